Background: an optimization exercise with open tools, aiming at small area. Do not read the settings as production practice.
RTL that was checked went through simulation tests only; none was proved equivalent to the original.
Runs are listed by start time; runs that overlapped did not see each other's results, and the first one shown may already differ from the original design.
Not every run is shown, and edits may drop behaviour that the tests do not exercise.
The RTL of runs 6 to 9 was laid out without a check of its function.
No driver is modelled on the clock port, so clocking that relies on it looks cheaper here than on a real chip.
Power is estimated from default activity; no workload was simulated.

===== design/flow/design.v =====
module VendingAlle (
    input wire clk,             
    input wire reset,			 
    input wire boton_moneda,
	 input wire boton_p1,		
	 input wire boton_p2,
	 input wire boton_p3,
	 input wire boton_p4,
    output reg [6:0] seg,       
    output reg [1:0] an,         
	 output reg [3:0] motor
);
reg [10:0] clk_divider;        
reg [16:0] multiplex_div;      
reg [6:0] contador;
reg [7:0] prueba;
reg [7:0] prueba1;
reg [7:0] prueba2;
reg [7:0] prueba3;
reg [7:0] prueba4;
reg [3:0] digit;
reg boton_moneda_prev;                
reg boton_prev_1; 
reg boton_prev_2; 
reg boton_prev_3; 
reg boton_prev_4;
reg [15:0] contador1;  
reg [15:0] contador2;
reg [15:0] contador3;
reg [15:0] contador4;
always @(posedge clk or posedge reset) begin
    if (reset) begin
        clk_divider <= 0;
        multiplex_div <= 0;
        contador <= 0;
        prueba <= 0;
        prueba1 <= 0;
        prueba2 <= 0;
        prueba3 <= 0;
        prueba4 <= 0;
        boton_moneda_prev <= 1'b0;  
		  boton_prev_1 <= 1'b0;  
		  boton_prev_2 <= 1'b0;  
		  boton_prev_3 <= 1'b0;  
		  boton_prev_4 <= 1'b0;  
		  motor <=0;
    end else begin
        clk_divider <= clk_divider + 1;
        multiplex_div <= multiplex_div + 1;
		  if (contador1 > 0) begin   
								contador1 <= contador1 - 1;
							end else begin
								motor[0] <= 0;    
							end
			if (contador2 > 0) begin   
								contador2 <= contador2 - 1;
							end else begin
								motor[1] <= 0;    
							end
			if (contador3 > 0) begin   
								contador3 <= contador3 - 1;
							end else begin
								motor[2] <= 0;    
							end
			if (contador4 > 0) begin   
					contador4 <= contador4 - 1;
				end else begin
					motor[3] <= 0;    
				end
        if(boton_moneda != boton_moneda_prev) begin
            if(boton_moneda && !boton_moneda_prev) begin
                prueba <= prueba + 1;
            end
            boton_moneda_prev <= boton_moneda;
        end
		   if(boton_p1 != boton_prev_1) begin
            if(boton_p1 && !boton_prev_1) begin
                prueba1 <= prueba1 + 1;
					 prueba2 <= 0;
					 prueba3 <= 0;
					 prueba4 <= 0;
            end
            boton_prev_1 <= boton_p1;
        end else if(boton_p2 != boton_prev_2) begin
            if(boton_p2 && !boton_prev_2) begin
                prueba2 <= prueba2 + 1;
					 prueba1 <= 0;
					 prueba3 <= 0;
					 prueba4 <= 0;
            end
            boton_prev_2 <= boton_p2;
        end else if(boton_p3 != boton_prev_3) begin
            if(boton_p3 && !boton_prev_3) begin
                prueba3 <= prueba3 + 1;
					 prueba1 <= 0;
					 prueba2 <= 0;
					 prueba4 <= 0;
            end
            boton_prev_3 <= boton_p3;
        end else if(boton_p4 != boton_prev_4) begin
            if(boton_p4 && !boton_prev_4) begin
                prueba4 <= prueba4 + 1;
					 prueba1 <= 0;
					 prueba2 <= 0;
					 prueba3 <= 0;
            end
            boton_prev_4 <= boton_p4;
        end
        if (clk_divider == 2000 - 1) begin
            clk_divider <= 0;
            if (prueba != 0) begin  
                prueba <= 0;
                if (boton_moneda) begin  
							if(contador !=95) begin 
                    contador <= contador + 5;
						  end
                end
            end
				if (prueba1 != 0 && motor==0) begin  
                prueba1 <= 0;
                if (boton_p1) begin  
							if(contador >= 5) begin 
                    contador <= contador - 5;
						  contador1 <=50000;
						  motor[0] <= 1;   
						  end
                end
            end else if (prueba2 != 0 && motor==0) begin  
                prueba2 <= 0;
                if (boton_p2) begin  
							if(contador >= 5) begin 
                    contador <= contador - 5;
						  contador2 <=50000;
						  motor[1] <= 1;
						  end
                end
            end else if (prueba3 != 0 && motor==0) begin  
                prueba3 <= 0;
                if (boton_p3) begin  
							if(contador >= 15) begin 
                    contador <= contador - 15;
						  contador3 <=50000;
						  motor[2] <= 1;
						  end
                end
            end else if (prueba4 != 0 && motor==0) begin  
                prueba4 <= 0;
                if (boton_p4) begin  
							if(contador >= 20) begin 
                    contador <= contador - 20;
						  contador4 <=50000;
						  motor[3] <= 1;
						  end
                end
            end
        end
        if (multiplex_div == 100000 - 1) begin   
            multiplex_div <= 0;
        end
    end
end
function [6:0] decodificar_7segmentos;
    input [3:0] digit;
    case (digit)
        4'd0: decodificar_7segmentos = 7'b0111111;
        4'd1: decodificar_7segmentos = 7'b0000110;
        4'd2: decodificar_7segmentos = 7'b1011011;
        4'd3: decodificar_7segmentos = 7'b1001111;
        4'd4: decodificar_7segmentos = 7'b1100110;
        4'd5: decodificar_7segmentos = 7'b1101101;
        4'd6: decodificar_7segmentos = 7'b1111101;
        4'd7: decodificar_7segmentos = 7'b0000111;
        4'd8: decodificar_7segmentos = 7'b1111111;
        4'd9: decodificar_7segmentos = 7'b1101111;
        default: decodificar_7segmentos = 7'b0000000;   
    endcase
endfunction
always @(posedge clk or posedge reset) begin
    if (reset) begin
        digit <= 4'd0;
        an <= 2'b00;   
        seg <= 7'b0000000;   
    end else begin
        an <= 2'b00;
        seg <= 7'b0000000;
        case (multiplex_div[16])   
            1'b0: begin
                an <= 2'b10;   
                digit <= contador / 10;
                seg <= decodificar_7segmentos(digit);   
           end
            1'b1: begin
                an <= 2'b01;   
                digit <= contador % 10;
                seg <= decodificar_7segmentos(digit);   
            end
        endcase
    end
end
endmodule

===== design/flow/constraint.sdc =====
create_clock -name core_clock -period 10.0 [get_ports {clk}]
set_input_delay 2.0000 -clock core_clock [delete_from_list [all_inputs] [get_ports {clk}]]
set_output_delay 2.0000 -clock core_clock [all_outputs]
set_load 0.01 [all_outputs]

===== design/flow/run.sh =====
#!/bin/bash
# synth_recipe.tcl (not shown) runs the flow's synth.tcl, then flattens the netlist and writes it again
# the make line also repeats each setting of config.mk as NAME=value (left out here)
make -C /OpenROAD-flow-scripts/flow DESIGN_CONFIG=/design/flow/config.mk WORK_HOME=/design/flow/orfs CLKGATE_MAP_FILE= SYNTH_SCRIPT=/design/flow/synth_recipe.tcl finish

===== design/flow/config.mk =====
export PLATFORM = sky130hd
export DESIGN_NAME = VendingAlle
export DESIGN_NICKNAME = VendingAlle
export VERILOG_FILES = /design/flow/design.v
export SDC_FILE = /design/flow/constraint.sdc
export NUM_CORES = 4
export LEC_CHECK = 0
export CAP_MARGIN = 20
export CORE_MARGIN = 2
export CORE_UTILIZATION = 40
export SLEW_MARGIN = 20

==> summary.md, run 1 <==
| Metric | Value |
|---|---|
| Most common cell in the synthesized netlist | `nor2_1` |
| Crit Reg-Reg Startpoint | `contador[2]` |
| N_diodes | `0` |
| Max-slew violations | `0` |
| Root Buffer | `clkbuf_16` |
| Vias per std cell | `between 5 and 6` |
| Nets@finish | `roughly 1100` |
| Max stage delay on crit path | `about 0.7 ns` |
| Part of the cycle the worst path needs | `~43%` |
| Crit. Startpoint | `boton_p1` |
| Synth area leader | `dfrtp_1` |
| Mean post-synth cell area | `around 9.2 um2` |
| Async SR Flop Fraction | `~60%` |
| Worst slew pin tran | `0.975 ns` |
| Worst rel slew slack | `about a third` |
| GR Overflow Total | `0` |
| Gr usage total | `16.9%` |
| Worst EP required | `around 10 ns` |
| CP Cell Sequence | `clkdlybuf4s50_1 > ha_1 > nand2_1 > nor2_1 > nand4_1 > or3_1 > a21oi_1` |
| Top FF cell, synth | `dfrtp_1` |
| Worst Skew | `approximately 0.012 ns` |
| DRC errors left | `0` |
| CORE AREA | `around 24000 um2` |
| Final core occ | `between 40% and 50%` |
| Initial antenna violation count | `0` |
| CP bufs+invs | `1` |
| Site Rows | `between 50 and 60` |
| Clock latency on the worst-skew pair | `0.43 ns` |
| Cells after Synth | `between 1000 and 1500` |
| Worst EP arrival | `4.66 ns` |
| Setup TNS | `0 ns` |
| Setup Buffers After CTS | `0` |
| Die span in x | `around 160 um` |
| Max frequency | `approximately 230 MHz` |
| Met2 Track Usage GR | `26.3%` |
| Yosys top cell area share | `about a quarter` |
| Outcome | `timing/DRC/antenna clean` |
| Initial core utilization | `40.5%` |
| Io pins | `20` |
| Tmin final | `4.31 ns` |
| Hold Crit Start | `clk_divider[0]` |
| Dpl ws | `roughly 5.3 ns` |
| Clock transition at path regs | `0.07 ns` |
| Fin. Hold Viols | `0` |
| Largest net degree at the start of global routing | `86` |
| Met1 GRT Util | `24.4%` |
| Netlist Area Pre-Place | `just under 10000 um2` |
| Die ar. | `roughly 26000 um2` |
| Fraction of layout cells with a size suffix above 1 | `under 10%` |
| Top delay family on crit path | `simple AND/OR/NAND/NOR gates` |
| CP Max Fanout | `17` |
| Routed wire length | `20800 um` |
| First-pass GRT wire length | `roughly 36000 um` |
| EDFF count, synth | `64` |
| CP startpoint kind | `primary input` |
| Ys Warns | `1` |
| Height of the die | `~160 um` |
| Syn nets | `around 1100` |
| CP endpoint kind | `flop` |
| Max clock buf depth | `2` |
| RSZ-0062 raised after global routing | `false` |
| PwrDens | `roughly 160 nW/um2` |
| Iteration-0 DRC count of the detailed router | `around 500` |
| Hpwl dp | `14400 um` |
| Hold_buf cts | `0` |
| Port bufs | `19` |
| Slowest CP cell | `ha_1` |
| H-tree Lvls | `4` |
| Yosys cell types | `75` |
| CTS Buf Count | `17` |
| WL/cell | `roughly 15 um` |
| Vias in the first global route | `a little over 7000` |
| Total Power | `1.75 mW` |
| Routed vias | `roughly 7600` |
| Static leakage | `about 4.3 nW` |
| Max Cap Violations | `0` |
| Area grow syn2layout | `10.2%` |
| M3 GR Usage | `under 10%` |
| Max IR drop VDD | `between 0.08 and 0.09 mV` |
| Post-synthesis sequential area ratio | `44.4%` |
| Yosys reg bits | `approximately 160` |
| DR pass1 iterations | `7` |
| Crit path kind | `in -> reg` |
| Largest cells by area after synthesis | `dfrtp_1 25%, edfxtp_1 20%, ha_1 5.7%` |
| GPL Wtd Cong | `0.923` |
| Final Worst Setup Slack | `approximately 5.7 ns` |
| Num Clock Sinks | `161` |
| CTS tree | `yes` |
| Setup violators final | `0` |
| Most frequent cells after synthesis | `133 x nor2_1, 109 x nand2_1, 97 x dfrtp_1` |
| CTS resizes | `0` |
| HP Class | `reg -> reg` |
| Gr busiest metal | `met2` |
| Antenna-violating nets left | `0` |
cell usage in the layout (no fill, tap or decap), drive strengths merged, types with 4 or more instances in the layout:
cell           instances
edfxtp                64
or4                    7
a211oi                 8
clkdlybuf4s50         19
mux2i                  9
dfrtp                 97
xnor2                 56
nor3b                  4
a21o                   4
nor4                  27
or3                   21
ha                    45
nor2b                 16
nor2                 135
o21ai                 63
nand4                 14
o22ai                 12
a22oi                  8
clkinv                 4
nand2                110
and3                  15
clkbuf                17
a21oi                 69
xor2                  30
nand3                 41
nand2b                10
nand4b                 4
nor3                  43
inv                   60
and2                   9
a31oi                 13
a221oi                 4
final cells by class:
| cell class | count | area [um2] |
|---|---|---|
| clock buffers | 17 | 425 |
| clock inverters | 15 | 123 |
| fillers | 2360 | 13400 |
| inverters | 50 | 193 |
| multi-input cells | 822 | 5090 |
| flip-flops and latches | 161 | 4350 |
| well taps | 324 | 405 |
| repair buffers | 22 | 213 |
power by group:
| group | total, mW | switching, mW | internal, mW |
|---|---|---|---|
| Clock | 0.626 | 0.300 | 0.327 |
| Sequential | 0.793 | 0.0474 | 0.746 |
| Combinational | 0.335 | 0.212 | 0.123 |
path summary, 6_finish.rpt:
path,endpoint,slack [ns],depth (start not counted)
worst min-delay path,clk_divider[0],0.46,1
worst max-delay path,prueba3[6],5.69,7
max in group asynchronous,prueba1[6],6.43,3
worst min register to register,clk_divider[0],0.46,1
worst max register to register,digit[2],5.74,16
min in group asynchronous,boton_moneda_prev,2.08,2
registers in the layout, indices dropped and copies added (netlist names), 4 cells and up:
register       flops
digit              4
contador1         16
clk_divider       11
contador           7
prueba             8
contador2         16
motor              4
prueba3            8
contador4         16
multiplex_div     17
seg                7
contador3         16
prueba2            8
prueba4            8
prueba1            8
stage by stage:
| stage | hold WS, ns | cells | area [um2] |
|---|---|---|---|
| floorplan | 0.355 | 1065 | 9800 |
| global placement | 0.447 | 1379 | 10300 |
| detailed placement | 0.455 | 1379 | 10300 |
| CTS | 0.465 | 1411 | 10800 |
| global route | 0.474 | 1411 | 10800 |
| finish | 0.462 | 1411 | 10800 |
cells by family (layout without fill, tap and decap cells):
group,count (synthesis),in the layout,synth area share [%]
and+or+nand+nor,466,466,23.4
AOI/OAI and AO/OA,213,213,13.7
DFF,161,161,44.4
xor gates and xnor gates,86,86,7.76
buffers and inverters,82,104,3.74
adders and majority gates,45,45,5.74
muxes,12,12,1.26
layer usage:
layer | routed length, um | up-vias
met1 | 10600 | 3607
met3 | 727 | 16
li1 | - | 3823
met2 | 9270 | 116
met4 | 245 | 0
met5 | 0 | -
==> run 2, diff against run 1 <==
==> design/flow/design.v (replaced) <==
module VendingAlle (
    input wire clk,
    input wire reset,
    input wire boton_moneda,
    input wire boton_p1,
    input wire boton_p2,
    input wire boton_p3,
    input wire boton_p4,
    output reg [6:0] seg,
    output reg [1:0] an,
    output reg [3:0] motor
);
reg [10:0] cd;
reg [5:0]  k;
reg [4:0]  credit;
reg        coin_prev, coin_pend, coin_go;
reg [3:0]  prev;
reg        sel_v;
reg [1:0]  sel;
reg [4:0]  tmr;         
reg [1:0]  midx;
reg        b16_d2;      
wire tick   = (cd == 11'd1999);
wire cd0    = (cd == 11'd0);
wire cd1    = (cd == 11'd1);
wire b16    = (k > 6'd32) | ((k == 6'd32) & cd[10] & cd[9]);
wire run    = (tmr != 5'd0);
wire coin_edge = boton_moneda & ~coin_prev;
wire [3:0] btn = {boton_p4, boton_p3, boton_p2, boton_p1};
wire [3:0] chg = btn ^ prev;
wire [3:0] first = chg & ~{chg[2:0] | {chg[1:0], 1'b0} | {chg[0], 2'b0}, 1'b0};
wire [3:0] pedge = first & btn;
wire       pe_any = |pedge;
wire [1:0] pe_idx = {pedge[3] | pedge[2], pedge[3] | pedge[1]};
wire consume = tick & sel_v & ~run;
reg  [2:0] price;
always @(*) begin
    case (sel)
        2'd0: price = 3'd1;
        2'd1: price = 3'd1;
        2'd2: price = 3'd3;
        default: price = 3'd4;
    endcase
end
wire buy = consume & btn[sel] & (credit >= {2'b00, price});
reg [2:0] mprice;
always @(*) begin
    case (midx)
        2'd0: mprice = 3'd1;
        2'd1: mprice = 3'd1;
        2'd2: mprice = 3'd3;
        default: mprice = 3'd4;
    endcase
end
wire bought = cd1 & (tmr == 5'd25);
always @(posedge clk or posedge reset) begin
    if (reset) begin
        cd <= 0;
        k <= 0;
        credit <= 0;
        coin_prev <= 0;
        coin_pend <= 0;
        coin_go <= 0;
        prev <= 0;
        sel_v <= 0;
        tmr <= 0;
        an <= 2'b00;
        b16_d2 <= 0;
    end else begin
        if (tick) begin
            cd <= 0;
            k <= (k == 6'd49) ? 6'd0 : k + 1'b1;
        end else begin
            cd <= cd + 1'b1;
        end
        an <= b16 ? 2'b01 : 2'b10;
        b16_d2 <= an[0];
        coin_prev <= boton_moneda;
        if (tick) begin
            coin_pend <= coin_pend ? 1'b0 : coin_edge;
            coin_go <= coin_pend & boton_moneda;
        end else begin
            coin_pend <= coin_pend | coin_edge;
        end
        prev <= prev ^ first;
        if (pe_any)
            sel_v <= ~(consume & (pe_idx == sel));
        else if (consume)
            sel_v <= 1'b0;
        if (buy)
            tmr <= 5'd26;
        else if (cd0 & run)
            tmr <= tmr - 1'b1;
        if (cd1) begin
            if (bought)
                credit <= credit - {2'b00, mprice};
            else if (coin_go & (credit != 5'd19))
                credit <= credit + 1'b1;
        end
    end
end
always @(posedge clk) begin
    if (pe_any) sel <= pe_idx;
    if (buy) midx <= sel;
end
function [6:0] decodificar_7segmentos;
    input [3:0] digit;
    case (digit)
        4'd0: decodificar_7segmentos = 7'b0111111;
        4'd1: decodificar_7segmentos = 7'b0000110;
        4'd2: decodificar_7segmentos = 7'b1011011;
        4'd3: decodificar_7segmentos = 7'b1001111;
        4'd4: decodificar_7segmentos = 7'b1100110;
        4'd5: decodificar_7segmentos = 7'b1101101;
        4'd6: decodificar_7segmentos = 7'b1111101;
        4'd7: decodificar_7segmentos = 7'b0000111;
        4'd8: decodificar_7segmentos = 7'b1111111;
        4'd9: decodificar_7segmentos = 7'b1101111;
        default: decodificar_7segmentos = 7'b0000000;
    endcase
endfunction
wire [3:0] digit = b16_d2 ? {1'b0, credit[0], 1'b0, credit[0]} : credit[4:1];
always @(*) begin
    seg = (an == 2'b00) ? 7'b0000000 : decodificar_7segmentos(digit);
    motor = run ? (4'b0001 << midx) : 4'b0000;
end
endmodule
==> summary.md, run 2 <==
| Metric | Value |
|---|---|
| Commonest non-fill, non-tap cell in the layout | `dfrtp_1` |
| Root Buffer | `clkbuf_8` |
| Mux cell area share after synthesis | `4.56% (+3.3 points)` |
| Most common cell in the synthesized netlist | `dfrtp_1` |
| Largest register FFs | `11 (-6)` |
| Netlist Area Pre-Place | `2610 um2 (-73%)` |
| Sw Pwr | `0.104 mW (-81%)` |
| Clock Power Share | `28.2% (-7.5 points)` |
| Io pins | `20 (unchanged)` |
| Routed vias | `1957 (-74%)` |
| Yosys reg bits | `42 (-74%)` |
| Hold_buf cts | `0 (unchanged)` |
| Area grow syn2layout | `13.7%` |
| Site Rows | `29 (-49%)` |
| Most frequent cells in the layout | `38 x dfrtp_1, 21 x nand2_1, 21 x nor2_1` |
| Setup Buffers After CTS | `0 (unchanged)` |
| Initial core utilization | `41.3% (+0.78 points)` |
| Max Cap Violations | `0 (unchanged)` |
| Mean post-synth cell area | `9.70 um2 (+5.4%)` |
| Die span in x | `84.8 um (-47%)` |
| DRC errors left | `0 (unchanged)` |
| Fin. Hold Viols | `0 (unchanged)` |
| CP startpoint kind | `flop` |
| Num Clock Sinks | `42 (-74%)` |
| Sequential share of power | `53.5% (+8.3 points)` |
| Hpwl dp | `3740 um (-74%)` |
| Vias per std cell | `5.32 (-0.77%)` |
| Cells after Synth | `269 (-75%)` |
| First-pass GRT wire length | `9160 um (-75%)` |
| Final core occ | `47.0% (+2.3 points)` |
| Max clock buf depth | `2 (unchanged)` |
| CORE AREA | `6310 um2 (-74%)` |
| Max-slew violations | `0 (unchanged)` |
| Max IR drop VDD | `0.0639 mV (-23%)` |
| Yosys top cell area share | `36.5% (+12 points)` |
| Post-synthesis adder-cell area fraction | `10.7% (+5.0 points)` |
| Post-synthesis sequential area ratio | `41.1% (-3.3 points)` |
| Regs by FF count | `cd (11), k (6)` |
| Largest cells by area after synthesis | `dfrtp_1 36%, ha_1 9.6%, xnor2_1 4.7%` |
| Worst Skew | `0.0101 ns (-0.00170 ns)` |
| Worst EP arrival | `2.31 ns (-2.35 ns)` |
| Switch share | `27.6% (-4.3 points)` |
| Fraction of layout cells with a size suffix above 1 | `6.87% (+1.1 points)` |
| N_diodes | `0 (unchanged)` |
| GR Overflow Total | `0 (unchanged)` |
| CTS resizes | `0 (unchanged)` |
| Fillers | `631 (-73%)` |
| Port bufs | `19 (unchanged)` |
| Synth area leader | `dfrtp_1` |
| Crit path kind | `reg -> out` |
| WL/cell | `13.9 um (-5.8%)` |
| Tmin final | `4.31 ns (-0.00573 ns)` |
| Internal Power | `0.272 mW (-77%)` |
| Worst rel slew slack | `42.6% (+8.1 points)` |
| Max frequency | `232 MHz (+0.13%)` |
| Dpl ws | `6.02 ns (+0.705 ns)` |
| Worst EP required | `8.00 ns (-2.35 ns)` |
| DR pass1 iterations | `4 (-3)` |
| CTS Buf Count | `5 (-12)` |
| Routed wire length | `5120 um (-75%)` |
| Yosys cell types | `49 (-35%)` |
| Setup violators final | `0 (unchanged)` |
| Async SR Flop Fraction | `90.5% (+30 points)` |
| Syn nets | `297 (-73%)` |
| Xor/xnor share of the synthesized area | `6.04% (-1.7 points)` |
| Gr usage total | `15.8% (-1.1 points)` |
| Antenna-violating nets left | `0 (unchanged)` |
| Static leakage | `1.25 nW (-71%)` |
| Simple-gate share of the synthesized area | `22.3% (-1.1 points)` |
| CP Cell Sequence | `inv_1 > o21a_1 > inv_1 > ha_1 > a21oi_1 > nor2_1 > nor3b_1 > clkdlybuf4s50_1` |
| CP endpoint kind | `primary output` |
| Crit path top cell by count | `inv_1` |
| EDFF count, synth | `4 (-94%)` |
| Max stage delay on crit path | `0.56 ns (-0.13 ns)` |
| Gate power share | `18.4% (-0.7 points)` |
| Worst slew pin tran | `0.853 ns (-0.122 ns)` |
| Height of the die | `84.8 um (-47%)` |
| Finished Layout Cells | `368 (-74%)` |
| Setup TNS | `0 ns (unchanged)` |
| Vias in the first global route | `1935 (-73%)` |
| Ys Warns | `1 (unchanged)` |
| Clock transition at path regs | `0.08 ns (about the same)` |
| Slowest CP cell | `clkdlybuf4s50_1` |
| Most frequent cells after synthesis | `38 x dfrtp_1, 21 x nand2_1, 21 x nor2_1` |
| GPL Wtd Cong | `0.802 (-13%)` |
| HP Class | `reg -> reg` |
| Largest family of logic cells by synthesized area | `simple AND/OR/NAND/NOR gates` |
| Iteration-0 DRC count of the detailed router | `114 (-78%)` |
| CP Max Fanout | `5 (-12)` |
| Final Worst Setup Slack | `5.69 ns (+0.00573 ns)` |
| PwrDens | `127 nW/um2 (-22%)` |
| Outcome | `timing/DRC/antenna clean` |
| CTS tree | `yes` |
| Top FF cell, synth | `dfrtp_1` |
| Initial antenna violation count | `0 (unchanged)` |
| RSZ-0062 raised after global routing | `false` |
| Compound-Gate Fraction of Synth Area | `11.4% (-2.3 points)` |
| Nets@finish | `318 (-72%)` |
| Die ar. | `7180 um2 (-72%)` |
| Largest net degree at the start of global routing | `39 (-55%)` |
| H-tree Lvls | `2 (-2)` |
| Clock latency on the worst-skew pair | `0.30 ns (-0.13 ns)` |
| Worst reg-to-reg setup slack | `7.04 ns (+1.30 ns)` |
| Dpl cells | `360 (-74%)` |
| Part of the cycle the worst path needs | `43.1% (-0.057 points)` |
| Top reg by flops | `cd` |
==> run 2: cell count changes in the layout (fill, tap and decap cells not counted), moves of 41 or more <==
cell      previous run  this run
nor2_1             133        21
nand2_1            109        21
edfxtp_1            64         4
dfrtp_1             97        38
a21oi_1             67        13
o21ai_0             57         8
xnor2_1             55        14
==> run 2: cell type report <==
type | count | area, um2 | share of cell area (%)
multi-input cells | 200 | 1440 | 48.4
flip-flops and latches | 42 | 1070 | 36.1
well taps | 77 | 96.3 | 3.25
clock buffers | 6 | 72.6 | 2.45
clock inverters | 2 | 8.76 | 0.295
inverters | 20 | 75.1 | 2.53
repair buffers | 21 | 205 | 6.92
==> run 2: routing by layer <==
| layer | share of wire, % | vias to the layer above | track usage (%) |
|---|---|---|---|
| li1 | - | 993 | - |
| met4 | 1.8 | 0 | 6.20 |
| met5 | 0 | - | 0 |
| met1 | 49 | 928 | 22.0 |
| met3 | 3.2 | 7 | 2.75 |
| met2 | 46 | 29 | 24.6 |
==> run 2: kinds of logic (layout without fill, tap and decap cells) <==
family	Yosys count	after routing
buffers and inverters	27	49
XOR/XNOR	18	18
multiplexers	10	10
AND/OR/NAND/NOR	104	104
adder cells (fa/ha/maj)	22	22
flip-flops	42	42
AO/OA/AOI/OAI	46	46
==> run 2: final timing paths <==
check,startpoint,endpoint,cells past startpoint
setup / recovery,credit[1],seg[6],8
hold reg to reg,coin_prev,coin_pend,1
hold / removal,coin_prev,coin_pend,1
min in group asynchronous,reset,credit[4],3
max in group asynchronous,reset,coin_pend,3
setup reg to reg,cd[4],credit[4],10
==> run 2: critical path: cells and delay by family, from the launching register on <==
kind	cells	cell delay, ns
AND/OR/NAND/NOR	2	0.23
buffers and inverters	3	0.78
adder cells (fa/ha/maj)	1	0.22
flip-flops	1	0.44
AO/OA/AOI/OAI	2	0.34
==> run 2: per-stage QoR <==
step,cell area (um2),total power [mW],hold slack (ns)
after floorplan,2610,0.257,0.400
after global placement,2880,0.273,0.418
after detailed placement,2880,0.275,0.417
after CTS,2970,0.383,0.430
after global routing,2970,0.403,0.439
final,2970,0.376,0.431
==> run 2: power by group through the flow <==
stage | combinational (mW) | sequential (mW) | clock (mW)
detailed placement | 0.0704 | 0.205 | 0
CTS | 0.0705 | 0.201 | 0.111
finish | 0.0690 | 0.201 | 0.106
floorplan | 0.0556 | 0.201 | 0
global route | 0.0807 | 0.204 | 0.119
global placement | 0.0687 | 0.204 | 0
==> run 3, diff against run 2 <==
==> design/flow/design.v (replaced) <==
module VendingAlle (
    input wire clk,
    input wire reset,
    input wire boton_moneda,
    input wire boton_p1,
    input wire boton_p2,
    input wire boton_p3,
    input wire boton_p4,
    output reg [6:0] seg,
    output reg [1:0] an,
    output reg [3:0] motor
);
reg [10:0] cd;
reg [5:0]  k;
reg [4:0]  credit;
reg        coin_prev, coin_pend, coin_go;
reg [3:0]  prev;
reg        sel_v;
reg [1:0]  sel;
reg [4:0]  tmr;         
reg [1:0]  midx;
reg        b16_d2;      
wire [11:0] cdn = cd + 1'b1;
wire tick   = cdn[11];
wire [6:0] kn = k + tick;
wire cd0    = (cd == 11'd48);
wire cd1    = (cd == 11'd49);
wire b16    = (k >= 6'd47) | ((k == 6'd46) & (cd >= 11'd1584));
wire run    = (tmr != 5'd0);
wire coin_edge = boton_moneda & ~coin_prev;
wire [3:0] btn = {boton_p4, boton_p3, boton_p2, boton_p1};
wire [3:0] chg = btn ^ prev;
wire [3:0] first = chg & ~{chg[2:0] | {chg[1:0], 1'b0} | {chg[0], 2'b0}, 1'b0};
wire [3:0] pedge = first & btn;
wire       pe_any = |pedge;
wire [1:0] pe_idx = {pedge[3] | pedge[2], pedge[3] | pedge[1]};
wire consume = tick & sel_v & ~run;
wire ge1 = |credit;
wire ge4 = credit[4] | credit[3] | credit[2];
wire ge3 = ge4 | (credit[1] & credit[0]);
wire afford = sel[1] ? (sel[0] ? ge4 : ge3) : ge1;
wire buy = consume & btn[sel] & afford;
wire bought = cd1 & (tmr == 5'd25);
wire coin_add = cd1 & coin_go & (credit != 5'd19);
wire [4:0] delta = bought ? (midx[1] ? (midx[0] ? 5'b11100 : 5'b11101) : 5'b11111)
                          : {4'b0000, coin_add};
always @(posedge clk or posedge reset) begin
    if (reset) begin
        cd <= 11'd48;
        k <= 6'd14;
        credit <= 0;
        coin_prev <= 0;
        coin_pend <= 0;
        coin_go <= 0;
        prev <= 0;
        sel_v <= 0;
        tmr <= 0;
        an <= 2'b00;
        b16_d2 <= 0;
    end else begin
        cd <= cdn[10:0] | {5'b0, tick, tick, 4'b0};
        k <= kn[5:0] | {2'b0, kn[6], kn[6], kn[6], 1'b0};
        an <= b16 ? 2'b01 : 2'b10;
        b16_d2 <= an[0];
        coin_prev <= boton_moneda;
        if (tick) begin
            coin_pend <= coin_pend ? 1'b0 : coin_edge;
            coin_go <= coin_pend & boton_moneda;
        end else begin
            coin_pend <= coin_pend | coin_edge;
        end
        prev <= prev ^ first;
        if (pe_any)
            sel_v <= ~(consume & (pe_idx == sel));
        else if (consume)
            sel_v <= 1'b0;
        if (buy)
            tmr <= 5'd26;
        else if (cd0 & run)
            tmr <= tmr - 1'b1;
        credit <= credit + delta;
    end
end
always @(posedge clk) begin
    if (pe_any) sel <= pe_idx;
    if (buy) midx <= sel;
end
wire       alive = an[1] | an[0];
wire       u = credit[0];
wire [3:0] t = credit[4:1];
wire sa = b16_d2 | t[3] | t[1] | ~(t[2] ^ t[0]);
wire sb = b16_d2 ? ~u : (~t[2] | ~(t[1] ^ t[0]));
wire sc = b16_d2 | t[2] | ~t[1] | t[0];
wire sd = b16_d2 | t[3] | (~t[2] & ~t[0]) | (t[1] & ~t[0]) | (~t[2] & t[1]) | (t[2] & ~t[1] & t[0]);
wire se = b16_d2 ? ~u : ((~t[2] & ~t[0]) | (t[1] & ~t[0]));
wire sf = b16_d2 | t[3] | (~t[1] & ~t[0]) | (t[2] & ~t[1]) | (t[2] & ~t[0]);
wire sg = b16_d2 ? u : (t[3] | (t[2] ^ t[1]) | (t[1] & ~t[0]));
always @(*) begin
    seg = {sg, sf, se, sd, sc, sb, sa} & {7{alive}};
    motor = run ? (4'b0001 << midx) : 4'b0000;
end
endmodule
==> summary.md, run 3 <==
| Metric | Value |
|---|---|
| Outcome | `timing/DRC/antenna clean` |
| GPL Wtd Cong | `0.789 (-1.7%)` |
| HP Class | `reg -> reg` |
| CP bufs+invs | `2 (-1)` |
| Met3 WL | `149 um (-9.7%)` |
| Top reg by flops | `cd` |
| Yosys reg bits | `42 (unchanged)` |
| Syn nets | `248 (-16%)` |
| Max IR drop VDD | `0.114 mV (+79%)` |
| Placed Area | `2640 um2 (-8.6%)` |
| Hpwl dp | `3090 um (-17%)` |
| Gr usage total | `14.7% (-1.1 points)` |
| Worst rel slew slack | `66.5% (+24 points)` |
| Sw Pwr | `0.106 mW (+2.2%)` |
| EDFF count, synth | `4 (unchanged)` |
| Max stage delay on crit path | `0.47 ns (-0.09 ns)` |
| CP endpoint kind | `primary output` |
| GR Overflow Total | `0 (unchanged)` |
| Commonest non-fill, non-tap cell in the layout | `dfrtp_1` |
| Regs by FF count | `cd (11), k (6)` |
| Max clock buf depth | `2 (unchanged)` |
| CTS resizes | `0 (unchanged)` |
| DR pass1 iterations | `4 (unchanged)` |
| Highest layer used for signal routing | `met4` |
| Clock latency on the worst-skew pair | `0.29 ns (about the same)` |
| Height of the die | `80.7 um (-4.8%)` |
| Max frequency | `240 MHz (+3.5%)` |
| Yosys top cell area share | `35.1% (-1.3 points)` |
| Antenna-violating nets left | `0 (unchanged)` |
| Final Worst Setup Slack | `5.84 ns (+0.147 ns)` |
| Finished Layout Cells | `321 (-13%)` |
| Gate power share | `17.2% (-1.2 points)` |
| Setup violators final | `0 (unchanged)` |
| Switch share | `27.7% (+0.071 points)` |
| Largest net degree at the start of global routing | `39 (unchanged)` |
| Synth area leader | `dfrtp_1` |
| Fillers | `538 (-15%)` |
| CP Cell Sequence | `inv_1 > ha_1 > or3b_4 > nor2_8 > and3b_1 > clkdlybuf4s50_1` |
| Most common cell in the synthesized netlist | `dfrtp_1` |
| Clock transition at path regs | `0.08 ns (about the same)` |
| Worst slew pin tran | `0.500 ns (-0.353 ns)` |
| Crit path kind | `reg -> out` |
| Max Cap Violations | `0 (unchanged)` |
| Largest cells by area after synthesis | `dfrtp_1 35%, ha_1 9.6%, dfstp_2 5.6%` |
| Initial antenna violation count | `0 (unchanged)` |
| Internal Power | `0.277 mW (+1.9%)` |
| Setup TNS | `0 ns (unchanged)` |
| Most frequent cells after synthesis | `33 x dfrtp_1, 18 x ha_1, 16 x nor2_1` |
| WL met1 | `2260 um (-9.3%)` |
| Iteration-0 DRC count of the detailed router | `60 (-47%)` |
| Root Buffer | `clkbuf_8` |
| Yosys cell types | `50 (+2.0%)` |
| Async SR Flop Fraction | `90.5% (unchanged)` |
| Vias per std cell | `5.06 (-4.9%)` |
| DRC errors left | `0 (unchanged)` |
| First-pass GRT wire length | `7310 um (-20%)` |
| Dpl ws | `6.16 ns (+0.143 ns)` |
| Fraction of layout cells with a size suffix above 1 | `11.2% (+4.4 points)` |
| CP Max Fanout | `7 (+2)` |
| Site Rows | `27 (-6.9%)` |
| Top FF cell, synth | `dfrtp_1` |
| Ys Warns | `1 (unchanged)` |
| Die ar. | `6510 um2 (-9.4%)` |
| H-tree Lvls | `2 (unchanged)` |
| Worst EP required | `8.00 ns (about the same)` |
| Io pins | `20 (unchanged)` |
| Setup Buffers After CTS | `0 (unchanged)` |
| Static leakage | `1.22 nW (-2.1%)` |
| Num Clock Sinks | `42 (unchanged)` |
| Mean post-synth cell area | `10.6 um2 (+9.3%)` |
| Tmin final | `4.16 ns (-0.147 ns)` |
| Slowest CP cell | `clkdlybuf4s50_1` |
| Worst reg-to-reg setup slack | `7.44 ns (+0.40 ns)` |
| Most frequent cells in the layout | `33 x dfrtp_1, 19 x clkdlybuf4s50_1, 18 x ha_1` |
| Die span in x | `80.7 um (-4.8%)` |
| DR WL met2 | `1800 um (-24%)` |
| PwrDens | `140 nW/um2 (+11%)` |
| Worst EP arrival | `2.16 ns (-0.15 ns)` |
| Nets@finish | `274 (-14%)` |
| Hold_buf cts | `0 (unchanged)` |
| Cells after Synth | `222 (-17%)` |
| Routed wire length | `4240 um (-17%)` |
| Port bufs | `19 (unchanged)` |
| Dpl cells | `313 (-13%)` |
| Max-slew violations | `0 (unchanged)` |
| Fin. Hold Viols | `0 (unchanged)` |
| WL/cell | `13.2 um (-5.1%)` |
| Largest register FFs | `11 (unchanged)` |
| Area grow syn2layout | `16.0%` |
| Final core occ | `48.6% (+1.7 points)` |
| Routed vias | `1623 (-17%)` |
| Vias in the first global route | `1560 (-19%)` |
| CP startpoint kind | `flop` |
| Part of the cycle the worst path needs | `41.6% (-1.5 points)` |
| CORE AREA | `5610 um2 (-11%)` |
| Worst Skew | `0.00164 ns (-0.00841 ns)` |
| Post-synthesis sequential area ratio | `45.8% (+4.7 points)` |
| Initial core utilization | `41.9% (+0.63 points)` |
| CTS tree | `yes` |
| Netlist Area Pre-Place | `2350 um2 (-9.8%)` |
| CTS Buf Count | `5 (unchanged)` |
| Fin area | `2730 um2 (-8.0%)` |
| Sequential share of power | `53.1% (-0.4 points)` |
| Top delay family on crit path | `simple AND/OR/NAND/NOR gates` |
| Clock Power Share | `29.7% (+1.5 points)` |
| N_diodes | `0 (unchanged)` |
| RSZ-0062 raised after global routing | `false` |
run 3: changes by cell type after synthesis, sizes merged, moves of 5 or more:
cell / delta
dfrtp: -5
nand2b: -7
nand2: -6
a21oi: -7
dfstp: +5
clkbuf: -6
inv: -5
run 3: layout make-up:
type                    instances  area [um2]  share of cell area (%)
multi-input cells             163        1210                    44.4
flip-flops and latches         42        1080                    39.5
repair buffers                 20         198                    7.25
well taps                      72        90.1                    3.30
clock buffers                   7        86.3                    3.17
inverters                      16        61.3                    2.25
clock inverters                 1        5.00                   0.183
run 3: stage by stage:
stage                     power [mW]  hold slack, ns
final                          0.383           0.415
after global routing           0.405           0.440
after CTS                      0.388           0.417
after detailed placement       0.273           0.395
after global placement         0.273           0.399
after floorplan                0.258           0.410
run 3: logic make-up (layout without fill, tap and decap cells):
family,count (synthesis),after routing,share of synthesized area (%)
and+or+nand+nor,85,85,20.9
DFF,42,42,45.8
AOI/OAI and AO/OA,29,29,8.19
xor gates and xnor gates,21,21,7.82
adders and majority gates,20,20,10.9
buffers and inverters,17,44,2.77
muxes,8,8,3.67
run 3: layer usage:
layer | GRT usage (%) | up-vias
met5 | 0 | -
met4 | 4.07 | 0
met3 | 4.27 | 2
met2 | 21.9 | 19
met1 | 20.7 | 763
li1 | - | 839
run 3: power by group through the flow:
stage	Combinational, mW	Sequential (mW)	Clock, mW
after global routing	0.0734	0.205	0.126
after detailed placement	0.0658	0.207	0
after CTS	0.0665	0.203	0.118
after floorplan	0.0543	0.203	0
final	0.0660	0.203	0.114
after global placement	0.0665	0.207	0
run 3: final timing paths:
check / startpoint / end / depth (start not counted)
min in group asynchronous: reset / cd[2] / 3
worst min-delay path: an[0] / b16_d2 / 0
worst max-delay path: tmr[0] / motor[3] / 6
max in group asynchronous: reset / k[1] / 3
worst max register to register: credit[2] / credit[4] / 11
worst min register to register: an[0] / b16_d2 / 0
run 3: worst register-to-register path, stage by stage (launching register included):
cell and delay (ns):
dfrtp_1 0.48, inv_1 0.19, ha_1 0.19, nand4_1 0.10, a31oi_1 0.18, nor2_1 0.06, ha_1 0.22, fa_1 0.46
o21ai_0 0.19, nand2b_1 0.07, mux2i_1 0.17, xor2_1 0.18
==> run 4, diff against run 3 <==
--- a/design/flow/config.mk
+++ b/design/flow/config.mk
@@ -9,3 +9,4 @@
 export CORE_MARGIN = 2
 export CORE_UTILIZATION = 40
+export CTS_BUF_LIST = sky130_fd_sc_hd__clkbuf_4
 export SLEW_MARGIN = 20
==> summary.md, run 4 <==
| Metric | Value |
|---|---|
| Outcome | `timing/DRC/antenna clean` |
| H-tree Lvls | `2 (unchanged)` |
| Yosys top cell area share | `35.1% (unchanged)` |
| RSZ-0062 raised after global routing | `false` |
| N_diodes | `0 (unchanged)` |
| CTS tree | `yes` |
| CP startpoint kind | `flop` |
| DR pass1 iterations | `4 (unchanged)` |
| Root Buffer | `clkbuf_4` |
| Part of the cycle the worst path needs | `42.3% (+0.71 points)` |
| Slowest CP cell | `clkdlybuf4s50_1` |
| Critical R2R Capture | `credit[4]` |
| Fin. Hold Viols | `0 (unchanged)` |
| Syn nets | `248 (unchanged)` |
| Hpwl dp | `3090 um (unchanged)` |
| First-pass GRT wire length | `7310 um (about the same)` |
| Cell count of the worst hold path | `0 (unchanged)` |
| Port bufs | `19 (unchanged)` |
| Area grow syn2layout | `14.4%` |
| CTS resizes | `0 (unchanged)` |
| CP Max Fanout | `7 (unchanged)` |
| Sequential share of power | `57.6% (+4.5 points)` |
| Top reg by flops | `cd` |
| Gr usage total | `14.7% (+0.048 points)` |
| Routed wire length | `4240 um (about the same)` |
| Post-synthesis sequential area ratio | `45.8% (unchanged)` |
| Hold Crit Start | `an[0]` |
| Final Worst Setup Slack | `5.77 ns (-0.0715 ns)` |
| Commonest non-fill, non-tap cell in the layout | `dfrtp_1` |
| Worst EP required | `8.00 ns (about the same)` |
| DRC errors left | `0 (unchanged)` |
| Max clock buf depth | `2 (unchanged)` |
| R2r worst-path depth | `11 (unchanged)` |
| Max-slew violations | `0 (unchanged)` |
| Worst reg-to-reg setup slack | `7.43 ns (about the same)` |
| Max Cap Violations | `0 (unchanged)` |
| WL/cell | `13.2 um (about the same)` |
| Nets@finish | `274 (unchanged)` |
| Fraction of layout cells with a size suffix above 1 | `11.2% (unchanged)` |
| Worst EP arrival | `2.23 ns (+0.07 ns)` |
| Vias per std cell | `5.07 (+0.31%)` |
| Setup TNS | `0 ns (unchanged)` |
| Yosys reg bits | `42 (unchanged)` |
| Die span in x | `80.7 um (unchanged)` |
| Worst slew pin tran | `0.502 ns (+0.00230 ns)` |
| HP Class | `reg -> reg` |
| CTS Buf Count | `5 (unchanged)` |
| Initial core utilization | `41.9% (unchanged)` |
| Async SR Flop Fraction | `90.5% (unchanged)` |
| Max IR drop VDD | `0.128 mV (+12%)` |
| Iteration-0 DRC count of the detailed router | `71 (+18%)` |
| CP endpoint kind | `primary output` |
| Yosys cell types | `50 (unchanged)` |
| Clock transition at path regs | `0.12 ns (+0.04 ns)` |
| Largest cells by area after synthesis | `dfrtp_1 35%, ha_1 9.6%, dfstp_2 5.6%` |
| Worst Skew | `0.00643 ns (+0.00478 ns)` |
| Finished Layout Cells | `321 (unchanged)` |
| Max frequency | `236 MHz (-1.7%)` |
| EDFF count, synth | `4 (unchanged)` |
| Ys Warns | `1 (unchanged)` |
| Sw Pwr | `0.103 mW (-3.1%)` |
| Setup Buffers After CTS | `0 (unchanged)` |
| Cells after Synth | `222 (unchanged)` |
| Fillers | `541 (+0.56%)` |
| Switch share | `29.1% (+1.4 points)` |
| Crit path kind | `reg -> out` |
| Site Rows | `27 (unchanged)` |
| Dpl ws | `6.16 ns (unchanged)` |
| CORE AREA | `5610 um2 (unchanged)` |
| GR Overflow Total | `0 (unchanged)` |
| Setup violators final | `0 (unchanged)` |
| Final core occ | `48.0% (-0.67 points)` |
| Netlist Area Pre-Place | `2350 um2 (unchanged)` |
| Antenna-violating nets left | `0 (unchanged)` |
| Most frequent cells after synthesis | `33 x dfrtp_1, 18 x ha_1, 16 x nor2_1` |
| Crit. Startpoint | `tmr[0]` |
| Synth area leader | `dfrtp_1` |
| CP Cell Sequence | `inv_1 > ha_1 > or3b_4 > nor2_8 > and3b_1 > clkdlybuf4s50_1` |
| Static leakage | `1.21 nW (-1.2%)` |
| GPL Wtd Cong | `0.789 (unchanged)` |
| CP endpoint | `motor[3]` |
| Tmin final | `4.23 ns (+0.0715 ns)` |
| Largest register FFs | `11 (unchanged)` |
| Top FF cell, synth | `dfrtp_1` |
| Height of the die | `80.7 um (unchanged)` |
| Die ar. | `6510 um2 (unchanged)` |
| Most common cell in the synthesized netlist | `dfrtp_1` |
| Internal Power | `0.251 mW (-9.6%)` |
| Initial antenna violation count | `0 (unchanged)` |
| Routed vias | `1628 (+0.31%)` |
| Num Clock Sinks | `42 (unchanged)` |
| Largest net degree at the start of global routing | `39 (unchanged)` |
| Hold_buf cts | `0 (unchanged)` |
| Crit Reg-Reg Startpoint | `credit[2]` |
| Vias in the first global route | `1558 (-0.13%)` |
| Clock Power Share | `23.7% (-6.0 points)` |
| Dpl cells | `313 (unchanged)` |
| Io pins | `20 (unchanged)` |
| PwrDens | `131 nW/um2 (-6.5%)` |
| Worst rel slew slack | `66.4% (-0.15 points)` |
| Regs by FF count | `cd (11), k (6)` |
| Clock latency on the worst-skew pair | `0.35 ns (+0.06 ns)` |
| Mean post-synth cell area | `10.6 um2 (unchanged)` |
| Max stage delay on crit path | `0.47 ns (about the same)` |
| Gate power share | `18.7% (+1.5 points)` |
| Most frequent cells in the layout | `33 x dfrtp_1, 19 x clkdlybuf4s50_1, 18 x ha_1` |
run 4: cell families after synthesis:
family | Yosys count | synth area share, %
mux | 8 | 3.67
fa+ha+maj | 20 | 10.9
flops | 42 | 45.8
buf+inv | 17 | 2.77
simple gates | 85 | 20.9
xor+xnor | 21 | 7.82
compound gates | 29 | 8.19
run 4: power groups by stage:
stage	Combinational (mW)	Clock, mW	Sequential [mW]
floorplan	0.0543	0	0.203
global placement	0.0665	0	0.207
detailed placement	0.0658	0	0.207
CTS	0.0664	0.0894	0.203
global route	0.0732	0.0964	0.206
finish	0.0661	0.0838	0.204
run 4: final cells by class:
cell class,count,area (um2),share of cell area (%)
clock inverter,2,8.76,0.326
multi-input combinational,163,1210,45.0
timing repair buffer,20,198,7.35
clock buffer,6,45.0,1.67
tap,72,90.1,3.35
sequential,42,1080,40.0
inverter,16,61.3,2.28
run 4: critical path: cells and delay by family, from the launching register on:
kind	cells	cell delay (ns)
flip-flops	1	0.41
AND/OR/NAND/NOR	3	0.74
adder cells (fa/ha/maj)	1	0.17
buffers and inverters	2	0.57
run 4: worst min-delay path by stage:
| stage | to | slack (ns) |
|---|---|---|
| 2_1_floorplan | coin_pend | 0.41 |
| 3_3_place_gp | b16_d2 | 0.40 |
| 3_5_place_dp | b16_d2 | 0.40 |
| 4_1_cts | b16_d2 | 0.43 |
| 5_1_grt | b16_d2 | 0.45 |
| 6_report | b16_d2 | 0.42 |
run 4: metal layers:
metal	routed length, um	global-route usage, %	share of wire, %	vias up
met5	0	0	0	-
met2	1820	22.0	43	18
met3	128	4.27	3.0	2
met4	29	4.58	0.68	0
li1	-	-	-	840
met1	2260	20.5	53	768
run 4: through the flow:
| step | instance area (um2) | hold WS (ns) | total power [mW] |
|---|---|---|---|
| floorplan | 2350 | 0.410 | 0.258 |
| global placement | 2640 | 0.399 | 0.273 |
| detailed placement | 2640 | 0.395 | 0.273 |
| CTS | 2690 | 0.427 | 0.359 |
| global route | 2690 | 0.449 | 0.375 |
| finish | 2690 | 0.422 | 0.353 |
==> run 5, diff against run 4 <==
==> design/flow/flow/run.sh (new file) <==
#!/bin/bash
# Own layout flow: the standard flow (standard.sh) with two changes:
#  - synthesis maps the logic with an area-oriented ABC script (flow/abc_area.script)
#    instead of ORFS's speed script; registers are mapped exactly as in the standard synthesis;
#  - port buffers use the smallest buffer cell.
set -euo pipefail
W=$(pwd)
{
  echo 'proc abc {args} {'
  echo '  set i [lsearch $args -script]'
  echo "  if {\$i >= 0} { lset args [expr {\$i+1}] $W/flow/abc_area.script }"
  echo '  yosys abc {*}$args'
  echo '}'
  cat "$W/synth_recipe.tcl"
} > "$W/own_synth.tcl"
bash "$W/standard.sh" "SYNTH_SCRIPT=$W/own_synth.tcl" \
  "BUFFER_PORTS_ARGS=-buffer_cell sky130_fd_sc_hd__buf_1" finish > "$W/flow.log" 2>&1
==> design/flow/flow/abc_area.script (new file) <==
strash
&get -n
&st
&dch -f
&nf -a -R 1000
&put
topo
==> design/flow/standard.sh (new file) <==
#!/bin/bash
# synth_recipe.tcl (not shown) runs the flow's synth.tcl, then flattens the netlist and writes it again
# the make line also repeats each setting of config.mk as NAME=value (left out here)
make -C /OpenROAD-flow-scripts/flow DESIGN_CONFIG=/design/flow/config.mk WORK_HOME=/design/flow/orfs CLKGATE_MAP_FILE= SYNTH_SCRIPT=/design/flow/synth_recipe.tcl "${@:-finish}"
--- a/design/flow/config.mk
+++ b/design/flow/config.mk
@@ -9,4 +9,3 @@
 export CORE_MARGIN = 2
 export CORE_UTILIZATION = 40
-export CTS_BUF_LIST = sky130_fd_sc_hd__clkbuf_4
 export SLEW_MARGIN = 20
removed: design/flow/run.sh
==> summary.md, run 5 <==
| Metric | Value |
|---|---|
| Max stage delay on crit path | `0.47 ns (about the same)` |
| Part of the cycle the worst path needs | `40.1% (-2.2 points)` |
| Worst slew pin tran | `0.529 ns (+0.0262 ns)` |
| First-pass GRT wire length | `7410 um (+1.4%)` |
| Num Clock Sinks | `42 (unchanged)` |
| Routed wire length | `4160 um (-1.9%)` |
| Commonest non-fill, non-tap cell in the layout | `dfrtp_1` |
| Max Cap Violations | `0 (unchanged)` |
| Syn nets | `237 (-4.4%)` |
| Hold Crit Start | `an[0]` |
| Largest cells by area after synthesis | `dfrtp_1 38%, ha_1 10%, dfstp_2 6.0%` |
| Top reg by flops | `cd` |
| Top delay family on crit path | `compound AO/OA/AOI/OAI gates` |
| Largest family of logic cells by synthesized area | `simple AND/OR/NAND/NOR gates` |
| Compound-Gate Fraction of Synth Area | `8.26% (+0.066 points)` |
| Iteration-0 DRC count of the detailed router | `55 (-23%)` |
| Synth area leader | `dfrtp_1` |
| Yosys top cell area share | `37.6% (+2.5 points)` |
| Hpwl dp | `3060 um (-0.96%)` |
| HP Class | `reg -> reg` |
| Placed Area | `2360 um2 (-10%)` |
| DR pass1 iterations | `4 (unchanged)` |
| Worst EP required | `8.00 ns (about the same)` |
| Worst path depth | `5 (-1)` |
| Regs by FF count | `cd (11), k (6)` |
| Async SR Flop Fraction | `90.5% (unchanged)` |
| Crit Reg-Reg Startpoint | `cd[5]` |
| Yosys reg bits | `42 (unchanged)` |
| Antenna-violating nets left | `0 (unchanged)` |
| Max IR drop VDD | `0.126 mV (-1.5%)` |
| Initial antenna violation count | `0 (unchanged)` |
| RSZ-0062 raised after global routing | `false` |
| Fraction of layout cells with a size suffix above 1 | `6.28% (-5.0 points)` |
| End of the worst hold path | `b16_d2` |
| H-tree Lvls | `2 (unchanged)` |
| Largest register FFs | `11 (unchanged)` |
| CP startpoint kind | `flop` |
| WL/cell | `13.5 um (+1.9%)` |
| CORE AREA | `5200 um2 (-7.2%)` |
| EDFF count, synth | `4 (unchanged)` |
| CP Max Fanout | `7 (unchanged)` |
| CTS resizes | `0 (unchanged)` |
| Critical R2R Capture | `credit[4]` |
| Tmin final | `4.01 ns (-0.223 ns)` |
| Slowest CP cell | `dfrtp_1` |
| Worst Skew | `0.00708 ns (+0.000655 ns)` |
| Gr usage total | `15.3% (+0.59 points)` |
| Crit path kind | `reg -> out` |
| Worst EP arrival | `2.01 ns (-0.22 ns)` |
| CTS tree | `yes` |
| Initial core utilization | `42.2% (+0.27 points)` |
| Simple-gate share of the synthesized area | `17.3% (-3.6 points)` |
| Outcome | `timing/DRC/antenna clean` |
| Routed vias | `1581 (-2.9%)` |
| Most frequent cells after synthesis | `33 x dfrtp_1, 24 x nand2_1, 18 x ha_1` |
| Hold_buf cts | `0 (unchanged)` |
| Netlist Area Pre-Place | `2200 um2 (-6.6%)` |
| Cell count of the worst hold path | `0 (unchanged)` |
| Most common cell in the synthesized netlist | `dfrtp_1` |
| Root Buffer | `clkbuf_8` |
| Post-synthesis sequential area ratio | `49.0% (+3.2 points)` |
| Max clock buf depth | `2 (unchanged)` |
| Height of the die | `78.1 um (-3.2%)` |
| Setup TNS | `0 ns (unchanged)` |
| CP endpoint kind | `primary output` |
| Xor/xnor share of the synthesized area | `10.4% (+2.5 points)` |
| Yosys cell types | `36 (-28%)` |
| Die span in x | `78.1 um (-3.2%)` |
| GPL Wtd Cong | `0.865 (+9.6%)` |
| Static leakage | `1.08 nW (-10%)` |
| Largest net degree at the start of global routing | `39 (unchanged)` |
| Worst reg-to-reg setup slack | `7.41 ns (-0.02 ns)` |
| Ys Warns | `1 (unchanged)` |
| CP Cell Sequence | `clkinv_1 > ha_1 > a2111oi_0 > a21oi_1 > buf_1` |
| GR Overflow Total | `0 (unchanged)` |
| Max frequency | `250 MHz (+5.6%)` |
| Cells after Synth | `211 (-5.0%)` |
| Setup violators final | `0 (unchanged)` |
| Post-synthesis adder-cell area fraction | `11.2% (+0.26 points)` |
| Area grow syn2layout | `12.5%` |
| R2r worst-path depth | `8 (-3)` |
| Mean post-synth cell area | `10.4 um2 (-1.7%)` |
| CP bufs+invs | `2 (unchanged)` |
| Top FF cell, synth | `dfrtp_1` |
| Die ar. | `6100 um2 (-6.3%)` |
| Nets@finish | `264 (-3.6%)` |
| PwrDens | `155 nW/um2 (+18%)` |
| Fin. Hold Viols | `0 (unchanged)` |
| Max-slew violations | `0 (unchanged)` |
| DRC errors left | `0 (unchanged)` |
| CTS Buf Count | `5 (unchanged)` |
| Io pins | `20 (unchanged)` |
| Site Rows | `26 (-3.7%)` |
| Worst rel slew slack | `64.3% (-2.1 points)` |
| Fin area | `2470 um2 (-8.1%)` |
| Clock transition at path regs | `0.08 ns (-0.04 ns)` |
| Vias per std cell | `5.12 (+0.88%)` |
| N_diodes | `0 (unchanged)` |
| Crit. Startpoint | `credit[1]` |
| Vias in the first global route | `1628 (+4.5%)` |
| Most frequent cells in the layout | `33 x dfrtp_1, 24 x nand2_1, 19 x buf_1` |
| Mux cell area share after synthesis | `1.03% (-2.6 points)` |
| Clock latency on the worst-skew pair | `0.30 ns (-0.05 ns)` |
| Setup Buffers After CTS | `0 (unchanged)` |
| Port bufs | `19 (unchanged)` |
## run 5: changes by cell type after synthesis, moves of 4 or more
cell,change
clkinv_1,+17
xor2_1,+8
inv_1,-15
nand2_1,+9
nand3_1,-4
mux2_2,-4
## run 5: routing by layer
layer / GRT usage [%] / wire, um
met5: 0 / 0
met4: 5.79 / 70
met3: 2.76 / 123
met2: 24.8 / 1940
met1: 20.5 / 2030
## run 5: worst max path at each step
stage	endpoint
2_1_floorplan	sel_v
3_3_place_gp	seg[3]
3_5_place_dp	motor[3]
6_report	seg[3]
4_1_cts	seg[3]
5_1_grt	seg[3]
## run 5: cells by family after synthesis
| kind of cell | after synthesis |
|---|---|
| AO/OA/AOI/OAI | 28 |
| XOR/XNOR | 26 |
| adder cells (fa/ha/maj) | 19 |
| buffers and inverters | 17 |
| flip-flops | 42 |
| multiplexers | 1 |
| AND/OR/NAND/NOR | 78 |
## run 5: final cells by class
class,count,area [um2]
flip-flops and latches,42,1080
clock buffers,5,68.8
well taps,70,87.6
clock inverters,3,40.0
inverters,17,63.8
fillers,512,2730
repair buffers,20,78.8
multi-input cells,152,1060
## run 5: stage by stage
step / instances / hold WS [ns] / utilization (%) / power, mW / setup WS, ns
4_1_cts: 309 / 0.441 / 47.5 / 0.389 / 6.01
5_1_grt: 309 / 0.464 / 47.5 / 0.402 / 5.86
2_1_floorplan: 211 / 0.435 / - / 0.241 / 6.60
3_5_place_dp: 301 / 0.422 / 45.4 / 0.254 / 6.37
6_report: 309 / 0.457 / 47.5 / 0.383 / 5.99
3_3_place_gp: 301 / 0.429 / 45.4 / 0.252 / 6.34
## run 5: report_power, final
part / total [mW] / switching (mW) / internal [mW]
Clock: 0.133 / 0.0598 / 0.0735
Combinational: 0.0483 / 0.0263 / 0.0220
Sequential: 0.201 / 0.0124 / 0.189
Total: 0.383 / 0.0985 / 0.284
==> run 6, diff against run 5 <==
--- a/design/flow/design.v
+++ b/design/flow/design.v
@@ -21,10 +21,11 @@
 reg [1:0]  midx;
 reg        b16_d2;      
-wire [11:0] cdn = cd + 1'b1;
-wire tick   = cdn[11];
+wire z49    = ~|cd[9:4];
+wire tick   = z49 & ~cd[3] & ~cd[2] & ~cd[1] & ~cd[0];             
+wire cd0    = z49 & ~cd[10] & ~cd[3] & ~cd[1] & ~cd[0];            
+wire cd1    = z49 & ~cd[10] & ~cd[2] & ~cd[1] & cd[0];             
+wire cd1536 = (cd == 11'b10010010001);                             
 wire [6:0] kn = k + tick;
-wire cd0    = (cd == 11'd48);
-wire cd1    = (cd == 11'd49);
-wire b16    = (k >= 6'd47) | ((k == 6'd46) & (cd >= 11'd1584));
+wire b16    = (k > 6'd46) | ((k == 6'd46) & (an[0] | cd1536));
 wire run    = (tmr != 5'd0);
 wire coin_edge = boton_moneda & ~coin_prev;
@@ -47,5 +48,5 @@
 always @(posedge clk or posedge reset) begin
     if (reset) begin
-        cd <= 11'd48;
+        cd <= 11'b00000000100;
         k <= 6'd14;
         credit <= 0;
@@ -59,5 +60,5 @@
         b16_d2 <= 0;
     end else begin
-        cd <= cdn[10:0] | {5'b0, tick, tick, 4'b0};
+        cd <= {cd[9:0], ~(cd[10] ^ cd[8])} | {8'b0, tick, 2'b0};
         k <= kn[5:0] | {2'b0, kn[6], kn[6], kn[6], 1'b0};
         an <= b16 ? 2'b01 : 2'b10;
==> design/flow/flow/run.sh (replaced) <==
#!/bin/bash
# Own layout flow: the standard flow (standard.sh) with these changes:
#  - synthesis maps the logic with an area-oriented ABC script (flow/abc_area.script)
#    instead of ORFS's speed script; registers are mapped exactly as in the standard synthesis;
#  - port buffers use the smallest buffer cell;
#  - clock tree synthesis options (CTS_ARGS below).
# Each tool's output goes to flow.log in the work folder (ORFS's own logs stay under orfs/logs).
set -euo pipefail
W=$(pwd)
{
  echo 'proc abc {args} {'
  echo '  set i [lsearch $args -script]'
  echo "  if {\$i >= 0} { lset args [expr {\$i+1}] $W/flow/abc_area.script }"
  echo '  yosys abc {*}$args'
  echo '}'
  cat "$W/synth_recipe.tcl"
} > "$W/own_synth.tcl"
bash "$W/standard.sh" "SYNTH_SCRIPT=$W/own_synth.tcl" \
  "BUFFER_PORTS_ARGS=-buffer_cell sky130_fd_sc_hd__buf_1" \
  "CTS_ARGS=-sink_clustering_enable -repair_clock_nets -dont_use_dummy_load -buf_list sky130_fd_sc_hd__clkbuf_4" finish > "$W/flow.log" 2>&1
==> summary.md, run 6 <==
| Metric | Value |
|---|---|
| Hpwl dp | `2520 um (-18%)` |
| Switch share | `27.4% (+1.6 points)` |
| HP Class | `reg -> reg` |
| Setup TNS | `0 ns (unchanged)` |
| Yosys cell types | `40 (+11%)` |
| Post-synthesis sequential area ratio | `53.1% (+4.1 points)` |
| CTS resizes | `0 (unchanged)` |
| Height of the die | `75.2 um (-3.8%)` |
| CP bufs+invs | `2 (unchanged)` |
| Antenna-violating nets left | `0 (unchanged)` |
| Gr usage total | `14.0% (-1.3 points)` |
| Max stage delay on crit path | `0.53 ns (+0.06 ns)` |
| Die span in x | `75.2 um (-3.8%)` |
| Top FF cell, synth | `dfrtp_1` |
| Clock latency on the worst-skew pair | `0.35 ns (+0.05 ns)` |
| Largest register FFs | `11 (unchanged)` |
| Yosys reg bits | `42 (unchanged)` |
| Top delay family on crit path | `compound AO/OA/AOI/OAI gates` |
| Setup violators final | `0 (unchanged)` |
| Hold_buf cts | `0 (unchanged)` |
| Worst Skew | `0.0278 ns (+0.0208 ns)` |
| Die ar. | `5650 um2 (-7.4%)` |
| Netlist Area Pre-Place | `2030 um2 (-7.8%)` |
| Initial core utilization | `42.1% (-0.16 points)` |
| PwrDens | `146 nW/um2 (-5.7%)` |
| Part of the cycle the worst path needs | `40.1% (+0.061 points)` |
| N_diodes | `0 (unchanged)` |
| Worst rel slew slack | `59.6% (-4.7 points)` |
| CP Cell Sequence | `clkinv_1 > ha_1 > a2111oi_0 > a21oi_1 > buf_1` |
| Mean post-synth cell area | `11.1 um2 (+6.9%)` |
| Tmin final | `4.01 ns (+0.00608 ns)` |
| GR Overflow Total | `0 (unchanged)` |
| Fraction of layout cells with a size suffix above 1 | `5.31% (-0.96 points)` |
| CP startpoint kind | `flop` |
| WL/cell | `12.5 um (-7.4%)` |
| Most common cell in the synthesized netlist | `dfrtp_1` |
| Routed wire length | `3410 um (-18%)` |
| Syn nets | `205 (-14%)` |
| Worst EP arrival | `2.01 ns (about the same)` |
| Nets@finish | `232 (-12%)` |
| Dpl ws | `6.29 ns (-0.0748 ns)` |
| Max-slew violations | `0 (unchanged)` |
| Setup Buffers After CTS | `0 (unchanged)` |
| CP Max Fanout | `9 (+2)` |
| Regs by FF count | `cd (11), k (6)` |
| Slowest CP cell | `dfrtp_1` |
| Cells after Synth | `182 (-14%)` |
| Ys Warns | `1 (unchanged)` |
| Root Buffer | `clkbuf_4` |
| DRC errors left | `0 (unchanged)` |
| Max clock buf depth | `2 (unchanged)` |
| Most frequent cells after synthesis | `34 x dfrtp_1, 15 x clkinv_1, 15 x ha_1` |
| Total Power | `0.325 mW (-15%)` |
| First-pass GRT wire length | `5730 um (-23%)` |
| Io pins | `20 (unchanged)` |
| Internal Power | `0.236 mW (-17%)` |
| CP endpoint kind | `primary output` |
| Area grow syn2layout | `9.88%` |
| GPL Wtd Cong | `0.745 (-14%)` |
| Commonest non-fill, non-tap cell in the layout | `dfrtp_1` |
| Gate power share | `15.5% (+2.9 points)` |
| DR pass1 iterations | `4 (unchanged)` |
| Iteration-0 DRC count of the detailed router | `33 (-40%)` |
| Sw Pwr | `0.0889 mW (-9.8%)` |
| RSZ-0062 raised after global routing | `false` |
| Largest net degree at the start of global routing | `39 (unchanged)` |
| Max Cap Violations | `0 (unchanged)` |
| Largest cells by area after synthesis | `dfrtp_1 42%, ha_1 9.3%, edfxtp_1 5.9%` |
| Routed vias | `1368 (-13%)` |
| Worst EP required | `8.00 ns (about the same)` |
| Worst slew pin tran | `0.601 ns (+0.0721 ns)` |
| Vias in the first global route | `1206 (-26%)` |
| Top reg by flops | `cd` |
| EDFF count, synth | `4 (unchanged)` |
| Num Clock Sinks | `42 (unchanged)` |
| Fin. Hold Viols | `0 (unchanged)` |
| Sequential share of power | `62.3% (+9.8 points)` |
| Site Rows | `25 (-3.8%)` |
| Initial antenna violation count | `0 (unchanged)` |
| CTS tree | `yes` |
| Most frequent cells in the layout | `34 x dfrtp_1, 19 x buf_1, 15 x clkinv_1, 15 x ha_1, 13 x nand2_1` |
| Max IR drop VDD | `0.0785 mV (-38%)` |
| CORE AREA | `4820 um2 (-7.5%)` |
| Outcome | `timing/DRC/antenna clean` |
| Crit path kind | `reg -> out` |
| Synth area leader | `dfrtp_1` |
| Worst hold slack | `0.396 ns (-0.0609 ns)` |
| Final Worst Setup Slack | `5.99 ns (-0.00608 ns)` |
| Static leakage | `0.877 nW (-19%)` |
| Async SR Flop Fraction | `90.5% (unchanged)` |
| Yosys top cell area share | `42.0% (+4.4 points)` |
| Max frequency | `249 MHz (-0.15%)` |
| Vias per std cell | `4.99 (-2.4%)` |
| CTS Buf Count | `5 (unchanged)` |
| H-tree Lvls | `2 (unchanged)` |
| Port bufs | `19 (unchanged)` |
| Clock Power Share | `22.2% (-13 points)` |
| Clock transition at path regs | `0.11 ns (+0.03 ns)` |
-- run 6: cell families after synthesis --
logic type | Yosys count | synth area share (%)
fa+ha+maj | 16 | 10.3
simple gates | 59 | 15.2
compound gates | 33 | 10.6
xor+xnor | 16 | 6.92
buf+inv | 15 | 2.78
flops | 42 | 53.1
mux | 1 | 1.11
-- run 6: power by group through the flow --
stage	Clock [mW]	Combinational [mW]	Sequential, mW
floorplan	0	0.0416	0.202
global placement	0	0.0504	0.205
detailed placement	0	0.0511	0.205
CTS	0.0761	0.0514	0.202
global route	0.0834	0.0582	0.204
finish	0.0722	0.0503	0.202
-- run 6: worst paths after layout --
path                           start        end  slack [ns]  cells past startpoint
max in group asynchronous      reset      cd[2]        7.94                      3
max                        credit[2]     seg[3]        5.99                      5
min                            cd[9]     cd[10]        0.40                      0
max reg2reg                    cd[7]  credit[3]        7.04                      9
min reg2reg                    cd[9]     cd[10]        0.40                      0
min in group asynchronous      reset       k[0]        1.71                      3
-- run 6: layout make-up --
class / count / area, um2
Inverter: 15 / 56.3
Timing Repair Buffer: 20 / 78.8
Fill cell: 490 / 2590
Tap cell: 67 / 83.8
Multi-Input combinational cell: 125 / 893
Clock buffer: 5 / 37.5
Sequential cell: 42 / 1080
-- run 6: stage by stage --
stage	util, %	instance area (um2)	instances
after floorplan	-	2030	182
after global placement	45.4	2190	269
after detailed placement	45.4	2190	269
after CTS	46.2	2230	274
after global routing	46.2	2230	274
final	46.2	2230	274
-- run 6: routing by layer --
layer	track usage, %	vias up	routed length, um
met4	6.43	0	72
met3	4.82	7	134
met1	19.4	632	1680
met2	19.8	23	1530
li1	-	706	-
met5	0	-	0
==> run 7, diff against run 6 <==
--- a/design/flow/flow/run.sh
+++ b/design/flow/flow/run.sh
@@ -18,3 +18,3 @@
 bash "$W/standard.sh" "SYNTH_SCRIPT=$W/own_synth.tcl" \
   "BUFFER_PORTS_ARGS=-buffer_cell sky130_fd_sc_hd__buf_1" \
-  "CTS_ARGS=-sink_clustering_enable -repair_clock_nets -dont_use_dummy_load -buf_list sky130_fd_sc_hd__clkbuf_4" finish > "$W/flow.log" 2>&1
+  "CTS_ARGS=-sink_clustering_enable -repair_clock_nets -dont_use_dummy_load -buf_list sky130_fd_sc_hd__clkbuf_8 -sink_clustering_size 50 -sink_clustering_max_diameter 500" finish > "$W/flow.log" 2>&1
==> summary.md, run 7 <==
| Metric | Value |
|---|---|
| Root Buffer | `clkbuf_8` |
| Hpwl dp | `2520 um (unchanged)` |
| Outcome | `timing/DRC/antenna clean` |
| CTS resizes | `0 (unchanged)` |
| DR pass1 iterations | `4 (unchanged)` |
| Max clock buf depth | `2 (unchanged)` |
| Regs by FF count | `cd (11), k (6)` |
| Part of the cycle the worst path needs | `39.5% (-0.61 points)` |
| First-pass GRT wire length | `5730 um (unchanged)` |
| Largest cells by area after synthesis | `dfrtp_1 42%, ha_1 9.3%, edfxtp_1 5.9%` |
| Hold_buf cts | `0 (unchanged)` |
| CP Max Fanout | `9 (unchanged)` |
| Die span in x | `75.2 um (unchanged)` |
| Post-synthesis sequential area ratio | `53.1% (unchanged)` |
| Max frequency | `253 MHz (+1.5%)` |
| Setup Buffers After CTS | `0 (unchanged)` |
| Crit path kind | `reg -> out` |
| WL/cell | `12.5 um (+0.32%)` |
| Most common cell in the synthesized netlist | `dfrtp_1` |
| Worst Skew | `0.0154 ns (-0.0125 ns)` |
| CTS Buf Count | `5 (unchanged)` |
| Slowest CP cell | `dfrtp_1` |
| Fin area | `2260 um2 (+1.4%)` |
| Antenna-violating nets left | `0 (unchanged)` |
| Most frequent cells after synthesis | `34 x dfrtp_1, 15 x clkinv_1, 15 x ha_1` |
| Area grow syn2layout | `11.4%` |
| Yosys top cell area share | `42.0% (unchanged)` |
| Worst hold slack | `0.387 ns (-0.00859 ns)` |
| Routed wire length | `3430 um (+0.32%)` |
| Site Rows | `25 (unchanged)` |
| Netlist Area Pre-Place | `2030 um2 (unchanged)` |
| Vias in the first global route | `1206 (unchanged)` |
| RSZ-0062 raised after global routing | `false` |
| Iteration-0 DRC count of the detailed router | `42 (+27%)` |
| Crit. Startpoint | `credit[2]` |
| Tmin final | `3.95 ns (-0.0607 ns)` |
| CP startpoint kind | `flop` |
| Hold Crit Start | `cd[9]` |
| Routed vias | `1364 (-0.29%)` |
| Max stage delay on crit path | `0.52 ns (about the same)` |
| Io pins | `20 (unchanged)` |
| CP endpoint kind | `primary output` |
| Synth area leader | `dfrtp_1` |
| Commonest non-fill, non-tap cell in the layout | `dfrtp_1` |
| Ys Warns | `1 (unchanged)` |
| Initial core utilization | `42.1% (unchanged)` |
| Setup violators final | `0 (unchanged)` |
| CP Cell Sequence | `clkinv_1 > ha_1 > a2111oi_0 > a21oi_1 > buf_1` |
| Worst rel slew slack | `59.8% (+0.19 points)` |
| Initial antenna violation count | `0 (unchanged)` |
| H-tree Lvls | `2 (unchanged)` |
| Crit Reg-Reg Startpoint | `cd[7]` |
| Fin. Hold Viols | `0 (unchanged)` |
| Height of the die | `75.2 um (unchanged)` |
| Max-slew violations | `0 (unchanged)` |
| CTS tree | `yes` |
| Placed Area | `2190 um2 (unchanged)` |
| GPL Wtd Cong | `0.745 (unchanged)` |
| EDFF count, synth | `4 (unchanged)` |
| Max Cap Violations | `0 (unchanged)` |
| Largest net degree at the start of global routing | `39 (unchanged)` |
| Port bufs | `19 (unchanged)` |
| Gr usage total | `13.8% (-0.14 points)` |
| Die ar. | `5650 um2 (unchanged)` |
| Worst EP required | `8.00 ns (about the same)` |
| Syn nets | `205 (unchanged)` |
| N_diodes | `0 (unchanged)` |
| CORE AREA | `4820 um2 (unchanged)` |
| Worst slew pin tran | `0.598 ns (-0.00282 ns)` |
| Worst reg-to-reg setup slack | `7.07 ns (+0.03 ns)` |
| Worst EP arrival | `1.95 ns (-0.06 ns)` |
| DRC errors left | `0 (unchanged)` |
| Fraction of layout cells with a size suffix above 1 | `5.31% (unchanged)` |
| Clock transition at path regs | `0.07 ns (-0.04 ns)` |
| Nets@finish | `232 (unchanged)` |
| HP Class | `reg -> reg` |
| PwrDens | `155 nW/um2 (+6.0%)` |
| Largest register FFs | `11 (unchanged)` |
| Yosys reg bits | `42 (unchanged)` |
| Cells after Synth | `182 (unchanged)` |
| Async SR Flop Fraction | `90.5% (unchanged)` |
| Yosys cell types | `40 (unchanged)` |
| Clock latency on the worst-skew pair | `0.29 ns (-0.06 ns)` |
| Top FF cell, synth | `dfrtp_1` |
| Setup TNS | `0 ns (unchanged)` |
| Num Clock Sinks | `42 (unchanged)` |
| Top reg by flops | `cd` |
| Static leakage | `0.890 nW (+1.5%)` |
| Max IR drop VDD | `0.0822 mV (+4.7%)` |
| Total Power | `0.349 mW (+7.5%)` |
| Most frequent cells in the layout | `34 x dfrtp_1, 19 x buf_1, 15 x clkinv_1, 15 x ha_1, 13 x nand2_1` |
| Mean post-synth cell area | `11.1 um2 (unchanged)` |
| Vias per std cell | `4.98 (-0.29%)` |
| GR Overflow Total | `0 (unchanged)` |
## run 7: cell types whose count changed in the layout (fill, tap and decap cells not counted)
cell / before / now
clkbuf_8: 0 / 5
clkbuf_4: 5 / 0
## run 7: kinds of logic (layout without fill, tap and decap cells)
| group | Yosys count | after routing | share of synthesized area, % |
|---|---|---|---|
| buffers and inverters | 15 | 40 | 2.78 |
| xor gates and xnor gates | 16 | 16 | 6.92 |
| DFF | 42 | 42 | 53.1 |
| muxes | 1 | 1 | 1.11 |
| and+or+nand+nor | 59 | 59 | 15.2 |
| AOI/OAI and AO/OA | 33 | 33 | 10.6 |
| adders and majority gates | 16 | 16 | 10.3 |
## run 7: stage by stage
| stage | util (%) | worst slack, ns | instances |
|---|---|---|---|
| 2_1_floorplan | - | 6.55 | 182 |
| 3_3_place_gp | 45.4 | 6.34 | 269 |
| 3_5_place_dp | 45.4 | 6.29 | 269 |
| 4_1_cts | 46.9 | 6.04 | 274 |
| 5_1_grt | 46.9 | 5.90 | 274 |
| 6_report | 46.9 | 6.05 | 274 |
## run 7: area by class of cell
cell class	count	area [um2]
fill	483	2560
sequential	42	1080
multi-input combinational	125	893
tap	67	83.8
timing repair buffer	20	78.8
clock buffer	5	68.8
inverter	15	56.3
## run 7: final timing paths
check | to | depth (start not counted)
min reg2reg | cd[10] | 0
min | cd[10] | 0
max | seg[3] | 5
min in group asynchronous | tmr[2] | 3
max reg2reg | credit[3] | 9
max in group asynchronous | cd[2] | 3
## run 7: worst max-delay path: cells and delay by family (launching register included)
kind | cells | cell delay, ns
adder cells (fa/ha/maj) | 1 | 0.25
buffers and inverters | 2 | 0.34
flip-flops | 1 | 0.52
AO/OA/AOI/OAI | 2 | 0.54
## run 7: report_power, final
group	internal (mW)	total (mW)	switching, mW
combinational	0.0234	0.0504	0.0271
sequential	0.189	0.202	0.0132
clock	0.0450	0.0965	0.0515
## run 7: per-layer routing
metal	GRT usage (%)	up-vias	routed length (um)
li1	-	704	-
met1	19.2	633	1700
met2	20.1	21	1530
met3	4.42	6	130
met4	5.85	0	63
met5	0	-	0
==> run 8, diff against run 7 <==
--- a/design/flow/flow/run.sh
+++ b/design/flow/flow/run.sh
@@ -18,3 +18,3 @@
 bash "$W/standard.sh" "SYNTH_SCRIPT=$W/own_synth.tcl" \
   "BUFFER_PORTS_ARGS=-buffer_cell sky130_fd_sc_hd__buf_1" \
-  "CTS_ARGS=-sink_clustering_enable -repair_clock_nets -dont_use_dummy_load -buf_list sky130_fd_sc_hd__clkbuf_8 -sink_clustering_size 50 -sink_clustering_max_diameter 500" finish > "$W/flow.log" 2>&1
+  "CTS_ARGS=-sink_clustering_enable -sink_clustering_levels 1 -sink_clustering_size 50 -sink_clustering_max_diameter 500 -repair_clock_nets -dont_use_dummy_load -buf_list sky130_fd_sc_hd__clkbuf_8" finish > "$W/flow.log" 2>&1
==> summary.md, run 8 <==
| Metric | Value |
|---|---|
| Outcome | `timing/DRC/antenna clean` |
| Most common cell in the synthesized netlist | `dfrtp_1` |
| Top reg by flops | `cd` |
| Regs by FF count | `cd (11), k (6)` |
| Worst EP required | `8.00 ns (about the same)` |
| Yosys reg bits | `42 (unchanged)` |
| Post-synthesis sequential area ratio | `53.1% (unchanged)` |
| Setup violators final | `0 (unchanged)` |
| DRC errors left | `0 (unchanged)` |
| CP endpoint kind | `primary output` |
| Top FF cell, synth | `dfrtp_1` |
| Largest register FFs | `11 (unchanged)` |
| Max IR drop VDD | `0.0822 mV (unchanged)` |
| Final Worst Setup Slack | `6.05 ns (unchanged)` |
| CP endpoint | `seg[3]` |
| Fraction of layout cells with a size suffix above 1 | `5.31% (unchanged)` |
| Max Cap Violations | `0 (unchanged)` |
| Yosys top cell area share | `42.0% (unchanged)` |
| Met1 GRT Util | `19.2% (unchanged)` |
| Max clock buf depth | `2 (unchanged)` |
| Setup TNS | `0 ns (unchanged)` |
| Met2 Track Usage GR | `20.1% (unchanged)` |
| Clock latency on the worst-skew pair | `0.29 ns (about the same)` |
| Fin. Hold Viols | `0 (unchanged)` |
| Dpl ws | `6.29 ns (unchanged)` |
| Hpwl dp | `2520 um (unchanged)` |
| GPL Wtd Cong | `0.745 (unchanged)` |
| CORE AREA | `4820 um2 (unchanged)` |
| Crit. Startpoint | `credit[2]` |
| Crit Reg-Reg Startpoint | `cd[7]` |
| Synth area leader | `dfrtp_1` |
| CP Max Fanout | `9 (unchanged)` |
| Part of the cycle the worst path needs | `39.5% (unchanged)` |
| Area grow syn2layout | `11.4% (unchanged)` |
| Slowest CP cell | `dfrtp_1` |
| CTS resizes | `0 (unchanged)` |
| M3 GR Usage | `4.42% (unchanged)` |
| CP startpoint kind | `flop` |
| Max frequency | `253 MHz (unchanged)` |
| Most frequent cells after synthesis | `34 x dfrtp_1, 15 x clkinv_1, 15 x ha_1` |
| Static leakage | `0.890 nW (unchanged)` |
| Syn nets | `205 (unchanged)` |
| Clock transition at path regs | `0.07 ns (about the same)` |
| Critical R2R Capture | `credit[3]` |
| Top delay family on crit path | `compound AO/OA/AOI/OAI gates` |
| Worst EP arrival | `1.95 ns (about the same)` |
| Antenna-violating nets left | `0 (unchanged)` |
| Initial antenna violation count | `0 (unchanged)` |
| R2r worst-path depth | `9 (unchanged)` |
| Crit path kind | `reg -> out` |
| Hold_buf cts | `0 (unchanged)` |
| H-tree Lvls | `2 (unchanged)` |
| Io pins | `20 (unchanged)` |
| Largest net degree at the start of global routing | `39 (unchanged)` |
| PwrDens | `155 nW/um2 (unchanged)` |
| Worst rel slew slack | `59.8% (unchanged)` |
| RSZ-0062 raised after global routing | `false` |
| Worst reg-to-reg setup slack | `7.07 ns (about the same)` |
| Tmin final | `3.95 ns (unchanged)` |
| Initial core utilization | `42.1% (unchanged)` |
| Most frequent cells in the layout | `34 x dfrtp_1, 19 x buf_1, 15 x clkinv_1, 15 x ha_1, 13 x nand2_1` |
| WL/cell | `12.5 um (unchanged)` |
| Fillers | `483 (unchanged)` |
| Die span in x | `75.2 um (unchanged)` |
| Setup Buffers After CTS | `0 (unchanged)` |
| First-pass GRT wire length | `5730 um (unchanged)` |
| Ys Warns | `1 (unchanged)` |
| Gr usage total | `13.8% (unchanged)` |
| Async SR Flop Fraction | `90.5% (unchanged)` |
| Vias per std cell | `4.98 (unchanged)` |
| Max-slew violations | `0 (unchanged)` |
| Total Power | `0.349 mW (unchanged)` |
| Iteration-0 DRC count of the detailed router | `42 (unchanged)` |
| Nets@finish | `232 (unchanged)` |
| Yosys cell types | `40 (unchanged)` |
| Largest cells by area after synthesis | `dfrtp_1 42%, ha_1 9.3%, edfxtp_1 5.9%` |
| Commonest non-fill, non-tap cell in the layout | `dfrtp_1` |
| DR pass1 iterations | `4 (unchanged)` |
| Height of the die | `75.2 um (unchanged)` |
| EDFF count, synth | `4 (unchanged)` |
| Die ar. | `5650 um2 (unchanged)` |
| Netlist Area Pre-Place | `2030 um2 (unchanged)` |
| GR Overflow Total | `0 (unchanged)` |
| Max stage delay on crit path | `0.52 ns (about the same)` |
| Mean post-synth cell area | `11.1 um2 (unchanged)` |
| Cells after Synth | `182 (unchanged)` |
| Worst Skew | `0.0154 ns (unchanged)` |
| CP Cell Sequence | `clkinv_1 > ha_1 > a2111oi_0 > a21oi_1 > buf_1` |
| HP Class | `reg -> reg` |
| Root Buffer | `clkbuf_8` |
| N_diodes | `0 (unchanged)` |
| Port bufs | `19 (unchanged)` |
| CTS Buf Count | `5 (unchanged)` |
| Site Rows | `25 (unchanged)` |
| CP bufs+invs | `2 (unchanged)` |
| Gr busiest metal | `met2` |
| Vias in the first global route | `1206 (unchanged)` |
| Routed vias | `1364 (unchanged)` |
| Worst slew pin tran | `0.598 ns (unchanged)` |
| Routed wire length | `3430 um (unchanged)` |
| Worst path depth | `5 (unchanged)` |
| CTS tree | `yes` |
| Num Clock Sinks | `42 (unchanged)` |
## run 8: cell families after synthesis
family	after synthesis	share of synthesized area (%)
AOI/OAI and AO/OA	33	10.6
xor gates and xnor gates	16	6.92
adders and majority gates	16	10.3
buffers and inverters	15	2.78
DFF	42	53.1
muxes	1	1.11
and+or+nand+nor	59	15.2
## run 8: worst min-delay path by stage
| stage | start | end | slack (ns) | cells after the start |
|---|---|---|---|---|
| floorplan | cd[9] | cd[10] | 0.35 | 0 |
| global placement | cd[9] | cd[10] | 0.36 | 0 |
| detailed placement | cd[9] | cd[10] | 0.37 | 0 |
| CTS | cd[9] | cd[10] | 0.39 | 0 |
| global route | cd[9] | cd[10] | 0.40 | 0 |
| finish | cd[9] | cd[10] | 0.39 | 0 |
## run 8: metal layers
metal | routed length, um | up-vias
li1 | - | 704
met1 | 1700 | 633
met2 | 1530 | 21
met3 | 130 | 6
met4 | 63 | 0
met5 | 0 | -
## run 8: area by class of cell
class	instances	area (um2)	area share [%]
inverters	15	56.3	2.49
repair buffers	20	78.8	3.49
clock buffers	5	68.8	3.05
flip-flops and latches	42	1080	47.7
well taps	67	83.8	3.71
multi-input cells	125	893	39.6
## run 8: metrics by stage
stage          hold slack, ns  util (%)  cell area [um2]  std cells
4_1_cts                 0.392      46.9             2260        274
5_1_grt                 0.405      46.9             2260        274
6_report                0.387      46.9             2260        274
3_5_place_dp            0.373      45.4             2190        269
3_3_place_gp            0.362      45.4             2190        269
2_1_floorplan           0.354         -             2030        182
## run 8: where the power goes
part	total, mW	switching, mW	leakage, nW	internal (mW)
logic	0.0504	0.0271	0.374	0.0234
registers	0.202	0.0132	0.480	0.189
clock network	0.0965	0.0515	0.0359	0.0450
total	0.349	0.0918	0.890	0.258
==> run 9, diff against run 8 <==
--- a/design/flow/flow/run.sh
+++ b/design/flow/flow/run.sh
@@ -18,3 +18,3 @@
 bash "$W/standard.sh" "SYNTH_SCRIPT=$W/own_synth.tcl" \
   "BUFFER_PORTS_ARGS=-buffer_cell sky130_fd_sc_hd__buf_1" \
-  "CTS_ARGS=-sink_clustering_enable -sink_clustering_levels 1 -sink_clustering_size 50 -sink_clustering_max_diameter 500 -repair_clock_nets -dont_use_dummy_load -buf_list sky130_fd_sc_hd__clkbuf_8" finish > "$W/flow.log" 2>&1
+  "CTS_ARGS=-repair_clock_nets -dont_use_dummy_load -buf_list sky130_fd_sc_hd__clkbuf_8" finish > "$W/flow.log" 2>&1
==> summary.md, run 9 <==
| Metric | Value |
|---|---|
| Outcome | `timing/DRC/antenna clean` |
| Most frequent cells after synthesis | `34 x dfrtp_1, 15 x clkinv_1, 15 x ha_1` |
| Async SR Flop Fraction | `90.5% (unchanged)` |
| Sequential share of power | `57.9% (about the same)` |
| Die span in x | `75.2 um (unchanged)` |
| CP startpoint kind | `flop` |
| Initial antenna violation count | `0 (unchanged)` |
| CORE AREA | `4820 um2 (unchanged)` |
| Initial core utilization | `42.1% (unchanged)` |
| Max frequency | `253 MHz (unchanged)` |
| Most frequent cells in the layout | `34 x dfrtp_1, 19 x buf_1, 15 x clkinv_1, 15 x ha_1, 13 x nand2_1` |
| Synth area leader | `dfrtp_1` |
| Routed vias | `1364 (unchanged)` |
| Top FF cell, synth | `dfrtp_1` |
| Switch share | `26.3% (unchanged)` |
| WL/cell | `12.5 um (unchanged)` |
| Max clock buf depth | `2 (unchanged)` |
| Vias per std cell | `4.98 (unchanged)` |
| Max Cap Violations | `0 (unchanged)` |
| Finished Layout Cells | `274 (unchanged)` |
| Clock latency on the worst-skew pair | `0.29 ns (about the same)` |
| Setup Buffers After CTS | `0 (unchanged)` |
| Max-slew violations | `0 (unchanged)` |
| Xor/xnor share of the synthesized area | `6.92% (unchanged)` |
| Total Power | `0.349 mW (unchanged)` |
| Yosys reg bits | `42 (unchanged)` |
| Yosys top cell area share | `42.0% (unchanged)` |
| Compound-Gate Fraction of Synth Area | `10.6% (unchanged)` |
| Iteration-0 DRC count of the detailed router | `42 (unchanged)` |
| Commonest non-fill, non-tap cell in the layout | `dfrtp_1` |
| Yosys cell types | `40 (unchanged)` |
| Largest net degree at the start of global routing | `39 (unchanged)` |
| Largest family of logic cells by synthesized area | `simple AND/OR/NAND/NOR gates` |
| Ys Warns | `1 (unchanged)` |
| DRC errors left | `0 (unchanged)` |
| Worst Skew | `0.0154 ns (unchanged)` |
| Simple-gate share of the synthesized area | `15.2% (unchanged)` |
| CTS Buf Count | `5 (unchanged)` |
| Sw Pwr | `0.0918 mW (unchanged)` |
| Worst slew pin tran | `0.598 ns (unchanged)` |
| Fillers | `483 (unchanged)` |
| Site Rows | `25 (unchanged)` |
| Final core occ | `46.9% (unchanged)` |
| CP Max Fanout | `9 (unchanged)` |
| Part of the cycle the worst path needs | `39.5% (unchanged)` |
| Io pins | `20 (unchanged)` |
| Mux cell area share after synthesis | `1.11% (unchanged)` |
| Worst rel slew slack | `59.8% (unchanged)` |
| Fraction of layout cells with a size suffix above 1 | `5.31% (unchanged)` |
| Dpl cells | `269 (unchanged)` |
| CP endpoint kind | `primary output` |
| HP Class | `reg -> reg` |
| Syn nets | `205 (unchanged)` |
| Top reg by flops | `cd` |
| Post-synthesis sequential area ratio | `53.1% (unchanged)` |
| Internal Power | `0.258 mW (unchanged)` |
| PwrDens | `155 nW/um2 (unchanged)` |
| Largest register FFs | `11 (unchanged)` |
| Vias in the first global route | `1206 (unchanged)` |
| Largest cells by area after synthesis | `dfrtp_1 42%, ha_1 9.3%, edfxtp_1 5.9%` |
| RSZ-0062 raised after global routing | `false` |
| Clock transition at path regs | `0.07 ns (about the same)` |
| GR Overflow Total | `0 (unchanged)` |
| Crit path kind | `reg -> out` |
| Most common cell in the synthesized netlist | `dfrtp_1` |
| Setup TNS | `0 ns (unchanged)` |
| N_diodes | `0 (unchanged)` |
| Regs by FF count | `cd (11), k (6)` |
| Area grow syn2layout | `11.4% (unchanged)` |
| Dpl ws | `6.29 ns (unchanged)` |
| Tmin final | `3.95 ns (unchanged)` |
| Die ar. | `5650 um2 (unchanged)` |
| Fin. Hold Viols | `0 (unchanged)` |
| Num Clock Sinks | `42 (unchanged)` |
| Static leakage | `0.890 nW (unchanged)` |
| First-pass GRT wire length | `5730 um (unchanged)` |
| Worst EP required | `8.00 ns (about the same)` |
| Routed wire length | `3430 um (unchanged)` |
| DR pass1 iterations | `4 (unchanged)` |
| Port bufs | `19 (unchanged)` |
| Placed Area | `2190 um2 (unchanged)` |
| Max IR drop VDD | `0.0822 mV (unchanged)` |
| Netlist Area Pre-Place | `2030 um2 (unchanged)` |
| Nets@finish | `232 (unchanged)` |
| Root Buffer | `clkbuf_8` |
| CTS resizes | `0 (unchanged)` |
| EDFF count, synth | `4 (unchanged)` |
| Worst EP arrival | `1.95 ns (about the same)` |
| Fin area | `2260 um2 (unchanged)` |
| CTS tree | `yes` |
| Gate power share | `14.4% (about the same)` |
| Hpwl dp | `2520 um (unchanged)` |
| Height of the die | `75.2 um (unchanged)` |
| Gr usage total | `13.8% (unchanged)` |
| Final Worst Setup Slack | `6.05 ns (unchanged)` |
| Cells after Synth | `182 (unchanged)` |
| Post-synthesis adder-cell area fraction | `10.3% (unchanged)` |
| Antenna-violating nets left | `0 (unchanged)` |
| Worst hold slack | `0.387 ns (unchanged)` |
| Mean post-synth cell area | `11.1 um2 (unchanged)` |
| Clock Power Share | `27.6% (about the same)` |
| Hold_buf cts | `0 (unchanged)` |
| GPL Wtd Cong | `0.745 (unchanged)` |
| Setup violators final | `0 (unchanged)` |
| H-tree Lvls | `2 (unchanged)` |
==> run 9: worst max-delay path, stage by stage, from the launching register on <==
cell	delay, ns
dfrtp_1	0.52
clkinv_1	0.20
ha_1	0.25
a2111oi_0	0.42
a21oi_1	0.12
buf_1	0.14
==> run 9: per-layer routing <==
layer | GRT usage, % | share of wire (%) | vias up
li1 | - | - | 704
met2 | 20.1 | 45 | 21
met3 | 4.42 | 3.8 | 6
met1 | 19.2 | 50 | 633
met5 | 0 | 0 | -
met4 | 5.85 | 1.8 | 0
==> run 9: final timing paths <==
path	start	endpoint	slack, ns	cells after the start
max	credit[2]	seg[3]	6.05	5
min	cd[9]	cd[10]	0.39	0
max reg2reg	cd[7]	credit[3]	7.07	9
min reg2reg	cd[9]	cd[10]	0.39	0
max in group asynchronous	reset	cd[2]	7.87	3
min in group asynchronous	reset	tmr[2]	1.78	3
==> run 9: final cells by class <==
class                      count  area, um2  share of cell area [%]
timing repair buffer          20       78.8                    3.49
multi-input combinational    125        893                    39.6
inverter                      15       56.3                    2.49
tap                           67       83.8                    3.71
clock buffer                   5       68.8                    3.05
sequential                    42       1080                    47.7
==> run 9: power by group through the flow <==
stage | Combinational, mW | Sequential [mW] | Clock [mW]
floorplan | 0.0416 | 0.202 | 0
global placement | 0.0504 | 0.205 | 0
detailed placement | 0.0511 | 0.205 | 0
CTS | 0.0514 | 0.202 | 0.101
global route | 0.0582 | 0.204 | 0.107
finish | 0.0504 | 0.202 | 0.0965
==> run 9: cells by family after synthesis <==
logic type,after synthesis
buffers and inverters,15
AOI/OAI and AO/OA,33
and+or+nand+nor,59
adders and majority gates,16
xor gates and xnor gates,16
muxes,1
DFF,42
==> run 10, diff against run 9 <==
--- a/design/flow/design.v
+++ b/design/flow/design.v
@@ -15,5 +15,5 @@
 reg [4:0]  credit;
 reg        coin_prev, coin_pend, coin_go;
-reg [3:0]  prev;
+reg        prev1, prev2, prev3, prev4;
 reg        sel_v;
 reg [1:0]  sel;
@@ -31,4 +31,5 @@
 wire coin_edge = boton_moneda & ~coin_prev;
 wire [3:0] btn = {boton_p4, boton_p3, boton_p2, boton_p1};
+wire [3:0] prev = {prev4, prev3, prev2, prev1};
 wire [3:0] chg = btn ^ prev;
 wire [3:0] first = chg & ~{chg[2:0] | {chg[1:0], 1'b0} | {chg[0], 2'b0}, 1'b0};
@@ -54,14 +55,15 @@
         coin_pend <= 0;
         coin_go <= 0;
-        prev <= 0;
+        prev1 <= 0;
+        prev2 <= 0;
+        prev3 <= 0;
+        prev4 <= 0;
         sel_v <= 0;
         tmr <= 0;
         an <= 2'b00;
-        b16_d2 <= 0;
     end else begin
         cd <= {cd[9:0], ~(cd[10] ^ cd[8])} | {8'b0, tick, 2'b0};
         k <= kn[5:0] | {2'b0, kn[6], kn[6], kn[6], 1'b0};
         an <= b16 ? 2'b01 : 2'b10;
-        b16_d2 <= an[0];
         coin_prev <= boton_moneda;
         if (tick) begin
@@ -71,5 +73,8 @@
             coin_pend <= coin_pend | coin_edge;
         end
-        prev <= prev ^ first;
+        if (first[0]) prev1 <= boton_p1;
+        if (first[1]) prev2 <= boton_p2;
+        if (first[2]) prev3 <= boton_p3;
+        if (first[3]) prev4 <= boton_p4;
         if (pe_any)
             sel_v <= ~(consume & (pe_idx == sel));
@@ -86,4 +91,5 @@
     if (pe_any) sel <= pe_idx;
     if (buy) midx <= sel;
+    b16_d2 <= an[0];
 end
 wire       alive = an[1] | an[0];
--- a/design/flow/flow/run.sh
+++ b/design/flow/flow/run.sh
@@ -3,4 +3,5 @@
 #  - synthesis maps the logic with an area-oriented ABC script (flow/abc_area.script)
 #    instead of ORFS's speed script; registers are mapped exactly as in the standard synthesis;
+#  - no adder extraction before ABC (ADDER_MAP_FILE empty), so ABC maps all logic;
 #  - port buffers use the smallest buffer cell;
 #  - clock tree synthesis options (CTS_ARGS below).
@@ -16,5 +17,5 @@
   cat "$W/synth_recipe.tcl"
 } > "$W/own_synth.tcl"
-bash "$W/standard.sh" "SYNTH_SCRIPT=$W/own_synth.tcl" \
+bash "$W/standard.sh" "SYNTH_SCRIPT=$W/own_synth.tcl" "ADDER_MAP_FILE=" \
   "BUFFER_PORTS_ARGS=-buffer_cell sky130_fd_sc_hd__buf_1" \
-  "CTS_ARGS=-repair_clock_nets -dont_use_dummy_load -buf_list sky130_fd_sc_hd__clkbuf_8" finish > "$W/flow.log" 2>&1
+  "CTS_ARGS=-sink_clustering_enable -repair_clock_nets -dont_use_dummy_load -buf_list sky130_fd_sc_hd__clkbuf_8" finish > "$W/flow.log" 2>&1
==> design/flow/flow/abc_area.script (replaced) <==
strash
&get -n
&st
&deepsyn -T 30
&dch -f
&nf -a -R 1000
&put
topo
==> summary.md, run 10 <==
| Metric | Value |
|---|---|
| Synth area leader | `dfrtp_1` |
| Hpwl dp | `2600 um (+3.2%)` |
| First-pass GRT wire length | `6010 um (+4.9%)` |
| Largest cells by area after synthesis | `dfrtp_1 45%, edfxtp_1 6.5%, dfstp_2 5.7%` |
| CP Cell Sequence | `nand2b_1 > nand3_1 > o21a_1 > a2111oi_0 > nor3_1 > buf_1` |
| Vias per std cell | `5.41 (+8.7%)` |
| Hold_buf cts | `0 (unchanged)` |
| CORE AREA | `4410 um2 (-8.4%)` |
| CTS tree | `yes` |
| CTS resizes | `0 (unchanged)` |
| Async SR Flop Fraction | `88.1% (-2.4 points)` |
| Clock transition at path regs | `0.07 ns (about the same)` |
| Fin. Hold Viols | `0 (unchanged)` |
| Final Worst Setup Slack | `6.04 ns (-0.0101 ns)` |
| Max frequency | `252 MHz (-0.25%)` |
| Part of the cycle the worst path needs | `39.6% (+0.10 points)` |
| Worst EP required | `8.00 ns (about the same)` |
| Mean post-synth cell area | `10.3 um2 (-7.2%)` |
| Max stage delay on crit path | `0.48 ns (-0.04 ns)` |
| Root Buffer | `clkbuf_8` |
| Initial core utilization | `41.9% (-0.19 points)` |
| Clock latency on the worst-skew pair | `0.29 ns (about the same)` |
| Worst Skew | `0.0172 ns (+0.00185 ns)` |
| CP startpoint kind | `flop` |
| Top delay family on crit path | `compound AO/OA/AOI/OAI gates` |
| EDFF count, synth | `4 (unchanged)` |
| Routed vias | `1385 (+1.5%)` |
| CTS Buf Count | `5 (unchanged)` |
| N_diodes | `0 (unchanged)` |
| Worst slew pin tran | `0.500 ns (-0.0976 ns)` |
| Most common cell in the synthesized netlist | `dfrtp_1` |
| Height of the die | `72.0 um (-4.3%)` |
| Max-slew violations | `0 (unchanged)` |
| Worst path depth | `6 (+1)` |
| Static leakage | `0.813 nW (-8.6%)` |
| Setup Buffers After CTS | `0 (unchanged)` |
| DR pass1 iterations | `4 (unchanged)` |
| Tmin final | `3.96 ns (+0.0101 ns)` |
| Largest net degree at the start of global routing | `38 (-2.6%)` |
| Vias in the first global route | `1332 (+10%)` |
| Top reg by flops | `cd` |
| Area grow syn2layout | `11.7%` |
| Crit path kind | `reg -> out` |
| Routed wire length | `3520 um (+2.7%)` |
| WL/cell | `13.7 um (+9.9%)` |
| CP endpoint kind | `primary output` |
| Most frequent cells in the layout | `33 x dfrtp_1, 22 x nor2_1, 19 x buf_1` |
| Regs by FF count | `cd (11), k (6)` |
| Slowest CP cell | `dfrtp_1` |
| Fraction of layout cells with a size suffix above 1 | `5.39% (+0.078 points)` |
| Placed Area | `2000 um2 (-8.8%)` |
| GPL Wtd Cong | `0.813 (+9.2%)` |
| Netlist Area Pre-Place | `1850 um2 (-8.8%)` |
| PwrDens | `146 nW/um2 (-5.4%)` |
| Die span in x | `72.0 um (-4.3%)` |
| Ys Warns | `1 (unchanged)` |
| CP Max Fanout | `8 (-1)` |
| Die ar. | `5180 um2 (-8.3%)` |
| CP bufs+invs | `1 (-1)` |
| Yosys cell types | `40 (unchanged)` |
| Worst EP arrival | `1.96 ns (about the same)` |
| Iteration-0 DRC count of the detailed router | `86 (+100%)` |
| HP Class | `reg -> reg` |
| Most frequent cells after synthesis | `33 x dfrtp_1, 22 x nor2_1, 18 x nand2_1` |
| GR Overflow Total | `0 (unchanged)` |
| Outcome | `timing/DRC/antenna clean` |
| Max Cap Violations | `0 (unchanged)` |
| H-tree Lvls | `2 (unchanged)` |
| Total Power | `0.302 mW (-13%)` |
| Setup violators final | `0 (unchanged)` |
| Nets@finish | `213 (-8.2%)` |
| Io pins | `20 (unchanged)` |
| Max clock buf depth | `2 (unchanged)` |
| Cell count of the worst hold path | `0 (unchanged)` |
| Top FF cell, synth | `dfrtp_1` |
| Cells after Synth | `179 (-1.6%)` |
| Worst rel slew slack | `66.4% (+6.6 points)` |
| R2r worst-path depth | `9 (unchanged)` |
| Port bufs | `19 (unchanged)` |
| Setup TNS | `0 ns (unchanged)` |
| Dpl ws | `5.87 ns (-0.424 ns)` |
| Antenna-violating nets left | `0 (unchanged)` |
| Commonest non-fill, non-tap cell in the layout | `dfrtp_1` |
| Num Clock Sinks | `42 (unchanged)` |
| Worst hold slack | `0.378 ns (-0.00953 ns)` |
| DRC errors left | `0 (unchanged)` |
| Yosys top cell area share | `44.7% (+2.7 points)` |
| Site Rows | `24 (-4.0%)` |
| Max IR drop VDD | `0.0511 mV (-38%)` |
| Gr usage total | `15.1% (+1.3 points)` |
| RSZ-0062 raised after global routing | `false` |
| Syn nets | `186 (-9.3%)` |
| Initial antenna violation count | `0 (unchanged)` |
| Fin area | `2060 um2 (-8.5%)` |
| Post-synthesis sequential area ratio | `58.0% (+4.8 points)` |
| Largest register FFs | `11 (unchanged)` |
| Yosys reg bits | `42 (unchanged)` |
-- run 10: metrics by stage --
step	std cells	utilization (%)
floorplan	179	-
global placement	251	45.2
detailed placement	251	45.2
CTS	256	46.8
global route	256	46.8
finish	256	46.8
-- run 10: power by group --
group	internal (mW)	leakage, nW	switching, mW
sequential	0.179	0.473	0.00618
combinational	0.00862	0.305	0.0120
clock	0.0450	0.0359	0.0516
-- run 10: final timing paths --
kind,from,end,slack (ns)
max,credit[2],seg[6],6.04
min,cd[9],cd[10],0.38
max reg2reg,cd[8],tmr[4],7.04
min reg2reg,cd[9],cd[10],0.38
max in group asynchronous,reset,cd[2],7.89
min in group asynchronous,reset,k[5],1.76
-- run 10: cells by family (layout without fill, tap and decap cells) --
| kind of cell | Yosys count | in the layout | synth area share (%) |
|---|---|---|---|
| buffers and inverters | 8 | 33 | 1.62 |
| multiplexers | 3 | 3 | 1.76 |
| AND/OR/NAND/NOR | 81 | 81 | 21.4 |
| AO/OA/AOI/OAI | 34 | 34 | 12.1 |
| XOR/XNOR | 11 | 11 | 5.21 |
| flip-flops | 42 | 42 | 58.0 |
-- run 10: worst register-to-register path, stage by stage (launching register included) --
cell and delay [ns]:
dfrtp_1 0.41, nor3_1 0.19, nand2_1 0.09, or3_1 0.36, nor4_1 0.35, nand2_1 0.15, nor3_1 0.48, nor2_1 0.16
or4_1 0.45, a21o_1 0.20
-- run 10: final cells by class --
cell class / instances / area, um2
fill: 403 / 2350
sequential: 42 / 1070
timing repair buffer: 21 / 86.3
clock buffer: 5 / 68.8
tap: 52 / 65.1
inverter: 7 / 26.3
multi-input combinational: 129 / 747
-- run 10: metal layers --
layer | wire length (um) | GRT usage [%] | up-vias
met4 | 35 | 6.29 | 0
met3 | 179 | 5.14 | 4
met5 | 0 | 0 | -
met2 | 1640 | 22.8 | 36
li1 | - | - | 693
met1 | 1660 | 20.1 | 652
==> run 11, diff against run 10 <==
==> design/flow/run.sh (new file) <==
#!/bin/bash
# synth_recipe.tcl (not shown) runs the flow's synth.tcl, then flattens the netlist and writes it again
# the make line also repeats each setting of config.mk as NAME=value (left out here)
make -C /OpenROAD-flow-scripts/flow DESIGN_CONFIG=/design/flow/config.mk WORK_HOME=/design/flow/orfs CLKGATE_MAP_FILE= SYNTH_SCRIPT=/design/flow/synth_recipe.tcl finish
removed: design/flow/flow/run.sh
removed: design/flow/flow/abc_area.script
removed: design/flow/standard.sh
==> summary.md, run 11 <==
| Metric | Value |
|---|---|
| Outcome | `timing/DRC/antenna clean` |
| Part of the cycle the worst path needs | `41.9% (+2.3 points)` |
| Dpl ws | `5.83 ns (-0.0399 ns)` |
| Gr usage total | `14.8% (-0.34 points)` |
| CTS resizes | `0 (unchanged)` |
| HP Class | `reg -> reg` |
| Routed wire length | `3980 um (+13%)` |
| Clock transition at path regs | `0.08 ns (about the same)` |
| Synth area leader | `dfrtp_1` |
| Static leakage | `1.04 nW (+28%)` |
| Crit path kind | `reg -> out` |
| Fillers | `510 (+27%)` |
| Dpl cells | `277 (+10%)` |
| Max Cap Violations | `0 (unchanged)` |
| Syn nets | `213 (+15%)` |
| Finished Layout Cells | `285 (+11%)` |
| Vias per std cell | `5.13 (-5.2%)` |
| Most common cell in the synthesized netlist | `dfrtp_1` |
| Commonest non-fill, non-tap cell in the layout | `dfrtp_1` |
| Iteration-0 DRC count of the detailed router | `99 (+15%)` |
| Ys Warns | `1 (unchanged)` |
| Hold_buf cts | `0 (unchanged)` |
| Max IR drop VDD | `0.0966 mV (+89%)` |
| Yosys top cell area share | `38.6% (-6.1 points)` |
| Top FF cell, synth | `dfrtp_1` |
| Crit Reg-Reg Startpoint | `cd[8]` |
| Io pins | `20 (unchanged)` |
| Site Rows | `26 (+8.3%)` |
| Regs by FF count | `cd (11), k (6)` |
| Worst Skew | `0.00694 ns (-0.0103 ns)` |
| Initial core utilization | `41.7% (-0.21 points)` |
| CP endpoint kind | `primary output` |
| Die span in x | `77.2 um (+7.2%)` |
| Clock latency on the worst-skew pair | `0.29 ns (about the same)` |
| CORE AREA | `5140 um2 (+16%)` |
| Setup Buffers After CTS | `0 (unchanged)` |
| DR pass1 iterations | `4 (unchanged)` |
| Yosys cell types | `45 (+13%)` |
| Async SR Flop Fraction | `88.1% (unchanged)` |
| Worst EP required | `8.00 ns (about the same)` |
| GR Overflow Total | `0 (unchanged)` |
| WL/cell | `14.0 um (+1.5%)` |
| Worst slew pin tran | `0.572 ns (+0.0715 ns)` |
| Die ar. | `5950 um2 (+15%)` |
| Setup violators final | `0 (unchanged)` |
| Nets@finish | `237 (+11%)` |
| Netlist Area Pre-Place | `2140 um2 (+16%)` |
| Largest cells by area after synthesis | `dfrtp_1 39%, ha_1 8.8%, edfxtp_1 5.6%` |
| CP startpoint kind | `flop` |
| Most frequent cells in the layout | `33 x dfrtp_1, 19 x clkdlybuf4s50_1, 15 x inv_1, 15 x ha_1, 11 x nor2_1` |
| Root Buffer | `clkbuf_8` |
| CTS tree | `yes` |
| Hold Crit Start | `cd[6]` |
| Max frequency | `239 MHz (-5.4%)` |
| Largest net degree at the start of global routing | `38 (unchanged)` |
| Worst rel slew slack | `61.6% (-4.8 points)` |
| Final core occ | `48.9% (+2.1 points)` |
| Routed vias | `1462 (+5.6%)` |
| N_diodes | `0 (unchanged)` |
| Fin. Hold Viols | `0 (unchanged)` |
| Post-synthesis sequential area ratio | `50.0% (-7.9 points)` |
| Worst EP arrival | `2.19 ns (+0.23 ns)` |
| Area grow syn2layout | `17.3%` |
| GPL Wtd Cong | `0.834 (+2.5%)` |
| Fraction of layout cells with a size suffix above 1 | `10.7% (+5.3 points)` |
| Height of the die | `77.2 um (+7.2%)` |
| Final Worst Setup Slack | `5.81 ns (-0.228 ns)` |
| Max-slew violations | `0 (unchanged)` |
| CP Max Fanout | `8 (unchanged)` |
| Largest register FFs | `11 (unchanged)` |
| Mean post-synth cell area | `11.3 um2 (+9.1%)` |
| EDFF count, synth | `4 (unchanged)` |
| Crit. Startpoint | `tmr[0]` |
| RSZ-0062 raised after global routing | `false` |
| DRC errors left | `0 (unchanged)` |
| Hpwl dp | `2930 um (+13%)` |
| H-tree Lvls | `2 (unchanged)` |
| Num Clock Sinks | `42 (unchanged)` |
| Top reg by flops | `cd` |
| Setup TNS | `0 ns (unchanged)` |
| Vias in the first global route | `1497 (+12%)` |
| Max clock buf depth | `2 (unchanged)` |
| Initial antenna violation count | `0 (unchanged)` |
| Worst hold slack | `0.379 ns (+0.00152 ns)` |
| Yosys reg bits | `42 (unchanged)` |
| Tmin final | `4.19 ns (+0.228 ns)` |
| Antenna-violating nets left | `0 (unchanged)` |
| PwrDens | `149 nW/um2 (+1.9%)` |
| First-pass GRT wire length | `6890 um (+15%)` |
| CTS Buf Count | `5 (unchanged)` |
| Port bufs | `19 (unchanged)` |
| Cells after Synth | `190 (+6.1%)` |
| Most frequent cells after synthesis | `33 x dfrtp_1, 15 x ha_1, 15 x inv_1` |
run 11: cell count changes after synthesis, sizes merged, moves of 4 or more:
cell and delta:
a21oi -6, clkinv -7, ha +15, nand2 -9, nor2 -10, a31oi +8
mux2i +4, inv +15, nor3 -4
run 11: per-stage QoR:
stage | power [mW] | instance area [um2]
final | 0.375 | 2510
after global routing | 0.397 | 2510
after global placement | 0.264 | 2410
after detailed placement | 0.266 | 2410
after floorplan | 0.250 | 2140
after CTS | 0.381 | 2500
run 11: power by group:
group          total, mW  internal [mW]  switching [mW]  leakage, nW
Combinational     0.0630         0.0297          0.0333        0.518
Sequential         0.199          0.188          0.0104        0.472
Clock              0.113         0.0557          0.0573       0.0482
run 11: final cells by class:
class	count	area [um2]	share of cell area, %
clock buffer	7	86.3	3.44
clock inverter	1	5.00	0.199
inverter	15	56.3	2.24
multi-input combinational	130	1010	40.1
sequential	42	1070	42.7
tap	70	87.6	3.49
timing repair buffer	20	198	7.87
run 11: per-layer routing:
layer  wire length [um]  up-vias  share of wire, %  track usage (%)
met5                  0        -                 0                0
met4                 85        0               2.1             6.43
met3                106        7               2.7             3.53
met2               1720       21                43             20.9
met1               2060      706                52             21.5
li1                   -      728                 -                -
run 11: path summary, 6_finish.rpt:
path | end | slack (ns) | cells past startpoint
worst min-delay path | cd[7] | 0.38 | 0
max in group asynchronous | cd[2] | 7.52 | 3
worst max register to register | credit[3] | 7.08 | 7
min in group asynchronous | cd[4] | 2.12 | 3
worst max-delay path | motor[3] | 5.81 | 6
worst min register to register | cd[7] | 0.38 | 0
run 11: cells by family after synthesis:
family	synth area share, %
XOR/XNOR	5.73
adder cells (fa/ha/maj)	11.1
multiplexers	3.39
AO/OA/AOI/OAI	10.2
buffers and inverters	3.21
AND/OR/NAND/NOR	16.4
flip-flops	50.0
run 11: critical path, cell delays in order (launching register included):
cell and delay [ns]:
dfrtp_1 0.42, inv_1 0.07, ha_1 0.13, inv_1 0.07, nor4_2 0.50, and3b_1 0.24, clkdlybuf4s50_1 0.47
==> run 12, diff against run 11 <==
--- a/design/flow/design.v
+++ b/design/flow/design.v
@@ -11,6 +11,8 @@
     output reg [3:0] motor
 );
-reg [10:0] cd;
-reg [5:0]  k;
+reg [10:0] cds;       
+reg [5:0]  ks;        
+wire [10:0] cd = cds ^ 11'b00000000100;
+wire [5:0]  k = ks ^ 6'b001110;
 reg [4:0]  credit;
 reg        coin_prev, coin_pend, coin_go;
@@ -33,6 +35,6 @@
 wire [3:0] prev = {prev4, prev3, prev2, prev1};
 wire [3:0] chg = btn ^ prev;
-wire [3:0] first = chg & ~{chg[2:0] | {chg[1:0], 1'b0} | {chg[0], 2'b0}, 1'b0};
-wire [3:0] pedge = first & btn;
+wire [3:0] later = {chg[2] | chg[1] | chg[0], chg[1] | chg[0], chg[0], 1'b0};
+wire [3:0] pedge = btn & ~prev & ~later;
 wire       pe_any = |pedge;
 wire [1:0] pe_idx = {pedge[3] | pedge[2], pedge[3] | pedge[1]};
@@ -49,6 +51,6 @@
 always @(posedge clk or posedge reset) begin
     if (reset) begin
-        cd <= 11'b00000000100;
-        k <= 6'd14;
+        cds <= 0;
+        ks <= 0;
         credit <= 0;
         coin_prev <= 0;
@@ -63,6 +65,6 @@
         an <= 2'b00;
     end else begin
-        cd <= {cd[9:0], ~(cd[10] ^ cd[8])} | {8'b0, tick, 2'b0};
-        k <= kn[5:0] | {2'b0, kn[6], kn[6], kn[6], 1'b0};
+        cds <= ({cd[9:0], ~(cd[10] ^ cd[8])} | {8'b0, tick, 2'b0}) ^ 11'b00000000100;
+        ks <= (kn[5:0] | {2'b0, kn[6], kn[6], kn[6], 1'b0}) ^ 6'b001110;
         an <= b16 ? 2'b01 : 2'b10;
         coin_prev <= boton_moneda;
@@ -73,8 +75,8 @@
             coin_pend <= coin_pend | coin_edge;
         end
-        if (first[0]) prev1 <= boton_p1;
-        if (first[1]) prev2 <= boton_p2;
-        if (first[2]) prev3 <= boton_p3;
-        if (first[3]) prev4 <= boton_p4;
+        prev1 <= boton_p1;
+        if (~later[1]) prev2 <= boton_p2;
+        if (~later[2]) prev3 <= boton_p3;
+        if (~later[3]) prev4 <= boton_p4;
         if (pe_any)
             sel_v <= ~(consume & (pe_idx == sel));
==> design/flow/flow/run.sh (new file) <==
#!/bin/bash
# Own layout flow: the standard flow (standard.sh) with these changes:
#  - synthesis maps the logic with an area-oriented ABC script (flow/abc_area.script)
#    instead of ORFS's speed script; registers are mapped exactly as in the standard synthesis;
#  - no adder extraction before ABC (ADDER_MAP_FILE empty), so ABC maps all logic;
#  - port buffers use the smallest buffer cell;
#  - clock tree synthesis options (CTS_ARGS below).
# Each tool's output goes to flow.log in the work folder (ORFS's own logs stay under orfs/logs).
set -euo pipefail
W=$(pwd)
{
  echo 'proc abc {args} {'
  echo '  set i [lsearch $args -script]'
  echo "  if {\$i >= 0} { lset args [expr {\$i+1}] $W/flow/abc_area.script }"
  echo '  yosys abc {*}$args'
  echo '}'
  cat "$W/synth_recipe.tcl"
} > "$W/own_synth.tcl"
bash "$W/standard.sh" "SYNTH_SCRIPT=$W/own_synth.tcl" "ADDER_MAP_FILE=" \
  "BUFFER_PORTS_ARGS=-buffer_cell sky130_fd_sc_hd__buf_1" \
  "CTS_ARGS=-sink_clustering_enable -repair_clock_nets -dont_use_dummy_load -buf_list sky130_fd_sc_hd__clkbuf_8" finish > "$W/flow.log" 2>&1
==> design/flow/flow/abc_area.script (new file) <==
strash
&get -n
&st
&deepsyn -T 30
&dch -f
&nf -a -R 1000
&put
topo
==> design/flow/standard.sh (new file) <==
#!/bin/bash
# synth_recipe.tcl (not shown) runs the flow's synth.tcl, then flattens the netlist and writes it again
# the make line also repeats each setting of config.mk as NAME=value (left out here)
make -C /OpenROAD-flow-scripts/flow DESIGN_CONFIG=/design/flow/config.mk WORK_HOME=/design/flow/orfs CLKGATE_MAP_FILE= SYNTH_SCRIPT=/design/flow/synth_recipe.tcl "${@:-finish}"
removed: design/flow/run.sh
==> summary.md, run 12 <==
| Metric | Value |
|---|---|
| Die ar. | `5180 um2 (-13%)` |
| Gr usage total | `15.1% (+0.32 points)` |
| Met1 GRT Util | `21.5% (about the same)` |
| First-pass GRT wire length | `6050 um (-12%)` |
| Iteration-0 DRC count of the detailed router | `109 (+10%)` |
| PwrDens | `145 nW/um2 (-2.7%)` |
| Mean post-synth cell area | `10.3 um2 (-8.3%)` |
| Vias per std cell | `5.14 (+0.28%)` |
| CP Max Fanout | `8 (unchanged)` |
| Tmin final | `3.88 ns (-0.308 ns)` |
| Crit path kind | `reg -> out` |
| Crit Reg-Reg Startpoint | `tmr[2]` |
| Commonest non-fill, non-tap cell in the layout | `dfrtp_1` |
| Yosys top cell area share | `50.1% (+11 points)` |
| Hold Crit Start | `cds[6]` |
| Largest register FFs | `11 (unchanged)` |
| Nets@finish | `214 (-9.7%)` |
| CP Cell Sequence | `nand2b_1 > nand3_1 > o21a_1 > nor3_1 > nor2_1 > nor2_1 > nor3_1 > buf_1` |
| Root Buffer | `clkbuf_8` |
| DR pass1 iterations | `4 (unchanged)` |
| GR Overflow Total | `0 (unchanged)` |
| Async SR Flop Fraction | `88.1% (unchanged)` |
| Worst Skew | `0.0115 ns (+0.00457 ns)` |
| Max clock buf depth | `2 (unchanged)` |
| M3 GR Usage | `4.58% (+1.1 points)` |
| Routed wire length | `3460 um (-13%)` |
| Worst hold slack | `0.378 ns (-0.00129 ns)` |
| Height of the die | `72.0 um (-6.7%)` |
| Max Cap Violations | `0 (unchanged)` |
| Top reg by flops | `cds` |
| Most frequent cells after synthesis | `37 x dfrtp_1, 25 x nor2_1, 21 x nand2_1` |
| Ys Warns | `1 (unchanged)` |
| Clock transition at path regs | `0.07 ns (about the same)` |
| WL/cell | `13.5 um (-3.5%)` |
| Largest cells by area after synthesis | `dfrtp_1 50%, edfxtp_1 6.5%, nor2_1 5.1%` |
| Largest net degree at the start of global routing | `38 (unchanged)` |
| N_diodes | `0 (unchanged)` |
| Top delay family on crit path | `simple AND/OR/NAND/NOR gates` |
| Syn nets | `186 (-13%)` |
| HP Class | `reg -> reg` |
| Clock latency on the worst-skew pair | `0.29 ns (about the same)` |
| Most frequent cells in the layout | `37 x dfrtp_1, 25 x nor2_1, 21 x nand2_1` |
| CORE AREA | `4410 um2 (-14%)` |
| GPL Wtd Cong | `0.798 (-4.3%)` |
| Worst EP arrival | `1.88 ns (-0.31 ns)` |
| Initial antenna violation count | `0 (unchanged)` |
| Cell count of the worst hold path | `0 (unchanged)` |
| CTS resizes | `0 (unchanged)` |
| Worst EP required | `8.00 ns (about the same)` |
| Top FF cell, synth | `dfrtp_1` |
| Static leakage | `0.842 nW (-19%)` |
| Initial core utilization | `41.9% (+0.24 points)` |
| Met2 Track Usage GR | `22.2% (+1.4 points)` |
| CP endpoint kind | `primary output` |
| Synth area leader | `dfrtp_1` |
| Num Clock Sinks | `42 (unchanged)` |
| Most common cell in the synthesized netlist | `dfrtp_1` |
| Multi-input logic area | `749 um2 (-26%)` |
| Yosys cell types | `38 (-16%)` |
| EDFF count, synth | `4 (unchanged)` |
| Setup TNS | `0 ns (unchanged)` |
| DRC errors left | `0 (unchanged)` |
| Setup Buffers After CTS | `0 (unchanged)` |
| Gr busiest metal | `met2` |
| End of the worst hold path | `cds[7]` |
| Outcome | `timing/DRC/antenna clean` |
| Fillers | `418 (-18%)` |
| CP startpoint kind | `flop` |
| Site Rows | `24 (-7.7%)` |
| Max IR drop VDD | `0.0937 mV (-2.9%)` |
| CP bufs+invs | `1 (-2)` |
| Antenna-violating nets left | `0 (unchanged)` |
| R2r worst-path depth | `10 (+3)` |
| Fin. Hold Viols | `0 (unchanged)` |
| Die span in x | `72.0 um (-6.7%)` |
| Area grow syn2layout | `11.9%` |
| Hpwl dp | `2580 um (-12%)` |
| Worst rel slew slack | `68.5% (+6.9 points)` |
| H-tree Lvls | `2 (unchanged)` |
| Hold_buf cts | `0 (unchanged)` |
| Yosys reg bits | `42 (unchanged)` |
| Cells after Synth | `179 (-5.8%)` |
| Slowest CP cell | `dfrtp_1` |
| Sequential Area | `1070 um2 (-0.47%)` |
| CTS tree | `yes` |
| Io pins | `20 (unchanged)` |
| Max-slew violations | `0 (unchanged)` |
| RSZ-0062 raised after global routing | `false` |
| Fraction of layout cells with a size suffix above 1 | `3.90% (-6.8 points)` |
| Worst slew pin tran | `0.469 ns (-0.103 ns)` |
| Netlist Area Pre-Place | `1850 um2 (-14%)` |
| Part of the cycle the worst path needs | `38.8% (-3.1 points)` |
| Worst reg-to-reg setup slack | `7.01 ns (-0.07 ns)` |
| Critical R2R Capture | `credit[4]` |
| Setup violators final | `0 (unchanged)` |
| Port bufs | `19 (unchanged)` |
| CTS Buf Count | `5 (unchanged)` |
| Post-synthesis sequential area ratio | `57.6% (+7.6 points)` |
| Max frequency | `258 MHz (+7.9%)` |
| Vias in the first global route | `1300 (-13%)` |
| Routed vias | `1322 (-9.6%)` |
| Regs by FF count | `cds (11), ks (6)` |
| Max stage delay on crit path | `0.47 ns (-0.03 ns)` |
## run 12: cell types whose count changed after synthesis, moves of 4 or more
cell | before | now
nor2_1 | 11 | 25
dfrtp_1 | 33 | 37
ha_1 | 15 | 0
a31oi_1 | 10 | 2
clkinv_1 | 0 | 9
dfstp_2 | 4 | 0
inv_1 | 15 | 0
mux2i_1 | 5 | 1
nand2_1 | 9 | 21
## run 12: per-stage QoR
stage,cell area [um2],util [%],std cells,setup slack (ns),power [mW]
floorplan,1850,-,179,6.30,0.202
global placement,2000,45.3,252,6.03,0.208
detailed placement,2000,45.3,252,5.87,0.209
CTS,2070,46.9,257,6.11,0.304
global route,2070,46.9,257,5.92,0.317
finish,2070,46.9,257,6.12,0.301
## run 12: layout make-up
cell class | count | share of cell area (%)
sequential | 42 | 51.5
multi-input combinational | 128 | 36.2
timing repair buffer | 21 | 4.17
clock buffer | 5 | 3.33
tap | 52 | 3.14
inverter | 9 | 1.63
## run 12: per-layer routing
layer | vias up | part of all wire, %
met5 | - | 0
met4 | 0 | 1.6
met3 | 6 | 3.5
met2 | 20 | 44
met1 | 622 | 51
li1 | 674 | -
## run 12: worst max-delay path by stage
stage                   start  endpoint  slack, ns  cells after the start
floorplan            boton_p1     sel_v       6.30                      9
global placement     boton_p1     sel_v       6.03                     10
detailed placement   boton_p1     sel_v       5.87                     10
CTS                 credit[2]    seg[6]       6.11                      9
global route        credit[2]    seg[6]       5.92                      9
finish              credit[3]    seg[6]       6.12                      8
## run 12: power breakdown
part,total [mW],switching (mW),internal [mW]
clock,0.0955,0.0505,0.0450
sequential,0.183,0.00464,0.179
combinational,0.0217,0.0129,0.00883
## run 12: worst reg2reg max path, cell delays in order, from the launching register on
cell and delay, ns:
dfrtp_1 0.39, nor4_1 0.45, nor2b_1 0.35, and3b_1 0.25, nor2b_1 0.13, nor4_1 0.39, nand2_1 0.15, nor2_1 0.23
mux2i_1 0.30, nor2_1 0.08, xor2_1 0.14
## run 12: cell families (layout without fill, tap and decap cells)
logic type / after synthesis / in the layout / share of synthesized area [%]
simple gates: 84 / 84 / 22.0
flops: 42 / 42 / 57.6
compound gates: 26 / 26 / 9.07
xor+xnor: 15 / 15 / 7.10
buf+inv: 9 / 35 / 1.83
mux: 3 / 3 / 2.37
==> run 13, diff against run 12 <==
--- a/design/flow/flow/run.sh
+++ b/design/flow/flow/run.sh
@@ -5,5 +5,7 @@
 #  - no adder extraction before ABC (ADDER_MAP_FILE empty), so ABC maps all logic;
 #  - port buffers use the smallest buffer cell;
-#  - clock tree synthesis options (CTS_ARGS below).
+#  - clock tree synthesis options (CTS_ARGS below);
+#  - after CTS, flow/post_cts.tcl gives each clock buffer the smallest size that
+#    keeps register clock-pin slews under 100 ps and timing met (when POSTCTS=1).
 # Each tool's output goes to flow.log in the work folder (ORFS's own logs stay under orfs/logs).
 set -euo pipefail
@@ -19,3 +21,3 @@
 bash "$W/standard.sh" "SYNTH_SCRIPT=$W/own_synth.tcl" "ADDER_MAP_FILE=" \
   "BUFFER_PORTS_ARGS=-buffer_cell sky130_fd_sc_hd__buf_1" \
-  "CTS_ARGS=-sink_clustering_enable -repair_clock_nets -dont_use_dummy_load -buf_list sky130_fd_sc_hd__clkbuf_8" finish > "$W/flow.log" 2>&1
+  "CTS_ARGS=-sink_clustering_enable -repair_clock_nets -dont_use_dummy_load -buf_list sky130_fd_sc_hd__clkbuf_8" "POST_CTS_TCL=$W/flow/post_cts.tcl" finish > "$W/flow.log" 2>&1
==> design/flow/flow/abc_area.script (replaced) <==
strash
&get -n
&st
&deepsyn -T 30
&dch -x
&nf -a -p -R 1000
&put
topo
==> design/flow/flow/post_cts.tcl (new file) <==
proc my_clk_pin_max_slew {} {
  set mx 0
  foreach inst [get_cells *] {
    foreach p [get_pins -of_objects $inst -filter "direction==input"] {
      if {[get_property $p name] != "CLK"} continue
      set s [get_property $p slew_max]
      if {$s > $mx} { set mx $s }
    }
  }
  return $mx
}
proc my_timing_ok {} {
  return [expr {[sta::worst_slack_cmd max] > 1e-9 && [sta::worst_slack_cmd min] > 1e-10}]
}
set my_sizes {sky130_fd_sc_hd__clkbuf_1 sky130_fd_sc_hd__clkbuf_2 sky130_fd_sc_hd__clkbuf_4 sky130_fd_sc_hd__clkbuf_8 sky130_fd_sc_hd__clkbuf_16}
set my_db [ord::get_db]
estimate_parasitics -placement
puts "clock buffer sizing: before, worst clock pin slew [my_clk_pin_max_slew]"
foreach inst [[ord::get_db_block] getInsts] {
  if {![string match "clkbuf_*" [$inst getName]]} continue
  set orig [[$inst getMaster] getName]
  if {[lsearch $my_sizes $orig] < 0} continue
  foreach m $my_sizes {
    if {$m == $orig} break
    $inst swapMaster [$my_db findMaster $m]
    estimate_parasitics -placement
    if {[my_clk_pin_max_slew] < 0.100 && [my_timing_ok]} break
    $inst swapMaster [$my_db findMaster $orig]
  }
  puts "clock buffer sizing: [$inst getName] $orig -> [[$inst getMaster] getName]"
}
estimate_parasitics -placement
puts "clock buffer sizing: after, worst clock pin slew [my_clk_pin_max_slew]"
==> summary.md, run 13 <==
| Metric | Value |
|---|---|
| CP endpoint kind | `primary output` |
| DR pass1 iterations | `4 (unchanged)` |
| Final Worst Setup Slack | `5.84 ns (-0.275 ns)` |
| GPL Wtd Cong | `0.751 (-5.9%)` |
| Static leakage | `0.796 nW (-5.4%)` |
| Setup violators final | `0 (unchanged)` |
| Port bufs | `19 (unchanged)` |
| Initial antenna violation count | `0 (unchanged)` |
| Max Cap Violations | `0 (unchanged)` |
| Cells after Synth | `181 (+1.1%)` |
| Yosys top cell area share | `50.5% (+0.41 points)` |
| Yosys reg bits | `42 (unchanged)` |
| Fin. Hold Viols | `0 (unchanged)` |
| Area grow syn2layout | `11.5%` |
| Most frequent cells after synthesis | `37 x dfrtp_1, 26 x nor2_1, 19 x nand2_1` |
| PwrDens | `143 nW/um2 (-1.6%)` |
| Worst hold slack | `0.377 ns (-0.000798 ns)` |
| Top delay family on crit path | `simple AND/OR/NAND/NOR gates` |
| Worst reg-to-reg setup slack | `6.53 ns (-0.48 ns)` |
| Worst EP required | `8.00 ns (about the same)` |
| Io pins | `20 (unchanged)` |
| EDFF count, synth | `4 (unchanged)` |
| N_diodes | `0 (unchanged)` |
| End of the worst hold path | `cds[10]` |
| Max stage delay on crit path | `0.36 ns (-0.11 ns)` |
| Height of the die | `71.7 um (-0.39%)` |
| Clock latency on the worst-skew pair | `0.53 ns (+0.24 ns)` |
| Mean post-synth cell area | `10.1 um2 (-1.9%)` |
| Slowest CP cell | `dfrtp_1` |
| Final core occ | `46.6% (-0.25 points)` |
| Crit path top cell by count | `nor2_1` |
| Cell count of the worst hold path | `0 (unchanged)` |
| Ys Warns | `1 (unchanged)` |
| Worst rel slew slack | `50.3% (-18 points)` |
| Routed wire length | `3220 um (-7.1%)` |
| Hpwl dp | `2330 um (-9.6%)` |
| Crit path kind | `reg -> out` |
| CP Cell Sequence | `clkinv_1 > nor2_1 > nor2b_1 > a21oi_1 > nor3_1 > nor2_1 > nor2_1 > nor3_1 > buf_1` |
| Routed vias | `1325 (+0.23%)` |
| Top FF cell, synth | `dfrtp_1` |
| Part of the cycle the worst path needs | `41.6% (+2.8 points)` |
| Syn nets | `188 (+1.1%)` |
| Outcome | `timing/DRC/antenna clean` |
| GR Overflow Total | `0 (unchanged)` |
| Hold Crit Start | `cds[9]` |
| Die ar. | `5140 um2 (-0.78%)` |
| Initial core utilization | `41.8% (-0.056 points)` |
| CORE AREA | `4380 um2 (-0.68%)` |
| Num Clock Sinks | `42 (unchanged)` |
| Crit Reg-Reg Startpoint | `cds[8]` |
| Site Rows | `24 (unchanged)` |
| Largest cells by area after synthesis | `dfrtp_1 50%, edfxtp_1 6.5%, nor2_1 5.3%` |
| Top reg by flops | `cds` |
| Tmin final | `4.16 ns (+0.275 ns)` |
| Gr usage total | `14.6% (-0.46 points)` |
| RSZ-0062 raised after global routing | `false` |
| Vias per std cell | `5.12 (-0.55%)` |
| Dpl ws | `5.86 ns (-0.00904 ns)` |
| Vias in the first global route | `1309 (+0.69%)` |
| Worst EP arrival | `2.16 ns (+0.28 ns)` |
| Netlist Area Pre-Place | `1830 um2 (-0.81%)` |
| Antenna-violating nets left | `0 (unchanged)` |
| Die span in x | `71.7 um (-0.39%)` |
| HP Class | `reg -> reg` |
| Largest register FFs | `11 (unchanged)` |
| Fin area | `2040 um2 (-1.2%)` |
| Crit. Startpoint | `credit[2]` |
| Async SR Flop Fraction | `88.1% (unchanged)` |
| Most common cell in the synthesized netlist | `dfrtp_1` |
| Max-slew violations | `0 (unchanged)` |
| CP Max Fanout | `5 (-3)` |
| Critical R2R Capture | `tmr[4]` |
| WL/cell | `12.4 um (-7.8%)` |
| Post-synthesis sequential area ratio | `58.1% (+0.47 points)` |
| Worst Skew | `0.0156 ns (+0.00409 ns)` |
| Placed Area | `1990 um2 (-0.75%)` |
| Max IR drop VDD | `0.0886 mV (-5.5%)` |
| Nets@finish | `216 (+0.93%)` |
| Commonest non-fill, non-tap cell in the layout | `dfrtp_1` |
| DRC errors left | `0 (unchanged)` |
| Worst slew pin tran | `0.738 ns (+0.270 ns)` |
| First-pass GRT wire length | `5820 um (-3.8%)` |
| Yosys cell types | `34 (-11%)` |
| CP startpoint kind | `flop` |
| Regs by FF count | `cds (11), ks (6)` |
| R2r worst-path depth | `10 (unchanged)` |
| Max frequency | `240 MHz (-6.6%)` |
| Setup TNS | `0 ns (unchanged)` |
| Total Power | `0.292 mW (-2.8%)` |
| Largest net degree at the start of global routing | `38 (unchanged)` |
| Dpl cells | `254 (+0.79%)` |
| Finished Layout Cells | `259 (+0.78%)` |
| CP bufs+invs | `2 (+1)` |
| CTS tree | `yes` |
| Iteration-0 DRC count of the detailed router | `68 (-38%)` |
| Most frequent cells in the layout | `37 x dfrtp_1, 26 x nor2_1, 19 x nand2_1, 19 x buf_1` |
| Synth area leader | `dfrtp_1` |
| Fraction of layout cells with a size suffix above 1 | `2.90% (-1.0 points)` |
| Clock transition at path regs | `0.08 ns (about the same)` |
-- run 13: final cells by class --
class / instances / area, um2
Clock buffer: 5 / 58.8
Fill cell: 442 / 2340
Inverter: 11 / 41.3
Multi-Input combinational cell: 128 / 727
Sequential cell: 42 / 1070
Tap cell: 52 / 65.1
Timing Repair Buffer: 21 / 86.3
-- run 13: power breakdown --
group          internal [mW]  switching, mW
combinational        0.00774         0.0130
sequential             0.179        0.00490
clock                 0.0367         0.0510
total                  0.223         0.0689
-- run 13: cells by family (layout without fill, tap and decap cells) --
logic type	Yosys count	after routing	synth area share (%)
buffers and inverters	11	37	2.25
AND/OR/NAND/NOR	80	80	21.3
multiplexers	2	2	1.16
flip-flops	42	42	58.1
XOR/XNOR	14	14	6.68
AO/OA/AOI/OAI	32	32	10.5
-- run 13: routing by layer --
metal / wire [um] / GRT usage, %
met5: 0 / 0
met3: 94 / 3.80
met4: 67 / 7.13
met2: 1400 / 22.1
met1: 1650 / 19.7
-- run 13: worst max-delay path by stage --
stage,depth (start not counted),end
3_5_place_dp,10,sel_v
2_1_floorplan,9,sel_v
3_3_place_gp,10,sel_v
5_1_grt,9,seg[6]
6_report,9,seg[6]
-- run 13: worst register-to-register path, cell delays in order (launching register included) --
cell,delay [ns]
dfrtp_1,0.41
nor3_1,0.19
nand2_1,0.08
or3_1,0.34
nor4_1,0.58
buf_4,0.25
nand2_1,0.08
nor4_1,0.65
nor2_1,0.13
or4_1,0.45
a21o_1,0.20
==> run 14, diff against run 13 <==
--- a/design/flow/config.mk
+++ b/design/flow/config.mk
@@ -9,3 +9,4 @@
 export CORE_MARGIN = 2
 export CORE_UTILIZATION = 40
+export GPL_TIMING_DRIVEN = 0
 export SLEW_MARGIN = 20
==> summary.md, run 14 <==
| Metric | Value |
|---|---|
| Most common cell in the synthesized netlist | `dfrtp_1` |
| Critical R2R Capture | `tmr[4]` |
| Routed wire length | `3150 um (-2.0%)` |
| Routed vias | `1322 (-0.23%)` |
| Fraction of layout cells with a size suffix above 1 | `2.93% (+0.028 points)` |
| Cells after Synth | `181 (unchanged)` |
| Gr usage total | `14.4% (-0.22 points)` |
| Initial core utilization | `41.8% (unchanged)` |
| Top FF cell, synth | `dfrtp_1` |
| DR pass1 iterations | `4 (unchanged)` |
| Crit Reg-Reg Startpoint | `cds[8]` |
| Cell count of the worst hold path | `0 (unchanged)` |
| Tmin final | `4.09 ns (-0.0646 ns)` |
| Die ar. | `5140 um2 (unchanged)` |
| CP Max Fanout | `5 (unchanged)` |
| WL/cell | `12.3 um (-1.3%)` |
| Io pins | `20 (unchanged)` |
| Dpl ws | `5.85 ns (-0.0107 ns)` |
| Ys Warns | `1 (unchanged)` |
| Regs by FF count | `cds (11), ks (6)` |
| Setup TNS | `0 ns (unchanged)` |
| Site Rows | `24 (unchanged)` |
| Outcome | `timing/DRC/antenna clean` |
| Nets@finish | `214 (-0.93%)` |
| Async SR Flop Fraction | `88.1% (unchanged)` |
| Most frequent cells in the layout | `37 x dfrtp_1, 26 x nor2_1, 19 x nand2_1, 19 x buf_1` |
| Yosys top cell area share | `50.5% (unchanged)` |
| Antenna-violating nets left | `0 (unchanged)` |
| Iteration-0 DRC count of the detailed router | `63 (-7.4%)` |
| Max Cap Violations | `0 (unchanged)` |
| Clock latency on the worst-skew pair | `0.50 ns (-0.03 ns)` |
| DRC errors left | `0 (unchanged)` |
| Max-slew violations | `0 (unchanged)` |
| Hpwl dp | `2330 um (+0.17%)` |
| Vias per std cell | `5.14 (+0.55%)` |
| Placed Area | `1980 um2 (-0.38%)` |
| Port bufs | `19 (unchanged)` |
| GPL Wtd Cong | `0.745 (-0.69%)` |
| Worst EP arrival | `2.09 ns (-0.07 ns)` |
| Top reg by flops | `cds` |
| Worst slew pin tran | `0.813 ns (+0.0745 ns)` |
| Commonest non-fill, non-tap cell in the layout | `dfrtp_1` |
| CP startpoint kind | `flop` |
| Num Clock Sinks | `42 (unchanged)` |
| End of the worst hold path | `cds[10]` |
| Syn nets | `188 (unchanged)` |
| Largest register FFs | `11 (unchanged)` |
| Fin. Hold Viols | `0 (unchanged)` |
| Part of the cycle the worst path needs | `40.9% (-0.65 points)` |
| CORE AREA | `4380 um2 (unchanged)` |
| Worst reg-to-reg setup slack | `6.59 ns (+0.06 ns)` |
| CTS tree | `yes` |
| GR Overflow Total | `0 (unchanged)` |
| R2r worst-path depth | `9 (-1)` |
| Largest cells by area after synthesis | `dfrtp_1 50%, edfxtp_1 6.5%, nor2_1 5.3%` |
| Max IR drop VDD | `0.0780 mV (-12%)` |
| First-pass GRT wire length | `5800 um (-0.36%)` |
| Fillers | `431 (-2.5%)` |
| Yosys reg bits | `42 (unchanged)` |
| Max frequency | `244 MHz (+1.6%)` |
| Fin area | `2030 um2 (-0.67%)` |
| Most frequent cells after synthesis | `37 x dfrtp_1, 26 x nor2_1, 19 x nand2_1` |
| Initial antenna violation count | `0 (unchanged)` |
| PwrDens | `141 nW/um2 (-1.3%)` |
| Sequential Area | `1070 um2 (unchanged)` |
| N_diodes | `0 (unchanged)` |
| Multi-input logic area | `733 um2 (+0.86%)` |
| Worst rel slew slack | `45.3% (-5.0 points)` |
| Setup violators final | `0 (unchanged)` |
| Largest net degree at the start of global routing | `38 (unchanged)` |
| Worst EP required | `8.00 ns (about the same)` |
| Height of the die | `71.7 um (unchanged)` |
| Mean post-synth cell area | `10.1 um2 (unchanged)` |
| Netlist Area Pre-Place | `1830 um2 (unchanged)` |
| Area grow syn2layout | `10.7%` |
| Synth area leader | `dfrtp_1` |
| RSZ-0062 raised after global routing | `false` |
| Vias in the first global route | `1290 (-1.5%)` |
| Crit path kind | `reg -> out` |
| Static leakage | `0.786 nW (-1.3%)` |
| Yosys cell types | `34 (unchanged)` |
| Final Worst Setup Slack | `5.91 ns (+0.0646 ns)` |
| HP Class | `reg -> reg` |
| CP endpoint kind | `primary output` |
| Post-synthesis sequential area ratio | `58.1% (unchanged)` |
| Worst Skew | `0.0140 ns (-0.00163 ns)` |
| Die span in x | `71.7 um (unchanged)` |
| EDFF count, synth | `4 (unchanged)` |
| Hold Crit Start | `cds[9]` |
| Clock transition at path regs | `0.08 ns (about the same)` |
[run 14: cell counts after synthesis]
Identical to the previous run, type by type.
[run 14: through the flow]
stage	power [mW]	hold WS (ns)	util, %	cells
3_3_place_gp	0.207	0.360	44.9	252
6_report	0.286	0.379	46.3	257
3_5_place_dp	0.207	0.361	45.1	252
2_1_floorplan	0.202	0.354	-	181
5_1_grt	0.302	0.400	46.3	257
[run 14: layout make-up]
type	instances	share of cell area (%)
tap	52	3.20
inverter	11	2.09
timing repair buffer	19	3.51
clock buffer	5	2.59
multi-input combinational	128	36.1
sequential	42	52.5
[run 14: kinds of logic after synthesis]
kind of cell	Yosys count	share of synthesized area, %
mux	2	1.16
compound gates	32	10.5
simple gates	80	21.3
buf+inv	11	2.25
xor+xnor	14	6.68
flops	42	58.1
[run 14: how the worst max path moves through the flow]
stage / to / cells past startpoint / from / slack [ns]
floorplan: sel_v / 9 / boton_p1 / 6.27
global placement: sel_v / 10 / boton_p1 / 5.87
detailed placement: sel_v / 10 / boton_p1 / 5.85
global route: seg[6] / 9 / credit[2] / 5.61
finish: seg[6] / 9 / credit[2] / 5.91
[run 14: power breakdown]
group	total, mW	internal, mW	leakage, nW	switching (mW)
Sequential	0.184	0.179	0.488	0.00515
Combinational	0.0199	0.00749	0.271	0.0125
Clock	0.0826	0.0325	0.0274	0.0501
[run 14: layer usage]
layer | part of all wire [%] | GRT usage (%)
met1 | 53 | 20.5
met5 | 0 | 0
met4 | 1.1 | 5.24
met2 | 43 | 21.1
met3 | 3.0 | 4.22
[run 14: critical path, stage by stage, from the launching register on]
cell      delay [ns]
dfrtp_1         0.36
clkinv_1        0.15
nor2_1          0.22
nor2b_1         0.09
a21oi_1         0.20
nor3_1          0.08
nor2_1          0.12
nor2_1          0.05
nor3_1          0.16
buf_1           0.17
==> run 15, diff against run 14 <==
--- a/design/flow/config.mk
+++ b/design/flow/config.mk
@@ -8,5 +8,6 @@
 export CAP_MARGIN = 20
 export CORE_MARGIN = 2
-export CORE_UTILIZATION = 40
+export CORE_UTILIZATION = 60
 export GPL_TIMING_DRIVEN = 0
+export PLACE_DENSITY = 0.8
 export SLEW_MARGIN = 20
==> summary.md, run 15 <==
| Metric | Value |
|---|---|
| Outcome | `timing/DRC/antenna clean` |
| GR Overflow Total | `0 (unchanged)` |
| CP endpoint kind | `primary output` |
| Top FF cell, synth | `dfrtp_1` |
| Fillers | `233 (-46%)` |
| Largest register FFs | `11 (unchanged)` |
| Iteration-0 DRC count of the detailed router | `98 (+56%)` |
| Final core occ | `67.4% (+21 points)` |
| Crit path kind | `reg -> out` |
| Finished Layout Cells | `238 (-7.4%)` |
| Initial core utilization | `61.6% (+20 points)` |
| Hpwl dp | `2390 um (+2.7%)` |
| Max IR drop VDD | `0.0972 mV (+25%)` |
| Most frequent cells in the layout | `37 x dfrtp_1, 26 x nor2_1, 19 x nand2_1, 19 x buf_1` |
| CORE AREA | `2980 um2 (-32%)` |
| Largest cells by area after synthesis | `dfrtp_1 50%, edfxtp_1 6.5%, nor2_1 5.3%` |
| Worst reg-to-reg setup slack | `6.72 ns (+0.13 ns)` |
| HP Class | `reg -> reg` |
| Part of the cycle the worst path needs | `41.9% (+0.99 points)` |
| First-pass GRT wire length | `5610 um (-3.3%)` |
| End of the worst hold path | `cds[7]` |
| Max stage delay on crit path | `0.37 ns (about the same)` |
| Synth area leader | `dfrtp_1` |
| CP startpoint kind | `flop` |
| Worst EP arrival | `2.19 ns (+0.10 ns)` |
| Routed wire length | `3240 um (+2.7%)` |
| Worst Skew | `0.0235 ns (+0.00947 ns)` |
| Regs by FF count | `cds (11), ks (6)` |
| Crit path top cell by count | `nor2_1` |
| DR pass1 iterations | `4 (unchanged)` |
| Ys Warns | `1 (unchanged)` |
| WL/cell | `13.6 um (+11%)` |
| Netlist Area Pre-Place | `1830 um2 (unchanged)` |
| Dpl cells | `233 (-7.5%)` |
| Clock latency on the worst-skew pair | `0.53 ns (+0.03 ns)` |
| Site Rows | `20 (-17%)` |
| Gr usage total | `21.9% (+7.4 points)` |
| Vias in the first global route | `1308 (+1.4%)` |
| Fin. Hold Viols | `0 (unchanged)` |
| Fin area | `2010 um2 (-1.2%)` |
| Num Clock Sinks | `42 (unchanged)` |
| RSZ-0062 raised after global routing | `false` |
| Max frequency | `239 MHz (-2.4%)` |
| Worst slew pin tran | `0.711 ns (-0.101 ns)` |
| Commonest non-fill, non-tap cell in the layout | `dfrtp_1` |
| Max-slew violations | `0 (unchanged)` |
| Placed Area | `1950 um2 (-1.5%)` |
| CP Max Fanout | `5 (unchanged)` |
| Die span in x | `59.3 um (-17%)` |
| Top reg by flops | `cds` |
| Yosys reg bits | `42 (unchanged)` |
| Initial antenna violation count | `0 (unchanged)` |
| Vias per std cell | `5.69 (+11%)` |
| Yosys top cell area share | `50.5% (unchanged)` |
| Nets@finish | `214 (unchanged)` |
| CP Cell Sequence | `clkinv_1 > nor2_1 > nor2b_1 > a21oi_1 > nor3_1 > nor2_1 > nor2_1 > nor3_1 > buf_1` |
| N_diodes | `0 (unchanged)` |
| Largest net degree at the start of global routing | `38 (unchanged)` |
| EDFF count, synth | `4 (unchanged)` |
| Setup violators final | `0 (unchanged)` |
| Most common cell in the synthesized netlist | `dfrtp_1` |
| Critical R2R Capture | `tmr[4]` |
| Static leakage | `0.786 nW (unchanged)` |
| Crit Reg-Reg Startpoint | `cds[8]` |
| Clock transition at path regs | `0.09 ns (about the same)` |
| Area grow syn2layout | `9.41%` |
| Cells after Synth | `181 (unchanged)` |
| Hold Crit Start | `cds[6]` |
| Fraction of layout cells with a size suffix above 1 | `2.93% (unchanged)` |
| Worst rel slew slack | `52.1% (+6.8 points)` |
| Post-synthesis sequential area ratio | `58.1% (unchanged)` |
| Tmin final | `4.19 ns (+0.0986 ns)` |
| Yosys cell types | `34 (unchanged)` |
| Async SR Flop Fraction | `88.1% (unchanged)` |
| Setup TNS | `0 ns (unchanged)` |
| Height of the die | `59.3 um (-17%)` |
| Max Cap Violations | `0 (unchanged)` |
| Die ar. | `3520 um2 (-32%)` |
| GPL Wtd Cong | `0.813 (+9.0%)` |
| PwrDens | `142 nW/um2 (+0.75%)` |
| Slowest CP cell | `dfrtp_1` |
| R2r worst-path depth | `9 (unchanged)` |
| Worst hold slack | `0.370 ns (-0.00916 ns)` |
| Routed vias | `1355 (+2.5%)` |
| Port bufs | `19 (unchanged)` |
| Mean post-synth cell area | `10.1 um2 (unchanged)` |
| CTS tree | `yes` |
| Syn nets | `188 (unchanged)` |
| Antenna-violating nets left | `0 (unchanged)` |
| Most frequent cells after synthesis | `37 x dfrtp_1, 26 x nor2_1, 19 x nand2_1` |
| Cell count of the worst hold path | `0 (unchanged)` |
| Worst EP required | `8.00 ns (about the same)` |
| Io pins | `20 (unchanged)` |
| DRC errors left | `0 (unchanged)` |
[run 15: cell counts after synthesis]
No cell type changed its count.
[run 15: worst max path at each step]
stage / startpoint / endpoint / slack, ns
final: credit[2] / seg[6] / 5.81
after global routing: credit[2] / seg[6] / 5.60
after detailed placement: boton_p1 / sel_v / 5.80
after global placement: boton_p1 / sel_v / 5.88
after floorplan: boton_p1 / sel_v / 6.27
[run 15: area by class of cell]
type	count	area, um2	share of cell area [%]
Clock buffer	5	52.6	2.62
Inverter	11	42.5	2.12
Multi-Input combinational cell	128	733	36.5
Sequential cell	42	1070	53.1
Tap cell	33	41.3	2.06
Timing Repair Buffer	19	71.3	3.55
[run 15: cells by family after synthesis]
kind of cell,count (synthesis),synth area share (%)
AO/OA/AOI/OAI,32,10.5
XOR/XNOR,14,6.68
buffers and inverters,11,2.25
flip-flops,42,58.1
multiplexers,2,1.16
AND/OR/NAND/NOR,80,21.3
[run 15: routing by layer]
| layer | part of all wire [%] | vias to the layer above | track usage [%] |
|---|---|---|---|
| met4 | 1.4 | 0 | 6.82 |
| met1 | 46 | 650 | 26.7 |
| met5 | 0 | - | 0 |
| met2 | 49 | 21 | 36.7 |
| met3 | 3.7 | 7 | 7.21 |
| li1 | - | 677 | - |
[run 15: power breakdown]
part / internal, mW / switching, mW / total (mW)
sequential: 0.179 / 0.00493 / 0.184
combinational: 0.00750 / 0.0129 / 0.0204
clock: 0.0325 / 0.0486 / 0.0810
total: 0.219 / 0.0664 / 0.285
[run 15: through the flow]
| step | total power, mW | setup WS [ns] |
|---|---|---|
| finish | 0.285 | 5.81 |
| global route | 0.300 | 5.60 |
| detailed placement | 0.208 | 5.80 |
| global placement | 0.206 | 5.88 |
| floorplan | 0.202 | 6.27 |
[run 15: critical path, delay by kind of cell, from the launching register on]
family          cells  cell delay, ns
simple gates        6            0.79
flops               1            0.37
compound gates      1            0.20
buf+inv             2            0.31
==> run 16, diff against run 15 <==
--- a/design/flow/design.v
+++ b/design/flow/design.v
@@ -45,6 +45,6 @@
 wire afford = sel[1] ? (sel[0] ? ge4 : ge3) : ge1;
 wire buy = consume & btn[sel] & afford;
-wire bought = cd1 & (tmr == 5'd25);
-wire coin_add = cd1 & coin_go & (credit != 5'd19);
+wire bought = cd1 & tmr[4] & tmr[3] & tmr[0];    
+wire coin_add = cd1 & coin_go & ~(credit[4] & credit[1] & credit[0]);    
 wire [4:0] delta = bought ? (midx[1] ? (midx[0] ? 5'b11100 : 5'b11101) : 5'b11111)
                           : {4'b0000, coin_add};
@@ -91,5 +91,5 @@
 end
 always @(posedge clk) begin
-    if (pe_any) sel <= pe_idx;
+    sel <= pe_idx | (sel & {2{~pe_any}});    
     if (buy) midx <= sel;
     b16_d2 <= an[0];
==> design/flow/flow/run.sh (replaced) <==
#!/bin/bash
set -euo pipefail
W=$(pwd)
export FLOW_ABC_SCRIPT="$W/flow/abc_area.script"
export FLOW_ABC_SEEDS="0 1 2 3"
cat "$W/flow/own_abc.tcl" "$W/synth_recipe.tcl" > "$W/own_synth.tcl"
bash "$W/standard.sh" "SYNTH_SCRIPT=$W/own_synth.tcl" "ADDER_MAP_FILE=" \
  "BUFFER_PORTS_ARGS=-buffer_cell sky130_fd_sc_hd__buf_1" \
  "CTS_ARGS=-sink_clustering_enable -repair_clock_nets -dont_use_dummy_load -buf_list sky130_fd_sc_hd__clkbuf_8" \
  "POST_CTS_TCL=$W/flow/post_cts.tcl" finish > "$W/flow.log" 2>&1
==> design/flow/flow/abc_area.script (replaced) <==
strash
&get -n
&st
&deepsyn -T 30 -S @SEED@
&dch -x
&nf -a -p -R 1000
&put
topo
==> design/flow/flow/own_abc.tcl (new file) <==
# Area-oriented logic mapping for the own flow. ORFS's synthesis calls abc once,
# for the combinational logic (registers are already mapped, as in the standard
# synthesis). This replaces that call: it runs ABC with flow/abc_area.script once
# per seed in FLOW_ABC_SEEDS (the script's @SEED@ is replaced by the seed) and
# keeps the mapping with the smallest cell area.
proc abc {args} {
  set i [lsearch $args -script]
  set lib [lindex $args [expr {[lsearch $args -liberty] + 1}]]
  set fh [open $::env(FLOW_ABC_SCRIPT)]; set tmpl [read $fh]; close $fh
  yosys design -save my_pre_abc
  set best_area -1
  set best_seed -1
  foreach seed $::env(FLOW_ABC_SEEDS) {
    yosys design -load my_pre_abc
    set sfile $::env(OBJECTS_DIR)/abc_seed_$seed.script
    set f [open $sfile w]; puts -nonewline $f [string map [list @SEED@ $seed] $tmpl]; close $f
    set a $args
    lset a [expr {$i + 1}] $sfile
    yosys abc {*}$a
    yosys tee -q -o $::env(OBJECTS_DIR)/abc_seed_$seed.stat stat -liberty $lib
    set area -1
    set fh [open $::env(OBJECTS_DIR)/abc_seed_$seed.stat]
    foreach line [split [read $fh] "\n"] {
      if {[regexp {Chip area for module.*:\s*([0-9.]+)} $line -> v]} { set area $v }
    }
    close $fh
    puts "ABC seed $seed: area $area"
    if {$best_area < 0 || $area < $best_area} {
      set best_area $area
      set best_seed $seed
      yosys design -save my_best_abc
    }
  }
  puts "ABC: keeping seed $best_seed, area $best_area"
  yosys design -load my_best_abc
}
--- a/design/flow/config.mk
+++ b/design/flow/config.mk
@@ -8,6 +8,5 @@
 export CAP_MARGIN = 20
 export CORE_MARGIN = 2
-export CORE_UTILIZATION = 60
+export CORE_UTILIZATION = 40
 export GPL_TIMING_DRIVEN = 0
-export PLACE_DENSITY = 0.8
 export SLEW_MARGIN = 20
==> summary.md, run 16 <==
| Metric | Value |
|---|---|
| Initial antenna violation count | `0 (unchanged)` |
| Most frequent cells after synthesis | `37 x dfrtp_1, 24 x nand2_1, 18 x nor2_1` |
| WL met1 | `1620 um (+9.7%)` |
| Synth area leader | `dfrtp_1` |
| GR Overflow Total | `0 (unchanged)` |
| Port bufs | `19 (unchanged)` |
| DRC errors left | `0 (unchanged)` |
| Post-synthesis sequential area ratio | `57.1% (-1.1 points)` |
| Placed Area | `1970 um2 (+1.2%)` |
| Internal Power | `0.224 mW (+2.3%)` |
| N_diodes | `0 (unchanged)` |
| Regs by FF count | `cds (11), ks (6)` |
| Worst EP arrival | `2.14 ns (-0.05 ns)` |
| Worst reg-to-reg setup slack | `6.60 ns (-0.12 ns)` |
| Syn nets | `193 (+2.7%)` |
| Mean post-synth cell area | `9.85 um2 (-2.8%)` |
| Crit. Startpoint | `tmr[2]` |
| Tmin final | `4.14 ns (-0.0500 ns)` |
| Worst EP required | `8.00 ns (about the same)` |
| Ys Warns | `1 (unchanged)` |
| Switch share | `24.5% (+1.2 points)` |
| Largest cells by area after synthesis | `dfrtp_1 51%, nand2_1 4.9%, a21oi_1 3.8%` |
| Largest register FFs | `11 (unchanged)` |
| Vias per std cell | `5.21 (-8.4%)` |
| HP Class | `reg -> reg` |
| Setup violators final | `0 (unchanged)` |
| Static leakage | `0.813 nW (+3.5%)` |
| Met3 WL | `124 um (+3.3%)` |
| Highest layer used for signal routing | `met4` |
| RSZ-0062 raised after global routing | `false` |
| Outcome | `timing/DRC/antenna clean` |
| Commonest non-fill, non-tap cell in the layout | `dfrtp_1` |
| Cells after Synth | `186 (+2.8%)` |
| Initial core utilization | `41.8% (-20 points)` |
| Routed wire length | `3330 um (+3.1%)` |
| Clock latency on the worst-skew pair | `0.51 ns (-0.02 ns)` |
| Yosys top cell area share | `50.5% (about the same)` |
| GPL Wtd Cong | `0.768 (-5.5%)` |
| Max frequency | `241 MHz (+1.2%)` |
| Crit path kind | `reg -> out` |
| Sw Pwr | `0.0727 mW (+9.5%)` |
| Clock Power Share | `29.6% (+1.2 points)` |
| Sequential share of power | `61.5% (-2.9 points)` |
| Area grow syn2layout | `10.8%` |
| DR pass1 iterations | `4 (unchanged)` |
| Slowest CP cell | `nor3b_1` |
| Critical R2R Capture | `midx[1]` |
| Nets@finish | `219 (+2.3%)` |
| Hpwl dp | `2470 um (+3.2%)` |
| Sequential Area | `1050 um2 (-1.9%)` |
| Max Cap Violations | `0 (unchanged)` |
| R2r worst-path depth | `6 (-3)` |
| Fin. Hold Viols | `0 (unchanged)` |
| Gr usage total | `14.4% (-7.5 points)` |
| WL/cell | `12.7 um (-6.4%)` |
| Max stage delay on crit path | `0.65 ns (+0.28 ns)` |
| Dpl cells | `257 (+10%)` |
| First-pass GRT wire length | `5770 um (+2.8%)` |
| Clock transition at path regs | `0.07 ns (-0.02 ns)` |
| Setup TNS | `0 ns (unchanged)` |
| Fin area | `2030 um2 (+1.2%)` |
| Fraction of layout cells with a size suffix above 1 | `2.38% (-0.55 points)` |
| Final core occ | `46.3% (-21 points)` |
| Num Clock Sinks | `42 (unchanged)` |
| Most frequent cells in the layout | `37 x dfrtp_1, 24 x nand2_1, 19 x buf_1` |
| Routed vias | `1366 (+0.81%)` |
| CP Max Fanout | `6 (+1)` |
| Io pins | `20 (unchanged)` |
| Site Rows | `24 (+20%)` |
| Netlist Area Pre-Place | `1830 um2 (about the same)` |
| Height of the die | `71.7 um (+21%)` |
| Iteration-0 DRC count of the detailed router | `35 (-64%)` |
| Async SR Flop Fraction | `88.1% (unchanged)` |
| EDFF count, synth | `2 (-2)` |
| CTS tree | `yes` |
| Worst slew pin tran | `1.08 ns (+0.366 ns)` |
| Crit Reg-Reg Startpoint | `cds[8]` |
| Top reg by flops | `cds` |
| CORE AREA | `4380 um2 (+47%)` |
| Crit path top cell by count | `nor3b_1` |
| CP startpoint kind | `flop` |
| Max IR drop VDD | `0.0706 mV (-27%)` |
| Worst Skew | `0.0109 ns (-0.0125 ns)` |
| Most common cell in the synthesized netlist | `dfrtp_1` |
| Fillers | `424 (+82%)` |
| Multi-input logic area | `751 um2 (+2.4%)` |
| Vias in the first global route | `1272 (-2.8%)` |
| Worst rel slew slack | `27.5% (-25 points)` |
| Part of the cycle the worst path needs | `41.4% (-0.50 points)` |
| PwrDens | `146 nW/um2 (+2.8%)` |
| Top FF cell, synth | `dfrtp_1` |
| Die span in x | `71.7 um (+21%)` |
| Yosys cell types | `36 (+5.9%)` |
| DR WL met2 | `1570 um (-1.7%)` |
| CP endpoint kind | `primary output` |
| Largest net degree at the start of global routing | `38 (unchanged)` |
| CP endpoint | `motor[2]` |
| Yosys reg bits | `42 (unchanged)` |
| Finished Layout Cells | `262 (+10%)` |
| Die ar. | `5140 um2 (+46%)` |
| Worst hold slack | `0.378 ns (+0.00822 ns)` |
| Gate power share | `8.9% (+1.7 points)` |
| Max-slew violations | `0 (unchanged)` |
| Antenna-violating nets left | `0 (unchanged)` |
| CP Cell Sequence | `nor3_1 > nor3b_1 > nor3b_1 > buf_1` |
==> run 16: logic make-up (layout without fill, tap and decap cells) <==
family                 Yosys count  count (layout)  share of synthesized area, %
AND/OR/NAND/NOR                 81              81                          21.2
buffers and inverters           10              34                          2.05
flip-flops                      42              42                          57.1
XOR/XNOR                        12              12                          5.73
multiplexers                     2               2                          1.16
AO/OA/AOI/OAI                   39              39                          12.8
==> run 16: power by group through the flow <==
stage               logic, mW  clock network, mW  registers, mW
detailed placement     0.0266                  0          0.186
floorplan              0.0202                  0          0.185
global placement       0.0256                  0          0.186
finish                 0.0264             0.0877          0.183
global route           0.0305             0.0974          0.184
==> run 16: cell type report <==
class,count,share of cell area [%]
tap,52,3.20
sequential,42,51.5
clock buffer,5,2.90
timing repair buffer,19,3.51
inverter,10,1.91
multi-input combinational,134,37.0
==> run 16: worst min-delay path by stage <==
| stage | endpoint | startpoint | slack, ns | cells past startpoint |
|---|---|---|---|---|
| final | cds[7] | cds[6] | 0.38 | 0 |
| after global routing | cds[7] | cds[6] | 0.39 | 0 |
| after detailed placement | cds[7] | cds[6] | 0.36 | 0 |
| after global placement | cds[7] | cds[6] | 0.36 | 0 |
| after floorplan | cds[7] | cds[6] | 0.35 | 0 |
==> run 16: critical path, delay by kind of cell (launching register included) <==
| kind | cells | cell delay (ns) |
|---|---|---|
| buf+inv | 1 | 0.16 |
| simple gates | 3 | 1.07 |
| flops | 1 | 0.42 |
==> run 16: per-layer routing <==
layer  GRT usage, %  vias to the layer above
met2           22.6                       24
met5              0                        -
met3           3.80                        4
met1           19.3                      641
li1               -                      697
met4           5.03                        0
==> run 16: stage by stage <==
step | setup slack [ns] | power [mW]
global route | 5.58 | 0.312
detailed placement | 5.93 | 0.213
finish | 5.86 | 0.297
floorplan | 6.39 | 0.205
global placement | 5.98 | 0.211
==> run 17, diff against run 16 <==
--- a/design/flow/flow/run.sh
+++ b/design/flow/flow/run.sh
@@ -3,5 +3,5 @@
 W=$(pwd)
 export FLOW_ABC_SCRIPT="$W/flow/abc_area.script"
-export FLOW_ABC_SEEDS="0 1 2 3"
+export FLOW_ABC_SEEDS="0 1 2 3 4 5"
 cat "$W/flow/own_abc.tcl" "$W/synth_recipe.tcl" > "$W/own_synth.tcl"
 bash "$W/standard.sh" "SYNTH_SCRIPT=$W/own_synth.tcl" "ADDER_MAP_FILE=" \
--- a/design/flow/flow/post_cts.tcl
+++ b/design/flow/flow/post_cts.tcl
@@ -25,5 +25,5 @@
     $inst swapMaster [$my_db findMaster $m]
     estimate_parasitics -placement
-    if {[my_clk_pin_max_slew] < 0.100 && [my_timing_ok]} break
+    if {[my_clk_pin_max_slew] < 0.110 && [my_timing_ok]} break
     $inst swapMaster [$my_db findMaster $orig]
   }
==> summary.md, run 17 <==
| Metric | Value |
|---|---|
| Yosys reg bits | `42 (unchanged)` |
| Outcome | `timing/DRC/antenna clean` |
| Mean post-synth cell area | `9.85 um2 (unchanged)` |
| N_diodes | `0 (unchanged)` |
| Die span in x | `71.7 um (unchanged)` |
| Commonest non-fill, non-tap cell in the layout | `dfrtp_1` |
| HP Class | `reg -> reg` |
| Worst EP required | `8.00 ns (about the same)` |
| Final core occ | `46.2% (-0.14 points)` |
| Sequential Area | `1050 um2 (unchanged)` |
| Dpl cells | `257 (unchanged)` |
| Cells after Synth | `186 (unchanged)` |
| Clock transition at path regs | `0.10 ns (+0.03 ns)` |
| Slowest CP cell | `nor3b_1` |
| Most frequent cells after synthesis | `37 x dfrtp_1, 24 x nand2_1, 18 x nor2_1` |
| Most common cell in the synthesized netlist | `dfrtp_1` |
| Cell count of the worst hold path | `0 (unchanged)` |
| Initial antenna violation count | `0 (unchanged)` |
| Height of the die | `71.7 um (unchanged)` |
| Clock latency on the worst-skew pair | `0.52 ns (about the same)` |
| Yosys top cell area share | `50.5% (unchanged)` |
| Io pins | `20 (unchanged)` |
| Worst slew pin tran | `1.08 ns (-0.00104 ns)` |
| Largest register FFs | `11 (unchanged)` |
| Finished Layout Cells | `262 (unchanged)` |
| CORE AREA | `4380 um2 (unchanged)` |
| Worst rel slew slack | `27.6% (+0.070 points)` |
| CP endpoint kind | `primary output` |
| Crit path top cell by count | `nor3b_1` |
| Fin area | `2020 um2 (-0.31%)` |
| Max-slew violations | `0 (unchanged)` |
| Tmin final | `4.12 ns (-0.0202 ns)` |
| DRC errors left | `0 (unchanged)` |
| Placed Area | `1970 um2 (unchanged)` |
| Worst EP arrival | `2.12 ns (-0.02 ns)` |
| Iteration-0 DRC count of the detailed router | `51 (+46%)` |
| R2r worst-path depth | `6 (unchanged)` |
| Initial core utilization | `41.8% (unchanged)` |
| Fillers | `425 (+0.24%)` |
| Vias in the first global route | `1269 (-0.24%)` |
| Synth area leader | `dfrtp_1` |
| Setup TNS | `0 ns (unchanged)` |
| Die ar. | `5140 um2 (unchanged)` |
| Async SR Flop Fraction | `88.1% (unchanged)` |
| GPL Wtd Cong | `0.768 (unchanged)` |
| Top FF cell, synth | `dfrtp_1` |
| Nets@finish | `219 (unchanged)` |
| DR pass1 iterations | `4 (unchanged)` |
| Yosys cell types | `36 (unchanged)` |
| CP startpoint kind | `flop` |
| Hpwl dp | `2470 um (unchanged)` |
| CP Cell Sequence | `nor3_1 > nor3b_1 > nor3b_1 > buf_1` |
| Max frequency | `243 MHz (+0.49%)` |
| Part of the cycle the worst path needs | `41.2% (-0.20 points)` |
| EDFF count, synth | `2 (unchanged)` |
| PwrDens | `144 nW/um2 (-1.2%)` |
| Routed vias | `1368 (+0.15%)` |
| Vias per std cell | `5.22 (+0.15%)` |
| Port bufs | `19 (unchanged)` |
| Syn nets | `193 (unchanged)` |
| Max stage delay on crit path | `0.63 ns (-0.02 ns)` |
| Ys Warns | `1 (unchanged)` |
| Crit path kind | `reg -> out` |
| Setup violators final | `0 (unchanged)` |
| Routed wire length | `3330 um (-0.24%)` |
| Fraction of layout cells with a size suffix above 1 | `2.38% (unchanged)` |
| Regs by FF count | `cds (11), ks (6)` |
| WL/cell | `12.7 um (-0.24%)` |
| CTS tree | `yes` |
| GR Overflow Total | `0 (unchanged)` |
| Max Cap Violations | `0 (unchanged)` |
| CP Max Fanout | `6 (unchanged)` |
| Most frequent cells in the layout | `37 x dfrtp_1, 24 x nand2_1, 19 x buf_1` |
| RSZ-0062 raised after global routing | `false` |
| Post-synthesis sequential area ratio | `57.1% (unchanged)` |
| Num Clock Sinks | `42 (unchanged)` |
| Worst Skew | `0.0282 ns (+0.0173 ns)` |
| Fin. Hold Viols | `0 (unchanged)` |
| Gr usage total | `14.4% (unchanged)` |
| Static leakage | `0.810 nW (-0.32%)` |
| Top reg by flops | `cds` |
| Largest net degree at the start of global routing | `38 (unchanged)` |
| Antenna-violating nets left | `0 (unchanged)` |
| Multi-input logic area | `751 um2 (unchanged)` |
| Netlist Area Pre-Place | `1830 um2 (unchanged)` |
| Site Rows | `24 (unchanged)` |
| Largest cells by area after synthesis | `dfrtp_1 51%, nand2_1 4.9%, a21oi_1 3.8%` |
| First-pass GRT wire length | `5780 um (+0.12%)` |
| Max IR drop VDD | `0.0706 mV (about the same)` |
| Area grow syn2layout | `10.4%` |
==> run 17: cell types whose count changed in the layout (fill, tap and decap cells not counted) <==
| cell | before | now |
|---|---|---|
| clkbuf_4 | 0 | 1 |
| clkbuf_8 | 4 | 3 |
==> run 17: cells by family (layout without fill, tap and decap cells) <==
| group | count (synthesis) | count (layout) | share of synthesized area, % |
|---|---|---|---|
| AO/OA/AOI/OAI | 39 | 39 | 12.8 |
| XOR/XNOR | 12 | 12 | 5.73 |
| buffers and inverters | 10 | 34 | 2.05 |
| flip-flops | 42 | 42 | 57.1 |
| multiplexers | 2 | 2 | 1.16 |
| AND/OR/NAND/NOR | 81 | 81 | 21.2 |
==> run 17: final timing paths <==
path                        start        to  slack, ns
max in group asynchronous   reset     prev1       8.06
min in group asynchronous   reset     prev4       1.50
setup reg to reg           cds[8]   midx[1]       6.64
hold reg to reg            cds[6]    cds[7]       0.38
hold / removal             cds[6]    cds[7]       0.38
setup / recovery           tmr[4]  motor[2]       5.88
==> run 17: final cells by class <==
type | instances | area share [%]
tap | 52 | 3.21
timing repair buffer | 19 | 3.52
clock buffer | 5 | 2.60
inverter | 10 | 1.92
sequential | 42 | 51.7
multi-input combinational | 134 | 37.1
==> run 17: layer usage <==
layer | up-vias | global-route usage [%] | part of all wire, %
met5 | - | 0 | 0
met4 | 0 | 5.03 | 1.5
met3 | 5 | 3.80 | 3.4
met2 | 24 | 22.5 | 46
met1 | 639 | 19.4 | 49
li1 | 700 | - | -
==> run 17: where the power goes <==
group | switching [mW] | total (mW) | leakage [nW] | internal [mW]
sequential | 0.00524 | 0.183 | 0.484 | 0.177
combinational | 0.0166 | 0.0264 | 0.300 | 0.00980
clock | 0.0507 | 0.0832 | 0.0274 | 0.0325
total | 0.0725 | 0.292 | 0.810 | 0.220
==> run 17: worst max-delay path: cells and delay by family, from the launching register on <==
| family | cells | cell delay (ns) |
|---|---|---|
| buf+inv | 1 | 0.16 |
| flops | 1 | 0.41 |
| simple gates | 3 | 1.03 |
==> run 17: per-stage QoR <==
stage                     hold slack [ns]  total power, mW  setup slack [ns]
after floorplan                     0.354            0.205              6.39
after global placement              0.356            0.211              5.98
after detailed placement            0.360            0.213              5.93
after global routing                0.387            0.307              5.60
final                               0.378            0.292              5.88
==> run 18, diff against run 17 <==
--- a/design/flow/flow/run.sh
+++ b/design/flow/flow/run.sh
@@ -3,5 +3,5 @@
 W=$(pwd)
 export FLOW_ABC_SCRIPT="$W/flow/abc_area.script"
-export FLOW_ABC_SEEDS="0 1 2 3 4 5"
+export FLOW_ABC_SEEDS="0 1 2 3 4 5 6 7 8 9"
 cat "$W/flow/own_abc.tcl" "$W/synth_recipe.tcl" > "$W/own_synth.tcl"
 bash "$W/standard.sh" "SYNTH_SCRIPT=$W/own_synth.tcl" "ADDER_MAP_FILE=" \
==> summary.md, run 18 <==
| Metric | Value |
|---|---|
| Met2 Track Usage GR | `21.6% (-0.93 points)` |
| Part of the cycle the worst path needs | `41.3% (+0.13 points)` |
| Crit path kind | `reg -> out` |
| Worst reg-to-reg setup slack | `7.31 ns (+0.67 ns)` |
| Largest cells by area after synthesis | `dfrtp_1 51%, nand2_1 5.6%, nor2_1 4.9%` |
| Post-synthesis adder-cell area fraction | `0% (unchanged)` |
| Worst EP required | `8.00 ns (about the same)` |
| CORE AREA | `4380 um2 (unchanged)` |
| Routed vias | `1333 (-2.6%)` |
| Fin. Hold Viols | `0 (unchanged)` |
| Yosys top cell area share | `50.8% (+0.31 points)` |
| CTS tree | `yes` |
| Vias in the first global route | `1206 (-5.0%)` |
| Compound-Gate Fraction of Synth Area | `12.0% (-0.81 points)` |
| Routed wire length | `3250 um (-2.2%)` |
| Top FF cell, synth | `dfrtp_1` |
| Die ar. | `5110 um2 (-0.58%)` |
| Ys Warns | `1 (unchanged)` |
| Xor/xnor share of the synthesized area | `7.69% (+2.0 points)` |
| Commonest non-fill, non-tap cell in the layout | `dfrtp_1` |
| Most common cell in the synthesized netlist | `dfrtp_1` |
| Syn nets | `191 (-1.0%)` |
| Io pins | `20 (unchanged)` |
| Final Worst Setup Slack | `5.87 ns (-0.0126 ns)` |
| Mean post-synth cell area | `9.90 um2 (+0.47%)` |
| Worst Skew | `0.0269 ns (-0.00129 ns)` |
| First-pass GRT wire length | `5550 um (-3.9%)` |
| CP Cell Sequence | `or2_0 > a31o_1 > nor2_1 > a31oi_1 > a21o_1 > buf_1` |
| N_diodes | `0 (unchanged)` |
| Initial core utilization | `41.6% (-0.26 points)` |
| HP Class | `reg -> reg` |
| Largest register FFs | `11 (unchanged)` |
| GPL Wtd Cong | `0.785 (+2.3%)` |
| Static leakage | `0.847 nW (+4.6%)` |
| DRC errors left | `0 (unchanged)` |
| Top reg by flops | `cds` |
| Vias per std cell | `5.13 (-1.8%)` |
| Gr usage total | `13.9% (-0.48 points)` |
| Tmin final | `4.13 ns (+0.0126 ns)` |
| CP endpoint kind | `primary output` |
| Gr busiest metal | `met2` |
| Max-slew violations | `0 (unchanged)` |
| Mux cell area share after synthesis | `1.24% (+0.076 points)` |
| CP Max Fanout | `10 (+4)` |
| PwrDens | `143 nW/um2 (-0.94%)` |
| Hpwl dp | `2370 um (-4.0%)` |
| GR Overflow Total | `0 (unchanged)` |
| Fraction of layout cells with a size suffix above 1 | `2.88% (+0.50 points)` |
| Site Rows | `24 (unchanged)` |
| Clock transition at path regs | `0.10 ns (about the same)` |
| Worst slew pin tran | `0.725 ns (-0.351 ns)` |
| Setup TNS | `0 ns (unchanged)` |
| WL/cell | `12.5 um (-1.4%)` |
| Async SR Flop Fraction | `88.1% (unchanged)` |
| Regs by FF count | `cds (11), ks (6)` |
| Cells after Synth | `184 (-1.1%)` |
| Num Clock Sinks | `42 (unchanged)` |
| Initial antenna violation count | `0 (unchanged)` |
| Fin area | `2010 um2 (-0.62%)` |
| Max IR drop VDD | `0.0772 mV (+9.4%)` |
| Port bufs | `19 (unchanged)` |
| Setup violators final | `0 (unchanged)` |
| Worst rel slew slack | `51.3% (+24 points)` |
| Antenna-violating nets left | `0 (unchanged)` |
| Met1 GRT Util | `19.1% (-0.36 points)` |
| Netlist Area Pre-Place | `1820 um2 (-0.61%)` |
| CP startpoint kind | `flop` |
| RSZ-0062 raised after global routing | `false` |
| Yosys reg bits | `42 (unchanged)` |
| Area grow syn2layout | `10.4% (about the same)` |
| DR pass1 iterations | `4 (unchanged)` |
| Largest family of logic cells by synthesized area | `simple AND/OR/NAND/NOR gates` |
| Placed Area | `1970 um2 (-0.32%)` |
| Slowest CP cell | `dfrtp_1` |
| Height of the die | `71.5 um (-0.29%)` |
| Fillers | `424 (-0.24%)` |
| Max Cap Violations | `0 (unchanged)` |
| EDFF count, synth | `2 (unchanged)` |
| Worst hold slack | `0.384 ns (+0.00573 ns)` |
| Most frequent cells after synthesis | `37 x dfrtp_1, 27 x nand2_1, 24 x nor2_1` |
| M3 GR Usage | `3.38% (-0.42 points)` |
| Sequential Area | `1050 um2 (unchanged)` |
| Worst EP arrival | `2.13 ns (about the same)` |
| Multi-input logic area | `744 um2 (-0.83%)` |
| Simple-gate share of the synthesized area | `19.6% (-1.6 points)` |
| Iteration-0 DRC count of the detailed router | `69 (+35%)` |
| Nets@finish | `217 (-0.91%)` |
| Max stage delay on crit path | `0.50 ns (-0.13 ns)` |
| Synth area leader | `dfrtp_1` |
| Dpl ws | `6.09 ns (+0.163 ns)` |
| Max frequency | `242 MHz (-0.30%)` |
| Post-synthesis sequential area ratio | `57.4% (+0.35 points)` |
| Most frequent cells in the layout | `37 x dfrtp_1, 27 x nand2_1, 24 x nor2_1` |
| Yosys cell types | `34 (-5.6%)` |
| Outcome | `timing/DRC/antenna clean` |
| Largest net degree at the start of global routing | `38 (unchanged)` |
| Clock latency on the worst-skew pair | `0.50 ns (-0.02 ns)` |
| Die span in x | `71.5 um (-0.29%)` |
## run 18: cell types whose count changed after synthesis, moves of 2 or more
cell	change
xnor2_1	+2
o21ai_0	-2
nor2_1	+6
nor2b_1	-2
a21oi_1	-4
or3_1	-2
nand2_1	+3
nor3b_1	-2
a21o_1	+3
xor2_1	+2
nor3_1	-3
## run 18: report_power, final
part / switching, mW / internal (mW) / leakage (nW)
clock: 0.0500 / 0.0283 / 0.0248
sequential: 0.00746 / 0.178 / 0.489
combinational: 0.0133 / 0.0108 / 0.334
## run 18: worst max-delay path: cells and delay by family (launching register included)
family	cells	cell delay, ns
AOI/OAI and AO/OA	3	0.56
DFF	1	0.50
and+or+nand+nor	2	0.46
buffers and inverters	1	0.12
## run 18: worst paths after layout
path                           start         to  cells past startpoint
setup reg to reg              cds[8]      ks[5]                      9
setup / recovery           credit[2]     seg[0]                      6
hold / removal                cds[6]     cds[7]                      0
min in group asynchronous      reset  coin_pend                      2
max in group asynchronous      reset      ks[5]                      2
hold reg to reg               cds[6]     cds[7]                      0
## run 18: layout make-up
cell class              instances  area share [%]
well taps                      52            3.23
clock buffers                   5            2.30
multi-input cells             132            37.0
inverters                      10            1.93
flip-flops and latches         42            52.0
repair buffers                 19            3.54
## run 18: kinds of logic after synthesis
| kind of cell | Yosys count |
|---|---|
| flops | 42 |
| simple gates | 79 |
| mux | 2 |
| compound gates | 35 |
| xor+xnor | 16 |
| buf+inv | 10 |
## run 18: routing by layer
metal	share of wire, %	wire, um
met5	0	0
met4	1.7	54
met3	2.9	94
met2	44	1430
met1	51	1670
## run 18: per-stage QoR
step | instances | util, % | power (mW)
after floorplan | 184 | - | 0.207
after detailed placement | 255 | 44.8 | 0.213
after global routing | 260 | 45.9 | 0.303
after global placement | 255 | 44.7 | 0.213
final | 260 | 45.9 | 0.288
==> run 19, diff against run 18 <==
--- a/design/flow/flow/run.sh
+++ b/design/flow/flow/run.sh
@@ -2,6 +2,6 @@
 set -euo pipefail
 W=$(pwd)
-export FLOW_ABC_SCRIPT="$W/flow/abc_area.script"
-export FLOW_ABC_SEEDS="0 1 2 3 4 5 6 7 8 9"
+export FLOW_ABC_SCRIPTS="$W/flow/abc_area.script $W/flow/abc_area2.script"
+export FLOW_ABC_SEEDS="0 1 2 3 4 5 6 7"
 cat "$W/flow/own_abc.tcl" "$W/synth_recipe.tcl" > "$W/own_synth.tcl"
 bash "$W/standard.sh" "SYNTH_SCRIPT=$W/own_synth.tcl" "ADDER_MAP_FILE=" \
==> design/flow/flow/abc_area2.script (new file) <==
strash
&get -n
&st
&deepsyn -T 30 -S @SEED@
&dch -f
&nf -a -R 1000
&put
topo
==> design/flow/flow/own_abc.tcl (replaced) <==
# Area-oriented logic mapping for the own flow. ORFS's synthesis calls abc once,
# for the combinational logic (registers are already mapped, as in the standard
# synthesis). This replaces that call: it runs ABC with each script in
# FLOW_ABC_SCRIPTS once per seed in FLOW_ABC_SEEDS (a script's @SEED@ is
# replaced by the seed) and keeps the mapping with the smallest cell area.
proc abc {args} {
  set i [lsearch $args -script]
  set lib [lindex $args [expr {[lsearch $args -liberty] + 1}]]
  yosys design -save my_pre_abc
  set best_area -1
  set best_run ""
  set n 0
  foreach script $::env(FLOW_ABC_SCRIPTS) {
    set fh [open $script]; set tmpl [read $fh]; close $fh
    foreach s $::env(FLOW_ABC_SEEDS) {
      set run "$n.$s"
      yosys design -load my_pre_abc
      set sfile $::env(OBJECTS_DIR)/abc_run_$run.script
      set f [open $sfile w]; puts -nonewline $f [string map [list @SEED@ $s] $tmpl]; close $f
      set a $args
      lset a [expr {$i + 1}] $sfile
      yosys abc {*}$a
      yosys tee -q -o $::env(OBJECTS_DIR)/abc_run_$run.stat stat -liberty $lib
      set area -1
      set fh [open $::env(OBJECTS_DIR)/abc_run_$run.stat]
      foreach line [split [read $fh] "\n"] {
        if {[regexp {Chip area for module.*:\s*([0-9.]+)} $line -> v]} { set area $v }
      }
      close $fh
      puts "ABC run $run (script $script, seed $s): area $area"
      if {$best_area < 0 || $area < $best_area} {
        set best_area $area
        set best_run $run
        yosys design -save my_best_abc
      }
    }
    incr n
  }
  puts "ABC: keeping run $best_run, area $best_area"
  yosys design -load my_best_abc
}
==> summary.md, run 19 <==
| Metric | Value |
|---|---|
| Outcome | `timing/DRC/antenna clean` |
| Compound-Gate Fraction of Synth Area | `12.0% (unchanged)` |
| Dpl ws | `6.09 ns (unchanged)` |
| Die ar. | `5110 um2 (unchanged)` |
| Worst hold slack | `0.384 ns (unchanged)` |
| Iteration-0 DRC count of the detailed router | `69 (unchanged)` |
| Async SR Flop Fraction | `88.1% (unchanged)` |
| Num Clock Sinks | `42 (unchanged)` |
| Max IR drop VDD | `0.0772 mV (unchanged)` |
| RSZ-0062 raised after global routing | `false` |
| CP bufs+invs | `1 (unchanged)` |
| N_diodes | `0 (unchanged)` |
| Top FF cell, synth | `dfrtp_1` |
| Yosys cell types | `34 (unchanged)` |
| Largest cells by area after synthesis | `dfrtp_1 51%, nand2_1 5.6%, nor2_1 4.9%` |
| Crit path kind | `reg -> out` |
| Largest net degree at the start of global routing | `38 (unchanged)` |
| Worst rel slew slack | `51.3% (unchanged)` |
| Top delay family on crit path | `compound AO/OA/AOI/OAI gates` |
| Post-synthesis sequential area ratio | `57.4% (unchanged)` |
| Static leakage | `0.847 nW (unchanged)` |
| Yosys top cell area share | `50.8% (unchanged)` |
| Max Cap Violations | `0 (unchanged)` |
| Simple-gate share of the synthesized area | `19.6% (unchanged)` |
| First-pass GRT wire length | `5550 um (unchanged)` |
| Post-synthesis adder-cell area fraction | `0% (unchanged)` |
| Setup violators final | `0 (unchanged)` |
| CP Cell Sequence | `or2_0 > a31o_1 > nor2_1 > a31oi_1 > a21o_1 > buf_1` |
| Hpwl dp | `2370 um (unchanged)` |
| Die span in x | `71.5 um (unchanged)` |
| Port bufs | `19 (unchanged)` |
| Worst EP arrival | `2.13 ns (about the same)` |
| Placed Area | `1970 um2 (unchanged)` |
| Largest register FFs | `11 (unchanged)` |
| Antenna-violating nets left | `0 (unchanged)` |
| Max stage delay on crit path | `0.50 ns (about the same)` |
| Synth area leader | `dfrtp_1` |
| Most common cell in the synthesized netlist | `dfrtp_1` |
| Most frequent cells in the layout | `37 x dfrtp_1, 27 x nand2_1, 24 x nor2_1` |
| Max-slew violations | `0 (unchanged)` |
| Area grow syn2layout | `10.4% (unchanged)` |
| Syn nets | `191 (unchanged)` |
| Vias per std cell | `5.13 (unchanged)` |
| DR pass1 iterations | `4 (unchanged)` |
| Fraction of layout cells with a size suffix above 1 | `2.88% (unchanged)` |
| CP startpoint kind | `flop` |
| Commonest non-fill, non-tap cell in the layout | `dfrtp_1` |
| Largest family of logic cells by synthesized area | `simple AND/OR/NAND/NOR gates` |
| Ys Warns | `1 (unchanged)` |
| Part of the cycle the worst path needs | `41.3% (unchanged)` |
| Xor/xnor share of the synthesized area | `7.69% (unchanged)` |
| Height of the die | `71.5 um (unchanged)` |
| Fin area | `2010 um2 (unchanged)` |
| Worst EP required | `8.00 ns (about the same)` |
| Cells after Synth | `184 (unchanged)` |
| Total Power | `0.288 mW (unchanged)` |
| CP endpoint kind | `primary output` |
| Initial antenna violation count | `0 (unchanged)` |
| HP Class | `reg -> reg` |
| Slowest CP cell | `dfrtp_1` |
| Final Worst Setup Slack | `5.87 ns (unchanged)` |
| Routed vias | `1333 (unchanged)` |
| Gr usage total | `13.9% (unchanged)` |
| Mean post-synth cell area | `9.90 um2 (unchanged)` |
| Dpl cells | `255 (unchanged)` |
| Clock transition at path regs | `0.10 ns (about the same)` |
| Fin. Hold Viols | `0 (unchanged)` |
| Top reg by flops | `cds` |
| EDFF count, synth | `2 (unchanged)` |
| GPL Wtd Cong | `0.785 (unchanged)` |
| Vias in the first global route | `1206 (unchanged)` |
| DRC errors left | `0 (unchanged)` |
| Yosys reg bits | `42 (unchanged)` |
| Regs by FF count | `cds (11), ks (6)` |
| GR Overflow Total | `0 (unchanged)` |
| Worst slew pin tran | `0.725 ns (unchanged)` |
| PwrDens | `143 nW/um2 (unchanged)` |
| Final core occ | `45.9% (unchanged)` |
| Tmin final | `4.13 ns (unchanged)` |
| Io pins | `20 (unchanged)` |
| WL/cell | `12.5 um (unchanged)` |
| Max frequency | `242 MHz (unchanged)` |
| Initial core utilization | `41.6% (unchanged)` |
| Nets@finish | `217 (unchanged)` |
| Setup TNS | `0 ns (unchanged)` |
| Mux cell area share after synthesis | `1.24% (unchanged)` |
| Routed wire length | `3250 um (unchanged)` |
| Site Rows | `24 (unchanged)` |
| CP Max Fanout | `10 (unchanged)` |
| Most frequent cells after synthesis | `37 x dfrtp_1, 27 x nand2_1, 24 x nor2_1` |
| Worst Skew | `0.0269 ns (unchanged)` |
| CORE AREA | `4380 um2 (unchanged)` |
| CTS tree | `yes` |
| Clock latency on the worst-skew pair | `0.50 ns (about the same)` |
| Netlist Area Pre-Place | `1820 um2 (unchanged)` |
| Finished Layout Cells | `260 (unchanged)` |
-- run 19: final timing paths --
| check | startpoint | endpoint | slack, ns | cells past startpoint |
|---|---|---|---|---|
| worst max-delay path | credit[2] | seg[0] | 5.87 | 6 |
| worst min-delay path | cds[6] | cds[7] | 0.38 | 0 |
| worst max register to register | cds[8] | ks[5] | 7.31 | 9 |
| worst min register to register | cds[6] | cds[7] | 0.38 | 0 |
| max in group asynchronous | reset | ks[5] | 8.06 | 2 |
| min in group asynchronous | reset | coin_pend | 1.53 | 2 |
-- run 19: power by group --
group / switching, mW / leakage, nW / internal (mW) / total [mW]
logic: 0.0133 / 0.334 / 0.0108 / 0.0241
registers: 0.00746 / 0.489 / 0.178 / 0.185
clock network: 0.0500 / 0.0248 / 0.0283 / 0.0783
total: 0.0707 / 0.847 / 0.217 / 0.288
-- run 19: routing by layer --
metal	track usage [%]	routed length, um	part of all wire, %
met1	19.1	1670	51
met2	21.6	1430	44
met3	3.38	94	2.9
met4	5.03	54	1.7
met5	0	0	0
-- run 19: layout make-up --
cell class / instances / area, um2
timing repair buffer: 19 / 71.3
inverter: 10 / 38.8
clock buffer: 5 / 46.3
sequential: 42 / 1050
multi-input combinational: 132 / 744
tap: 52 / 65.1
fill: 424 / 2370
-- run 19: kinds of logic after synthesis --
| family | count (synthesis) |
|---|---|
| AOI/OAI and AO/OA | 35 |
| muxes | 2 |
| buffers and inverters | 10 |
| DFF | 42 |
| and+or+nand+nor | 79 |
| xor gates and xnor gates | 16 |

[what the ideal ports hide]
No port has a modelled driver above. Below, the same layouts with a new extraction and two added sets of constraints. Step 1, drivers: a clkbuf_16 drives clk and a buf_2 each remaining input, both assumed. Step 2, shift: input delay + t, output delay - t, t = (earliest + latest rising clock arrival at the registers) / 2. This alone moves slack from input paths to output paths. a / b / c = ideal / step 1 / step 2; a / b = the first two.
| run | t (ns) | setup slack, ns | worst hold slack (ns) | clock arrival spread, ns | worst register clock-pin slew, ns |
|---|---|---|---|---|---|
| run 1 | 0.473 | 5.689 / 5.716 / 5.243 | 0.462 / 0.462 / 0.462 | 0.012 / 0.012 | 0.07 / 0.07 |
| run 2 | 0.319 | 5.694 / 5.666 / 5.985 | 0.431 / 0.431 / 0.431 | 0.010 / 0.010 | 0.08 / 0.08 |
| run 3 | 0.316 | 5.841 / 5.814 / 6.129 | 0.415 / 0.415 / 0.415 | 0.002 / 0.001 | 0.08 / 0.08 |
| run 4 | 0.367 | 5.769 / 5.744 / 6.111 | 0.422 / 0.422 / 0.422 | 0.006 / 0.006 | 0.12 / 0.12 |
| run 5 | 0.321 | 5.993 / 5.966 / 6.287 | 0.457 / 0.457 / 0.457 | 0.007 / 0.007 | 0.08 / 0.08 |
| run 6 | 0.366 | 5.987 / 5.962 / 6.296 | 0.396 / 0.396 / 0.396 | 0.028 / 0.028 | 0.12 / 0.12 |
| run 7 | 0.310 | 6.047 / 6.022 / 6.292 | 0.387 / 0.387 / 0.387 | 0.015 / 0.015 | 0.08 / 0.08 |
| run 8 | 0.310 | 6.047 / 6.022 / 6.292 | 0.387 / 0.387 / 0.387 | 0.015 / 0.015 | 0.08 / 0.08 |
| run 9 | 0.310 | 6.047 / 6.022 / 6.292 | 0.387 / 0.387 / 0.387 | 0.015 / 0.015 | 0.08 / 0.08 |
| run 10 | 0.311 | 6.037 / 6.010 / 5.880 | 0.378 / 0.378 / 0.378 | 0.018 / 0.018 | 0.08 / 0.08 |
| run 11 | 0.319 | 5.809 / 5.783 / 6.101 | 0.379 / 0.379 / 0.379 | 0.007 / 0.007 | 0.08 / 0.08 |
| run 12 | 0.308 | 6.117 / 6.091 / 5.868 | 0.378 / 0.378 / 0.378 | 0.012 / 0.011 | 0.07 / 0.07 |
| run 13 | 0.548 | 5.842 / 5.817 / 5.859 | 0.377 / 0.377 / 0.377 | 0.016 / 0.016 | 0.08 / 0.08 |
| run 14 | 0.516 | 5.906 / 5.885 / 5.840 | 0.379 / 0.379 / 0.379 | 0.014 / 0.014 | 0.08 / 0.08 |
| run 15 | 0.538 | 5.808 / 5.787 / 5.752 | 0.370 / 0.370 / 0.370 | 0.024 / 0.024 | 0.09 / 0.09 |
| run 16 | 0.524 | 5.858 / 5.834 / 5.896 | 0.378 / 0.378 / 0.378 | 0.011 / 0.011 | 0.08 / 0.08 |
| run 17 | 0.528 | 5.878 / 5.854 / 5.925 | 0.378 / 0.378 / 0.378 | 0.028 / 0.028 | 0.10 / 0.10 |
| run 18 | 0.504 | 5.865 / 5.843 / 6.117 | 0.384 / 0.384 / 0.384 | 0.027 / 0.027 | 0.10 / 0.10 |
| run 19 | 0.504 | 5.865 / 5.843 / 6.117 | 0.384 / 0.384 / 0.384 | 0.027 / 0.027 | 0.10 / 0.10 |
After both steps setup and hold are still met in every run listed. For run 1, which loses most, drivers alone change the setup slack by +0.027 ns; drivers and shift together by -0.446 ns.
